What follows belongs to an exercise in optimizing a design on an open flow for small area; a production flow would make more cautious choices.
RTL that was checked went through simulation tests only; none was proved equivalent to the original.
Order is by start time. A run may have started before the one above it ended, and the first run may already hold edits.
Some runs may be left out. An edit can pass the tests and still lose a function that they never use.
No functional check of the RTL was part of runs 13, 14, 18 and 21.
In runs 22 to 28 the design's own scripts or RTL, not TritonCTS, make the clock network.
No driver is modelled on the clock port, so clock power and skew are understated where the tree is cut down; a real chip needs a root buffer or a tree.
No activity file was given, so power comes from the tool's default toggle rates.

[design.v]
module interFrameSpace (samplePoint, rst, canRX, frameReady, endOverload, isOverload, isStart);
	input wire samplePoint, rst, canRX, frameReady, endOverload;
	output wire isOverload, isStart;
	parameter bit1_intermission = 0, bit2_intermission = 1, bit3_intermission = 2, bus_idle = 3;
	reg [2:0]state;
	reg isOverload0, isStart0;
	reg endError;
	assign isOverload = isOverload0;
	assign isStart = isStart0;
	always @ (posedge samplePoint) begin
		if (rst) begin
			state <= bus_idle;
			isOverload0 <= 0;
			isStart0 <= 0;
			endError <= 0;
		end else begin
		if (frameReady == 0)begin
			state <= bit1_intermission;
			isOverload0 <= 0;
			isStart0 <= 0;
			if (endOverload)
				endError <= 1;
		end
		if (isOverload) begin
			isOverload0 <= 0;
		end
		if (frameReady == 1 && endOverload == 1) begin
			if (canRX == 1) begin
				state <= bit2_intermission;
				isOverload0 <= 0;
				isStart0 <= 0;
			end else begin
				state <= bit1_intermission;
				isOverload0 <= 1;
				isStart0 <= 0;
			end
		end
		if ((frameReady == 1 && endOverload == 0) || endError == 1) begin
			case (state)
				bit1_intermission:
					if (canRX == 1) begin
						state <= bit2_intermission;
						isOverload0 <= 0;
						isStart0 <= 0;
					end else begin
						state <= bit1_intermission;
						isOverload0 <= 1;
						isStart0 <= 0;
						endError <= 0;
					end
				bit2_intermission:
					if (canRX == 1) begin
						state <= bit3_intermission;
						isOverload0 <= 0;
						isStart0 <= 0;
					end else begin
						state <= bit1_intermission;
						isOverload0 <= 1;
						isStart0 <= 0;
						endError <= 0;
					end
				bit3_intermission:
					if (canRX == 1) begin
						state <= bus_idle;
						isOverload0 <= 0;
						isStart0 <= 0;
					end else begin
						state <= bit1_intermission;
						isOverload0 <= 0;
						isStart0 <= 1;
						endError <= 0;
					end
				bus_idle:
					if (canRX == 1) begin
						state <= bus_idle;
						isOverload0 <= 0;
						isStart0 <= 0;
					end else begin
						state <= bit1_intermission;
						isOverload0 <= 0;
						isStart0 <= 1;
						endError <= 0;
					end
			endcase
		end
		end
	end
endmodule
module overload (samplePoint, rst, canRX, isOverload, isError, endOverload);
	input wire samplePoint, rst, canRX, isOverload, isError;
	output wire endOverload;
	parameter overload_flag = 0, overload_superposition = 1, overload_delimiter = 2;
	reg [1:0]state;
	reg [4:0]count;
	reg endOverload0;
	reg alredyOverError;
	assign endOverload = endOverload0;
	always @ (posedge samplePoint) begin
		if (rst) begin
			state <= overload_flag;
			count <= 0;
			endOverload0 <= 0;
			alredyOverError <= 0;
		end else begin
		if (endOverload0) begin
			endOverload0 <= 0;
		end
		if (isOverload == 1 || isError == 1 || alredyOverError == 1) begin
			case (state)
				overload_flag:  
					if (isOverload == 1 || alredyOverError == 1) begin
						if (canRX == 0) begin 
							if (count == 4) begin
								state <= overload_superposition;
								count <= count + 1;
							end else begin
								alredyOverError <= 1;
								count <= count + 1;
							end
						end else if (canRX == 1) begin
							alredyOverError <= 1;
							count <= 0;
							state <= overload_flag;
						end
					end else if (isError == 1 || alredyOverError == 1) begin
						if (canRX == 0) begin 
							if (count == 5) begin
								state <= overload_superposition;
								count <= count + 1;
							end else begin
								alredyOverError <= 1;
								count <= count + 1;
							end
						end else if (canRX == 1) begin
							alredyOverError <= 1;
							count <= 0;
							state <= overload_flag;
						end
					end
				overload_superposition:
					if (canRX == 0) begin 
						if (count < 11) begin
							count <= count + 1;
						end else begin
							count <= 0;
							state <= overload_flag;
						end
					end else if (canRX == 1) begin
						state <= overload_delimiter;
						count <= 1;
					end
				overload_delimiter:
					if (canRX == 1) begin 
						if (count < 7) begin
							count <= count + 1;
						end else begin
							endOverload0 <= 1;
							alredyOverError <= 0;
							state <= overload_flag;
							count <= 0;
						end
					end else if (canRX == 0) begin
						if (count == 7) begin 
							state <= overload_flag;
							count <= 1;
						end else begin
							count <= 0;
							state <= overload_flag;
						end
					end
			endcase
		end
		end
	end
endmodule
module framecontroller
(
	input	sp, rst, CAN_RX, reset, isStuff, errorFlag,
	output reg BS_onoff,
	output reg [1:0]CRCtype,
	output reg BRS_Stop,
	output reg invalidBit,
	output reg  CRCcalc_on,
	output reg  CRCtime, 
	output reg ackValue,
	output reg  RTR_SRR,
	output reg  IDE,
	output reg 	EDL,
	output reg  BRS,
	output reg RTR_r1,
	output reg frameReady
);
	parameter arbID_st = 0, RTR_SRR_st = 1, IDE0_st = 2, IDE1_st = 3, r0_EDL_st = 4;
	parameter extID_st = 5, extRTR_st = 6, r1_EDL_st = 7, r0_FD_st = 8, BRS_st = 9;
	parameter ESI_st = 10, DLC_st = 11, data_st = 12, crc15_st = 13, crc17_st = 14;
	parameter crc21_st = 15, crcDel_st = 16, ack_st = 17, ackDel_st = 18, eof_st = 19;
	parameter ready_st = 20, error_st = 21;
	reg		[4:0]state;
	reg		[9:0]cont;
	reg		[6:0]dlc;
	reg		FD;
	reg		bitlido;
	reg		frameReady_v;
	always @ (posedge sp) begin
		if (rst) begin
			state <= ready_st;
			cont = 0;
			dlc = 0;
			FD = 0;
			BS_onoff = 0;
			CRCtype = 0;
			CRCtime = 0;
			CRCcalc_on = 0;
			BRS_Stop = 0;
			invalidBit = 0;
			ackValue = 0;
			RTR_SRR = 0;
			IDE = 0;
			EDL = 0;
			BRS = 0;
			RTR_r1 = 0;
			frameReady_v = 1;
		end
		else
		if (reset) begin
			state <= arbID_st;
			cont = 1;
			dlc = 0;
			FD = 0;
			BS_onoff = 0;
			CRCtype = 0;
			CRCtime = 0;
			CRCcalc_on = 0;
			BRS_Stop = 0;
			invalidBit = 0;
			ackValue = 0;
			RTR_SRR = 0;
			IDE = 0;
			EDL = 0;
			BRS = 0;
			RTR_r1 = 0;
			frameReady_v = 0;
			BS_onoff = 1;
			CRCcalc_on = 1;
			if(errorFlag)
			begin
				state <= error_st;
			end
		end
		else
		if (~isStuff) begin
			case (state)
				arbID_st:  
					begin
						if(cont < 10)
						begin
							cont = cont +1;
						end
						else
						begin
							state <= RTR_SRR_st;
						end
					end
				RTR_SRR_st:  
					begin
						RTR_SRR = CAN_RX;
						if (CAN_RX)
						begin
							state <= IDE1_st;
						end
						else
						begin
							state <= IDE0_st;
						end
					end
				IDE0_st:
					begin
					IDE = CAN_RX;
					if(~CAN_RX)
						begin
							state <= r0_EDL_st;
						end
					else
						begin
							state <= error_st;
						end
					end
				IDE1_st:
					begin
					IDE = CAN_RX;
					if (CAN_RX)
						begin
							cont = 0;
							state <= extID_st;
						end
						else
						begin
							state <= r0_EDL_st;
						end
					end
				extID_st:
					if (cont < 17)
					begin
						cont = cont + 1;
					end
					else
					begin
						state <= extRTR_st;
					end
				extRTR_st:
					begin
						RTR_r1 = CAN_RX;
						state <= r1_EDL_st;
					end
				r1_EDL_st:
					begin
						EDL = CAN_RX;
						if (CAN_RX)
						begin
							state <= r0_FD_st;
						end
						else
						begin
							state <= r0_EDL_st;
						end
					end
				r0_EDL_st:
					begin
						EDL = CAN_RX;
						if (CAN_RX)
						begin
							state <= r0_FD_st;
						end
						else
						begin
							cont = 0;
							state <= DLC_st;
						end
					end
				r0_FD_st:
					if(~CAN_RX)
					begin
						FD = 1;
						state <= BRS_st;
					end
					else
					begin
						state <= error_st;
					end
				BRS_st:
					begin
						BRS = CAN_RX;
						BRS_Stop = CAN_RX;
						state <= ESI_st;
					end
				ESI_st:
					begin
						cont = 0;
						state <= DLC_st;
					end
				DLC_st: 
					begin
						dlc = dlc << 1;
						dlc = dlc + CAN_RX;
						cont = cont + 1;
						bitlido = CAN_RX;
						if (cont == 4  && dlc != 0) 
						begin
							cont = 0;
							if(dlc > 8 && FD == 0)
							begin
								dlc = 8;
							end
							else if(dlc > 8)
							begin
								case(dlc)
									9:
										dlc = 12;
									10:
										dlc = 16;
									11:
										dlc = 20;
									12:
										dlc = 24;
									13:
										dlc = 32;
									14:
										dlc = 48;
									15:
										dlc = 64;
								endcase
							end
							state <= data_st;
						end
						else if(cont == 4 && dlc == 0)
						begin
							cont =0;
							if(FD == 0)
							begin
								state <= crc15_st;
							end
							else if(dlc <= 16)
							begin
								state <= crc17_st;
							end
							else
							begin
								state <= crc21_st;
							end
						end
					end
				data_st:
					begin
						if(FD)
							begin
								BRS_Stop = 1;
							end
						cont = cont + 1;
						if (cont==8*dlc)  
						begin
							if(FD == 0)
							begin
								cont = 0;
								state <= crc15_st;
							end
							else if(dlc <= 16)
							begin
								cont = 0;
								state <= crc17_st;
							end
							else
							begin
								cont = 0;
								state <= crc21_st;
							end
						end
					end
				crc15_st:
					begin
						CRCcalc_on =0;
						CRCtime = 1;
						CRCtype = 1;
						cont = cont +1;
						if (cont==15)
						begin
							state <= crcDel_st;
						end
					end
				crc17_st:
					begin
						CRCcalc_on =0;
						CRCtime = 1;
						CRCtype = 2;
						cont = cont +1;
						if (cont==17)
						begin
							state <= crcDel_st;
						end
					end
				crc21_st:
					begin
						CRCcalc_on =0;
						CRCtime = 1;
						CRCtype = 3;
						cont = cont +1;
						if (cont==21)
						begin
							state <= crcDel_st;
						end
					end
				crcDel_st:
					begin
						CRCtime = 0;
						CRCtype = 0;
						BS_onoff = 0;
						BRS_Stop = 0;
						if(CAN_RX)
						begin
							state <= ack_st;
						end
						else
						begin
							state <= error_st;
						end
					end
				ack_st:
					state <= ackDel_st;
				ackDel_st:
					if(CAN_RX)
					begin
						cont = 0;
						state <= eof_st;
					end
					else
					begin
						state <= error_st;
					end
				eof_st:
					begin
						cont = cont +1;
						if(cont==7)
						begin
							frameReady_v = 1;
							state <= ready_st;
						end
					end
				ready_st:
					begin
						frameReady_v = 1;
						state <= ready_st;
					end
				error_st:
					begin
						cont = 0;
						dlc = 0;
						FD = 0;
					end
			endcase
		end
		frameReady <= frameReady_v;
	end
endmodule
module DatavsRemote(
RTR_SRR,
IDE,
RTR_r1,
isRemote
);
	input RTR_SRR, IDE, RTR_r1;
	output isRemote;
	assign isRemote = RTR_SRR & (IDE ~^ RTR_r1);
endmodule
module frameSize
(
	input	sp, rst, isStuff, reset,
	output reg [9:0] size
);
	always @ (posedge sp) begin
		if (rst)
			begin
				size <= 10'b0;
			end
		else if (reset)
			begin
				size <= 10'b1;
			end
		else if (~isStuff)
			begin
				size <= size + 1;
			end
	end
endmodule
module frameStorage
(
	input	sp, rst, CAN_RX, isStuff, reset,
	output reg [150:0] frame
);
	always @ (posedge sp) begin
		if (rst)
			begin
				frame = 0;
			end
		else if (reset)
			begin
				frame = 0;
				frame = frame << 1;
				frame = frame + CAN_RX;
			end
		else if (~isStuff)
			begin
				frame = frame << 1;
				frame = frame + CAN_RX;
			end
	end
endmodule
module frameMakerTop (samplePoint, reset, canRX, isError, isStuff, endOverload, BS_onoff, CRCtype, BRS_Stop, invalidBit, CRCcalc_on, CRCtime, ackValue, IDE, EDL, BRS, isRemote, size, frame, frameReady, isStart);
	input wire samplePoint, reset, canRX, isError, isStuff;
	output wire endOverload, BS_onoff, BRS_Stop, invalidBit, CRCcalc_on, CRCtime, ackValue, IDE, EDL, BRS, isRemote, frameReady, isStart;
	output wire [1:0] CRCtype;
	output wire [9:0] size;
	output wire [150:0] frame;
	wire isOverloadFromInterframe, RTR_SRR, RTR_r1;
	interFrameSpace ifs (samplePoint, reset, canRX, frameReady, endOverload, isOverloadFromInterframe, isStart);
	overload ov (samplePoint, reset, canRX, isOverloadFromInterframe, isError, endOverload);
	framecontroller fc (samplePoint, reset, canRX, isStart, isStuff, isError, BS_onoff, CRCtype, BRS_Stop, invalidBit, CRCcalc_on, CRCtime, ackValue, RTR_SRR, IDE, EDL, BRS, RTR_r1, frameReady);
	DatavsRemote dr (RTR_SRR, IDE, RTR_r1, isRemote);
	frameSize fsz (samplePoint, reset, isStuff, isStart, size);
	frameStorage fst (samplePoint, reset, canRX, isStuff, isStart, frame);
endmodule
[run.sh]
#!/bin/bash
# synth_recipe.tcl (not shown) runs the flow's synth.tcl, then flattens the netlist and writes it again
# the make line also repeats each setting of config.mk as NAME=value (left out here)
make -C /OpenROAD-flow-scripts/flow DESIGN_CONFIG=/design/flow/config.mk WORK_HOME=/design/flow/orfs CLKGATE_MAP_FILE= SYNTH_SCRIPT=/design/flow/synth_recipe.tcl finish
[config.mk]
export PLATFORM = sky130hd
export DESIGN_NAME = frameMakerTop
export DESIGN_NICKNAME = frameMakerTop
export VERILOG_FILES = /design/flow/design.v
export SDC_FILE = /design/flow/constraint.sdc
export NUM_CORES = 4
export LEC_CHECK = 0
export ABC_AREA = 1
export CAP_MARGIN = 20
export CORE_MARGIN = 2
export CORE_UTILIZATION = 40
export SLEW_MARGIN = 20
[constraint.sdc]
create_clock -name core_clock -period 5.0 [get_ports {samplePoint}]
set_input_delay 1.0000 -clock core_clock [delete_from_list [all_inputs] [get_ports {samplePoint}]]
set_output_delay 1.0000 -clock core_clock [all_outputs]
set_load 0.01 [all_outputs]
==> results of run 1 <==
[power breakdown]
part / leakage, nW / internal, mW / total (mW) / switching (mW)
Sequential: 1.70 / 1.76 / 1.89 / 0.128
Clock: 0.381 / 1.00 / 1.72 / 0.720
Combinational: 2.20 / 0.371 / 1.14 / 0.767
Total: 4.28 / 3.13 / 4.75 / 1.61
[registers in the layout, summed over array words and instances, names as in the netlist, 2 cells and up]
signal      cells
fst.frame     151
fc.cont        10
fsz.size       10
fc.dlc          7
fc.state        5
ov.count        5
ifs.state       3
fc.CRCtype      2
ov.state        2
[layout make-up]
cell class	count	area [sq um]	share of cell area [%]
multi-input combinational	975	4522	37.40
sequential	211	4224	34.94
timing repair buffer	187	1859	15.38
clock buffer	34	678.2	5.610
tap	313	391.6	3.239
inverter	83	316.6	2.619
clock inverter	9	97.59	0.8073
[path summary, 6_finish.rpt]
| kind | endpoint | slack (ns) | startpoint |
|---|---|---|---|
| worst max-delay path | fc.cont[2] | 2.20 | canRX |
| worst min-delay path | ov.alredyOverError | 0.46 | ov.alredyOverError |
| worst max register to register | fc.state[0] | 2.59 | fc.cont[1] |
| worst min register to register | ov.alredyOverError | 0.46 | ov.alredyOverError |
[worst reg2reg max path: cells and delay by family, from the launching register on]
family                     cells  cell delay, ns
AOI/OAI and AO/OA              1            0.15
adders and majority gates      1            0.27
DFF                            1            0.46
and+or+nand+nor               14            1.42
[metal layers]
metal	up-vias	global-route usage, %	wire [microns]
met5	-	0	0
met4	0	4.937	521
met3	41	6.896	2245
met2	224	33.31	11850
met1	4125	27.49	11620
li1	4628	-	-
[cell usage in the layout (no fill, tap or decap), types with 3 or more instances in the layout]
cell / count
a211oi_1: 3
nand3_1: 60
a21oi_1: 212
nand2_2: 8
nand2_1: 458
nor2_2: 9
ha_1: 12
nand4_1: 14
nor3_1: 12
nor2_4: 8
buf_4: 9
clkbuf_16: 24
nand3_2: 5
o21ai_0: 44
clkdlybuf4s50_1: 177
dfxtp_1: 211
o21ai_1: 5
o211ai_1: 4
clkinv_2: 6
clkbuf_1: 6
clkbuf_8: 4
inv_2: 8
inv_1: 71
nor2_1: 92
[logic make-up after synthesis]
family                     count (synthesis)  synth area share (%)
other                                      1               0.04016
DFF                                      211                 45.24
and+or+nand+nor                          677                 30.70
buffers and inverters                    152                 6.405
AOI/OAI and AO/OA                        284                 16.01
adders and majority gates                 12                 1.608
==> flow_summary.toml, run 1 <==
[clock_tree]
postCtsResizedCells = 0
clock-sinks = 211
cts-buffers-inserted = 24
postCtsHoldBufs = 0
clock-root-buffer = "clkbuf_16"
cts_post_setup_buffers_inserted = 0
worst_setup_hold_path_clk_slew_ns = 0.06
cts_tree = "built"
cts-root-to-sink-buffers = 3
htree_num_levels = 1
clock_latency_ns = 0.53

[yosys]
synth.avg_cell_area_sq_um = 6.984
synth.lib_cells_used.distinct = 45
synth_most_common_cell = "nand2_1"
synth-main-ff-cell = "dfxtp_1"
synth_sequential_area_ratio_pct = 45.24
synth.area.top_cells = "dfxtp_1 (45%), nand2_1 (18%), a21oi_1 (11%)"
synth_common_cells = "nand2_1 (458), a21oi_1 (212), dfxtp_1 (211)"
synth_top_cell_by_area = "dfxtp_1"
ys_seq_elements = 211
postSynth.asyncResetShare_pct = 0
synthDominantCellAreaShare_pct = 45.24
synth_edf_count = 0
netlist_instances = 1337
synth.cell_area_sq_mm = 0.009338
ys.warnings.count = 5

[grt]
vias_in_the_first_global_route = 8286
pin_count_of_the_biggest_net_entering_global_routing = 104
grt_first_pass_wirelength_microns = 42550
antenna_found_initial = 0
gr_usage_total_pct = 20.93
global_route.overflow_total = 0

[floorplan]
std_cell_rows = 55
top_level_ports = 181
start_util_pct = 40.99
die-width_microns = 156.8
die_y_microns = 156.8
core_sq_mm = 0.02278
floorplan.die_area_sq_mm = 0.02458

[min_path]
min_path_cells = 2
hold_path_class = "flip-flop to flip-flop"

[routing]
drt-initial-drc-count = 609
detail_route.drc_violations = 0
antenna_violating_nets_post_route = 0
vias = 9018
via_per_inst = 4.977
wl_per_cell_microns = 14.48
detail_route.first_pass.iterations = 5
wirelength_microns = 26230

[timing]
clock_skew_ns = 0.01112
rsz0062_at_grt = "no"
fin_worst_hold_slack_ns = 0.4599
timing.setup.tns_ns = 0
post-route-min-period_ns = 2.798
timing_hold_violations_final = 0
max_slew.worst_pin.slew_ns = 1.060
final.period_utilization_pct = 55.96
postLayoutSetupSlackWorst_ns = 2.202
slew_violations = 0
setup_viol_count_final = 0
achievable-frequency_mhz = 357.4
timing.max_slew.rel_slack_pct = 29.35

[worst_setup_path]
worst-endpoint-required_ns = 5.48
critPathTopFamily = "buffers and inverters"
critical_path_max_stage_delay_ns = 0.57
path_depth = 12
timing.critical_path.buf_inv = 5
cp_cell_sequence = "clkdlybuf4s50_1 > buf_4 > clkinv_1 > buf_4 > o21ai_0 > a21oi_1 > o211ai_1 > nor2_2 > nand3_1 > o21ai_1 > nand2_1 > inv_1"
critPathSlowestCell = "nor2_2"
worst_r2r_path_depth = 16
timing.critical_path.from_type = "input pin"
timing.setup.critical_path_class = "input pin to flip-flop"
cp_common_cell = "buf_4"
cp-end-kind = "flip-flop"
critical_path_arrival_ns = 3.27
path_max_fanout = 20

[power_and_ir_drop]
fin_total_pwr_mw = 4.749
power-per-cell-area_mw_per_mm2 = 392.9
leakage_power_figure_nw = 4.285
irDropWorstVdd_mv = 0.2569

[placed_design]
globalplace.congestion = 0.9565
post-place-cells = 1769
io_buffer_count = 178
detailedPlace.worstSlack_ns = 1.734
place_hpwl_microns = 17720
post_dp_cell_area_sq_mm = 0.01131

[run_status]
run_status = "finished clean"

[cells_and_area]
instances_no_fill = 1812
numnets_final = 1499
finish.instance_area_sq_mm = 0.01209
fillers = 2256
layout-drive-gt1-share_pct = 6.604
finish.utilization_pct = 53.07
antenna_cells_inserted = 0
synthToLayoutAreaGrowth_pct = 29.47

[flow_run]
maxCapViolations = 0
==> run 2, diff against run 1 <==
==> design.v (replaced) <==
module interFrameSpace (samplePoint, rst, canRX, frameReady, endOverload, isOverload, isStart);
	input wire samplePoint, rst, canRX, frameReady, endOverload;
	output wire isOverload, isStart;
	parameter bit1_intermission = 0, bit2_intermission = 1, bit3_intermission = 2, bus_idle = 3;
	reg [1:0]state;
	reg isOverload0, isStart0;
	reg endError;
	assign isOverload = isOverload0;
	assign isStart = isStart0;
	always @ (posedge samplePoint) begin
		if (rst) begin
			state <= bus_idle;
			isOverload0 <= 0;
			isStart0 <= 0;
			endError <= 0;
		end else begin
		if (frameReady == 0)begin
			state <= bit1_intermission;
			isOverload0 <= 0;
			isStart0 <= 0;
			if (endOverload)
				endError <= 1;
		end
		if (isOverload) begin
			isOverload0 <= 0;
		end
		if (frameReady == 1 && endOverload == 1) begin
			if (canRX == 1) begin
				state <= bit2_intermission;
				isOverload0 <= 0;
				isStart0 <= 0;
			end else begin
				state <= bit1_intermission;
				isOverload0 <= 1;
				isStart0 <= 0;
			end
		end
		if ((frameReady == 1 && endOverload == 0) || endError == 1) begin
			case (state)
				bit1_intermission:
					if (canRX == 1) begin
						state <= bit2_intermission;
						isOverload0 <= 0;
						isStart0 <= 0;
					end else begin
						state <= bit1_intermission;
						isOverload0 <= 1;
						isStart0 <= 0;
						endError <= 0;
					end
				bit2_intermission:
					if (canRX == 1) begin
						state <= bit3_intermission;
						isOverload0 <= 0;
						isStart0 <= 0;
					end else begin
						state <= bit1_intermission;
						isOverload0 <= 1;
						isStart0 <= 0;
						endError <= 0;
					end
				bit3_intermission:
					if (canRX == 1) begin
						state <= bus_idle;
						isOverload0 <= 0;
						isStart0 <= 0;
					end else begin
						state <= bit1_intermission;
						isOverload0 <= 0;
						isStart0 <= 1;
						endError <= 0;
					end
				bus_idle:
					if (canRX == 1) begin
						state <= bus_idle;
						isOverload0 <= 0;
						isStart0 <= 0;
					end else begin
						state <= bit1_intermission;
						isOverload0 <= 0;
						isStart0 <= 1;
						endError <= 0;
					end
			endcase
		end
		end
	end
endmodule
module overload (samplePoint, rst, canRX, isOverload, isError, endOverload);
	input wire samplePoint, rst, canRX, isOverload, isError;
	output reg endOverload;
	reg [3:0] count;
	reg del;
	reg alredyOverError;
	wire active = isOverload | isError | alredyOverError;
	wire flag = ~count[3] & ~(count[2] & (count[1] | count[0]));
	wire c7 = count[2] & count[1] & count[0];
	wire c11 = count[3] & count[1] & count[0];
	always @ (posedge samplePoint) begin
		if (rst) begin
			count <= 4'd0;
			del <= 1'b0;
			endOverload <= 1'b0;
			alredyOverError <= 1'b0;
		end else begin
			endOverload <= 1'b0;
			if (active) begin
				alredyOverError <= 1'b1;
				if (!del) begin
					if (!canRX)
						count <= (!flag && c11) ? 4'd0 : count + 4'd1;
					else if (flag)
						count <= 4'd0;
					else begin
						del <= 1'b1;
						count <= 4'd1;
					end
				end else begin
					if (canRX) begin
						if (c7) begin
							endOverload <= 1'b1;
							alredyOverError <= 1'b0;
							del <= 1'b0;
							count <= 4'd0;
						end else
							count <= count + 4'd1;
					end else begin
						del <= 1'b0;
						count <= {3'b000, c7};
					end
				end
			end
		end
	end
endmodule
module framecontroller
(
	input	sp, rst, CAN_RX, reset, isStuff, errorFlag,
	output reg BS_onoff,
	output reg [1:0] CRCtype,
	output reg BRS_Stop,
	output wire invalidBit,
	output reg CRCcalc_on,
	output wire CRCtime,
	output wire ackValue,
	output reg RTR_SRR,
	output reg IDE,
	output reg EDL,
	output reg BRS,
	output reg RTR_r1,
	output reg frameReady
);
	localparam [3:0] ARB = 4'd0, RTR = 4'd1, IDEs = 4'd2, EXT = 4'd3,
	                 EXTRTR = 4'd4, R1EDL = 4'd5, R0EDL = 4'd6, R0FD = 4'd7,
	                 BRSs = 4'd8, ESI = 4'd9, DLC = 4'd10, DATA = 4'd11,
	                 CRC = 4'd12, TAIL = 4'd13, ERR = 4'd14;
	reg [3:0] state;
	reg [8:0] cnt;
	reg big;    
	assign invalidBit = 1'b0;
	assign ackValue = 1'b0;
	assign CRCtime = |CRCtype;
	wire zero = (cnt == 9'd0);
	wire [3:0] dlc = {cnt[2:0], CAN_RX};
	reg [5:0] nbm1;
	always @* begin
		if (!EDL || !dlc[3])
			nbm1 = dlc[3] ? 6'd7 : {3'b000, dlc[2:0] - 3'd1};
		else case (dlc[2:0])
			3'd0: nbm1 = 6'd7;
			3'd1: nbm1 = 6'd11;
			3'd2: nbm1 = 6'd15;
			3'd3: nbm1 = 6'd19;
			3'd4: nbm1 = 6'd23;
			3'd5: nbm1 = 6'd31;
			3'd6: nbm1 = 6'd47;
			default: nbm1 = 6'd63;
		endcase
	end
	always @ (posedge sp) begin
		if (rst) begin
			state <= ERR;
			frameReady <= 1'b1;
			BS_onoff <= 1'b0;
			CRCtype <= 2'd0;
			CRCcalc_on <= 1'b0;
			BRS_Stop <= 1'b0;
			RTR_SRR <= 1'b0;
			IDE <= 1'b0;
			EDL <= 1'b0;
			BRS <= 1'b0;
			RTR_r1 <= 1'b0;
		end else if (reset) begin
			state <= errorFlag ? ERR : ARB;
			cnt <= 9'd9;
			frameReady <= 1'b0;
			BS_onoff <= 1'b1;
			CRCtype <= 2'd0;
			CRCcalc_on <= 1'b1;
			BRS_Stop <= 1'b0;
			RTR_SRR <= 1'b0;
			IDE <= 1'b0;
			EDL <= 1'b0;
			BRS <= 1'b0;
			RTR_r1 <= 1'b0;
		end else if (!isStuff) begin
			case (state)
				ARB: begin
					cnt <= cnt - 9'd1;
					if (zero) state <= RTR;
				end
				RTR: begin
					RTR_SRR <= CAN_RX;
					state <= IDEs;
				end
				IDEs: begin
					IDE <= CAN_RX;
					cnt <= 9'd17;
					if (!CAN_RX) state <= R0EDL;
					else if (RTR_SRR) state <= EXT;
					else state <= ERR;
				end
				EXT: begin
					cnt <= cnt - 9'd1;
					if (zero) state <= EXTRTR;
				end
				EXTRTR: begin
					RTR_r1 <= CAN_RX;
					state <= R1EDL;
				end
				R1EDL, R0EDL: begin
					EDL <= CAN_RX;
					cnt <= 9'd1;
					if (CAN_RX) state <= R0FD;
					else if (state == R1EDL) state <= R0EDL;
					else state <= DLC;
				end
				R0FD: state <= CAN_RX ? ERR : BRSs;
				BRSs: begin
					BRS <= CAN_RX;
					BRS_Stop <= CAN_RX;
					state <= ESI;
				end
				ESI: state <= DLC;
				DLC: begin
					if (!cnt[3]) begin
						cnt <= {cnt[7:0], CAN_RX};
					end else if (dlc != 4'd0) begin
						cnt <= {nbm1, 3'b111};
						big <= EDL & dlc[3] & (dlc[2] | (dlc[1] & dlc[0]));
						state <= DATA;
					end else begin
						cnt <= EDL ? 9'd16 : 9'd14;
						state <= CRC;
					end
				end
				DATA: begin
					if (EDL) BRS_Stop <= 1'b1;
					cnt <= cnt - 9'd1;
					if (zero) begin
						cnt <= !EDL ? 9'd14 : big ? 9'd20 : 9'd16;
						state <= CRC;
					end
				end
				CRC: begin
					CRCcalc_on <= 1'b0;
					if (CRCtype == 2'd0)
						CRCtype <= {cnt[4], ~cnt[4] | cnt[2]};
					cnt <= cnt - 9'd1;
					if (zero) begin
						cnt <= 9'd9;
						state <= TAIL;
					end
				end
				TAIL: begin
					CRCtype <= 2'd0;
					BS_onoff <= 1'b0;
					BRS_Stop <= 1'b0;
					cnt <= cnt - 9'd1;
					if (!CAN_RX && ((cnt[3] && cnt[0]) || (cnt[2] && cnt[1] && cnt[0])))
						state <= ERR;
					else if (zero) begin
						frameReady <= 1'b1;
						state <= ERR;
					end
				end
				default: ;
			endcase
		end
	end
endmodule
module DatavsRemote(
RTR_SRR,
IDE,
RTR_r1,
isRemote
);
	input RTR_SRR, IDE, RTR_r1;
	output isRemote;
	assign isRemote = RTR_SRR & (IDE ~^ RTR_r1);
endmodule
module frameSize
(
	input	sp, rst, isStuff, reset,
	output reg [9:0] size
);
	always @ (posedge sp) begin
		if (rst)
			begin
				size <= 10'b0;
			end
		else if (reset)
			begin
				size <= 10'b1;
			end
		else if (~isStuff)
			begin
				size <= size + 1;
			end
	end
endmodule
module frameStorage
(
	input	sp, rst, CAN_RX, isStuff, reset,
	output reg [150:0] frame
);
	wire clr = rst | reset;
	wire hold = isStuff & ~clr;
	wire shift = ~isStuff & ~clr;
	always @ (posedge sp) begin
		frame[150:1] <= ({150{hold}} & frame[150:1]) | ({150{shift}} & frame[149:0]);
		frame[0] <= ~rst & ((isStuff & ~reset) ? frame[0] : CAN_RX);
	end
endmodule
module frameMakerTop (samplePoint, reset, canRX, isError, isStuff, endOverload, BS_onoff, CRCtype, BRS_Stop, invalidBit, CRCcalc_on, CRCtime, ackValue, IDE, EDL, BRS, isRemote, size, frame, frameReady, isStart);
	input wire samplePoint, reset, canRX, isError, isStuff;
	output wire endOverload, BS_onoff, BRS_Stop, invalidBit, CRCcalc_on, CRCtime, ackValue, IDE, EDL, BRS, isRemote, frameReady, isStart;
	output wire [1:0] CRCtype;
	output wire [9:0] size;
	output wire [150:0] frame;
	wire isOverloadFromInterframe, RTR_SRR, RTR_r1;
	interFrameSpace ifs (samplePoint, reset, canRX, frameReady, endOverload, isOverloadFromInterframe, isStart);
	overload ov (samplePoint, reset, canRX, isOverloadFromInterframe, isError, endOverload);
	framecontroller fc (samplePoint, reset, canRX, isStart, isStuff, isError, BS_onoff, CRCtype, BRS_Stop, invalidBit, CRCcalc_on, CRCtime, ackValue, RTR_SRR, IDE, EDL, BRS, RTR_r1, frameReady);
	DatavsRemote dr (RTR_SRR, IDE, RTR_r1, isRemote);
	frameSize fsz (samplePoint, reset, isStuff, isStart, size);
	frameStorage fst (samplePoint, reset, canRX, isStuff, isStart, frame);
endmodule
==> run 2 against run 1 <==
  * Fmax shrank 7.7%
  * Count of clock-buffer cells in the layout shrank 17
  * Sequential cell count shrank 13
  * Clock power shrank 23%
  * Clock skew is essentially flat
  * Global-route usage shrank 2.4 points
  * Worst setup slack lost 0.23 ns
  * Area after synthesis shrank 18%
  * Worst hold slack gained 0.0065 ns
  * Largest cell class is now flip-flops and latches
  * Largest power group unchanged
  * Highest routed layer unchanged
==> flow_summary.toml, run 2 <==
[timing]
final.period_utilization_pct = 60.61
max_slew.worst_pin.slew_ns = 1.020
timing.max_slew.rel_slack_pct = 31.69
timing_hold_violations_final = 0
post-route-min-period_ns = 3.031
rsz0062_at_grt = "no"
achievable-frequency_mhz = 330.0
timing.setup.tns_ns = 0
slew_violations = 0
clock_skew_ns = 0.01137
setup_viol_count_final = 0

[cells_and_area]
antenna_cells_inserted = 0
most-common-layout-cells = "inv_1 (201), dfxtp_1 (188), clkdlybuf4s50_1 (178)"
finish.utilization_pct = 54.49
instances_no_fill = 1330
numnets_final = 1100
synthToLayoutAreaGrowth_pct = 32.85
fillers = 1802
layout-drive-gt1-share_pct = 6.478
largest_reg_flops = 151
layout.cells.most_common = "inv_1"
finish.instance_area_sq_mm = 0.01023

[clock_tree]
clock_latency_ns = 0.42
cts-buffers-inserted = 17
clock-root-buffer = "clkbuf_16"
clock-sinks = 198
cts_post_setup_buffers_inserted = 0
cts_tree = "built"
cts-root-to-sink-buffers = 2
postCtsResizedCells = 0
htree_num_levels = 4
postCtsHoldBufs = 0
worst_setup_hold_path_clk_slew_ns = 0.07

[worst_setup_path]
ff2ff_setup_slack_ns = 2.61
cp-end-kind = "flip-flop"
worst_r2r_endpoint = "fc.cnt[5]"
critical_path.reg2reg.startpoint = "fc.state[1]"
timing.critical_path.from_type = "input pin"
worst_r2r_path_depth = 8
path_max_fanout = 15
timing.setup.critical_path_class = "input pin to flip-flop"
worst-endpoint-required_ns = 5.04
critical_path_arrival_ns = 3.07

[floorplan]
std_cell_rows = 50
floorplan.die_area_sq_mm = 0.02037
die-width_microns = 142.7
top_level_ports = 181
start_util_pct = 41.02
core_sq_mm = 0.01877
die_y_microns = 142.7

[min_path]
hold_path_class = "flip-flop to flip-flop"
hold-path-endpoint = "ifs.isStart0"
min_path_cells = 2
hold_start = "ifs.state[1]"

[placed_design]
globalplace.congestion = 0.9074
post_dp_cell_area_sq_mm = 0.009666
io_buffer_count = 178
post-place-cells = 1299
place_hpwl_microns = 13620

[routing]
vias = 6607
antenna_violating_nets_post_route = 0
wl_per_cell_microns = 14.51
via_per_inst = 4.968
drt-initial-drc-count = 299
detail_route.first_pass.iterations = 7
wirelength_microns = 19290
detail_route.drc_violations = 0

[yosys]
synth-main-ff-cell = "dfxtp_1"
synth_most_common_cell = "inv_1"
synth.cell_area_sq_mm = 0.007699
postSynth.asyncResetShare_pct = 0
synth_edf_count = 10
synth_common_cells = "inv_1 (201), dfxtp_1 (188), o22ai_1 (151)"
synth_top_cell_by_area = "dfxtp_1"
ys_seq_elements = 198
synth.area.top_cells = "dfxtp_1 (49%), o22ai_1 (12%), inv_1 (9.8%)"
synthDominantCellAreaShare_pct = 48.89
synth.lib_cells_used.distinct = 38
synth_sequential_area_ratio_pct = 52.79
synth.avg_cell_area_sq_um = 8.350
ys.warnings.count = 5
netlist_instances = 922

[grt]
gr_usage_total_pct = 18.56
grt_first_pass_wirelength_microns = 30300
pin_count_of_the_biggest_net_entering_global_routing = 76
global_route.overflow_total = 0
antenna_found_initial = 0
vias_in_the_first_global_route = 6025

[flow_run]
maxCapViolations = 0

[power_and_ir_drop]
leakage_power_figure_nw = 3.618
p_int_mw = 2.494
irDropWorstVdd_mv = 0.2374
p_comb_share_pct = 13.9
power.share.sequential_pct = 48.3
power_frac_clock_pct = 37.9
net_sw_power_uw = 999.5
power-per-cell-area_mw_per_mm2 = 341.6
sw_frac_of_total_pct = 28.61

[run_status]
run_status = "finished clean"
## run 2: cell count changes in the layout (fill, tap and decap cells not counted), sizes merged, moves of 17 or more
cell,previous run,this run
clkbuf,34,17
o22ai,2,151
o21ai,49,30
dfxtp,211,188
nor2,109,61
nand3,67,35
a21oi,213,41
nand2,468,92
inv,81,217
## run 2: kinds of logic (layout without fill, tap and decap cells)
| group | after synthesis | after routing | share of synthesized area [%] |
|---|---|---|---|
| buffers and inverters | 255 | 428 | 13.02 |
| AOI/OAI and AO/OA | 245 | 245 | 19.11 |
| and+or+nand+nor | 207 | 207 | 12.68 |
| DFF | 198 | 198 | 52.79 |
| adders and majority gates | 11 | 11 | 1.788 |
| xor gates and xnor gates | 5 | 5 | 0.5688 |
| other | 1 | 2 | 0.04871 |
## run 2: stage by stage
stage               setup WS [ns]  power [mW]  hold WS [ns]
floorplan                   2.463       2.084        0.4322
global placement            1.572       2.204        0.4491
detailed placement          1.532       2.203        0.4467
CTS                         1.962       3.533        0.4630
global route                1.853       3.666        0.4906
finish                      1.969       3.494        0.4664
## run 2: how the worst max path moves through the flow
| stage | start | end | slack (ns) | depth (start not counted) |
|---|---|---|---|---|
| after global routing | isStuff | fc.cnt[1] | 1.85 | 4 |
| after global placement | isStuff | fc.cnt[2] | 1.57 | 4 |
| final | isStuff | fc.cnt[5] | 1.97 | 4 |
| after floorplan | canRX | fc.cnt[2] | 2.46 | 13 |
| after CTS | isStuff | fc.cnt[5] | 1.96 | 4 |
| after detailed placement | isStuff | fc.cnt[4] | 1.53 | 4 |
## run 2: layout make-up
cell class / instances / area [sq um] / share of cell area, %
Tap cell: 234 / 292.8 / 2.863
Clock inverter: 14 / 136.4 / 1.333
Sequential cell: 198 / 4064 / 39.74
Clock buffer: 17 / 425.4 / 4.160
Multi-Input combinational cell: 470 / 2651 / 25.92
Inverter: 212 / 798.3 / 7.805
Timing Repair Buffer: 185 / 1859 / 18.18
## run 2: layer usage
metal  track usage [%]  wire (microns)  share of wire [%]  vias to the layer above
li1                  -               -                  -                     3386
met1             24.58            9235                 48                     3030
met2             29.58            8547                 44                      176
met3             6.103            1342                7.0                       15
met4             4.117             166               0.86                        0
met5                 0               0                  0                        -
## run 2: power groups by stage
stage / registers (mW) / clock network [mW] / logic (mW)
after floorplan: 1.71 / 0 / 0.376
after global routing: 1.69 / 1.43 / 0.541
final: 1.69 / 1.32 / 0.484
after CTS: 1.69 / 1.36 / 0.483
after global placement: 1.72 / 0 / 0.481
after detailed placement: 1.72 / 0 / 0.481
## run 2: critical path, stage by stage
cell             delay [ns]
clkdlybuf4s50_1        0.68
inv_2                  0.39
o21ai_0                0.18
a31oi_1                0.80
==> run 3, diff against run 2 <==
==> flow/run.sh (new file) <==
#!/bin/bash
# Standard ORFS flow with smaller port buffers and a lighter clock tree.
set -uo pipefail
export BUFFER_PORTS_ARGS="-buffer_cell sky130_fd_sc_hd__buf_1"
export CTS_ARGS="-sink_clustering_enable -repair_clock_nets -dont_use_dummy_load -buf_list sky130_fd_sc_hd__clkbuf_8 -root_buf sky130_fd_sc_hd__clkbuf_8 -sink_clustering_size 24 -sink_clustering_max_diameter 60"
bash standard.sh > standard.log 2>&1
==> standard.sh (new file) <==
#!/bin/bash
# synth_recipe.tcl (not shown) runs the flow's synth.tcl, then flattens the netlist and writes it again
# the make line also repeats each setting of config.mk as NAME=value (left out here)
make -C /OpenROAD-flow-scripts/flow DESIGN_CONFIG=/design/flow/config.mk WORK_HOME=/design/flow/orfs CLKGATE_MAP_FILE= SYNTH_SCRIPT=/design/flow/synth_recipe.tcl "${@:-finish}"
--- a/config.mk
+++ b/config.mk
@@ -10,3 +10,3 @@
 export CORE_MARGIN = 2
-export CORE_UTILIZATION = 40
+export CORE_UTILIZATION = 60
 export SLEW_MARGIN = 20
removed: run.sh
==> run 3 against run 2 <==
  * Via count decreased by 0.54%
  * Count of clock-buffer cells in the layout is the same
  * Critical path depth up 5
  * Global-route usage increased by 5.7 points
  * Highest routed layer unchanged
  * Die area is 32% lower
  * Utilization rose by 15 points
  * Power decreased by 17%
  * Fmax is 14% higher
  * Sequential power is essentially flat
==> flow_summary.toml, run 3 <==
[routing]
via_per_inst = 5.244
drt-initial-drc-count = 493
wirelength_microns = 17090
antenna_violating_nets_post_route = 0
wl_per_cell_microns = 13.64
vias = 6571
detail_route.drc_violations = 0
detail_route.first_pass.iterations = 5

[placed_design]
globalplace.congestion = 0.9719
io_buffer_count = 178
post_dp_cell_area_sq_mm = 0.008442
place_hpwl_microns = 12210
detailedPlace.worstSlack_ns = 1.936

[timing]
post-route-min-period_ns = 2.648
max_slew.worst_pin.slew_ns = 1.012
timing.max_slew.rel_slack_pct = 32.21
slew_violations = 0
clock_skew_ns = 0.02729
timing.setup.tns_ns = 0
final.period_utilization_pct = 52.96
postLayoutSetupSlackWorst_ns = 2.352
setup_viol_count_final = 0
fin_worst_hold_slack_ns = 0.4634
achievable-frequency_mhz = 377.7
timing_hold_violations_final = 0
rsz0062_at_grt = "no"

[cells_and_area]
fillers = 1095
finish.instance_area_sq_mm = 0.008676
most-common-layout-cells = "inv_1 (201), dfxtp_1 (188), buf_1 (178)"
antenna_cells_inserted = 0
largest_reg_flops = 151
numnets_final = 1099
layout-drive-gt1-share_pct = 5.180
layout.cells.most_common = "inv_1"
synthToLayoutAreaGrowth_pct = 12.69

[worst_setup_path]
cp_cell_sequence = "buf_1 > clkinv_1 > ha_1 > nand2_1 > nand3_1 > o211ai_1 > nand2_1 > nor2_1 > a21oi_1"
critical_path_arrival_ns = 2.80
cp_common_cell = "nand2_1"
path_max_fanout = 13
cp-end-kind = "flip-flop"
timing.setup.critical_path_class = "input pin to flip-flop"
critPathTopFamily = "buffers and inverters"
worst-endpoint-required_ns = 5.15
timing.critical_path.from_type = "input pin"
critPathSlowestCell = "buf_1"
critical_path_max_stage_delay_ns = 0.49
timing.critical_path.buf_inv = 2

[grt]
grt_first_pass_wirelength_microns = 26590
pin_count_of_the_biggest_net_entering_global_routing = 93
vias_in_the_first_global_route = 5637
antenna_found_initial = 0
global_route.overflow_total = 0
gr_usage_total_pct = 24.29

[clock_tree]
worst_setup_hold_path_clk_slew_ns = 0.08
cts-buffers-inserted = 17
clock_latency_ns = 0.45
postCtsHoldBufs = 0
clock-sinks = 198
postCtsResizedCells = 0
htree_num_levels = 4
cts_tree = "built"
cts_post_setup_buffers_inserted = 0
clock-root-buffer = "clkbuf_8"
cts-root-to-sink-buffers = 2

[floorplan]
start_util_pct = 61.25
die-width_microns = 117.3
top_level_ports = 181
std_cell_rows = 41
core_sq_mm = 0.01257
die_y_microns = 117.3
floorplan.die_area_sq_mm = 0.01375

[yosys]
synth_most_common_cell = "inv_1"
ys_seq_elements = 198
synth.lib_cells_used.distinct = 38
synth-main-ff-cell = "dfxtp_1"
ys.warnings.count = 5
synth.area.top_cells = "dfxtp_1 (49%), o22ai_1 (12%), inv_1 (9.8%)"
synth.avg_cell_area_sq_um = 8.350
synthDominantCellAreaShare_pct = 48.89
netlist_instances = 922
synth_edf_count = 10
synth_sequential_area_ratio_pct = 52.79
synth.cell_area_sq_mm = 0.007699
postSynth.asyncResetShare_pct = 0
synth_common_cells = "inv_1 (201), dfxtp_1 (188), o22ai_1 (151)"
synth_top_cell_by_area = "dfxtp_1"

[power_and_ir_drop]
power-per-cell-area_mw_per_mm2 = 335.7
p_int_mw = 2.081
p_comb_share_pct = 16.0
irDropWorstVdd_mv = 0.1857
power_frac_clock_pct = 26.0
leakage_power_figure_nw = 3.060
sw_frac_of_total_pct = 28.54
fin_total_pwr_mw = 2.913
net_sw_power_uw = 831.2
power.share.sequential_pct = 58.0

[min_path]
hold_path_class = "flip-flop to flip-flop"

[flow_run]
maxCapViolations = 0

[run_status]
run_status = "finished clean"
run 3: changes by cell type in the layout (fill, tap and decap cells not counted), moves of 2 or more:
cell             delta
inv_6               -5
buf_12              -2
clkbuf_8           +17
clkinv_2            -2
inv_8               -2
clkbuf_16          -17
clkdlybuf4s50_1   -178
buf_1             +178
clkinvlp_4          -4
run 3: cells by family after synthesis:
group / count (synthesis) / share of synthesized area, %
AO/OA/AOI/OAI: 245 / 19.11
XOR/XNOR: 5 / 0.5688
adder cells (fa/ha/maj): 11 / 1.788
buffers and inverters: 255 / 13.02
flip-flops: 198 / 52.79
other: 1 / 0.04871
AND/OR/NAND/NOR: 207 / 12.68
run 3: area by class of cell:
cell class | count | area (sq um) | share of cell area, %
Sequential cell | 198 | 4064 | 46.84
Timing Repair Buffer | 184 | 713.2 | 8.220
Inverter | 212 | 798.3 | 9.201
Tap cell | 172 | 215.2 | 2.481
Clock buffer | 17 | 234.0 | 2.697
Multi-Input combinational cell | 470 | 2651 | 30.56
run 3: final timing paths:
path	from	endpoint	slack, ns	cells past startpoint
worst min register to register	ifs.state[1]	ifs.isStart0	0.46	2
worst min-delay path	ifs.state[1]	ifs.isStart0	0.46	2
worst max-delay path	canRX	fc.cnt[4]	2.35	9
worst max register to register	ifs.isStart0	fst.frame[59]	2.56	5
run 3: power groups by stage:
stage | Clock [mW] | Combinational [mW] | Sequential [mW]
3_3_place_gp | 0 | 0.460 | 1.72
3_5_place_dp | 0 | 0.458 | 1.72
4_1_cts | 0.777 | 0.460 | 1.69
6_report | 0.758 | 0.466 | 1.69
5_1_grt | 0.833 | 0.527 | 1.69
2_1_floorplan | 0 | 0.376 | 1.71
run 3: tightest hold or removal path: cells and delay by family (launching register included):
family / cells / cell delay, ns
DFF: 1 / 0.33
and+or+nand+nor: 2 / 0.10
run 3: per-layer routing:
layer	track usage, %	part of all wire, %	vias to the layer above
met4	8.392	1.8	0
li1	-	-	3351
met5	0	0	-
met1	33.67	47	2958
met3	5.664	7.5	27
met2	37.47	43	235
run 3: per-stage QoR:
| stage | instances | util (%) |
|---|---|---|
| 6_report | 1253 | 69.03 |
| 5_1_grt | 1253 | 69.03 |
| 4_1_cts | 1253 | 69.03 |
| 3_5_place_dp | 1236 | 67.17 |
| 3_3_place_gp | 1236 | 67.17 |
| 2_1_floorplan | 923 | - |
==> run 4, diff against run 3 <==
==> flow/run.sh (replaced) <==
#!/bin/bash
# Layout flow: the standard ORFS flow (standard.sh) with three changes:
#  - synthesis maps the logic with an area-oriented ABC script (flow/area.abc);
#    the rest of the synthesis script, and so every register, is unchanged
#  - ports are buffered with sky130_fd_sc_hd__buf_1
#  - the clock tree uses small clock buffers and no dummy loads
# Each tool's output goes to the ORFS logs under orfs/logs and to standard.log.
set -uo pipefail
W=$PWD
F=$W/flow
sed 's#^source \$::env(SCRIPTS_DIR)/synth_preamble.tcl$#&\nset abc_args [lreplace $abc_args 1 1 '"$F"'/area.abc]#' \
  "$FLOW_HOME/scripts/synth.tcl" > "$W/my_synth.tcl"
grep -q "area.abc" "$W/my_synth.tcl" || { echo "synth.tcl patch failed"; exit 1; }
sed 's#source \$::env(SCRIPTS_DIR)/synth.tcl#source '"$W"'/my_synth.tcl#' synth_recipe.tcl > "$W/my_synth_recipe.tcl"
grep -q "my_synth.tcl" "$W/my_synth_recipe.tcl" || { echo "synth_recipe.tcl patch failed"; exit 1; }
sed 's#SYNTH_SCRIPT=[^ ]*#SYNTH_SCRIPT='"$W"'/my_synth_recipe.tcl#' standard.sh > "$W/my_standard.sh"
grep -q "my_synth_recipe.tcl" "$W/my_standard.sh" || { echo "standard.sh patch failed"; exit 1; }
export BUFFER_PORTS_ARGS="-buffer_cell sky130_fd_sc_hd__buf_1"
export CTS_ARGS="-sink_clustering_enable -repair_clock_nets -dont_use_dummy_load -buf_list sky130_fd_sc_hd__clkbuf_8 -root_buf sky130_fd_sc_hd__clkbuf_8 -sink_clustering_size 30 -sink_clustering_max_diameter 120"
bash "$W/my_standard.sh" > "$W/standard.log" 2>&1
==> flow/area.abc (new file) <==
strash
&get -n
&dch
&nf -R 1000
&put
topo
stime -c
==> run 4 against run 3 <==
  * Sequential power up 2%
  * Via count down 11%
  * Final area fell by 5.7%
  * Critical path type is now flip-flop to flip-flop
  * Largest cell class unchanged
==> flow_summary.toml, run 4 <==
[grt]
vias_in_the_first_global_route = 5301
global_route.overflow_total = 0
pin_count_of_the_biggest_net_entering_global_routing = 128
grt_first_pass_wirelength_microns = 26210
gr_usage_total_pct = 25.32
antenna_found_initial = 0

[cells_and_area]
antenna_cells_inserted = 0
register_area_sq_mm = 0.004064
synthToLayoutAreaGrowth_pct = 16.47
finish.instance_area_sq_mm = 0.008183
most-common-layout-cells = "dfxtp_1 (188), buf_1 (178), a22o_1 (151)"
fillers = 897
area_of_combinational_cells_with_multiple_inputs_sq_mm = 0.002913
largest_reg_flops = 151
numnets_final = 859
layout-drive-gt1-share_pct = 3.210
layout.cells.most_common = "dfxtp_1"

[timing]
post-route-min-period_ns = 3.288
timing.setup.tns_ns = 0
timing.max_slew.rel_slack_pct = 36.49
slew_violations = 0
setup_viol_count_final = 0
max_slew.worst_pin.slew_ns = 0.9454
rsz0062_at_grt = "no"
achievable-frequency_mhz = 304.1
clock_skew_ns = 0.02514
final.period_utilization_pct = 65.76
timing_hold_violations_final = 0

[yosys]
synth_edf_count = 10
netlist_instances = 639
ys_seq_elements = 198
ys.warnings.count = 5
synth-main-ff-cell = "dfxtp_1"
synth.avg_cell_area_sq_um = 10.99
synth.lib_cells_used.distinct = 44
synth.cell_area_sq_mm = 0.007025
synth.area.top_cells = "dfxtp_1 (54%), a22o_1 (19%), edfxtp_1 (4.3%)"
synthDominantCellAreaShare_pct = 53.57
synth_top_cell_by_area = "dfxtp_1"
synth_common_cells = "dfxtp_1 (188), a22o_1 (151), nor2_1 (51)"
synth_sequential_area_ratio_pct = 57.85
synth_most_common_cell = "dfxtp_1"
postSynth.asyncResetShare_pct = 0

[clock_tree]
postCtsResizedCells = 0
clock-sinks = 198
cts_tree = "built"
postCtsHoldBufs = 0
cts-buffers-inserted = 17
clock-root-buffer = "clkbuf_8"
cts-root-to-sink-buffers = 2
cts_post_setup_buffers_inserted = 0
worst_setup_hold_path_clk_slew_ns = 0.08
clock_latency_ns = 0.44
htree_num_levels = 4

[routing]
detail_route.first_pass.iterations = 5
antenna_violating_nets_post_route = 0
detail_route.drc_violations = 0
wirelength_microns = 16020
via_per_inst = 5.967
drt-initial-drc-count = 481
wl_per_cell_microns = 16.28
vias = 5872

[run_status]
run_status = "finished clean"

[worst_setup_path]
worst-endpoint-required_ns = 5.31
timing.setup.critical_path_class = "flip-flop to flip-flop"
cp_common_cell = "nor2_1"
critical_path_arrival_ns = 3.60
cp_cell_sequence = "clkinv_1 > ha_1 > nand2_1 > nor3_1 > or3b_1 > nor2_1 > a31oi_1 > nor4_1 > nor2_1 > a21oi_1 > o21ai_0"
critical_path_max_stage_delay_ns = 0.53
critPathSlowestCell = "edfxtp_1"
cp-end-kind = "flip-flop"
timing.critical_path.from_type = "flip-flop"
path_max_fanout = 8

[floorplan]
floorplan.die_area_sq_mm = 0.01259
core_sq_mm = 0.01142
die-width_microns = 112.2
start_util_pct = 61.53
std_cell_rows = 39
die_y_microns = 112.2
top_level_ports = 181

[power_and_ir_drop]
irDropWorstVdd_mv = 0.3192
leakage_power_figure_nw = 3.043
power-per-cell-area_mw_per_mm2 = 359.8

[min_path]
hold_path_class = "flip-flop to flip-flop"

[flow_run]
maxCapViolations = 0

[placed_design]
post_dp_cell_area_sq_mm = 0.007949
place_hpwl_microns = 11000
io_buffer_count = 178
globalplace.congestion = 0.9149
[run 4: cell types whose count changed in the layout (fill, tap and decap cells not counted), moves of 7 or more]
cell | previous run | this run
nor2b_1 | 0 | 7
a22o_1 | 0 | 151
o22ai_1 | 151 | 2
nand2_1 | 83 | 26
clkinv_1 | 2 | 14
o21ai_0 | 30 | 15
inv_1 | 201 | 0
and3_1 | 0 | 11
inv_2 | 8 | 0
nor3_1 | 10 | 20
nand3_1 | 33 | 13
[run 4: kinds of logic after synthesis]
logic type,count (synthesis),share of synthesized area [%]
compound gates,250,27.39
xor+xnor,9,1.122
fa+ha+maj,11,1.959
buf+inv,16,0.9616
flops,198,57.85
mux,3,0.4274
other cells,1,0.05338
simple gates,151,10.24
[run 4: report_power, final]
| group | switching [mW] | internal, mW | leakage [nW] |
|---|---|---|---|
| registers | 0.0771 | 1.65 | 1.61 |
| clock network | 0.450 | 0.302 | 0.122 |
| logic | 0.300 | 0.166 | 1.31 |
| total | 0.827 | 2.12 | 3.04 |
[run 4: layout make-up]
cell class,instances,share of cell area (%)
clock buffers,17,2.859
inverters,14,0.6422
multi-input cells,426,35.60
flip-flops and latches,198,49.66
well taps,143,2.187
repair buffers,186,9.052
[run 4: path summary, 6_finish.rpt]
| path | cells past startpoint | slack (ns) | endpoint | startpoint |
|---|---|---|---|---|
| max | 11 | 1.71 | fc.state[3] | fc.cnt[0] |
| min | 1 | 0.46 | fsz.size[9] | fsz.size[9] |
| max reg2reg | 11 | 1.71 | fc.state[3] | fc.cnt[0] |
| min reg2reg | 1 | 0.46 | fsz.size[9] | fsz.size[9] |
[run 4: stage by stage]
stage	utilization (%)	setup WS [ns]	std cells	total power, mW	hold slack, ns
floorplan	-	0.1314	640	2.082	0.4667
global placement	69.61	1.644	967	2.211	0.4321
detailed placement	69.61	1.648	967	2.217	0.4571
CTS	71.66	1.764	984	2.954	0.4626
global route	71.66	1.359	984	3.084	0.4924
finish	71.66	1.712	984	2.944	0.4622
[run 4: metal layers]
metal | vias to the layer above | part of all wire, % | track usage [%]
met2 | 192 | 46 | 39.68
li1 | 2864 | - | -
met5 | - | 0 | 0
met3 | 18 | 5.8 | 6.479
met1 | 2798 | 46 | 34.52
met4 | 0 | 1.4 | 8.618
[run 4: worst max-delay path, delay by kind of cell, from the launching register on]
kind | cells | cell delay (ns)
adders and majority gates | 1 | 0.21
buffers and inverters | 1 | 0.17
and+or+nand+nor | 6 | 1.92
DFF | 1 | 0.53
AOI/OAI and AO/OA | 3 | 0.36
==> run 5, diff against run 4 <==
--- a/flow/run.sh
+++ b/flow/run.sh
@@ -18,3 +18,3 @@
 export BUFFER_PORTS_ARGS="-buffer_cell sky130_fd_sc_hd__buf_1"
-export CTS_ARGS="-sink_clustering_enable -repair_clock_nets -dont_use_dummy_load -buf_list sky130_fd_sc_hd__clkbuf_8 -root_buf sky130_fd_sc_hd__clkbuf_8 -sink_clustering_size 30 -sink_clustering_max_diameter 120"
+export CTS_ARGS="-sink_clustering_enable -repair_clock_nets -dont_use_dummy_load -buf_list sky130_fd_sc_hd__clkbuf_8 -root_buf sky130_fd_sc_hd__clkbuf_8 -sink_clustering_size 24 -sink_clustering_max_diameter 60"
 bash "$W/my_standard.sh" > "$W/standard.log" 2>&1
==> run 5 against run 4 <==
  * Still clean
  * Fmax unchanged
  * Sequential cell count stayed put
  * Worst hold slack unchanged
  * Worst setup slack is the same
  * Die area stayed put
  * Critical path depth unchanged
  * Register-to-register slack about the same
  * Power unchanged
  * Final area is the same
  * Count of clock-buffer cells in the layout is the same
  * Via count unchanged
  * Largest cell class unchanged
  * Highest routed layer unchanged
==> flow_summary.toml, run 5 <==
[cells_and_area]
fillers = 897
numnets_final = 859
synthToLayoutAreaGrowth_pct = 16.47
antenna_cells_inserted = 0
largest_reg_flops = 151
layout.cells.most_common = "dfxtp_1"
finish.utilization_pct = 71.66
most-common-layout-cells = "dfxtp_1 (188), buf_1 (178), a22o_1 (151)"
layout-drive-gt1-share_pct = 3.210

[timing]
post-route-min-period_ns = 3.288
achievable-frequency_mhz = 304.1
final.period_utilization_pct = 65.76
timing.max_slew.rel_slack_pct = 36.49
postLayoutSetupSlackWorst_ns = 1.712
timing.setup.tns_ns = 0
max_slew.worst_pin.slew_ns = 0.9454
slew_violations = 0
timing_hold_violations_final = 0
setup_viol_count_final = 0
fin_worst_hold_slack_ns = 0.4622
clock_skew_ns = 0.02514
rsz0062_at_grt = "no"

[floorplan]
start_util_pct = 61.53
top_level_ports = 181
core_sq_mm = 0.01142
die-width_microns = 112.2
die_y_microns = 112.2
std_cell_rows = 39
floorplan.die_area_sq_mm = 0.01259

[placed_design]
globalplace.congestion = 0.9149
place_hpwl_microns = 11000
io_buffer_count = 178
detailedPlace.worstSlack_ns = 1.648

[min_path]
hold_path_class = "flip-flop to flip-flop"

[yosys]
synth.cell_area_sq_mm = 0.007025
synth.lib_cells_used.distinct = 44
ys.warnings.count = 5
synth.area.top_cells = "dfxtp_1 (54%), a22o_1 (19%), edfxtp_1 (4.3%)"
synth.avg_cell_area_sq_um = 10.99
synth_common_cells = "dfxtp_1 (188), a22o_1 (151), nor2_1 (51)"
ys_seq_elements = 198
synth_top_cell_by_area = "dfxtp_1"
synth_sequential_area_ratio_pct = 57.85
postSynth.asyncResetShare_pct = 0
netlist_instances = 639
synthDominantCellAreaShare_pct = 53.57
synth_most_common_cell = "dfxtp_1"
synth_edf_count = 10
synth-main-ff-cell = "dfxtp_1"

[routing]
vias = 5872
detail_route.drc_violations = 0
via_per_inst = 5.967
wirelength_microns = 16020
wl_per_cell_microns = 16.28
detail_route.first_pass.iterations = 5
drt-initial-drc-count = 481
antenna_violating_nets_post_route = 0

[worst_setup_path]
cp_common_cell = "nor2_1"
critPathSlowestCell = "edfxtp_1"
path_max_fanout = 8
timing.critical_path.from_type = "flip-flop"
cp_cell_sequence = "clkinv_1 > ha_1 > nand2_1 > nor3_1 > or3b_1 > nor2_1 > a31oi_1 > nor4_1 > nor2_1 > a21oi_1 > o21ai_0"
cp-end-kind = "flip-flop"
critical_path_max_stage_delay_ns = 0.53
worst-endpoint-required_ns = 5.31
timing.setup.critical_path_class = "flip-flop to flip-flop"
critical_path_arrival_ns = 3.60

[flow_run]
maxCapViolations = 0

[power_and_ir_drop]
irDropWorstVdd_mv = 0.3192
power-per-cell-area_mw_per_mm2 = 359.8
leakage_power_figure_nw = 3.043
fin_total_pwr_mw = 2.944

[clock_tree]
cts_tree = "built"
clock-sinks = 198
worst_setup_hold_path_clk_slew_ns = 0.08
postCtsHoldBufs = 0
clock_latency_ns = 0.44
postCtsResizedCells = 0
cts-root-to-sink-buffers = 2
htree_num_levels = 4
cts_post_setup_buffers_inserted = 0
clock-root-buffer = "clkbuf_8"
cts-buffers-inserted = 17

[grt]
grt_first_pass_wirelength_microns = 26210
met2_usage_pct = 39.68
global_route.overflow_total = 0
gr-max-usage-layer = "met2"
globalRouteMet1Util_pct = 34.52
pin_count_of_the_biggest_net_entering_global_routing = 128
antenna_found_initial = 0
vias_in_the_first_global_route = 5301
gr_usage_total_pct = 25.32
globalRouteMet3Util_pct = 6.479

[run_status]
run_status = "finished clean"
-- run 5: cell counts after synthesis --
Identical to the previous run, type by type.
-- run 5: path summary, 6_finish.rpt --
path | cells past startpoint | slack, ns | from | end
max | 11 | 1.71 | fc.cnt[0] | fc.state[3]
min | 1 | 0.46 | fsz.size[9] | fsz.size[9]
max reg2reg | 11 | 1.71 | fc.cnt[0] | fc.state[3]
min reg2reg | 1 | 0.46 | fsz.size[9] | fsz.size[9]
-- run 5: power breakdown --
part	total, mW	switching (mW)	internal, mW
Sequential	1.73	0.0771	1.65
Combinational	0.465	0.300	0.166
Clock	0.752	0.450	0.302
Total	2.94	0.827	2.12
-- run 5: area by class of cell --
type | count | area [sq um] | area share (%)
clock buffers | 17 | 234.0 | 2.859
multi-input cells | 426 | 2913 | 35.60
repair buffers | 186 | 740.7 | 9.052
flip-flops and latches | 198 | 4064 | 49.66
well taps | 143 | 178.9 | 2.187
inverters | 14 | 52.55 | 0.6422
-- run 5: worst max-delay path: cells and delay by family (launching register included) --
family	cells	cell delay, ns
buffers and inverters	1	0.17
flip-flops	1	0.53
adder cells (fa/ha/maj)	1	0.21
AND/OR/NAND/NOR	6	1.92
AO/OA/AOI/OAI	3	0.36
-- run 5: cells by family (layout without fill, tap and decap cells) --
group / after synthesis / after routing / synth area share [%]
DFF: 198 / 198 / 57.85
and+or+nand+nor: 151 / 151 / 10.24
buffers and inverters: 16 / 217 / 0.9616
xor gates and xnor gates: 9 / 9 / 1.122
adders and majority gates: 11 / 11 / 1.959
AOI/OAI and AO/OA: 250 / 250 / 27.39
muxes: 3 / 3 / 0.4274
other: 1 / 2 / 0.05338
-- run 5: per-stage QoR --
| stage | instance area [sq um] | instances |
|---|---|---|
| CTS | 8183 | 984 |
| finish | 8183 | 984 |
| global route | 8183 | 984 |
| detailed placement | 7949 | 967 |
| global placement | 7949 | 967 |
| floorplan | 7034 | 640 |
-- run 5: metal layers --
metal / wire [microns] / part of all wire, % / vias to the layer above
met5: 0 / 0 / -
met4: 225 / 1.4 / 0
met3: 937 / 5.8 / 18
met2: 7448 / 46 / 192
met1: 7408 / 46 / 2798
li1: - / - / 2864
==> run 6, diff against run 5 <==
--- a/design.v
+++ b/design.v
@@ -138,2 +138,3 @@
 	input	sp, rst, CAN_RX, reset, isStuff, errorFlag,
+	input	[4:0] size,
 	output reg BS_onoff,
@@ -194,3 +195,2 @@
 			state <= errorFlag ? ERR : ARB;
-			cnt <= 9'd9;
 			frameReady <= 1'b0;
@@ -207,6 +207,3 @@
 			case (state)
-				ARB: begin
-					cnt <= cnt - 9'd1;
-					if (zero) state <= RTR;
-				end
+				ARB: if (size[3] && size[1]) state <= RTR;    
 				RTR: begin
@@ -217,3 +214,2 @@
 					IDE <= CAN_RX;
-					cnt <= 9'd17;
 					if (!CAN_RX) state <= R0EDL;
@@ -222,6 +218,3 @@
 				end
-				EXT: begin
-					cnt <= cnt - 9'd1;
-					if (zero) state <= EXTRTR;
-				end
+				EXT: if (&size[4:1]) state <= EXTRTR;    
 				EXTRTR: begin
@@ -343,3 +336,3 @@
 	overload ov (samplePoint, reset, canRX, isOverloadFromInterframe, isError, endOverload);
-	framecontroller fc (samplePoint, reset, canRX, isStart, isStuff, isError, BS_onoff, CRCtype, BRS_Stop, invalidBit, CRCcalc_on, CRCtime, ackValue, RTR_SRR, IDE, EDL, BRS, RTR_r1, frameReady);
+	framecontroller fc (samplePoint, reset, canRX, isStart, isStuff, isError, size[4:0], BS_onoff, CRCtype, BRS_Stop, invalidBit, CRCcalc_on, CRCtime, ackValue, RTR_SRR, IDE, EDL, BRS, RTR_r1, frameReady);
 	DatavsRemote dr (RTR_SRR, IDE, RTR_r1, isRemote);
==> run 6 against run 5 <==
  * First-iteration DRC count rose by 23%
  * Largest cell class unchanged
  * Via count is 1.2% higher
  * Final cell count shrank 0.81%
==> flow_summary.toml, run 6 <==
[min_path]
hold_start = "fsz.size[9]"
min_path_cells = 1
hold_path_class = "flip-flop to flip-flop"
hold-path-endpoint = "fsz.size[9]"

[routing]
vias = 5945
wl_per_cell_microns = 16.68
wirelength_microns = 16280
drt-initial-drc-count = 594
detail_route.drc_violations = 0
antenna_violating_nets_post_route = 0
via_per_inst = 6.091
detail_route.first_pass.iterations = 6

[cells_and_area]
layout-drive-gt1-share_pct = 3.001
antenna_cells_inserted = 0
synthToLayoutAreaGrowth_pct = 16.50
largest_reg_flops = 151
layout.cells.most_common = "dfxtp_1"
fillers = 904
finish.instance_area_sq_mm = 0.008155
finish.utilization_pct = 71.42
most-common-layout-cells = "dfxtp_1 (188), buf_1 (178), a22o_1 (151)"
instances_no_fill = 976
numnets_final = 850

[timing]
timing.setup.tns_ns = 0
fin_worst_hold_slack_ns = 0.4590
clock_skew_ns = 0.02353
post-route-min-period_ns = 3.176
rsz0062_at_grt = "no"
max_slew.worst_pin.slew_ns = 0.9544
timing.max_slew.rel_slack_pct = 36.37
achievable-frequency_mhz = 314.9
final.period_utilization_pct = 63.52
setup_viol_count_final = 0
postLayoutSetupSlackWorst_ns = 1.824
timing_hold_violations_final = 0
slew_violations = 0

[run_status]
run_status = "finished clean"

[grt]
vias_in_the_first_global_route = 5172
gr-max-usage-layer = "met2"
global_route.overflow_total = 0
globalRouteMet3Util_pct = 5.886
pin_count_of_the_biggest_net_entering_global_routing = 124
antenna_found_initial = 0
grt_first_pass_wirelength_microns = 25760
met2_usage_pct = 40.20
gr_usage_total_pct = 25.13
globalRouteMet1Util_pct = 33.82

[floorplan]
std_cell_rows = 39
core_sq_mm = 0.01142
floorplan.die_area_sq_mm = 0.01255
start_util_pct = 61.31
die-width_microns = 112.0
die_y_microns = 112.0
top_level_ports = 181

[worst_setup_path]
worst-endpoint-required_ns = 5.18
path_max_fanout = 21
critical_path_arrival_ns = 3.36
timing.setup.critical_path_class = "input pin to flip-flop"
ff2ff_setup_slack_ns = 1.99
timing.critical_path.from_type = "input pin"
cp-end-kind = "flip-flop"
worst_r2r_endpoint = "fc.state[2]"
worst_r2r_path_depth = 12
critical_path.reg2reg.startpoint = "fc.cnt[0]"

[placed_design]
place_hpwl_microns = 11150
post-place-cells = 959
globalplace.congestion = 0.8746
detailedPlace.worstSlack_ns = 1.423
io_buffer_count = 178
post_dp_cell_area_sq_mm = 0.007921

[clock_tree]
cts-buffers-inserted = 17
clock-root-buffer = "clkbuf_8"
worst_setup_hold_path_clk_slew_ns = 0.07
clock-sinks = 198
postCtsResizedCells = 0
clock_latency_ns = 0.44
cts-root-to-sink-buffers = 2
cts_tree = "built"
cts_post_setup_buffers_inserted = 0
htree_num_levels = 4
postCtsHoldBufs = 0

[yosys]
compound_cell_area_share_of_the_yosys_netlist_pct = 28.44
synth_sequential_area_ratio_pct = 58.05
synth.lib_cells_used.distinct = 46
synth_common_cells = "dfxtp_1 (188), a22o_1 (151), nor2_1 (39)"
netlist_instances = 633
synth_edf_count = 10
synth_top_cell_by_area = "dfxtp_1"
postSynth.asyncResetShare_pct = 0
ys.warnings.count = 5
synth_adder_area_share_pct = 1.787
synth.area.top_cells = "dfxtp_1 (54%), a22o_1 (19%), edfxtp_1 (4.3%)"
synth-simple-area-share_pct = 9.437
synth-main-ff-cell = "dfxtp_1"
muxShareOfSynthArea_pct = 0.1430
ys_seq_elements = 198
main_combinational_cell_family_by_area_after_synthesis = "compound AO/OA/AOI/OAI gates"
synth_most_common_cell = "dfxtp_1"
synth_xor_xnor_area_share_pct = 1.126
synthDominantCellAreaShare_pct = 53.76
synth.cell_area_sq_mm = 0.007000
synth.avg_cell_area_sq_um = 11.06

[power_and_ir_drop]
irDropWorstVdd_mv = 0.2689
net_sw_power_uw = 779.6
p_int_mw = 2.080
power-per-cell-area_mw_per_mm2 = 350.7
sw_frac_of_total_pct = 27.26
power.share.sequential_pct = 59.8
power_frac_clock_pct = 26.3
leakage_power_figure_nw = 3.013
fin_total_pwr_mw = 2.860
p_comb_share_pct = 14.0

[flow_run]
maxCapViolations = 0
[run 6: cell count changes after synthesis, sizes merged, moves of 3 or more]
cell,before,now
o31ai,4,1
o21ai,15,29
o211ai,5,2
a21oi,43,37
nand3,13,10
o21a,1,6
nand2b,5,2
a41oi,0,3
nor2,51,39
nand2,26,32
a211oi,3,7
a31oi,8,5
[run 6: worst max-delay path by stage]
stage	startpoint	to
final	canRX	fc.cnt[5]
after CTS	canRX	fc.cnt[5]
after detailed placement	canRX	fc.cnt[5]
after global placement	canRX	fc.state[2]
after floorplan	reset	fst.frame[100]
after global routing	canRX	fc.cnt[5]
[run 6: power by group through the flow]
| stage | clock [mW] | sequential (mW) | combinational, mW |
|---|---|---|---|
| after floorplan | 0 | 1.73 | 0.284 |
| after global placement | 0 | 1.74 | 0.378 |
| after detailed placement | 0 | 1.74 | 0.391 |
| after CTS | 0.771 | 1.71 | 0.393 |
| after global routing | 0.824 | 1.71 | 0.445 |
| final | 0.751 | 1.71 | 0.399 |
[run 6: kinds of logic after synthesis]
kind of cell,count (synthesis)
AOI/OAI and AO/OA,260
xor gates and xnor gates,9
adders and majority gates,10
buffers and inverters,16
DFF,198
muxes,1
other,1
and+or+nand+nor,138
[run 6: layout make-up]
class	count	area, sq um	share of cell area, %
sequential	198	4064	49.83
multi-input combinational	420	2888	35.41
timing repair buffer	184	738.2	9.052
clock buffer	17	234.0	2.869
tap	143	178.9	2.194
inverter	14	52.55	0.6444
[run 6: worst max-delay path, stage by stage]
cell and delay [ns]:
buf_1 0.69, clkinv_1 0.24, buf_4 0.26, ha_1 0.25, a2111oi_0 0.36, nand2_1 0.14, o21ai_0 0.10, nor3_1 0.08
a21oi_1 0.13, o21ai_0 0.10
[run 6: metal layers]
metal,part of all wire [%],vias up
met1,45,2834
met4,2.3,0
li1,-,2850
met5,0,-
met3,6.1,32
met2,47,229
==> run 7, diff against run 6 <==
==> flow/area.abc (replaced) <==
strash
&get -n
&deepsyn -T 60 -S 1
&dch
&nf -p -F 8 -A 4 -R 1000
&put
mfs3 -ae
topo
stime -c
==> run 7 against run 6 <==
  * Routed wire length fell by 4.3%
  * Die area fell by 2.6%
  * Worst setup slack got worse by 0.15 ns
  * Sequential share of layout area rose by 1.2 points
  * Critical path type is now flip-flop to flip-flop
  * Critical endpoint is now fc.cnt[4]
  * Highest routed layer unchanged
==> flow_summary.toml, run 7 <==
[run_status]
run_status = "finished clean"

[yosys]
synth_edf_count = 10
synth.cell_area_sq_mm = 0.006809
synth.lib_cells_used.distinct = 46
synth_common_cells = "dfxtp_1 (188), a22o_1 (153), nor2_1 (31)"
synth_sequential_area_ratio_pct = 59.68
postSynth.asyncResetShare_pct = 0
synth.avg_cell_area_sq_um = 11.52
synth_most_common_cell = "dfxtp_1"
netlist_instances = 591
ys.warnings.count = 5
synth.area.top_cells = "dfxtp_1 (55%), a22o_1 (20%), edfxtp_1 (4.4%)"
synth-main-ff-cell = "dfxtp_1"
ys_seq_elements = 198
synth_top_cell_by_area = "dfxtp_1"
synthDominantCellAreaShare_pct = 55.27

[cells_and_area]
finish.utilization_pct = 72.79
layout-drive-gt1-share_pct = 3.161
layout.cells.most_common = "dfxtp_1"
register_area_sq_mm = 0.004064
largest_reg_flops = 151
numnets_final = 808
antenna_cells_inserted = 0
synthToLayoutAreaGrowth_pct = 16.91
fillers = 852
most-common-layout-cells = "dfxtp_1 (188), buf_1 (178), a22o_1 (153)"
area_of_combinational_cells_with_multiple_inputs_sq_mm = 0.002700

[clock_tree]
postCtsResizedCells = 0
cts-root-to-sink-buffers = 2
cts-buffers-inserted = 17
worst_setup_hold_path_clk_slew_ns = 0.07
htree_num_levels = 4
cts_tree = "built"
postCtsHoldBufs = 0
clock-root-buffer = "clkbuf_8"
cts_post_setup_buffers_inserted = 0
clock-sinks = 198
clock_latency_ns = 0.45

[worst_setup_path]
path_max_fanout = 11
critical_path_max_stage_delay_ns = 0.64
ff2ff_setup_slack_ns = 1.67
critical_path.reg2reg.startpoint = "fc.cnt[0]"
critical_path_arrival_ns = 3.52
cp_common_cell = "nand2b_1"
timing.critical_path.from_type = "flip-flop"
worst_r2r_endpoint = "fc.cnt[4]"
timing.setup.critical_path_class = "flip-flop to flip-flop"
cp_cell_sequence = "clkinv_1 > ha_1 > nand2b_1 > or3_1 > nor4_1 > nand2b_1 > nor2_1 > nor3_1 > a21oi_1 > a22oi_1 > a21o_1"
cp-end-kind = "flip-flop"
critPathSlowestCell = "a21oi_1"
worst-endpoint-required_ns = 5.19
worst_r2r_path_depth = 11

[power_and_ir_drop]
fin_total_pwr_mw = 2.514
power-per-cell-area_mw_per_mm2 = 315.8
irDropWorstVdd_mv = 0.2629
leakage_power_figure_nw = 2.983

[timing]
slew_violations = 0
post-route-min-period_ns = 3.328
max_slew.worst_pin.slew_ns = 0.8771
final.period_utilization_pct = 66.56
setup_viol_count_final = 0
timing_hold_violations_final = 0
timing.setup.tns_ns = 0
fin_worst_hold_slack_ns = 0.4722
achievable-frequency_mhz = 300.5
clock_skew_ns = 0.02139
timing.max_slew.rel_slack_pct = 40.99
rsz0062_at_grt = "no"

[floorplan]
std_cell_rows = 38
floorplan.die_area_sq_mm = 0.01222
start_util_pct = 62.27
die-width_microns = 110.5
top_level_ports = 181
die_y_microns = 110.5
core_sq_mm = 0.01094

[grt]
gr_usage_total_pct = 25.49
grt_first_pass_wirelength_microns = 25660
global_route.overflow_total = 0
antenna_found_initial = 0
pin_count_of_the_biggest_net_entering_global_routing = 150
vias_in_the_first_global_route = 5037

[min_path]
hold_start = "ifs.state[1]"
hold-path-endpoint = "ifs.isStart0"
min_path_cells = 2
hold_path_class = "flip-flop to flip-flop"

[routing]
vias = 5665
detail_route.first_pass.iterations = 7
drt-initial-drc-count = 746
detail_route.drc_violations = 0
wirelength_microns = 15580
wl_per_cell_microns = 16.73
via_per_inst = 6.085
antenna_violating_nets_post_route = 0

[placed_design]
io_buffer_count = 178
place_hpwl_microns = 10700
globalplace.congestion = 0.9244

[flow_run]
maxCapViolations = 0
==> run 7: cell types whose count changed after synthesis, moves of 4 or more <==
cell	before	now
a211oi_1	7	3
nand2_1	32	24
o21ai_0	29	20
xor2_1	5	0
nand2b_1	2	8
a21oi_1	37	25
o21a_1	6	1
nor2_1	39	31
==> run 7: cells by family after synthesis <==
| group | synth area share [%] |
|---|---|
| buffers and inverters | 0.9371 |
| flip-flops | 59.68 |
| other | 0.05507 |
| adder cells (fa/ha/maj) | 1.838 |
| multiplexers | 0.1470 |
| AO/OA/AOI/OAI | 27.53 |
| XOR/XNOR | 0.7718 |
| AND/OR/NAND/NOR | 9.041 |
==> run 7: worst max-delay path: cells and delay by family, from the launching register on <==
family / cells / cell delay [ns]
AOI/OAI and AO/OA: 3 / 1.03
buffers and inverters: 1 / 0.16
and+or+nand+nor: 6 / 1.18
adders and majority gates: 1 / 0.18
DFF: 1 / 0.53
==> run 7: cell type report <==
class / count / share of cell area (%)
repair buffers: 184 / 9.274
inverters: 13 / 0.6130
flip-flops and latches: 198 / 51.05
clock buffers: 17 / 2.939
well taps: 140 / 2.201
multi-input cells: 379 / 33.92
==> run 7: through the flow <==
| stage | setup slack (ns) | std cells | instance area, sq um |
|---|---|---|---|
| floorplan | 0.7724 | 592 | 6828 |
| global placement | 1.867 | 914 | 7726 |
| detailed placement | 1.768 | 914 | 7726 |
| CTS | 1.738 | 931 | 7960 |
| global route | 1.290 | 931 | 7960 |
| finish | 1.672 | 931 | 7960 |
==> run 7: power breakdown <==
part / total (mW) / internal, mW / switching, mW
registers: 1.62 / 1.60 / 0.0197
clock network: 0.757 / 0.301 / 0.455
logic: 0.134 / 0.0391 / 0.0945
total: 2.51 / 1.94 / 0.570
==> run 7: routing by layer <==
layer	track usage, %	wire length, microns	up-vias	part of all wire (%)
met5	0	0	-	0
met4	10.92	387	0	2.5
met3	5.543	1048	33	6.7
met2	38.40	6913	279	44
met1	35.59	7231	2659	46
li1	-	-	2694	-
==> run 7: worst max-delay path by stage <==
stage	endpoint	slack, ns	start
3_5_place_dp	fc.cnt[4]	1.77	fc.cnt[0]
5_1_grt	fc.cnt[4]	1.29	fc.cnt[0]
4_1_cts	fc.cnt[4]	1.74	fc.cnt[0]
3_3_place_gp	fc.cnt[4]	1.87	fc.cnt[0]
6_report	fc.cnt[4]	1.67	fc.cnt[0]
2_1_floorplan	fc.CRCcalc_on	0.77	reset
==> run 8, diff against run 7 <==
--- a/design.v
+++ b/design.v
@@ -139,7 +139,7 @@
 	input	[4:0] size,
-	output reg BS_onoff,
-	output reg [1:0] CRCtype,
+	output wire BS_onoff,
+	output wire [1:0] CRCtype,
 	output reg BRS_Stop,
 	output wire invalidBit,
-	output reg CRCcalc_on,
+	output wire CRCcalc_on,
 	output wire CRCtime,
@@ -156,3 +156,3 @@
 	                 BRSs = 4'd8, ESI = 4'd9, DLC = 4'd10, DATA = 4'd11,
-	                 CRC = 4'd12, TAIL = 4'd13, ERR = 4'd14;
+	                 CRC = 4'd12, TAIL = 4'd13, ERR = 4'd14, ERR2 = 4'd15;
 	reg [3:0] state;
@@ -162,3 +162,8 @@
 	assign ackValue = 1'b0;
-	assign CRCtime = |CRCtype;
+	wire crcFirst = EDL ? (cnt[4] & ~cnt[3] & (cnt[2] == big) & ~cnt[1] & ~cnt[0])
+	                    : (~cnt[4] & cnt[3] & cnt[2] & cnt[1] & ~cnt[0]);
+	assign CRCtime = ((state == CRC) & ~crcFirst) | ((state == TAIL) & cnt[3] & cnt[0]);
+	assign CRCtype = {CRCtime & EDL, CRCtime & (~EDL | big)};
+	assign CRCcalc_on = ~CRCtime & (state != TAIL) & (state != ERR2);
+	assign BS_onoff = (state != ERR2) & ~((state == TAIL) & ~(cnt[3] & cnt[0]));
 	wire zero = (cnt == 9'd0);
@@ -182,7 +187,4 @@
 		if (rst) begin
-			state <= ERR;
+			state <= ERR2;
 			frameReady <= 1'b1;
-			BS_onoff <= 1'b0;
-			CRCtype <= 2'd0;
-			CRCcalc_on <= 1'b0;
 			BRS_Stop <= 1'b0;
@@ -196,5 +198,2 @@
 			frameReady <= 1'b0;
-			BS_onoff <= 1'b1;
-			CRCtype <= 2'd0;
-			CRCcalc_on <= 1'b1;
 			BRS_Stop <= 1'b0;
@@ -245,2 +244,3 @@
 					end else begin
+						big <= 1'b0;
 						cnt <= EDL ? 9'd16 : 9'd14;
@@ -258,6 +258,3 @@
 				CRC: begin
-					CRCcalc_on <= 1'b0;
-					if (CRCtype == 2'd0)
-						CRCtype <= {cnt[4], ~cnt[4] | cnt[2]};
-					cnt <= cnt - 9'd1;
+							cnt <= cnt - 9'd1;
 					if (zero) begin
@@ -268,11 +265,9 @@
 				TAIL: begin
-					CRCtype <= 2'd0;
-					BS_onoff <= 1'b0;
-					BRS_Stop <= 1'b0;
+							BRS_Stop <= 1'b0;
 					cnt <= cnt - 9'd1;
 					if (!CAN_RX && ((cnt[3] && cnt[0]) || (cnt[2] && cnt[1] && cnt[0])))
-						state <= ERR;
+						state <= ERR2;
 					else if (zero) begin
 						frameReady <= 1'b1;
-						state <= ERR;
+						state <= ERR2;
 					end
==> run 8 against run 7 <==
  * Still clean on timing, DRC and antenna
  * Worst hold slack got worse by 0.012 ns
  * Combinational power increased by 42%
  * Utilization decreased by 0.46 points
  * Routed wire length decreased by 4.4%
  * Final area decreased by 1.1%
  * Via count decreased by 3.2%
  * Final cell count decreased by 0.11%
  * Area after synthesis decreased by 1.1%
  * Critical path type is now flip-flop to output port
  * Highest routed layer unchanged
==> flow_summary.toml, run 8 <==
[yosys]
synthDominantCellAreaShare_pct = 54.72
ys.warnings.count = 5
synth.cell_area_sq_mm = 0.006731
ys_seq_elements = 194
synth-main-ff-cell = "dfxtp_1"
netlist_instances = 591
synth_common_cells = "dfxtp_1 (184), a22o_1 (153), nor2_1 (35)"
synth.lib_cells_used.distinct = 45
synth_top_cell_by_area = "dfxtp_1"
synth.avg_cell_area_sq_um = 11.39
synth.area.top_cells = "dfxtp_1 (55%), a22o_1 (20%), edfxtp_1 (4.5%)"
synth_edf_count = 10
synth_sequential_area_ratio_pct = 59.18
synth_most_common_cell = "dfxtp_1"
postSynth.asyncResetShare_pct = 0

[floorplan]
start_util_pct = 61.82
core_sq_mm = 0.01089
floorplan.die_area_sq_mm = 0.01208
top_level_ports = 181
std_cell_rows = 38
die_y_microns = 109.9
die-width_microns = 109.9

[grt]
pin_count_of_the_biggest_net_entering_global_routing = 152
grt_first_pass_wirelength_microns = 23020
globalRouteMet1Util_pct = 32.51
gr_usage_total_pct = 24.31
globalRouteMet3Util_pct = 5.809
gr-max-usage-layer = "met2"
vias_in_the_first_global_route = 4674
global_route.overflow_total = 0
antenna_found_initial = 0
met2_usage_pct = 38.17

[timing]
timing_hold_violations_final = 0
post-route-min-period_ns = 3.342
final.period_utilization_pct = 66.84
setup_viol_count_final = 0
max_slew.worst_pin.slew_ns = 0.8943
postLayoutSetupSlackWorst_ns = 1.658
timing.setup.tns_ns = 0
clock_skew_ns = 0.01825
rsz0062_at_grt = "no"
slew_violations = 0
timing.max_slew.rel_slack_pct = 39.83
achievable-frequency_mhz = 299.2

[clock_tree]
postCtsHoldBufs = 0
cts-root-to-sink-buffers = 2
htree_num_levels = 4
clock_latency_ns = 0.45
clock-sinks = 194
cts_post_setup_buffers_inserted = 0
worst_setup_hold_path_clk_slew_ns = 0.08
clock-root-buffer = "clkbuf_8"
cts_tree = "built"
cts-buffers-inserted = 17
postCtsResizedCells = 0

[placed_design]
io_buffer_count = 178
place_hpwl_microns = 10200
detailedPlace.worstSlack_ns = 1.362
post_dp_cell_area_sq_mm = 0.007641
post-place-cells = 913
globalplace.congestion = 0.8574

[worst_setup_path]
critical_path_arrival_ns = 2.34
worst-endpoint-required_ns = 4.00
cp-end-kind = "output port"
critical_path_max_stage_delay_ns = 0.57
path_max_fanout = 12
critical_path.reg2reg.startpoint = "fc.cnt[0]"
cp_cell_sequence = "nor2_1 > o21ai_0 > a21o_1 > a2111oi_0 > nor3_1 > and3_1 > buf_1"
critPathSlowestCell = "edfxtp_1"
timing.setup.critical_path_class = "flip-flop to output port"
setup.worst_path.start = "fc.cnt[3]"
timing.critical_path.from_type = "flip-flop"

[cells_and_area]
most-common-layout-cells = "dfxtp_1 (184), buf_1 (178), a22o_1 (153)"
layout.cells.most_common = "dfxtp_1"
instances_no_fill = 930
largest_reg_flops = 151
synthToLayoutAreaGrowth_pct = 16.99
numnets_final = 807
finish.instance_area_sq_mm = 0.007875
antenna_cells_inserted = 0
layout-drive-gt1-share_pct = 3.038
fillers = 853

[routing]
wl_per_cell_microns = 16.02
detail_route.first_pass.iterations = 5
drt-initial-drc-count = 467
detail_route.drc_violations = 0
via_per_inst = 5.894
antenna_violating_nets_post_route = 0
wirelength_microns = 14900
vias = 5481

[power_and_ir_drop]
fin_total_pwr_mw = 2.544
irDropWorstVdd_mv = 0.2199
power-per-cell-area_mw_per_mm2 = 323.0
leakage_power_figure_nw = 2.897

[flow_run]
maxCapViolations = 0

[min_path]
hold_path_class = "flip-flop to flip-flop"
hold_start = "ifs.state[0]"

[run_status]
run_status = "finished clean"
-- run 8: changes by cell type in the layout (fill, tap and decap cells not counted), sizes merged, moves of 3 or more --
cell	delta
xnor2	+3
clkinv	+4
nand2	+3
o21a	+4
dfxtp	-4
nand3b	-3
and3	-4
o21ai	-3
o21bai	-3
nand2b	-6
nor2	+4
o22ai	+3
nor2b	+4
-- run 8: worst paths after layout --
path	cells after the start	slack, ns	end
worst max-delay path	7	1.66	CRCtype[1]
worst min-delay path	1	0.46	ifs.state[0]
worst max register to register	12	1.91	fc.state[2]
worst min register to register	1	0.46	ifs.state[0]
-- run 8: final cells by class --
| cell class | instances | area, sq um | share of cell area [%] |
|---|---|---|---|
| clock buffers | 17 | 234.0 | 2.971 |
| multi-input cells | 379 | 2688 | 34.13 |
| flip-flops and latches | 194 | 3984 | 50.59 |
| repair buffers | 183 | 730.7 | 9.279 |
| well taps | 140 | 175.2 | 2.224 |
| inverters | 17 | 63.81 | 0.8103 |
-- run 8: critical path: cells and delay by family, from the launching register on --
kind / cells / cell delay (ns)
AO/OA/AOI/OAI: 3 / 0.69
buffers and inverters: 1 / 0.12
flip-flops: 1 / 0.57
AND/OR/NAND/NOR: 3 / 0.51
-- run 8: cell families after synthesis --
logic type,Yosys count,synth area share (%)
AO/OA/AOI/OAI,237,27.94
flip-flops,194,59.18
AND/OR/NAND/NOR,121,8.625
buffers and inverters,19,1.171
adder cells (fa/ha/maj),10,1.859
XOR/XNOR,9,1.171
other,1,0.05571
-- run 8: routing by layer --
layer,routed length (microns),up-vias
li1,-,2683
met1,6662,2597
met2,6944,180
met3,1029,21
met4,261,0
met5,0,-
-- run 8: power breakdown --
part           switching, mW  total, mW  internal [mW]
Sequential            0.0300       1.61           1.58
Combinational          0.131      0.190         0.0591
Clock                  0.445      0.746          0.301
-- run 8: through the flow --
stage	utilization (%)	hold slack, ns
2_1_floorplan	-	0.4161
5_1_grt	72.33	0.4995
3_5_place_dp	70.18	0.4474
3_3_place_gp	70.18	0.4291
6_report	72.33	0.4605
4_1_cts	72.33	0.4608
==> run 9, diff against run 8 <==
--- a/config.mk
+++ b/config.mk
@@ -8,5 +8,5 @@
 export ABC_AREA = 1
-export CAP_MARGIN = 20
+export CAP_MARGIN = 0
 export CORE_MARGIN = 2
 export CORE_UTILIZATION = 60
-export SLEW_MARGIN = 20
+export SLEW_MARGIN = 0
==> run 9 against run 8 <==
  * Still clean on timing, DRC and antenna
  * Count of clock-buffer cells in the layout stayed put
  * Via count is the same
  * Critical path depth unchanged
  * Final area did not move
  * Fmax unchanged
  * Utilization is the same
  * Final cell count did not move
  * First-iteration DRC count unchanged
  * Global-route usage is the same
  * Worst setup slack stayed put
  * Largest cell class unchanged
  * Largest power group unchanged
==> flow_summary.toml, run 9 <==
[yosys]
ys.warnings.count = 5
synth_most_common_cell = "dfxtp_1"
postSynth.asyncResetShare_pct = 0
synth.lib_cells_used.distinct = 45
synth_top_cell_by_area = "dfxtp_1"
synth.cell_area_sq_mm = 0.006731
synthDominantCellAreaShare_pct = 54.72
synth-main-ff-cell = "dfxtp_1"
compound_cell_area_share_of_the_yosys_netlist_pct = 27.94
synth-simple-area-share_pct = 8.625
synth_common_cells = "dfxtp_1 (184), a22o_1 (153), nor2_1 (35)"
synth_edf_count = 10
synth_sequential_area_ratio_pct = 59.18
muxShareOfSynthArea_pct = 0
synth_xor_xnor_area_share_pct = 1.171
ys_seq_elements = 194
synth.area.top_cells = "dfxtp_1 (55%), a22o_1 (20%), edfxtp_1 (4.5%)"
synth_adder_area_share_pct = 1.859
netlist_instances = 591
synth.avg_cell_area_sq_um = 11.39
main_combinational_cell_family_by_area_after_synthesis = "compound AO/OA/AOI/OAI gates"

[clock_tree]
clock-root-buffer = "clkbuf_8"
clock_latency_ns = 0.45
worst_setup_hold_path_clk_slew_ns = 0.08
cts-root-to-sink-buffers = 2
clock-sinks = 194
cts_post_setup_buffers_inserted = 0
cts-buffers-inserted = 17
postCtsResizedCells = 0
htree_num_levels = 4
postCtsHoldBufs = 0
cts_tree = "built"

[floorplan]
std_cell_rows = 38
floorplan.die_area_sq_mm = 0.01208
start_util_pct = 61.82
die_y_microns = 109.9
die-width_microns = 109.9
core_sq_mm = 0.01089
top_level_ports = 181

[grt]
gr_usage_total_pct = 24.31
pin_count_of_the_biggest_net_entering_global_routing = 152
grt_first_pass_wirelength_microns = 23020
antenna_found_initial = 0
vias_in_the_first_global_route = 4674
global_route.overflow_total = 0

[worst_setup_path]
critPathTopFamily = "compound AO/OA/AOI/OAI gates"
critPathSlowestCell = "edfxtp_1"
critical_path_arrival_ns = 2.34
path_max_fanout = 12
critical_path_max_stage_delay_ns = 0.57
timing.setup.critical_path_class = "flip-flop to output port"
cp-end-kind = "output port"
worst-endpoint-required_ns = 4.00
timing.critical_path.buf_inv = 1
critical_path.reg2reg.startpoint = "fc.cnt[0]"
cp_cell_sequence = "nor2_1 > o21ai_0 > a21o_1 > a2111oi_0 > nor3_1 > and3_1 > buf_1"
timing.critical_path.from_type = "flip-flop"
setup.worst_path.start = "fc.cnt[3]"

[routing]
drt-initial-drc-count = 467
detail_route.first_pass.iterations = 5
vias = 5481
detail_route.drc_violations = 0
via_per_inst = 5.894
wl_per_cell_microns = 16.02
antenna_violating_nets_post_route = 0
wirelength_microns = 14900

[timing]
max_slew.worst_pin.slew_ns = 0.8943
clock_skew_ns = 0.01825
rsz0062_at_grt = "no"
timing.max_slew.rel_slack_pct = 39.83
final.period_utilization_pct = 66.84
post-route-min-period_ns = 3.342
timing_hold_violations_final = 0
timing.setup.tns_ns = 0
setup_viol_count_final = 0
achievable-frequency_mhz = 299.2
slew_violations = 0

[cells_and_area]
numnets_final = 807
fillers = 853
largest_reg_flops = 151
register_area_sq_mm = 0.003984
synthToLayoutAreaGrowth_pct = 16.99
antenna_cells_inserted = 0
layout.cells.most_common = "dfxtp_1"
most-common-layout-cells = "dfxtp_1 (184), buf_1 (178), a22o_1 (153)"
area_of_combinational_cells_with_multiple_inputs_sq_mm = 0.002688
layout-drive-gt1-share_pct = 3.038
instances_no_fill = 930

[placed_design]
io_buffer_count = 178
place_hpwl_microns = 10200
globalplace.congestion = 0.8574
post-place-cells = 913

[min_path]
hold_path_class = "flip-flop to flip-flop"
hold_start = "ifs.state[0]"

[run_status]
run_status = "finished clean"

[power_and_ir_drop]
leakage_power_figure_nw = 2.897
irDropWorstVdd_mv = 0.2199
power-per-cell-area_mw_per_mm2 = 323.0

[flow_run]
maxCapViolations = 0
run 9: cell counts after synthesis:
Identical to the previous run, type by type.
run 9: routing by layer:
layer | GRT usage [%] | up-vias | routed length [microns]
met5 | 0 | - | 0
met4 | 9.313 | 0 | 261
met3 | 5.809 | 21 | 1029
met2 | 38.17 | 180 | 6944
met1 | 32.51 | 2597 | 6662
li1 | - | 2683 | -
run 9: kinds of logic (layout without fill, tap and decap cells):
group / after synthesis / count (layout)
xor gates and xnor gates: 9 / 9
DFF: 194 / 194
other: 1 / 2
buffers and inverters: 19 / 217
AOI/OAI and AO/OA: 237 / 237
adders and majority gates: 10 / 10
and+or+nand+nor: 121 / 121
run 9: power breakdown:
group | internal [mW] | leakage [nW] | switching [mW]
combinational | 0.0591 | 1.20 | 0.131
sequential | 1.58 | 1.58 | 0.0300
clock | 0.301 | 0.122 | 0.445
run 9: worst paths after layout:
kind                                endpoint  slack (ns)  depth (start not counted)
worst min register to register  ifs.state[0]        0.46                          1
worst max register to register   fc.state[2]        1.91                         12
worst min-delay path            ifs.state[0]        0.46                          1
worst max-delay path              CRCtype[1]        1.66                          7
run 9: layout make-up:
class,count,share of cell area (%)
sequential,194,50.59
multi-input combinational,379,34.13
timing repair buffer,183,9.279
clock buffer,17,2.971
tap,140,2.224
inverter,17,0.8103
run 9: through the flow:
step | setup slack, ns | utilization (%) | cell area (sq um) | hold slack (ns) | total power [mW]
final | 1.658 | 72.33 | 7875 | 0.4605 | 2.544
after CTS | 1.654 | 72.33 | 7875 | 0.4608 | 2.556
after floorplan | 0.3348 | - | 6750 | 0.4161 | 1.768
after global placement | 1.492 | 70.18 | 7641 | 0.4291 | 1.827
after global routing | 1.417 | 72.33 | 7875 | 0.4995 | 2.642
after detailed placement | 1.362 | 70.18 | 7641 | 0.4474 | 1.831
run 9: worst reg2reg max path: stages, from the launching register on:
cell and delay [ns]:
edfxtp_1 0.55, clkinv_1 0.18, ha_1 0.20, nand2_1 0.09, nor4_1 0.40, nand2b_1 0.12, or3_1 0.47, nand2_1 0.19
o21a_1 0.23, o2111a_1 0.22, nand2_1 0.09, o21ai_0 0.17, a21oi_1 0.08
==> run 10, diff against run 9 <==
--- a/config.mk
+++ b/config.mk
@@ -8,5 +8,5 @@
 export ABC_AREA = 1
-export CAP_MARGIN = 0
+export CAP_MARGIN = 20
 export CORE_MARGIN = 2
-export CORE_UTILIZATION = 60
-export SLEW_MARGIN = 0
+export CORE_UTILIZATION = 70
+export SLEW_MARGIN = 20
==> run 10 against run 9 <==
  * Non-clock buffer count is 1 higher
  * Critical path depth stayed put
  * Final area fell by 0.40%
  * Combinational power about the same
  * Fmax fell by 0.47%
  * Sequential share of layout area up 0.20 points
  * Utilization increased by 12 points
  * Area after synthesis stayed put
  * Largest power group unchanged
==> flow_summary.toml, run 10 <==
[run_status]
run_status = "finished clean"

[clock_tree]
cts_post_setup_buffers_inserted = 0
worst_setup_hold_path_clk_slew_ns = 0.08
htree_num_levels = 4
postCtsResizedCells = 0
clock-sinks = 194
cts-root-to-sink-buffers = 2
clock-root-buffer = "clkbuf_8"
cts-buffers-inserted = 17
cts_tree = "built"
postCtsHoldBufs = 0
clock_latency_ns = 0.46

[power_and_ir_drop]
fin_total_pwr_mw = 2.539
irDropWorstVdd_mv = 0.2477
leakage_power_figure_nw = 2.896
power-per-cell-area_mw_per_mm2 = 323.7

[routing]
detail_route.first_pass.iterations = 5
wl_per_cell_microns = 17.38
vias = 5590
wirelength_microns = 15990
detail_route.drc_violations = 0
antenna_violating_nets_post_route = 0
via_per_inst = 6.076
drt-initial-drc-count = 267

[worst_setup_path]
path_max_fanout = 12
cp_cell_sequence = "nor2_1 > o21ai_0 > a21o_1 > a2111oi_0 > nor3_1 > and3_1 > buf_1"
critPathSlowestCell = "edfxtp_1"
timing.critical_path.from_type = "flip-flop"
timing.setup.critical_path_class = "flip-flop to output port"
worst-endpoint-required_ns = 4.00
critical_path_max_stage_delay_ns = 0.57
timing.critical_path.buf_inv = 1
critical_path_arrival_ns = 2.36
ff2ff_setup_slack_ns = 1.87
critPathTopFamily = "compound AO/OA/AOI/OAI gates"
cp-end-kind = "output port"

[timing]
clock_skew_ns = 0.02746
postLayoutSetupSlackWorst_ns = 1.642
post-route-min-period_ns = 3.358
max_slew.worst_pin.slew_ns = 0.9500
achievable-frequency_mhz = 297.8
fin_worst_hold_slack_ns = 0.4564
timing.setup.tns_ns = 0
timing.max_slew.rel_slack_pct = 36.66
timing_hold_violations_final = 0
slew_violations = 0
setup_viol_count_final = 0
final.period_utilization_pct = 67.16
rsz0062_at_grt = "no"

[yosys]
ys_seq_elements = 194
synth.area.top_cells = "dfxtp_1 (55%), a22o_1 (20%), edfxtp_1 (4.5%)"
synth-main-ff-cell = "dfxtp_1"
synthDominantCellAreaShare_pct = 54.72
synth_most_common_cell = "dfxtp_1"
postSynth.asyncResetShare_pct = 0
synth_sequential_area_ratio_pct = 59.18
ys.warnings.count = 5
synth_edf_count = 10
synth_top_cell_by_area = "dfxtp_1"
synth.lib_cells_used.distinct = 45
synth_common_cells = "dfxtp_1 (184), a22o_1 (153), nor2_1 (35)"
synth.avg_cell_area_sq_um = 11.39
synth.cell_area_sq_mm = 0.006731
netlist_instances = 591

[placed_design]
detailedPlace.worstSlack_ns = 1.369
globalplace.congestion = 0.9121
place_hpwl_microns = 11000
io_buffer_count = 178

[cells_and_area]
most-common-layout-cells = "dfxtp_1 (184), buf_1 (178), a22o_1 (153)"
layout-drive-gt1-share_pct = 3.161
largest_reg_flops = 151
layout.cells.most_common = "dfxtp_1"
antenna_cells_inserted = 0
finish.utilization_pct = 84.49
numnets_final = 808
synthToLayoutAreaGrowth_pct = 16.52

[floorplan]
die_y_microns = 102.1
start_util_pct = 72.51
top_level_ports = 181
floorplan.die_area_sq_mm = 0.01042
std_cell_rows = 35
die-width_microns = 102.1
core_sq_mm = 0.009284

[min_path]
hold_path_class = "flip-flop to flip-flop"

[grt]
gr_usage_total_pct = 30.88
vias_in_the_first_global_route = 5004
grt_first_pass_wirelength_microns = 25270
global_route.overflow_total = 0
antenna_found_initial = 0
pin_count_of_the_biggest_net_entering_global_routing = 100

[flow_run]
maxCapViolations = 0
## run 10: cell types whose count changed in the layout (fill, tap and decap cells not counted), sizes merged
cell  previous run  this run
buf            183       184
## run 10: final cells by class
cell class                      count  area, sq um
Tap cell                          129        161.4
Sequential cell                   194         3984
Multi-Input combinational cell    379         2688
Fill cell                         552         1440
Clock buffer                       17        234.0
Timing Repair Buffer              184        713.2
Inverter                           17        63.81
## run 10: worst paths after layout
kind / endpoint / cells past startpoint / from
min: ifs.state[0] / 1 / ifs.state[0]
max: CRCtype[1] / 7 / fc.cnt[3]
max reg2reg: fc.state[2] / 12 / fc.cnt[0]
min reg2reg: ifs.state[0] / 1 / ifs.state[0]
## run 10: layer usage
metal  up-vias  global-route usage, %  wire length [microns]
li1       2680                      -                      -
met1      2670                  40.24                   6657
met2       217                  49.54                   7836
met3        23                  9.302                   1240
met4         0                  10.36                    257
met5         -                      0                      0
## run 10: through the flow
stage | cell area (sq um) | cells
detailed placement | 7610 | 903
global route | 7844 | 920
CTS | 7844 | 920
finish | 7844 | 920
floorplan | 6750 | 592
global placement | 7610 | 903
## run 10: cell families after synthesis
kind of cell    after synthesis  share of synthesized area [%]
fa+ha+maj                    10                          1.859
flops                       194                          59.18
buf+inv                      19                          1.171
compound gates              237                          27.94
xor+xnor                      9                          1.171
simple gates                121                          8.625
other cells                   1                        0.05571
## run 10: where the power goes
part / internal, mW / leakage [nW] / switching (mW) / total, mW
clock: 0.301 / 0.122 / 0.441 / 0.742
sequential: 1.58 / 1.58 / 0.0307 / 1.61
combinational: 0.0572 / 1.20 / 0.132 / 0.189
total: 1.94 / 2.90 / 0.603 / 2.54
==> run 11, diff against run 10 <==
--- a/design.v
+++ b/design.v
@@ -146,3 +146,3 @@
 	output wire ackValue,
-	output reg RTR_SRR,
+	output reg isRemote,
 	output reg IDE,
@@ -150,4 +150,3 @@
 	output reg BRS,
-	output reg RTR_r1,
-	output reg frameReady
+	output wire frameReady
 );
@@ -164,2 +163,3 @@
 	                    : (~cnt[4] & cnt[3] & cnt[2] & cnt[1] & ~cnt[0]);
+	assign frameReady = (state == ERR2) & cnt[8];
 	assign CRCtime = ((state == CRC) & ~crcFirst) | ((state == TAIL) & cnt[3] & cnt[0]);
@@ -188,5 +188,5 @@
 			state <= ERR2;
-			frameReady <= 1'b1;
+			cnt[8] <= 1'b1;
 			BRS_Stop <= 1'b0;
-			RTR_SRR <= 1'b0;
+			isRemote <= 1'b0;
 			IDE <= 1'b0;
@@ -194,8 +194,6 @@
 			BRS <= 1'b0;
-			RTR_r1 <= 1'b0;
 		end else if (reset) begin
 			state <= errorFlag ? ERR : ARB;
-			frameReady <= 1'b0;
 			BRS_Stop <= 1'b0;
-			RTR_SRR <= 1'b0;
+			isRemote <= 1'b0;
 			IDE <= 1'b0;
@@ -203,3 +201,2 @@
 			BRS <= 1'b0;
-			RTR_r1 <= 1'b0;
 		end else if (!isStuff) begin
@@ -208,3 +205,3 @@
 				RTR: begin
-					RTR_SRR <= CAN_RX;
+					isRemote <= CAN_RX;
 					state <= IDEs;
@@ -213,4 +210,5 @@
 					IDE <= CAN_RX;
+					isRemote <= isRemote & ~CAN_RX;
 					if (!CAN_RX) state <= R0EDL;
-					else if (RTR_SRR) state <= EXT;
+					else if (isRemote) state <= EXT;
 					else state <= ERR;
@@ -219,3 +217,3 @@
 				EXTRTR: begin
-					RTR_r1 <= CAN_RX;
+					isRemote <= CAN_RX;
 					state <= R1EDL;
@@ -269,6 +267,4 @@
 						state <= ERR2;
-					else if (zero) begin
-						frameReady <= 1'b1;
-						state <= ERR2;
-					end
+					else if (zero)
+						state <= ERR2;    
 				end
@@ -328,7 +324,6 @@
 	output wire [150:0] frame;
-	wire isOverloadFromInterframe, RTR_SRR, RTR_r1;
+	wire isOverloadFromInterframe;
 	interFrameSpace ifs (samplePoint, reset, canRX, frameReady, endOverload, isOverloadFromInterframe, isStart);
 	overload ov (samplePoint, reset, canRX, isOverloadFromInterframe, isError, endOverload);
-	framecontroller fc (samplePoint, reset, canRX, isStart, isStuff, isError, size[4:0], BS_onoff, CRCtype, BRS_Stop, invalidBit, CRCcalc_on, CRCtime, ackValue, RTR_SRR, IDE, EDL, BRS, RTR_r1, frameReady);
-	DatavsRemote dr (RTR_SRR, IDE, RTR_r1, isRemote);
+	framecontroller fc (samplePoint, reset, canRX, isStart, isStuff, isError, size[4:0], BS_onoff, CRCtype, BRS_Stop, invalidBit, CRCcalc_on, CRCtime, ackValue, isRemote, IDE, EDL, BRS, frameReady);
 	frameSize fsz (samplePoint, reset, isStuff, isStart, size);
==> run 11 against run 10 <==
  * Synthesized cell count shrank 0.85%
  * Sequential cell count shrank 2
  * First-iteration DRC count rose by 33%
  * Clock power down 0.5%
  * Sequential share of layout area decreased by 0.34 points
  * Via count up 2.0%
  * Utilization fell by 0.10 points
  * Power rose by 12%
  * Critical path type is now flip-flop to flip-flop
==> flow_summary.toml, run 11 <==
[power_and_ir_drop]
p_comb_share_pct = 15.2
sw_frac_of_total_pct = 28.60
leakage_power_figure_nw = 2.901
power.share.sequential_pct = 58.8
power-per-cell-area_mw_per_mm2 = 363.4
net_sw_power_uw = 810.4
power_frac_clock_pct = 26.1
irDropWorstVdd_mv = 0.2125
p_int_mw = 2.024

[cells_and_area]
area_of_combinational_cells_with_multiple_inputs_sq_mm = 0.002675
layout.cells.most_common = "dfxtp_1"
finish.instance_area_sq_mm = 0.007797
fillers = 545
most-common-layout-cells = "dfxtp_1 (183), buf_1 (178), a22o_1 (155)"
instances_no_fill = 916
layout-drive-gt1-share_pct = 3.431
register_area_sq_mm = 0.003934
finish.utilization_pct = 84.39
synthToLayoutAreaGrowth_pct = 17.23
numnets_final = 804
largest_reg_flops = 151
antenna_cells_inserted = 0

[clock_tree]
clock_latency_ns = 0.45
htree_num_levels = 4
cts-root-to-sink-buffers = 2
cts-buffers-inserted = 17
cts_tree = "built"
clock-sinks = 192
worst_setup_hold_path_clk_slew_ns = 0.07
clock-root-buffer = "clkbuf_8"
cts_post_setup_buffers_inserted = 0
postCtsResizedCells = 0
postCtsHoldBufs = 0

[timing]
post-route-min-period_ns = 3.503
timing_hold_violations_final = 0
rsz0062_at_grt = "no"
slew_violations = 0
clock_skew_ns = 0.04245
setup_viol_count_final = 0
achievable-frequency_mhz = 285.4
timing.setup.tns_ns = 0
final.period_utilization_pct = 70.07
timing.max_slew.rel_slack_pct = 33.00
max_slew.worst_pin.slew_ns = 0.9944

[routing]
wl_per_cell_microns = 17.32
drt-initial-drc-count = 354
detail_route.drc_violations = 0
detail_route.first_pass.iterations = 5
wirelength_microns = 15860
vias = 5701
via_per_inst = 6.224
antenna_violating_nets_post_route = 0

[floorplan]
std_cell_rows = 35
top_level_ports = 181
die_y_microns = 101.5
die-width_microns = 101.5
floorplan.die_area_sq_mm = 0.01030
core_sq_mm = 0.009240
start_util_pct = 71.98

[yosys]
synth.lib_cells_used.distinct = 43
synth.area.top_cells = "dfxtp_1 (55%), a22o_1 (20%), edfxtp_1 (4.1%)"
synth_sequential_area_ratio_pct = 59.14
synth_most_common_cell = "dfxtp_1"
synth_top_cell_by_area = "dfxtp_1"
ys.warnings.count = 5
synth_common_cells = "dfxtp_1 (183), a22o_1 (155), nor2_1 (29)"
synth.cell_area_sq_mm = 0.006651
postSynth.asyncResetShare_pct = 0
netlist_instances = 586
synthDominantCellAreaShare_pct = 55.08
ys_seq_elements = 192
synth-main-ff-cell = "dfxtp_1"
synth.avg_cell_area_sq_um = 11.35
synth_edf_count = 9

[worst_setup_path]
path_max_fanout = 9
worst-endpoint-required_ns = 5.29
ff2ff_setup_slack_ns = 1.50
cp-end-kind = "flip-flop"
critPathTopFamily = "simple AND/OR/NAND/NOR gates"
timing.critical_path.from_type = "flip-flop"
timing.critical_path.buf_inv = 1
critPathSlowestCell = "edfxtp_1"
cp_cell_sequence = "clkinv_1 > ha_1 > nand2_1 > nor3_1 > nand2b_1 > or3_1 > nand3_1 > o21ai_0 > o311a_1 > nor3_1 > nand3_1 > a211oi_1 > nor2_1"
critical_path_max_stage_delay_ns = 0.54
critical_path_arrival_ns = 3.79
timing.setup.critical_path_class = "flip-flop to flip-flop"

[grt]
globalRouteMet3Util_pct = 7.384
gr-max-usage-layer = "met2"
vias_in_the_first_global_route = 5014
globalRouteMet1Util_pct = 39.67
grt_first_pass_wirelength_microns = 24860
antenna_found_initial = 0
pin_count_of_the_biggest_net_entering_global_routing = 96
met2_usage_pct = 49.01
global_route.overflow_total = 0
gr_usage_total_pct = 30.31

[placed_design]
post_dp_cell_area_sq_mm = 0.007536
io_buffer_count = 178
globalplace.congestion = 0.9056
place_hpwl_microns = 10730
post-place-cells = 898

[min_path]
hold_path_class = "flip-flop to flip-flop"

[flow_run]
maxCapViolations = 0

[run_status]
run_status = "finished clean"
-- run 11: cell count changes in the layout (fill, tap and decap cells not counted), sizes merged, moves of 5 or more --
cell	previous run	this run
nor2	35	29
nand4	1	6
nand2b	2	7
nor2b	10	1
nand3	8	13
o21ai	17	22
-- run 11: power groups by stage --
stage	clock network [mW]	logic (mW)	registers [mW]
5_1_grt	0.813	0.478	1.67
3_5_place_dp	0	0.414	1.70
6_report	0.738	0.430	1.67
4_1_cts	0.743	0.418	1.66
2_1_floorplan	0	0.297	1.68
3_3_place_gp	0	0.400	1.69
-- run 11: routing by layer --
metal	vias up	share of wire (%)
li1	2687	-
met1	2705	42
met2	274	48
met4	0	2.2
met3	35	7.5
met5	-	0
-- run 11: cells by family after synthesis --
| family | share of synthesized area, % |
|---|---|
| xor+xnor | 1.053 |
| flops | 59.14 |
| other cells | 0.05638 |
| simple gates | 9.406 |
| buf+inv | 1.016 |
| fa+ha+maj | 1.881 |
| mux | 0.1505 |
| compound gates | 27.30 |
-- run 11: final cells by class --
type / instances / share of cell area (%)
Timing Repair Buffer: 185 / 9.499
Multi-Input combinational cell: 379 / 34.31
Sequential cell: 192 / 50.45
Inverter: 14 / 0.6739
Clock buffer: 17 / 3.001
Tap cell: 129 / 2.070
-- run 11: worst paths after layout --
| path | from | end | cells after the start |
|---|---|---|---|
| worst max-delay path | fc.cnt[0] | fc.state[2] | 13 |
| worst max register to register | fc.cnt[0] | fc.state[2] | 13 |
| worst min-delay path | fc.BRS | fc.BRS | 2 |
| worst min register to register | fc.BRS | fc.BRS | 2 |
-- run 11: worst min-delay path: cells and delay by family (launching register included) --
| kind | cells | cell delay (ns) |
|---|---|---|
| AO/OA/AOI/OAI | 1 | 0.05 |
| buffers and inverters | 1 | 0.04 |
| flip-flops | 1 | 0.31 |
-- run 11: metrics by stage --
stage / setup slack [ns] / power, mW / hold WS (ns)
final: 1.497 / 2.834 / 0.4516
after global routing: 1.190 / 2.962 / 0.4693
after CTS: 1.560 / 2.824 / 0.4516
after detailed placement: 1.206 / 2.112 / 0.4403
after global placement: 1.347 / 2.094 / 0.4320
after floorplan: 0.01336 / 1.977 / 0.4161
==> run 12, diff against run 11 <==
--- a/design.v
+++ b/design.v
@@ -163,8 +163,10 @@
 	                    : (~cnt[4] & cnt[3] & cnt[2] & cnt[1] & ~cnt[0]);
-	assign frameReady = (state == ERR2) & cnt[8];
-	assign CRCtime = ((state == CRC) & ~crcFirst) | ((state == TAIL) & cnt[3] & cnt[0]);
+	wire tailFirst = cnt[3] & cnt[2] & cnt[1] & cnt[0];    
+	assign frameReady = (state == ERR2) & cnt[0];
+	assign CRCtime = ((state == CRC) & ~crcFirst) | ((state == TAIL) & tailFirst);
 	assign CRCtype = {CRCtime & EDL, CRCtime & (~EDL | big)};
 	assign CRCcalc_on = ~CRCtime & (state != TAIL) & (state != ERR2);
-	assign BS_onoff = (state != ERR2) & ~((state == TAIL) & ~(cnt[3] & cnt[0]));
+	assign BS_onoff = (state != ERR2) & ~((state == TAIL) & ~tailFirst);
 	wire zero = (cnt == 9'd0);
+	wire [8:0] crcLoad = !EDL ? 9'd14 : big ? 9'd20 : 9'd16;
 	wire [3:0] dlc = {cnt[2:0], CAN_RX};
@@ -188,3 +190,3 @@
 			state <= ERR2;
-			cnt[8] <= 1'b1;
+			cnt[0] <= 1'b1;
 			BRS_Stop <= 1'b0;
@@ -196,2 +198,3 @@
 			state <= errorFlag ? ERR : ARB;
+			big <= 1'b0;
 			BRS_Stop <= 1'b0;
@@ -242,4 +245,3 @@
 					end else begin
-						big <= 1'b0;
-						cnt <= EDL ? 9'd16 : 9'd14;
+						cnt <= crcLoad;
 						state <= CRC;
@@ -251,3 +253,3 @@
 					if (zero) begin
-						cnt <= !EDL ? 9'd14 : big ? 9'd20 : 9'd16;
+						cnt <= crcLoad;
 						state <= CRC;
@@ -256,15 +258,12 @@
 				CRC: begin
-							cnt <= cnt - 9'd1;
-					if (zero) begin
-						cnt <= 9'd9;
-						state <= TAIL;
-					end
+					cnt <= cnt - 9'd1;
+					if (zero) state <= TAIL;    
 				end
 				TAIL: begin
-							BRS_Stop <= 1'b0;
+					BRS_Stop <= 1'b0;
 					cnt <= cnt - 9'd1;
-					if (!CAN_RX && ((cnt[3] && cnt[0]) || (cnt[2] && cnt[1] && cnt[0])))
+					if (!CAN_RX && cnt[3] && cnt[2] && cnt[0])    
+						state <= ERR2;
+					else if (!cnt[3] && !cnt[0])                 
 						state <= ERR2;
-					else if (zero)
-						state <= ERR2;    
 				end
==> run 12 against run 11 <==
  * Sequential power fell by 5%
  * Final area decreased by 0.91%
  * Sequential cell count did not move
  * Final cell count shrank 2.6%
  * Still clean
==> flow_summary.toml, run 12 <==
[run_status]
run_status = "finished clean"

[worst_setup_path]
worst_r2r_path_depth = 12
critical_path_max_stage_delay_ns = 0.53
critical_path.reg2reg.startpoint = "fc.cnt[1]"
critical_path.endpoint = "fc.state[0]"
worst_r2r_endpoint = "fc.state[0]"
cp_common_cell = "or3_1"
ff2ff_setup_slack_ns = 1.47
critPathSlowestCell = "edfxtp_1"
path_max_fanout = 9
timing.critical_path.from_type = "flip-flop"
cp-end-kind = "flip-flop"
setup.worst_path.start = "fc.cnt[1]"
critical_path_arrival_ns = 3.86
cp_cell_sequence = "clkinv_1 > ha_1 > nand2_1 > or3_1 > nor4_1 > nand2b_1 > a21oi_1 > o21ai_0 > or3_1 > a311oi_1 > o2111ai_1 > a21o_1"
worst-endpoint-required_ns = 5.33
critPathTopFamily = "simple AND/OR/NAND/NOR gates"
timing.setup.critical_path_class = "flip-flop to flip-flop"
timing.critical_path.buf_inv = 1
path_depth = 12

[cells_and_area]
layout.cells.most_common = "dfxtp_1"
largest_reg_flops = 151
antenna_cells_inserted = 0
finish.utilization_pct = 84.01
layout-drive-gt1-share_pct = 3.329
fillers = 554
synthToLayoutAreaGrowth_pct = 16.53
instances_no_fill = 892
most-common-layout-cells = "dfxtp_1 (183), buf_1 (178), a22o_1 (152)"
numnets_final = 798

[routing]
antenna_violating_nets_post_route = 0
via_per_inst = 6.404
met2_length_microns = 8530
detail_route.first_pass.iterations = 5
vias = 5712
met3_routed_length_microns = 1169
drt-initial-drc-count = 403
wirelength_microns = 16990
detail_route.drc_violations = 0
top_layer = "met4"
m1WireLength_microns = 6913
wl_per_cell_microns = 19.04

[clock_tree]
cts_post_setup_buffers_inserted = 0
htree_num_levels = 4
worst_setup_hold_path_clk_slew_ns = 0.07
clock-root-buffer = "clkbuf_8"
postCtsResizedCells = 0
postCtsHoldBufs = 0
cts-root-to-sink-buffers = 2
clock_latency_ns = 0.46
cts_tree = "built"
cts-buffers-inserted = 17
clock-sinks = 192

[yosys]
synth_common_cells = "dfxtp_1 (183), a22o_1 (152), nor2_1 (31)"
netlist_instances = 581
synth_edf_count = 9
synth_top_cell_by_area = "dfxtp_1"
synth_most_common_cell = "dfxtp_1"
synth.avg_cell_area_sq_um = 11.41
synth.area.top_cells = "dfxtp_1 (55%), a22o_1 (20%), edfxtp_1 (4.1%)"
synth_sequential_area_ratio_pct = 59.33
synth.lib_cells_used.distinct = 46
ys_seq_elements = 192
postSynth.asyncResetShare_pct = 0
synth.cell_area_sq_mm = 0.006630
ys.warnings.count = 5
synth-main-ff-cell = "dfxtp_1"
synthDominantCellAreaShare_pct = 55.26

[flow_run]
maxCapViolations = 0

[min_path]
hold_path_class = "flip-flop to flip-flop"

[floorplan]
floorplan.die_area_sq_mm = 0.01027
die-width_microns = 101.3
top_level_ports = 181
core_sq_mm = 0.009196
die_y_microns = 101.3
start_util_pct = 72.10
std_cell_rows = 35

[placed_design]
place_hpwl_microns = 11510
post-place-cells = 875
globalplace.congestion = 0.9065
detailedPlace.worstSlack_ns = 1.528
io_buffer_count = 178

[grt]
global_route.overflow_total = 0
antenna_found_initial = 0
pin_count_of_the_biggest_net_entering_global_routing = 79
gr_usage_total_pct = 32.69
grt_first_pass_wirelength_microns = 26320
vias_in_the_first_global_route = 5117

[timing]
timing.setup.tns_ns = 0
rsz0062_at_grt = "no"
clock_skew_ns = 0.03224
achievable-frequency_mhz = 283.5
timing.max_slew.rel_slack_pct = 41.05
max_slew.worst_pin.slew_ns = 0.8843
post-route-min-period_ns = 3.528
timing_hold_violations_final = 0
slew_violations = 0
final.period_utilization_pct = 70.55
postLayoutSetupSlackWorst_ns = 1.472
setup_viol_count_final = 0

[power_and_ir_drop]
power-per-cell-area_mw_per_mm2 = 326.1
irDropWorstVdd_mv = 0.2331
leakage_power_figure_nw = 2.896
[run 12: changes by cell type in the layout (fill, tap and decap cells not counted), sizes merged, moves of 3 or more]
cell	delta
nand3	-6
nand4	-5
o22ai	+4
or3	+4
a211o	+3
a22o	-3
a31oi	-3
o31ai	+3
[run 12: how the worst min path moves through the flow]
stage | start | to | cells past startpoint
final | fsz.size[9] | fsz.size[9] | 1
after global routing | fsz.size[9] | fsz.size[9] | 1
after CTS | fsz.size[9] | fsz.size[9] | 1
after detailed placement | fsz.size[9] | fsz.size[9] | 1
after global placement | fsz.size[9] | fsz.size[9] | 1
after floorplan | ifs.state[0] | ifs.state[0] | 1
[run 12: cells by family after synthesis]
group           synth area share [%]
buf+inv                        1.076
xor+xnor                      0.9247
simple gates                   8.303
mux                           0.4718
fa+ha+maj                      1.887
compound gates                 27.95
flops                          59.33
other cells                  0.05656
[run 12: report_power, final]
part / total (mW) / switching, mW / internal (mW) / leakage (nW)
Clock: 0.751 / 0.450 / 0.301 / 0.122
Sequential: 1.59 / 0.0291 / 1.56 / 1.56
Combinational: 0.181 / 0.132 / 0.0494 / 1.21
Total: 2.52 / 0.611 / 1.91 / 2.90
[run 12: layout make-up]
class                      count  area [sq um]  area share, %
clock buffer                  17         234.0          3.028
inverter                      15         56.30         0.7287
multi-input combinational    373          2650          34.30
sequential                   192          3934          50.91
tap                          111         138.9          1.798
timing repair buffer         184         713.2          9.231
[run 12: through the flow]
step	cell area, sq um	hold slack [ns]	total power [mW]
global route	7726	0.4756	2.604
floorplan	6644	0.4246	1.736
detailed placement	7492	0.4394	1.799
finish	7726	0.4479	2.520
global placement	7486	0.4360	1.789
CTS	7726	0.4510	2.520
[run 12: worst reg2reg max path, cell delays in order (launching register included)]
cell	delay, ns
edfxtp_1	0.53
clkinv_1	0.13
ha_1	0.21
nand2_1	0.08
or3_1	0.36
nor4_1	0.38
nand2b_1	0.19
a21oi_1	0.17
o21ai_0	0.11
or3_1	0.47
a311oi_1	0.42
o2111ai_1	0.19
a21o_1	0.19
[run 12: layer usage]
layer | up-vias | global-route usage (%)
met5 | - | 0
met4 | 0 | 12.37
met3 | 31 | 7.246
met2 | 254 | 55.53
met1 | 2771 | 40.93
li1 | 2656 | -
==> run 13, diff against run 12 <==
--- a/design.v
+++ b/design.v
@@ -90,3 +90,3 @@
 	input wire samplePoint, rst, canRX, isOverload, isError;
-	output reg endOverload;
+	output wire endOverload;
 	reg [3:0] count;
@@ -98,2 +98,4 @@
 	wire c11 = count[3] & count[1] & count[0];
+	wire ended = del & (count == 4'd0);
+	assign endOverload = ended;
 	always @ (posedge samplePoint) begin
@@ -102,33 +104,29 @@
 			del <= 1'b0;
-			endOverload <= 1'b0;
 			alredyOverError <= 1'b0;
-		end else begin
-			endOverload <= 1'b0;
-			if (active) begin
-				alredyOverError <= 1'b1;
-				if (!del) begin
-					if (!canRX)
-						count <= (!flag && c11) ? 4'd0 : count + 4'd1;
-					else if (flag)
+		end else if (active) begin
+			alredyOverError <= 1'b1;
+			if (!del || ended) begin
+				del <= 1'b0;
+				if (!canRX)
+					count <= (!flag && c11) ? 4'd0 : count + 4'd1;
+				else if (flag)
+					count <= 4'd0;
+				else begin
+					del <= 1'b1;
+					count <= 4'd1;
+				end
+			end else begin
+				if (canRX) begin
+					if (c7) begin
+						alredyOverError <= 1'b0;
 						count <= 4'd0;
-					else begin
-						del <= 1'b1;
-						count <= 4'd1;
-					end
+					end else
+						count <= count + 4'd1;
 				end else begin
-					if (canRX) begin
-						if (c7) begin
-							endOverload <= 1'b1;
-							alredyOverError <= 1'b0;
-							del <= 1'b0;
-							count <= 4'd0;
-						end else
-							count <= count + 4'd1;
-					end else begin
-						del <= 1'b0;
-						count <= {3'b000, c7};
-					end
+					del <= 1'b0;
+					count <= {3'b000, c7};
 				end
 			end
-		end
+		end else if (ended)
+			del <= 1'b0;
 	end
==> run 13 against run 12 <==
  * Worst setup slack worse by 0.61 ns
  * Worst hold slack better by 0.030 ns
  * Sequential power is essentially flat
  * Critical path type unchanged
  * Critical endpoint is now fc.state[2]
  * Largest cell class unchanged
==> flow_summary.toml, run 13 <==
[run_status]
run_status = "finished clean"

[clock_tree]
htree_num_levels = 4
postCtsResizedCells = 0
clock_latency_ns = 0.46
clock-root-buffer = "clkbuf_8"
postCtsHoldBufs = 0
clock-sinks = 191
worst_setup_hold_path_clk_slew_ns = 0.09
cts-root-to-sink-buffers = 2
cts_post_setup_buffers_inserted = 0
cts-buffers-inserted = 17
cts_tree = "built"

[yosys]
ys.warnings.count = 5
synth.area.top_cells = "dfxtp_1 (55%), a22o_1 (20%), edfxtp_1 (4.1%)"
synth_top_cell_by_area = "dfxtp_1"
synth_edf_count = 9
synth_common_cells = "dfxtp_1 (182), a22o_1 (154), nor2_1 (38)"
netlist_instances = 588
synth.avg_cell_area_sq_um = 11.29
synth.cell_area_sq_mm = 0.006639
ys_seq_elements = 191
synth_most_common_cell = "dfxtp_1"
synth.lib_cells_used.distinct = 45
postSynth.asyncResetShare_pct = 0
synth_sequential_area_ratio_pct = 58.95
synth-main-ff-cell = "dfxtp_1"
synthDominantCellAreaShare_pct = 54.88

[timing]
fin_worst_hold_slack_ns = 0.4779
post-route-min-period_ns = 4.140
timing_hold_violations_final = 0
max_slew.worst_pin.slew_ns = 0.9367
rsz0062_at_grt = "no"
clock_skew_ns = 0.04269
postLayoutSetupSlackWorst_ns = 0.8603
timing.max_slew.rel_slack_pct = 37.07
setup_viol_count_final = 0
timing.setup.tns_ns = 0
slew_violations = 0
achievable-frequency_mhz = 241.6
final.period_utilization_pct = 82.79

[worst_setup_path]
cp-end-kind = "flip-flop"
path_max_fanout = 12
timing.setup.critical_path_class = "flip-flop to flip-flop"
timing.critical_path.from_type = "flip-flop"
ff2ff_setup_slack_ns = 0.86
critical_path_arrival_ns = 4.50
worst-endpoint-required_ns = 5.36

[floorplan]
die_y_microns = 101.4
floorplan.die_area_sq_mm = 0.01028
core_sq_mm = 0.009240
start_util_pct = 71.85
die-width_microns = 101.4
std_cell_rows = 35
top_level_ports = 181

[placed_design]
place_hpwl_microns = 11350
detailedPlace.worstSlack_ns = 0.9919
io_buffer_count = 178
post-place-cells = 898
globalplace.congestion = 0.8763
post_dp_cell_area_sq_mm = 0.007515

[cells_and_area]
finish.instance_area_sq_mm = 0.007776
register_area_sq_mm = 0.003914
most-common-layout-cells = "dfxtp_1 (182), buf_1 (178), a22o_1 (154)"
largest_reg_flops = 151
fillers = 514
layout.cells.most_common = "dfxtp_1"
instances_no_fill = 916
numnets_final = 804
antenna_cells_inserted = 0
synthToLayoutAreaGrowth_pct = 17.13
layout-drive-gt1-share_pct = 3.050
area_of_combinational_cells_with_multiple_inputs_sq_mm = 0.002673

[routing]
drt-initial-drc-count = 386
vias = 5809
antenna_violating_nets_post_route = 0
detail_route.first_pass.iterations = 5
detail_route.drc_violations = 0
wirelength_microns = 16810
via_per_inst = 6.342
wl_per_cell_microns = 18.35

[power_and_ir_drop]
sw_frac_of_total_pct = 23.78
p_int_mw = 1.896
power.share.sequential_pct = 63.1
net_sw_power_uw = 591.6
p_comb_share_pct = 6.8
power-per-cell-area_mw_per_mm2 = 319.9
irDropWorstVdd_mv = 0.1951
power_frac_clock_pct = 30.1
leakage_power_figure_nw = 2.923

[grt]
pin_count_of_the_biggest_net_entering_global_routing = 143
antenna_found_initial = 0
vias_in_the_first_global_route = 5217
grt_first_pass_wirelength_microns = 25810
global_route.overflow_total = 0
gr_usage_total_pct = 31.49

[flow_run]
maxCapViolations = 0

[min_path]
hold_path_class = "flip-flop to flip-flop"
==> run 13: worst max-delay path, cell delays in order, from the launching register on <==
cell	delay, ns
edfxtp_1	0.59
clkinv_1	0.12
ha_1	0.21
nand2_1	0.08
or3_1	0.34
or3_1	0.37
or3_1	0.38
and2_0	0.19
or3_1	0.42
a221oi_1	0.42
a21oi_1	0.13
nor2_1	0.20
nand2_1	0.11
nor3_1	0.22
a21oi_1	0.08
a31oi_1	0.18
==> run 13: path summary, 6_finish.rpt <==
check | startpoint | end | cells past startpoint
min | ifs.state[0] | ifs.state[0] | 1
min reg2reg | ifs.state[0] | ifs.state[0] | 1
max reg2reg | fc.cnt[1] | fc.state[2] | 15
max | fc.cnt[1] | fc.state[2] | 15
==> run 13: power groups by stage <==
stage	logic [mW]	registers (mW)	clock network (mW)
2_1_floorplan	0.110	1.60	0
3_3_place_gp	0.153	1.60	0
3_5_place_dp	0.160	1.60	0
4_1_cts	0.161	1.57	0.751
5_1_grt	0.185	1.57	0.815
6_report	0.168	1.57	0.749
==> run 13: cell type report <==
cell class              count  share of cell area [%]
repair buffers            183                   9.493
inverters                  15                  0.7241
multi-input cells         381                   34.37
well taps                 129                   2.076
flip-flops and latches    191                   50.33
clock buffers              17                   3.009
==> run 13: per-stage QoR <==
step | power [mW] | utilization, %
after floorplan | 1.709 | -
after global placement | 1.756 | 81.33
after detailed placement | 1.765 | 81.33
after CTS | 2.481 | 83.86
after global routing | 2.572 | 84.16
final | 2.487 | 84.16
==> run 13: routing by layer <==
layer,GRT usage (%),vias to the layer above,routed length (microns)
li1,-,2679,-
met1,42.16,2806,7004
met2,49.97,294,8241
met3,7.729,30,1259
met4,11.64,0,306
met5,0,-,0
==> run 13: cell families after synthesis <==
family	synth area share, %
xor gates and xnor gates	0.7916
AOI/OAI and AO/OA	28.35
other	0.05649
buffers and inverters	1.074
muxes	0.1508
and+or+nand+nor	8.745
adders and majority gates	1.885
DFF	58.95
==> run 14, diff against run 13 <==
--- a/design.v
+++ b/design.v
@@ -90,3 +90,3 @@
 	input wire samplePoint, rst, canRX, isOverload, isError;
-	output wire endOverload;
+	output reg endOverload;
 	reg [3:0] count;
@@ -98,4 +98,2 @@
 	wire c11 = count[3] & count[1] & count[0];
-	wire ended = del & (count == 4'd0);
-	assign endOverload = ended;
 	always @ (posedge samplePoint) begin
@@ -104,29 +102,33 @@
 			del <= 1'b0;
+			endOverload <= 1'b0;
 			alredyOverError <= 1'b0;
-		end else if (active) begin
-			alredyOverError <= 1'b1;
-			if (!del || ended) begin
-				del <= 1'b0;
-				if (!canRX)
-					count <= (!flag && c11) ? 4'd0 : count + 4'd1;
-				else if (flag)
-					count <= 4'd0;
-				else begin
-					del <= 1'b1;
-					count <= 4'd1;
-				end
-			end else begin
-				if (canRX) begin
-					if (c7) begin
-						alredyOverError <= 1'b0;
+		end else begin
+			endOverload <= 1'b0;
+			if (active) begin
+				alredyOverError <= 1'b1;
+				if (!del) begin
+					if (!canRX)
+						count <= (!flag && c11) ? 4'd0 : count + 4'd1;
+					else if (flag)
 						count <= 4'd0;
-					end else
-						count <= count + 4'd1;
+					else begin
+						del <= 1'b1;
+						count <= 4'd1;
+					end
 				end else begin
-					del <= 1'b0;
-					count <= {3'b000, c7};
+					if (canRX) begin
+						if (c7) begin
+							endOverload <= 1'b1;
+							alredyOverError <= 1'b0;
+							del <= 1'b0;
+							count <= 4'd0;
+						end else
+							count <= count + 4'd1;
+					end else begin
+						del <= 1'b0;
+						count <= {3'b000, c7};
+					end
 				end
 			end
-		end else if (ended)
-			del <= 1'b0;
+		end
 	end
@@ -152,3 +154,3 @@
 	                 EXTRTR = 4'd4, R1EDL = 4'd5, R0EDL = 4'd6, R0FD = 4'd7,
-	                 BRSs = 4'd8, ESI = 4'd9, DLC = 4'd10, DATA = 4'd11,
+	                 BRSs = 4'd8, CRC0 = 4'd9, DLC = 4'd10, DATA = 4'd11,
 	                 CRC = 4'd12, TAIL = 4'd13, ERR = 4'd14, ERR2 = 4'd15;
@@ -159,7 +161,5 @@
 	assign ackValue = 1'b0;
-	wire crcFirst = EDL ? (cnt[4] & ~cnt[3] & (cnt[2] == big) & ~cnt[1] & ~cnt[0])
-	                    : (~cnt[4] & cnt[3] & cnt[2] & cnt[1] & ~cnt[0]);
 	wire tailFirst = cnt[3] & cnt[2] & cnt[1] & cnt[0];    
 	assign frameReady = (state == ERR2) & cnt[0];
-	assign CRCtime = ((state == CRC) & ~crcFirst) | ((state == TAIL) & tailFirst);
+	assign CRCtime = (state == CRC) | ((state == TAIL) & tailFirst);
 	assign CRCtype = {CRCtime & EDL, CRCtime & (~EDL | big)};
@@ -223,3 +223,3 @@
 					EDL <= CAN_RX;
-					cnt <= 9'd1;
+					cnt <= {8'd0, ~CAN_RX};    
 					if (CAN_RX) state <= R0FD;
@@ -230,7 +230,9 @@
 				BRSs: begin
-					BRS <= CAN_RX;
-					BRS_Stop <= CAN_RX;
-					state <= ESI;
+					if (!cnt[0]) begin
+						BRS <= CAN_RX;
+						BRS_Stop <= CAN_RX;
+						cnt[0] <= 1'b1;
+					end else
+						state <= DLC;
 				end
-				ESI: state <= DLC;
 				DLC: begin
@@ -244,3 +246,3 @@
 						cnt <= crcLoad;
-						state <= CRC;
+						state <= CRC0;
 					end
@@ -252,5 +254,9 @@
 						cnt <= crcLoad;
-						state <= CRC;
+						state <= CRC0;
 					end
 				end
+				CRC0: begin
+					cnt <= cnt - 9'd1;
+					state <= CRC;
+				end
 				CRC: begin
==> run 14 against run 13 <==
  * Largest cell class unchanged
  * Die area is 0.35% higher
  * Still clean
  * Utilization is 0.34 points higher
  * Final cell count is 0.11% lower
  * Clock power is 2% lower
  * Sequential cell count is 1 higher
  * First-iteration DRC count is 3.4% higher
  * Critical path type is now flip-flop to output port
  * Largest power group unchanged
  * Combinational power is 18% higher
  * Non-clock buffer count is 2 higher
==> flow_summary.toml, run 14 <==
[power_and_ir_drop]
net_sw_power_uw = 601.8
leakage_power_figure_nw = 2.925
p_comb_share_pct = 7.9
power.share.sequential_pct = 63.0
irDropWorstVdd_mv = 0.2087
sw_frac_of_total_pct = 23.89
p_int_mw = 1.918
power_frac_clock_pct = 29.1
power-per-cell-area_mw_per_mm2 = 322.7

[min_path]
min_path_cells = 1
hold-path-endpoint = "ifs.state[0]"
hold_start = "ifs.state[0]"
hold_path_class = "flip-flop to flip-flop"

[placed_design]
post_dp_cell_area_sq_mm = 0.007574
detailedPlace.worstSlack_ns = 1.698
globalplace.congestion = 1.045
io_buffer_count = 178
place_hpwl_microns = 10850

[yosys]
synth.area.top_cells = "dfxtp_1 (55%), a22o_1 (20%), edfxtp_1 (4.1%)"
netlist_instances = 585
synth.cell_area_sq_mm = 0.006663
main_combinational_cell_family_by_area_after_synthesis = "compound AO/OA/AOI/OAI gates"
synth_adder_area_share_pct = 2.254
synth_top_cell_by_area = "dfxtp_1"
synth.lib_cells_used.distinct = 46
muxShareOfSynthArea_pct = 0
synth_edf_count = 9
ys_seq_elements = 192
synth_most_common_cell = "dfxtp_1"
synth_sequential_area_ratio_pct = 59.04
compound_cell_area_share_of_the_yosys_netlist_pct = 27.38
synth-simple-area-share_pct = 8.732
synth.avg_cell_area_sq_um = 11.39
synthDominantCellAreaShare_pct = 54.99
synth_xor_xnor_area_share_pct = 1.183
postSynth.asyncResetShare_pct = 0
ys.warnings.count = 5
synth-main-ff-cell = "dfxtp_1"
synth_common_cells = "dfxtp_1 (183), a22o_1 (153), nand2_1 (30)"

[clock_tree]
postCtsResizedCells = 0
worst_setup_hold_path_clk_slew_ns = 0.06
cts_post_setup_buffers_inserted = 0
cts-root-to-sink-buffers = 2
cts-buffers-inserted = 17
clock-root-buffer = "clkbuf_8"
postCtsHoldBufs = 0
clock_latency_ns = 0.44
htree_num_levels = 4
clock-sinks = 192
cts_tree = "built"

[routing]
detail_route.drc_violations = 0
detail_route.first_pass.iterations = 7
wirelength_microns = 15790
via_per_inst = 6.227
antenna_violating_nets_post_route = 0
wl_per_cell_microns = 17.26
drt-initial-drc-count = 399
vias = 5698

[floorplan]
core_sq_mm = 0.009240
top_level_ports = 181
die_y_microns = 101.6
floorplan.die_area_sq_mm = 0.01031
start_util_pct = 72.11
std_cell_rows = 35
die-width_microns = 101.6

[worst_setup_path]
timing.critical_path.from_type = "flip-flop"
critPathSlowestCell = "o311ai_0"
critical_path.reg2reg.startpoint = "fc.state[2]"
worst_r2r_path_depth = 9
path_max_fanout = 10
ff2ff_setup_slack_ns = 2.19
cp_cell_sequence = "clkinv_1 > o311ai_0 > nand3_1 > nor2_1 > buf_1"
worst_r2r_endpoint = "fc.state[2]"
timing.setup.critical_path_class = "flip-flop to output port"
critical_path_arrival_ns = 2.40
worst-endpoint-required_ns = 4.00
cp-end-kind = "output port"
critical_path_max_stage_delay_ns = 0.62

[timing]
final.period_utilization_pct = 67.99
timing_hold_violations_final = 0
timing.max_slew.rel_slack_pct = 29.81
timing.setup.tns_ns = 0
max_slew.worst_pin.slew_ns = 1.050
clock_skew_ns = 0.03895
post-route-min-period_ns = 3.400
achievable-frequency_mhz = 294.2
postLayoutSetupSlackWorst_ns = 1.600
setup_viol_count_final = 0
slew_violations = 0
rsz0062_at_grt = "no"

[grt]
vias_in_the_first_global_route = 4937
antenna_found_initial = 0
global_route.overflow_total = 0
pin_count_of_the_biggest_net_entering_global_routing = 152
grt_first_pass_wirelength_microns = 24800
gr_usage_total_pct = 29.95

[cells_and_area]
synthToLayoutAreaGrowth_pct = 17.18
largest_reg_flops = 151
finish.instance_area_sq_mm = 0.007807
fillers = 556
most-common-layout-cells = "dfxtp_1 (183), buf_1 (178), a22o_1 (153)"
antenna_cells_inserted = 0
layout.cells.most_common = "dfxtp_1"
numnets_final = 805
layout-drive-gt1-share_pct = 3.308

[flow_run]
maxCapViolations = 0

[run_status]
run_status = "finished clean"
run 14: cell count changes after synthesis, sizes merged, moves of 3 or more:
cell    previous run  this run
nor2              38        29
a311oi             3         0
o32ai              0         4
clkinv            15        20
nand4              1         4
nand2             26        30
a31oi              6         3
a21oi             30        24
a311o              3         0
xor2               1         4
o21ai             19        14
nand3              6        11
run 14: worst max-delay path by stage:
stage	startpoint	endpoint	slack, ns	cells after the start
after global placement	reset	fst.frame[100]	1.77	6
after detailed placement	reset	fst.frame[109]	1.70	6
after global routing	fc.cnt[1]	CRCtype[0]	1.49	5
after CTS	fc.cnt[1]	CRCtype[0]	1.68	5
final	fc.cnt[1]	CRCtype[1]	1.60	5
after floorplan	reset	fst.frame[0]	-0.02	3
run 14: per-layer routing:
metal / GRT usage, % / routed length [microns] / share of wire, %
met5: 0 / 0 / 0
met4: 9.252 / 300 / 1.9
met3: 7.591 / 1191 / 7.5
met2: 46.66 / 7552 / 48
met1: 41.31 / 6747 / 43
run 14: cell type report:
cell class / instances / area (sq um) / share of cell area (%)
sequential: 192 / 3934 / 50.38
tap: 129 / 161.4 / 2.067
timing repair buffer: 185 / 745.7 / 9.551
multi-input combinational: 372 / 2658 / 34.04
inverter: 20 / 75.07 / 0.9615
clock buffer: 17 / 234.0 / 2.997
run 14: cell families after synthesis:
| group | Yosys count |
|---|---|
| AO/OA/AOI/OAI | 227 |
| flip-flops | 192 |
| AND/OR/NAND/NOR | 122 |
| buffers and inverters | 22 |
| adder cells (fa/ha/maj) | 12 |
| XOR/XNOR | 9 |
| other | 1 |
run 14: power by group through the flow:
| stage | Clock [mW] | Sequential [mW] | Combinational, mW |
|---|---|---|---|
| after floorplan | 0 | 1.62 | 0.128 |
| after global placement | 0 | 1.62 | 0.188 |
| after detailed placement | 0 | 1.62 | 0.195 |
| after CTS | 0.744 | 1.59 | 0.196 |
| after global routing | 0.804 | 1.59 | 0.220 |
| final | 0.734 | 1.59 | 0.199 |
run 14: worst max-delay path, delay by kind of cell, from the launching register on:
kind,cells,cell delay [ns]
buffers and inverters,2,0.41
DFF,1,0.55
and+or+nand+nor,2,0.41
AOI/OAI and AO/OA,1,0.62
run 14: stage by stage:
step / power (mW) / instances / utilization (%) / hold slack (ns)
global route: 2.614 / 915 / 84.50 / 0.4850
detailed placement: 1.816 / 898 / 81.96 / 0.4560
floorplan: 1.744 / 586 / - / 0.4161
finish: 2.519 / 915 / 84.50 / 0.4673
global placement: 1.808 / 898 / 81.96 / 0.4286
CTS: 2.526 / 915 / 84.50 / 0.4660
==> run 15, diff against run 14 <==
--- a/design.v
+++ b/design.v
@@ -154,3 +154,3 @@
 	                 EXTRTR = 4'd4, R1EDL = 4'd5, R0EDL = 4'd6, R0FD = 4'd7,
-	                 BRSs = 4'd8, CRC0 = 4'd9, DLC = 4'd10, DATA = 4'd11,
+	                 BRSs = 4'd8, ESI = 4'd9, DLC = 4'd10, DATA = 4'd11,
 	                 CRC = 4'd12, TAIL = 4'd13, ERR = 4'd14, ERR2 = 4'd15;
@@ -161,5 +161,7 @@
 	assign ackValue = 1'b0;
+	wire crcFirst = EDL ? (cnt[4] & ~cnt[3] & (cnt[2] == big) & ~cnt[1] & ~cnt[0])
+	                    : (~cnt[4] & cnt[3] & cnt[2] & cnt[1] & ~cnt[0]);
 	wire tailFirst = cnt[3] & cnt[2] & cnt[1] & cnt[0];    
 	assign frameReady = (state == ERR2) & cnt[0];
-	assign CRCtime = (state == CRC) | ((state == TAIL) & tailFirst);
+	assign CRCtime = ((state == CRC) & ~crcFirst) | ((state == TAIL) & tailFirst);
 	assign CRCtype = {CRCtime & EDL, CRCtime & (~EDL | big)};
@@ -223,3 +225,3 @@
 					EDL <= CAN_RX;
-					cnt <= {8'd0, ~CAN_RX};    
+					cnt <= 9'd1;
 					if (CAN_RX) state <= R0FD;
@@ -230,9 +232,7 @@
 				BRSs: begin
-					if (!cnt[0]) begin
-						BRS <= CAN_RX;
-						BRS_Stop <= CAN_RX;
-						cnt[0] <= 1'b1;
-					end else
-						state <= DLC;
+					BRS <= CAN_RX;
+					BRS_Stop <= CAN_RX;
+					state <= ESI;
 				end
+				ESI: state <= DLC;
 				DLC: begin
@@ -246,3 +246,3 @@
 						cnt <= crcLoad;
-						state <= CRC0;
+						state <= CRC;
 					end
@@ -254,9 +254,5 @@
 						cnt <= crcLoad;
-						state <= CRC0;
+						state <= CRC;
 					end
 				end
-				CRC0: begin
-					cnt <= cnt - 9'd1;
-					state <= CRC;
-				end
 				CRC: begin
--- a/config.mk
+++ b/config.mk
@@ -10,3 +10,3 @@
 export CORE_MARGIN = 2
-export CORE_UTILIZATION = 70
+export CORE_UTILIZATION = 76
 export SLEW_MARGIN = 20
==> run 15 against run 14 <==
  * Clock power grew 3.7%
  * Fmax shrank 2.0%
  * First-iteration DRC count grew 28%
  * Via count grew 3.7%
==> flow_summary.toml, run 15 <==
[grt]
globalRouteMet1Util_pct = 44.77
met2_usage_pct = 64.56
gr_usage_total_pct = 37.72
grt_first_pass_wirelength_microns = 28630
pin_count_of_the_biggest_net_entering_global_routing = 85
globalRouteMet3Util_pct = 9.784
vias_in_the_first_global_route = 5375
gr-max-usage-layer = "met2"
global_route.overflow_total = 0
antenna_found_initial = 0

[worst_setup_path]
path_depth = 12
timing.setup.critical_path_class = "flip-flop to flip-flop"
worst_r2r_path_depth = 12
worst-endpoint-required_ns = 5.33
worst_r2r_endpoint = "fc.state[0]"
critical_path_max_stage_delay_ns = 0.45
critical_path.reg2reg.startpoint = "fc.cnt[0]"
cp_common_cell = "or3_1"
timing.critical_path.buf_inv = 1
ff2ff_setup_slack_ns = 1.53
cp-end-kind = "flip-flop"
critPathSlowestCell = "or3_1"
critPathTopFamily = "simple AND/OR/NAND/NOR gates"
path_max_fanout = 8
critical_path_arrival_ns = 3.80
timing.critical_path.from_type = "flip-flop"
cp_cell_sequence = "clkinv_1 > ha_1 > nand2_1 > or3_1 > nor4_1 > nand2b_1 > a21oi_1 > o21ai_0 > or3_1 > a311oi_1 > o2111ai_1 > a21o_1"

[yosys]
synthDominantCellAreaShare_pct = 55.26
ys.warnings.count = 5
synth.cell_area_sq_mm = 0.006630
ys_seq_elements = 192
synth.avg_cell_area_sq_um = 11.41
synth_top_cell_by_area = "dfxtp_1"
postSynth.asyncResetShare_pct = 0
netlist_instances = 581
synth-main-ff-cell = "dfxtp_1"
synth_most_common_cell = "dfxtp_1"
synth_edf_count = 9
synth_common_cells = "dfxtp_1 (183), a22o_1 (152), nor2_1 (31)"
synth_sequential_area_ratio_pct = 59.33
synth.lib_cells_used.distinct = 46
synth.area.top_cells = "dfxtp_1 (55%), a22o_1 (20%), edfxtp_1 (4.1%)"

[floorplan]
die_y_microns = 97.40
std_cell_rows = 34
start_util_pct = 77.15
floorplan.die_area_sq_mm = 0.009487
top_level_ports = 181
die-width_microns = 97.40
core_sq_mm = 0.008593

[power_and_ir_drop]
power.share.sequential_pct = 62.8
p_comb_share_pct = 7.1
sw_frac_of_total_pct = 24.57
leakage_power_figure_nw = 2.886
irDropWorstVdd_mv = 0.2138
fin_total_pwr_mw = 2.529
power-per-cell-area_mw_per_mm2 = 328.1
power_frac_clock_pct = 30.1
p_int_mw = 1.908
net_sw_power_uw = 621.5

[timing]
achievable-frequency_mhz = 288.3
post-route-min-period_ns = 3.468
slew_violations = 0
rsz0062_at_grt = "no"
clock_skew_ns = 0.04314
timing_hold_violations_final = 0
final.period_utilization_pct = 69.37
setup_viol_count_final = 0
timing.setup.tns_ns = 0
max_slew.worst_pin.slew_ns = 0.9527
timing.max_slew.rel_slack_pct = 36.48
postLayoutSetupSlackWorst_ns = 1.532

[min_path]
hold_path_class = "flip-flop to flip-flop"
min_path_cells = 1
hold-path-endpoint = "ifs.state[0]"
hold_start = "ifs.state[0]"

[clock_tree]
postCtsResizedCells = 0
clock-root-buffer = "clkbuf_8"
cts-root-to-sink-buffers = 2
cts-buffers-inserted = 17
clock_latency_ns = 0.48
cts_tree = "built"
worst_setup_hold_path_clk_slew_ns = 0.07
postCtsHoldBufs = 0
cts_post_setup_buffers_inserted = 0
clock-sinks = 192
htree_num_levels = 4

[cells_and_area]
most-common-layout-cells = "dfxtp_1 (183), buf_1 (178), a22o_1 (152)"
synthToLayoutAreaGrowth_pct = 16.25
layout.cells.most_common = "dfxtp_1"
largest_reg_flops = 151
layout-drive-gt1-share_pct = 3.081
finish.instance_area_sq_mm = 0.007707
numnets_final = 796
fillers = 371
instances_no_fill = 887
antenna_cells_inserted = 0

[placed_design]
globalplace.congestion = 0.8844
post-place-cells = 870
io_buffer_count = 178
detailedPlace.worstSlack_ns = 1.405
post_dp_cell_area_sq_mm = 0.007467
place_hpwl_microns = 11650

[routing]
via_per_inst = 6.664
drt-initial-drc-count = 511
detail_route.drc_violations = 0
detail_route.first_pass.iterations = 5
vias = 5911
wl_per_cell_microns = 20.53
antenna_violating_nets_post_route = 0
wirelength_microns = 18210

[run_status]
run_status = "finished clean"

[flow_run]
maxCapViolations = 0
-- run 15: cell types whose count changed in the layout (fill, tap and decap cells not counted), moves of 3 or more --
cell,change
clkinv_1,-5
xor2_1,-3
o22ai_1,+3
nand2_1,-4
o21ai_0,+7
or3_1,+3
a21oi_1,+4
nand3_1,-4
nand4_1,-3
o32ai_1,-4
a311oi_1,+3
nor3_1,-4
-- run 15: per-layer routing --
metal	share of wire (%)	vias up
met5	0	-
met4	3.7	0
met3	8.6	73
met2	51	338
met1	37	2852
li1	-	2648
-- run 15: kinds of logic after synthesis --
family | count (synthesis) | synth area share, %
AOI/OAI and AO/OA | 236 | 27.95
adders and majority gates | 10 | 1.887
and+or+nand+nor | 115 | 8.303
muxes | 3 | 0.4718
xor gates and xnor gates | 7 | 0.9247
DFF | 192 | 59.33
other | 1 | 0.05656
buffers and inverters | 17 | 1.076
-- run 15: area by class of cell --
class | count | area, sq um | area share [%]
clock buffers | 17 | 234.0 | 3.036
inverters | 15 | 56.30 | 0.7305
multi-input cells | 373 | 2650 | 34.38
flip-flops and latches | 192 | 3934 | 51.04
well taps | 108 | 135.1 | 1.753
repair buffers | 182 | 698.2 | 9.058
-- run 15: worst reg2reg max path, stage by stage, from the launching register on --
cell and delay [ns]:
dfxtp_1 0.41, clkinv_1 0.21, ha_1 0.23, nand2_1 0.07, or3_1 0.36, nor4_1 0.35
nand2b_1 0.17, a21oi_1 0.17, o21ai_0 0.11, or3_1 0.45, a311oi_1 0.44, o2111ai_1 0.20
a21o_1 0.20
-- run 15: how the worst max path moves through the flow --
stage,startpoint,slack [ns],end
after detailed placement,canRX,1.41,fc.cnt[4]
after global routing,fc.cnt[1],1.19,fc.state[0]
after global placement,canRX,1.45,fc.cnt[4]
after CTS,fc.cnt[1],1.56,fc.state[0]
after floorplan,reset,0.03,fst.frame[0]
final,fc.cnt[0],1.53,fc.state[0]
-- run 15: per-stage QoR --
step                      utilization (%)  hold slack [ns]
after floorplan                         -           0.4246
after global placement              86.90           0.4380
after detailed placement            86.90           0.4516
after CTS                           89.62           0.4601
after global routing                89.69           0.4809
final                               89.69           0.4570
-- run 15: power by group through the flow --
stage / combinational (mW) / sequential (mW) / clock, mW
after floorplan: 0.121 / 1.61 / 0
after global placement: 0.166 / 1.62 / 0
after detailed placement: 0.174 / 1.62 / 0
after CTS: 0.176 / 1.58 / 0.759
after global routing: 0.199 / 1.59 / 0.811
final: 0.181 / 1.59 / 0.761
==> run 16, diff against run 15 <==
--- a/config.mk
+++ b/config.mk
@@ -10,3 +10,5 @@
 export CORE_MARGIN = 2
-export CORE_UTILIZATION = 76
+export CORE_UTILIZATION = 70
+export GPL_ROUTABILITY_DRIVEN = 0
+export GPL_TIMING_DRIVEN = 0
 export SLEW_MARGIN = 20
==> run 16 against run 15 <==
  * Area after synthesis unchanged
  * Clock power decreased by 3.4%
  * Critical endpoint unchanged
  * Critical path depth unchanged
  * Non-clock buffer count increased by 8
  * Die area increased by 8.2%
  * First-iteration DRC count decreased by 34%
  * Sequential share of layout area decreased by 1.6 points
  * Largest power group unchanged
  * Synthesized cell count unchanged
  * Global-route usage decreased by 6.8 points
  * Sequential cell count unchanged
==> flow_summary.toml, run 16 <==
[clock_tree]
postCtsResizedCells = 0
cts_post_setup_buffers_inserted = 0
postCtsHoldBufs = 0
cts-buffers-inserted = 17
cts_tree = "built"
worst_setup_hold_path_clk_slew_ns = 0.07
clock_latency_ns = 0.43
clock-root-buffer = "clkbuf_8"
cts-root-to-sink-buffers = 2
htree_num_levels = 4
clock-sinks = 192

[worst_setup_path]
critical_path_arrival_ns = 3.78
worst_r2r_endpoint = "fc.state[0]"
path_max_fanout = 9
critical_path.reg2reg.startpoint = "fc.cnt[1]"
ff2ff_setup_slack_ns = 1.50
setup.worst_path.start = "fc.cnt[1]"
timing.setup.critical_path_class = "flip-flop to flip-flop"
cp-end-kind = "flip-flop"
worst_r2r_path_depth = 12
worst-endpoint-required_ns = 5.29
timing.critical_path.from_type = "flip-flop"

[grt]
grt_first_pass_wirelength_microns = 25440
antenna_found_initial = 0
pin_count_of_the_biggest_net_entering_global_routing = 41
gr_usage_total_pct = 30.92
global_route.overflow_total = 0
vias_in_the_first_global_route = 5029

[routing]
via_per_inst = 6.392
drt-initial-drc-count = 338
wirelength_microns = 16240
vias = 5740
antenna_violating_nets_post_route = 0
wl_per_cell_microns = 18.08
detail_route.first_pass.iterations = 5
detail_route.drc_violations = 0

[yosys]
synth.avg_cell_area_sq_um = 11.41
ys_seq_elements = 192
synth.lib_cells_used.distinct = 46
netlist_instances = 581
synth_common_cells = "dfxtp_1 (183), a22o_1 (152), nor2_1 (31)"
synth_sequential_area_ratio_pct = 59.33
postSynth.asyncResetShare_pct = 0
synthDominantCellAreaShare_pct = 55.26
synth-main-ff-cell = "dfxtp_1"
synth_most_common_cell = "dfxtp_1"
ys.warnings.count = 5
synth.area.top_cells = "dfxtp_1 (55%), a22o_1 (20%), edfxtp_1 (4.1%)"
synth.cell_area_sq_mm = 0.006630
synth_top_cell_by_area = "dfxtp_1"
synth_edf_count = 9

[timing]
achievable-frequency_mhz = 286.1
clock_skew_ns = 0.03646
rsz0062_at_grt = "no"
max_slew.worst_pin.slew_ns = 0.9898
slew_violations = 0
timing.setup.tns_ns = 0
timing.max_slew.rel_slack_pct = 34.01
post-route-min-period_ns = 3.496
setup_viol_count_final = 0
postLayoutSetupSlackWorst_ns = 1.504
timing_hold_violations_final = 0
final.period_utilization_pct = 69.92

[cells_and_area]
layout-drive-gt1-share_pct = 4.066
finish.utilization_pct = 86.52
layout.cells.most_common = "dfxtp_1"
finish.instance_area_sq_mm = 0.007956
most-common-layout-cells = "dfxtp_1 (183), buf_1 (178), a22o_1 (152)"
antenna_cells_inserted = 0
synthToLayoutAreaGrowth_pct = 20.00
fillers = 504
largest_reg_flops = 151
numnets_final = 804

[floorplan]
die_y_microns = 101.3
floorplan.die_area_sq_mm = 0.01027
start_util_pct = 72.10
top_level_ports = 181
std_cell_rows = 35
die-width_microns = 101.3
core_sq_mm = 0.009196

[min_path]
hold-path-endpoint = "fsz.size[9]"
hold_path_class = "flip-flop to flip-flop"
hold_start = "fsz.size[9]"
min_path_cells = 1

[power_and_ir_drop]
power-per-cell-area_mw_per_mm2 = 318.4
fin_total_pwr_mw = 2.534
irDropWorstVdd_mv = 0.2001
leakage_power_figure_nw = 2.989

[run_status]
run_status = "finished clean"

[placed_design]
detailedPlace.worstSlack_ns = 1.270
io_buffer_count = 178
post_dp_cell_area_sq_mm = 0.007716
place_hpwl_microns = 11120

[flow_run]
maxCapViolations = 0
-- run 16: cell counts after synthesis --
No cell type changed its count.
-- run 16: per-layer routing --
metal	vias up	track usage, %	share of wire [%]
li1	2675	-	-
met1	2761	39.52	40
met2	267	51.76	49
met3	37	6.625	7.9
met4	0	11.75	2.4
met5	-	0	0
-- run 16: worst max path at each step --
stage / cells after the start / slack [ns] / end
after floorplan: 3 / 0.03 / fst.frame[0]
after global placement: 4 / -1.50 / fst.frame[0]
after detailed placement: 7 / 1.27 / fc.big
after CTS: 12 / 1.59 / fc.state[0]
after global routing: 12 / 1.29 / fc.state[0]
final: 12 / 1.50 / fc.state[0]
-- run 16: area by class of cell --
class                      count  area [sq um]  area share, %
tap                          111         138.9          1.746
multi-input combinational    373          2650          33.31
timing repair buffer         188         928.4          11.67
clock buffer                  17         234.0          2.941
sequential                   192          3934          49.44
inverter                      15         56.30         0.7077
buffer                         2         15.01         0.1887
-- run 16: through the flow --
step | instances | hold slack, ns
3_3_place_gp | 871 | 0.4371
5_1_grt | 898 | 0.5079
3_5_place_dp | 881 | 0.4438
6_report | 898 | 0.4689
4_1_cts | 898 | 0.4632
2_1_floorplan | 582 | 0.4246
-- run 16: power breakdown --
group	internal, mW	switching [mW]	total (mW)	leakage, nW
logic	0.0736	0.139	0.212	1.31
clock network	0.302	0.433	0.735	0.122
registers	1.56	0.0280	1.59	1.56
-- run 16: cells by family (layout without fill, tap and decap cells) --
group | count (synthesis) | count (layout) | share of synthesized area [%]
fa+ha+maj | 10 | 10 | 1.887
simple gates | 115 | 115 | 8.303
other cells | 1 | 2 | 0.05656
compound gates | 236 | 236 | 27.95
buf+inv | 17 | 222 | 1.076
mux | 3 | 3 | 0.4718
xor+xnor | 7 | 7 | 0.9247
flops | 192 | 192 | 59.33
-- run 16: worst max-delay path, stage by stage, from the launching register on --
cell       delay (ns)
edfxtp_1         0.52
clkinv_1         0.13
ha_1             0.20
nand2_1          0.07
or3_1            0.35
nor4_1           0.38
nand2b_1         0.19
a21oi_1          0.16
o21ai_0          0.11
or3_1            0.44
a311oi_1         0.46
o2111ai_1        0.18
a21o_1           0.19
==> run 17, diff against run 16 <==
--- a/design.v
+++ b/design.v
@@ -161,6 +161,6 @@
 	assign ackValue = 1'b0;
-	wire crcFirst = EDL ? (cnt[4] & ~cnt[3] & (cnt[2] == big) & ~cnt[1] & ~cnt[0])
-	                    : (~cnt[4] & cnt[3] & cnt[2] & cnt[1] & ~cnt[0]);
-	wire tailFirst = cnt[3] & cnt[2] & cnt[1] & cnt[0];    
-	assign frameReady = (state == ERR2) & cnt[0];
+	wire crcFirst = EDL ? (cnt[4] & ~cnt[3] & (cnt[2] == big) & ~cnt[1] & cnt[0])
+	                    : (~cnt[4] & cnt[3] & cnt[2] & cnt[1] & cnt[0]);
+	wire tailFirst = ~cnt[3] & ~cnt[2] & ~cnt[1] & ~cnt[0];    
+	assign frameReady = (state == ERR2) & ~cnt[0];
 	assign CRCtime = ((state == CRC) & ~crcFirst) | ((state == TAIL) & tailFirst);
@@ -169,18 +169,18 @@
 	assign BS_onoff = (state != ERR2) & ~((state == TAIL) & ~tailFirst);
-	wire zero = (cnt == 9'd0);
-	wire [8:0] crcLoad = !EDL ? 9'd14 : big ? 9'd20 : 9'd16;
+	wire one = (cnt == 9'd1);
+	wire [8:0] crcLoad = !EDL ? 9'd15 : big ? 9'd21 : 9'd17;
 	wire [3:0] dlc = {cnt[2:0], CAN_RX};
-	reg [5:0] nbm1;
+	reg [5:0] nb;
 	always @* begin
 		if (!EDL || !dlc[3])
-			nbm1 = dlc[3] ? 6'd7 : {3'b000, dlc[2:0] - 3'd1};
+			nb = dlc[3] ? 6'd8 : {3'b000, dlc[2:0]};
 		else case (dlc[2:0])
-			3'd0: nbm1 = 6'd7;
-			3'd1: nbm1 = 6'd11;
-			3'd2: nbm1 = 6'd15;
-			3'd3: nbm1 = 6'd19;
-			3'd4: nbm1 = 6'd23;
-			3'd5: nbm1 = 6'd31;
-			3'd6: nbm1 = 6'd47;
-			default: nbm1 = 6'd63;
+			3'd0: nb = 6'd8;
+			3'd1: nb = 6'd12;
+			3'd2: nb = 6'd16;
+			3'd3: nb = 6'd20;
+			3'd4: nb = 6'd24;
+			3'd5: nb = 6'd32;
+			3'd6: nb = 6'd48;
+			default: nb = 6'd0;    
 		endcase
@@ -190,3 +190,3 @@
 			state <= ERR2;
-			cnt[0] <= 1'b1;
+			cnt[0] <= 1'b0;
 			BRS_Stop <= 1'b0;
@@ -241,3 +241,3 @@
 					end else if (dlc != 4'd0) begin
-						cnt <= {nbm1, 3'b111};
+						cnt <= {nb, 3'b000};    
 						big <= EDL & dlc[3] & (dlc[2] | (dlc[1] & dlc[0]));
@@ -252,3 +252,3 @@
 					cnt <= cnt - 9'd1;
-					if (zero) begin
+					if (one) begin
 						cnt <= crcLoad;
@@ -259,3 +259,3 @@
 					cnt <= cnt - 9'd1;
-					if (zero) state <= TAIL;    
+					if (one) state <= TAIL;
 				end
@@ -264,5 +264,5 @@
 					cnt <= cnt - 9'd1;
-					if (!CAN_RX && cnt[3] && cnt[2] && cnt[0])    
+					if (!CAN_RX && !cnt[0] && (cnt[3:1] == 3'b000 || cnt[3:1] == 3'b111))    
 						state <= ERR2;
-					else if (!cnt[3] && !cnt[0])                 
+					else if (!cnt[3] && cnt[2] && cnt[1] && cnt[0])    
 						state <= ERR2;
--- a/config.mk
+++ b/config.mk
@@ -11,4 +11,2 @@
 export CORE_UTILIZATION = 70
-export GPL_ROUTABILITY_DRIVEN = 0
-export GPL_TIMING_DRIVEN = 0
 export SLEW_MARGIN = 20
==> run 17 against run 16 <==
  * Still clean on timing, DRC and antenna
  * Register-to-register slack improved by 0.45 ns
  * Final cell count decreased by 2.0%
  * Clock power increased by 3%
  * Fmax increased by 5.9%
  * Synthesized cell count decreased by 1.9%
  * First-iteration DRC count increased by 23%
  * Critical path depth decreased by 6
  * Clock skew increased by 0.0037 ns
  * Sequential power about the same
  * Critical path type is now flip-flop to output port
  * Critical endpoint is now CRCtype[1]
  * Largest power group unchanged
  * Highest routed layer unchanged
==> flow_summary.toml, run 17 <==
[yosys]
netlist_instances = 570
synth_most_common_cell = "dfxtp_1"
synth.avg_cell_area_sq_um = 11.53
postSynth.asyncResetShare_pct = 0
synth.area.top_cells = "dfxtp_1 (56%), a22o_1 (21%), edfxtp_1 (4.1%)"
ys.warnings.count = 5
synth_edf_count = 9
synth.lib_cells_used.distinct = 45
synthDominantCellAreaShare_pct = 55.74
synth-main-ff-cell = "dfxtp_1"
synth_common_cells = "dfxtp_1 (183), a22o_1 (155), nand2_1 (27)"
synth.cell_area_sq_mm = 0.006573
ys_seq_elements = 192
synth_top_cell_by_area = "dfxtp_1"
synth_sequential_area_ratio_pct = 59.85

[power_and_ir_drop]
p_int_mw = 1.906
power-per-cell-area_mw_per_mm2 = 326.8
p_comb_share_pct = 7.0
power_frac_clock_pct = 30.1
irDropWorstVdd_mv = 0.2073
sw_frac_of_total_pct = 24.05
leakage_power_figure_nw = 2.845
net_sw_power_uw = 603.7
power.share.sequential_pct = 62.9

[routing]
via_per_inst = 6.432
antenna_violating_nets_post_route = 0
wirelength_microns = 16280
detail_route.drc_violations = 0
drt-initial-drc-count = 415
vias = 5660
detail_route.first_pass.iterations = 8
wl_per_cell_microns = 18.50

[grt]
vias_in_the_first_global_route = 5003
antenna_found_initial = 0
global_route.overflow_total = 0
gr_usage_total_pct = 31.10
pin_count_of_the_biggest_net_entering_global_routing = 152
grt_first_pass_wirelength_microns = 25340

[clock_tree]
cts_post_setup_buffers_inserted = 0
postCtsResizedCells = 0
clock-sinks = 192
htree_num_levels = 4
clock-root-buffer = "clkbuf_8"
postCtsHoldBufs = 0
cts-root-to-sink-buffers = 2
worst_setup_hold_path_clk_slew_ns = 0.08
cts_tree = "built"
cts-buffers-inserted = 17
clock_latency_ns = 0.46

[floorplan]
die-width_microns = 100.9
top_level_ports = 181
die_y_microns = 100.9
floorplan.die_area_sq_mm = 0.01018
start_util_pct = 71.47
std_cell_rows = 35
core_sq_mm = 0.009196

[timing]
post-route-min-period_ns = 3.300
clock_skew_ns = 0.04018
slew_violations = 0
timing.max_slew.rel_slack_pct = 32.59
achievable-frequency_mhz = 303.0
timing_hold_violations_final = 0
setup_viol_count_final = 0
rsz0062_at_grt = "no"
final.period_utilization_pct = 66.00
max_slew.worst_pin.slew_ns = 1.011
timing.setup.tns_ns = 0

[cells_and_area]
largest_reg_flops = 151
layout.cells.most_common = "dfxtp_1"
instances_no_fill = 880
fillers = 535
antenna_cells_inserted = 0
layout-drive-gt1-share_pct = 3.121
finish.instance_area_sq_mm = 0.007680
numnets_final = 783
synthToLayoutAreaGrowth_pct = 16.85
most-common-layout-cells = "dfxtp_1 (183), buf_1 (178), a22o_1 (155)"

[placed_design]
io_buffer_count = 178
place_hpwl_microns = 10590
post_dp_cell_area_sq_mm = 0.007446
post-place-cells = 863
globalplace.congestion = 0.8888

[worst_setup_path]
worst-endpoint-required_ns = 4.00
cp-end-kind = "output port"
timing.setup.critical_path_class = "flip-flop to output port"
path_max_fanout = 13
timing.critical_path.from_type = "flip-flop"
critical_path_arrival_ns = 2.30

[min_path]
hold_path_class = "flip-flop to flip-flop"

[run_status]
run_status = "finished clean"

[flow_run]
maxCapViolations = 0
## run 17: cell types whose count changed in the layout (fill, tap and decap cells not counted), sizes merged, moves of 4 or more
cell | previous run | this run
a21oi | 28 | 23
buf | 190 | 183
nand3 | 7 | 12
nor2 | 31 | 26
nor2b | 3 | 7
nor3 | 17 | 13
o21ai | 21 | 14
or3 | 5 | 0
## run 17: stage by stage
stage	setup WS, ns	hold WS, ns	utilization [%]	power [mW]
after detailed placement	1.659	0.4373	80.97	1.786
after global placement	1.827	0.4312	80.97	1.778
final	1.700	0.4461	83.51	2.510
after floorplan	0.4872	0.4161	-	1.725
after CTS	1.737	0.4469	83.51	2.509
after global routing	1.539	0.4760	83.51	2.592
## run 17: kinds of logic after synthesis
logic type                 after synthesis  share of synthesized area [%]
muxes                                    2                         0.3046
buffers and inverters                   17                          1.085
DFF                                    192                          59.85
other                                    1                        0.05706
and+or+nand+nor                        115                          8.548
AOI/OAI and AO/OA                      226                          27.49
xor gates and xnor gates                10                          1.333
adders and majority gates                7                          1.333
## run 17: worst paths after layout
| check | slack, ns | startpoint | end | cells past startpoint |
|---|---|---|---|---|
| setup / recovery | 1.70 | fc.cnt[2] | CRCtype[1] | 6 |
| hold / removal | 0.45 | fc.BRS | fc.BRS | 2 |
| setup reg to reg | 1.95 | fc.state[1] | fc.cnt[1] | 8 |
| hold reg to reg | 0.45 | fc.BRS | fc.BRS | 2 |
## run 17: layout make-up
class | count | area (sq um) | area share, %
Multi-Input combinational cell | 362 | 2586 | 33.68
Timing Repair Buffer | 183 | 730.7 | 9.514
Clock buffer | 17 | 234.0 | 3.047
Inverter | 15 | 56.30 | 0.7331
Tap cell | 111 | 138.9 | 1.808
Sequential cell | 192 | 3934 | 51.22
## run 17: power by group through the flow
stage / Sequential [mW] / Combinational (mW) / Clock [mW]
after global placement: 1.61 / 0.165 / 0
after floorplan: 1.61 / 0.116 / 0
final: 1.58 / 0.176 / 0.754
after detailed placement: 1.61 / 0.173 / 0
after CTS: 1.58 / 0.173 / 0.758
after global routing: 1.58 / 0.195 / 0.815
## run 17: per-layer routing
layer	wire length (microns)	GRT usage, %	up-vias
met2	7851	50.31	314
met5	0	0	-
li1	-	-	2619
met3	1388	8.183	44
met1	6616	39.85	2683
met4	427	12.58	0
## run 17: critical path, cell delays in order (launching register included)
cell	delay (ns)
edfxtp_1	0.61
nor2_1	0.31
nand3_1	0.23
o21ai_0	0.29
nand2b_1	0.13
nor2_1	0.12
buf_1	0.17
==> run 18, diff against run 17 <==
--- a/design.v
+++ b/design.v
@@ -205,2 +205,3 @@
 		end else if (!isStuff) begin
+			if (state != ERR2) cnt <= cnt - 9'd1;
 			case (state)
@@ -236,3 +237,6 @@
 				end
-				ESI: state <= DLC;
+				ESI: begin
+					cnt <= 9'd1;
+					state <= DLC;
+				end
 				DLC: begin
@@ -251,3 +255,2 @@
 					if (EDL) BRS_Stop <= 1'b1;
-					cnt <= cnt - 9'd1;
 					if (one) begin
@@ -258,3 +261,2 @@
 				CRC: begin
-					cnt <= cnt - 9'd1;
 					if (one) state <= TAIL;
@@ -263,3 +265,2 @@
 					BRS_Stop <= 1'b0;
-					cnt <= cnt - 9'd1;
 					if (!CAN_RX && !cnt[0] && (cnt[3:1] == 3'b000 || cnt[3:1] == 3'b111))    
==> run 18 against run 17 <==
  * Fmax decreased by 4.5%
  * Via count is 1.9% lower
  * Synthesized cell count is 1.4% higher
  * Worst setup slack worse by 0.15 ns
  * Utilization is 0.24 points higher
  * Combinational power is 72% higher
  * Clock power down 2%
  * Global-route usage decreased by 1.6 points
  * Power rose by 6.2%
  * Routed wire length fell by 6.8%
  * Area after synthesis up 0.48%
  * Critical path depth up 2
  * Critical path type unchanged
==> flow_summary.toml, run 18 <==
[yosys]
synth_sequential_area_ratio_pct = 59.57
synth.lib_cells_used.distinct = 43
ys.warnings.count = 5
synth.avg_cell_area_sq_um = 11.43
synth_top_cell_by_area = "dfxtp_1"
synth_common_cells = "dfxtp_1 (183), a22o_1 (153), nand2_1 (34)"
synth_edf_count = 9
synth.area.top_cells = "dfxtp_1 (55%), a22o_1 (20%), edfxtp_1 (4.1%)"
ys_seq_elements = 192
netlist_instances = 578
synthDominantCellAreaShare_pct = 55.48
synth.cell_area_sq_mm = 0.006604
synth-main-ff-cell = "dfxtp_1"
synth_most_common_cell = "dfxtp_1"
postSynth.asyncResetShare_pct = 0

[timing]
postLayoutSetupSlackWorst_ns = 1.545
timing_hold_violations_final = 0
max_slew.worst_pin.slew_ns = 0.8236
final.period_utilization_pct = 69.09
achievable-frequency_mhz = 289.5
clock_skew_ns = 0.03124
timing.max_slew.rel_slack_pct = 45.09
setup_viol_count_final = 0
slew_violations = 0
timing.setup.tns_ns = 0
rsz0062_at_grt = "no"
post-route-min-period_ns = 3.455

[routing]
wirelength_microns = 15170
via_per_inst = 6.253
detail_route.first_pass.iterations = 5
vias = 5553
detail_route.drc_violations = 0
drt-initial-drc-count = 421
wl_per_cell_microns = 17.09
antenna_violating_nets_post_route = 0

[floorplan]
start_util_pct = 71.81
std_cell_rows = 35
top_level_ports = 181
core_sq_mm = 0.009196
die_y_microns = 101.1
die-width_microns = 101.1
floorplan.die_area_sq_mm = 0.01023

[power_and_ir_drop]
power-per-cell-area_mw_per_mm2 = 346.1
p_comb_share_pct = 11.4
irDropWorstVdd_mv = 0.2526
net_sw_power_uw = 694.5
leakage_power_figure_nw = 2.860
p_int_mw = 1.971
power_frac_clock_pct = 27.7
sw_frac_of_total_pct = 26.06
power.share.sequential_pct = 60.9

[clock_tree]
cts-root-to-sink-buffers = 2
clock_latency_ns = 0.44
cts-buffers-inserted = 17
postCtsResizedCells = 0
clock-sinks = 192
postCtsHoldBufs = 0
clock-root-buffer = "clkbuf_8"
cts_post_setup_buffers_inserted = 0
cts_tree = "built"
htree_num_levels = 4
worst_setup_hold_path_clk_slew_ns = 0.09

[cells_and_area]
fillers = 563
finish.utilization_pct = 83.76
finish.instance_area_sq_mm = 0.007702
antenna_cells_inserted = 0
layout.cells.most_common = "dfxtp_1"
most-common-layout-cells = "dfxtp_1 (183), buf_1 (178), a22o_1 (153)"
layout-drive-gt1-share_pct = 3.089
synthToLayoutAreaGrowth_pct = 16.64
largest_reg_flops = 151
numnets_final = 792

[grt]
gr-max-usage-layer = "met2"
global_route.overflow_total = 0
globalRouteMet1Util_pct = 39.89
vias_in_the_first_global_route = 4968
pin_count_of_the_biggest_net_entering_global_routing = 154
globalRouteMet3Util_pct = 9.593
met2_usage_pct = 45.08
antenna_found_initial = 0
grt_first_pass_wirelength_microns = 24230
gr_usage_total_pct = 29.52

[placed_design]
place_hpwl_microns = 9935
io_buffer_count = 178
detailedPlace.worstSlack_ns = 1.673
globalplace.congestion = 0.9144
post_dp_cell_area_sq_mm = 0.007465

[worst_setup_path]
timing.critical_path.from_type = "flip-flop"
cp-end-kind = "output port"
critical_path_arrival_ns = 2.45
worst-endpoint-required_ns = 4.00
timing.setup.critical_path_class = "flip-flop to output port"
path_max_fanout = 10

[run_status]
run_status = "finished clean"

[min_path]
hold_path_class = "flip-flop to flip-flop"

[flow_run]
maxCapViolations = 0
## run 18: logic make-up after synthesis
family	count (synthesis)	synth area share (%)
AOI/OAI and AO/OA	237	28.29
xor gates and xnor gates	7	0.9284
adders and majority gates	8	1.516
buffers and inverters	15	0.9663
DFF	192	59.57
other	1	0.05679
and+or+nand+nor	118	8.677
## run 18: worst max-delay path: stages, from the launching register on
cell and delay [ns]:
edfxtp_1 0.55, clkinv_1 0.31, o2111a_1 0.24, a32o_1 0.21, a21oi_1 0.14, o21bai_1 0.11, nor2b_1 0.19, and2_0 0.14
buf_1 0.15
## run 18: path summary, 6_finish.rpt
check	start	end	slack (ns)	depth (start not counted)
setup reg to reg	fc.state[2]	fc.state[2]	1.93	9
hold reg to reg	ifs.state[1]	ifs.isStart0	0.44	2
setup / recovery	fc.cnt[1]	CRCtype[1]	1.55	8
hold / removal	ifs.state[1]	ifs.isStart0	0.44	2
## run 18: cell type report
cell class | instances | area, sq um | area share [%]
Sequential cell | 192 | 3934 | 51.07
Multi-Input combinational cell | 372 | 2625 | 34.08
Timing Repair Buffer | 183 | 721.9 | 9.373
Clock buffer | 17 | 234.0 | 3.038
Tap cell | 111 | 138.9 | 1.803
Inverter | 13 | 48.80 | 0.6335
## run 18: power by group through the flow
stage	sequential, mW	combinational (mW)	clock (mW)
3_3_place_gp	1.65	0.279	0
3_5_place_dp	1.66	0.293	0
2_1_floorplan	1.65	0.210	0
6_report	1.62	0.303	0.738
5_1_grt	1.63	0.335	0.818
4_1_cts	1.62	0.296	0.745
## run 18: stage by stage
step	hold WS, ns	power (mW)	cells
detailed placement	0.4536	1.950	871
floorplan	0.4216	1.857	579
global route	0.4533	2.782	888
global placement	0.4369	1.933	871
CTS	0.4413	2.662	888
finish	0.4422	2.665	888
## run 18: metal layers
metal / part of all wire (%) / up-vias
met4: 2.5 / 0
met2: 46 / 266
met5: 0 / -
met1: 42 / 2604
met3: 9.1 / 40
li1: - / 2643
==> run 19, diff against run 18 <==
--- a/design.v
+++ b/design.v
@@ -90,3 +90,3 @@
 	input wire samplePoint, rst, canRX, isOverload, isError;
-	output reg endOverload;
+	output wire endOverload;
 	reg [3:0] count;
@@ -98,2 +98,4 @@
 	wire c11 = count[3] & count[1] & count[0];
+	wire ended = del & (count == 4'd0);
+	assign endOverload = ended;
 	always @ (posedge samplePoint) begin
@@ -102,33 +104,29 @@
 			del <= 1'b0;
-			endOverload <= 1'b0;
 			alredyOverError <= 1'b0;
-		end else begin
-			endOverload <= 1'b0;
-			if (active) begin
-				alredyOverError <= 1'b1;
-				if (!del) begin
-					if (!canRX)
-						count <= (!flag && c11) ? 4'd0 : count + 4'd1;
-					else if (flag)
+		end else if (active) begin
+			alredyOverError <= 1'b1;
+			if (!del || ended) begin
+				del <= 1'b0;
+				if (!canRX)
+					count <= (!flag && c11) ? 4'd0 : count + 4'd1;
+				else if (flag)
+					count <= 4'd0;
+				else begin
+					del <= 1'b1;
+					count <= 4'd1;
+				end
+			end else begin
+				if (canRX) begin
+					if (c7) begin
+						alredyOverError <= 1'b0;
 						count <= 4'd0;
-					else begin
-						del <= 1'b1;
-						count <= 4'd1;
-					end
+					end else
+						count <= count + 4'd1;
 				end else begin
-					if (canRX) begin
-						if (c7) begin
-							endOverload <= 1'b1;
-							alredyOverError <= 1'b0;
-							del <= 1'b0;
-							count <= 4'd0;
-						end else
-							count <= count + 4'd1;
-					end else begin
-						del <= 1'b0;
-						count <= {3'b000, c7};
-					end
+					del <= 1'b0;
+					count <= {3'b000, c7};
 				end
 			end
-		end
+		end else if (ended)
+			del <= 1'b0;
 	end
@@ -205,3 +203,2 @@
 		end else if (!isStuff) begin
-			if (state != ERR2) cnt <= cnt - 9'd1;
 			case (state)
@@ -237,6 +234,3 @@
 				end
-				ESI: begin
-					cnt <= 9'd1;
-					state <= DLC;
-				end
+				ESI: state <= DLC;
 				DLC: begin
@@ -255,2 +249,3 @@
 					if (EDL) BRS_Stop <= 1'b1;
+					cnt <= cnt - 9'd1;
 					if (one) begin
@@ -261,2 +256,3 @@
 				CRC: begin
+					cnt <= cnt - 9'd1;
 					if (one) state <= TAIL;
@@ -265,2 +261,3 @@
 					BRS_Stop <= 1'b0;
+					cnt <= cnt - 9'd1;
 					if (!CAN_RX && !cnt[0] && (cnt[3:1] == 3'b000 || cnt[3:1] == 3'b111))    
==> run 19 against run 18 <==
  * Worst setup slack better by 0.091 ns
  * Fmax is 2.7% higher
  * Utilization is 0.078 points lower
  * Routed wire length is 3.1% higher
  * Critical endpoint is now CRCtype[0]
  * Highest routed layer unchanged
==> flow_summary.toml, run 19 <==
[timing]
post-route-min-period_ns = 3.363
timing.setup.tns_ns = 0
clock_skew_ns = 0.03624
max_slew.worst_pin.slew_ns = 1.033
rsz0062_at_grt = "no"
final.period_utilization_pct = 67.27
achievable-frequency_mhz = 297.3
slew_violations = 0
timing.max_slew.rel_slack_pct = 31.17
timing_hold_violations_final = 0
setup_viol_count_final = 0

[routing]
vias = 5588
detail_route.first_pass.iterations = 5
detail_route.drc_violations = 0
drt-initial-drc-count = 377
antenna_violating_nets_post_route = 0
wirelength_microns = 15640
via_per_inst = 6.328
wl_per_cell_microns = 17.71

[power_and_ir_drop]
power.share.sequential_pct = 62.6
power-per-cell-area_mw_per_mm2 = 331.7
net_sw_power_uw = 626.1
leakage_power_figure_nw = 2.847
power_frac_clock_pct = 29.2
sw_frac_of_total_pct = 24.64
irDropWorstVdd_mv = 0.3606
p_int_mw = 1.914
p_comb_share_pct = 8.2

[cells_and_area]
finish.utilization_pct = 83.68
layout-drive-gt1-share_pct = 3.238
register_area_sq_mm = 0.003914
layout.cells.most_common = "dfxtp_1"
numnets_final = 785
area_of_combinational_cells_with_multiple_inputs_sq_mm = 0.002610
synthToLayoutAreaGrowth_pct = 16.59
most-common-layout-cells = "dfxtp_1 (182), buf_1 (178), a22o_1 (154)"
largest_reg_flops = 151
fillers = 557
antenna_cells_inserted = 0

[clock_tree]
htree_num_levels = 4
clock-root-buffer = "clkbuf_8"
worst_setup_hold_path_clk_slew_ns = 0.07
cts_tree = "built"
cts_post_setup_buffers_inserted = 0
postCtsResizedCells = 0
cts-root-to-sink-buffers = 2
cts-buffers-inserted = 17
clock-sinks = 191
clock_latency_ns = 0.44
postCtsHoldBufs = 0

[grt]
gr_usage_total_pct = 30.65
vias_in_the_first_global_route = 4981
global_route.overflow_total = 0
grt_first_pass_wirelength_microns = 24840
pin_count_of_the_biggest_net_entering_global_routing = 108
antenna_found_initial = 0

[yosys]
synthDominantCellAreaShare_pct = 55.47
synth_common_cells = "dfxtp_1 (182), a22o_1 (154), nand2_1 (29)"
synth_sequential_area_ratio_pct = 59.58
ys_seq_elements = 191
synth.cell_area_sq_mm = 0.006569
synth_most_common_cell = "dfxtp_1"
synth-main-ff-cell = "dfxtp_1"
synth.area.top_cells = "dfxtp_1 (55%), a22o_1 (21%), edfxtp_1 (4.1%)"
synth_edf_count = 9
postSynth.asyncResetShare_pct = 0
netlist_instances = 572
synth_top_cell_by_area = "dfxtp_1"
synth.lib_cells_used.distinct = 48
ys.warnings.count = 5
synth.avg_cell_area_sq_um = 11.48

[worst_setup_path]
timing.setup.critical_path_class = "flip-flop to output port"
worst_r2r_path_depth = 12
path_max_fanout = 12
cp-end-kind = "output port"
timing.critical_path.from_type = "flip-flop"
worst_r2r_endpoint = "fc.state[2]"
ff2ff_setup_slack_ns = 2.13
worst-endpoint-required_ns = 4.00
critical_path.reg2reg.startpoint = "fc.cnt[1]"
critical_path_arrival_ns = 2.36

[floorplan]
top_level_ports = 181
std_cell_rows = 35
floorplan.die_area_sq_mm = 0.01017
core_sq_mm = 0.009153
start_util_pct = 71.77
die_y_microns = 100.9
die-width_microns = 100.9

[placed_design]
globalplace.congestion = 0.8868
io_buffer_count = 178
place_hpwl_microns = 10460

[min_path]
hold-path-endpoint = "fc.IDE"
min_path_cells = 2
hold_start = "fc.IDE"
hold_path_class = "flip-flop to flip-flop"

[flow_run]
maxCapViolations = 0

[run_status]
run_status = "finished clean"
[run 19: layout make-up]
class / count / share of cell area, %
tap: 111 / 1.813
multi-input combinational: 367 / 34.08
timing repair buffer: 184 / 9.312
clock buffer: 17 / 3.055
inverter: 13 / 0.6372
sequential: 191 / 51.10
[run 19: power groups by stage]
stage               Clock, mW  Combinational, mW  Sequential (mW)
floorplan                   0              0.141             1.62
global placement            0              0.196             1.62
detailed placement          0              0.205             1.62
CTS                     0.748              0.206             1.59
global route            0.812              0.233             1.59
finish                  0.742              0.208             1.59
[run 19: critical path, stage by stage, from the launching register on]
cell and delay (ns):
dfxtp_1 0.59, clkinv_1 0.24, a2111oi_0 0.32, o21ai_0 0.15, a31oi_1 0.27, nor2b_1 0.10, and2_0 0.14, buf_1 0.13
[run 19: worst max path at each step]
stage	from	to	depth (start not counted)
floorplan	reset	fst.frame[0]	3
finish	fc.cnt[0]	CRCtype[0]	7
global placement	reset	fc.cnt[2]	7
CTS	fc.cnt[0]	CRCtype[0]	7
detailed placement	canRX	fc.state[2]	10
global route	fc.cnt[0]	CRCtype[0]	7
[run 19: metrics by stage]
step | hold slack, ns | area (sq um) | power, mW | worst slack, ns | std cells
2_1_floorplan | 0.4161 | 6583 | 1.756 | 0.04927 | 573
3_5_place_dp | 0.4496 | 7425 | 1.828 | 1.735 | 866
3_3_place_gp | 0.4292 | 7425 | 1.818 | 1.833 | 866
5_1_grt | 0.4924 | 7659 | 2.638 | 1.443 | 883
4_1_cts | 0.4577 | 7659 | 2.543 | 1.704 | 883
6_report | 0.4607 | 7659 | 2.540 | 1.637 | 883
[run 19: routing by layer]
metal	share of wire, %	track usage [%]	vias up
met4	2.0	9.589	0
li1	-	-	2620
met3	7.0	7.559	28
met1	42	40.95	2689
met5	0	0	-
met2	49	49.38	251
[run 19: cell families after synthesis]
| group | count (synthesis) | synth area share, % |
|---|---|---|
| mux | 3 | 0.4762 |
| flops | 191 | 59.58 |
| compound gates | 229 | 27.54 |
| fa+ha+maj | 6 | 1.143 |
| other cells | 1 | 0.05709 |
| simple gates | 117 | 8.895 |
| xor+xnor | 10 | 1.333 |
| buf+inv | 15 | 0.9714 |
==> run 20, diff against run 19 <==
--- a/design.v
+++ b/design.v
@@ -152,3 +152,3 @@
 	                 EXTRTR = 4'd4, R1EDL = 4'd5, R0EDL = 4'd6, R0FD = 4'd7,
-	                 BRSs = 4'd8, ESI = 4'd9, DLC = 4'd10, DATA = 4'd11,
+	                 BRSs = 4'd8, DLC = 4'd10, DATA = 4'd11,
 	                 CRC = 4'd12, TAIL = 4'd13, ERR = 4'd14, ERR2 = 4'd15;
@@ -223,3 +223,3 @@
 					EDL <= CAN_RX;
-					cnt <= 9'd1;
+					cnt <= {7'd0, ~CAN_RX, CAN_RX};    
 					if (CAN_RX) state <= R0FD;
@@ -232,7 +232,6 @@
 					BRS_Stop <= CAN_RX;
-					state <= ESI;
+					state <= DLC;
 				end
-				ESI: state <= DLC;
 				DLC: begin
-					if (!cnt[3]) begin
+					if (!cnt[4]) begin
 						cnt <= {cnt[7:0], CAN_RX};
==> run 20 against run 19 <==
  * Still clean
  * Sequential power about the same
  * Count of clock-buffer cells in the layout unchanged
  * Sequential share of layout area increased by 0.18 points
  * Area after synthesis shrank 0.19%
  * Clock power barely moved
  * Via count increased by 1.1%
  * Fmax decreased by 4.6%
  * Power fell by 0.85%
  * Combinational power shrank 6%
  * First-iteration DRC count shrank 8.2%
==> flow_summary.toml, run 20 <==
[yosys]
synth.area.top_cells = "dfxtp_1 (56%), a22o_1 (20%), edfxtp_1 (4.1%)"
postSynth.asyncResetShare_pct = 0
synth_common_cells = "dfxtp_1 (182), a22o_1 (153), nand2_1 (35)"
ys.warnings.count = 5
synth_sequential_area_ratio_pct = 59.69
synth_edf_count = 9
synth.cell_area_sq_mm = 0.006556
netlist_instances = 580
synth.avg_cell_area_sq_um = 11.30
ys_seq_elements = 191
synth_top_cell_by_area = "dfxtp_1"
synthDominantCellAreaShare_pct = 55.57
synth_most_common_cell = "dfxtp_1"
synth.lib_cells_used.distinct = 41
synth-main-ff-cell = "dfxtp_1"

[power_and_ir_drop]
leakage_power_figure_nw = 2.840
power-per-cell-area_mw_per_mm2 = 330.1
irDropWorstVdd_mv = 0.2049
fin_total_pwr_mw = 2.519

[timing]
clock_skew_ns = 0.04012
timing_hold_violations_final = 0
achievable-frequency_mhz = 283.5
post-route-min-period_ns = 3.527
rsz0062_at_grt = "no"
timing.max_slew.rel_slack_pct = 35.88
max_slew.worst_pin.slew_ns = 0.9544
slew_violations = 0
final.period_utilization_pct = 70.55
timing.setup.tns_ns = 0
setup_viol_count_final = 0

[cells_and_area]
instances_no_fill = 889
largest_reg_flops = 151
finish.utilization_pct = 83.38
most-common-layout-cells = "dfxtp_1 (182), buf_1 (178), a22o_1 (153)"
layout-drive-gt1-share_pct = 2.956
synthToLayoutAreaGrowth_pct = 16.39
antenna_cells_inserted = 0
fillers = 566
layout.cells.most_common = "dfxtp_1"
numnets_final = 791

[worst_setup_path]
critical_path_arrival_ns = 2.53
timing.setup.critical_path_class = "flip-flop to output port"
worst-endpoint-required_ns = 4.00
timing.critical_path.from_type = "flip-flop"
cp-end-kind = "output port"
path_max_fanout = 14

[floorplan]
std_cell_rows = 35
floorplan.die_area_sq_mm = 0.01016
core_sq_mm = 0.009153
start_util_pct = 71.63
die-width_microns = 100.8
die_y_microns = 100.8
top_level_ports = 181

[grt]
grt_first_pass_wirelength_microns = 25060
gr_usage_total_pct = 31.15
pin_count_of_the_biggest_net_entering_global_routing = 102
antenna_found_initial = 0
global_route.overflow_total = 0
vias_in_the_first_global_route = 5008

[clock_tree]
postCtsResizedCells = 0
postCtsHoldBufs = 0
cts_tree = "built"
cts_post_setup_buffers_inserted = 0
htree_num_levels = 4
cts-root-to-sink-buffers = 2
worst_setup_hold_path_clk_slew_ns = 0.08
clock-sinks = 191
clock_latency_ns = 0.45
cts-buffers-inserted = 17
clock-root-buffer = "clkbuf_8"

[routing]
via_per_inst = 6.355
antenna_violating_nets_post_route = 0
wl_per_cell_microns = 18.08
vias = 5650
detail_route.first_pass.iterations = 5
detail_route.drc_violations = 0
drt-initial-drc-count = 346
wirelength_microns = 16080

[placed_design]
io_buffer_count = 178
post-place-cells = 872
place_hpwl_microns = 10860
globalplace.congestion = 0.9351

[flow_run]
maxCapViolations = 0

[run_status]
run_status = "finished clean"

[min_path]
hold_path_class = "flip-flop to flip-flop"
[run 20: cell types whose count changed in the layout (fill, tap and decap cells not counted), sizes merged, moves of 3 or more]
cell | previous run | this run
xnor2 | 5 | 8
a21oi | 22 | 25
nor2b | 6 | 3
xor2 | 5 | 2
nand2b | 3 | 6
nor3 | 13 | 16
nor2 | 24 | 28
nand2 | 29 | 35
clkinv | 13 | 16
[run 20: area by class of cell]
class / count / area (sq um) / area share, %
Multi-Input combinational cell: 372 / 2586 / 33.89
Tap cell: 111 / 138.9 / 1.820
Timing Repair Buffer: 182 / 698.2 / 9.149
Inverter: 16 / 60.06 / 0.7870
Sequential cell: 191 / 3914 / 51.29
Clock buffer: 17 / 234.0 / 3.066
[run 20: cell families after synthesis]
group | Yosys count | synth area share [%]
flops | 191 | 59.69
compound gates | 232 | 27.86
simple gates | 122 | 8.760
xor+xnor | 10 | 1.336
other cells | 1 | 0.05720
fa+ha+maj | 6 | 1.145
buf+inv | 18 | 1.145
[run 20: worst paths after layout]
| check | from | to | slack [ns] | depth (start not counted) |
|---|---|---|---|---|
| min | fsz.size[9] | fsz.size[9] | 0.47 | 1 |
| max reg2reg | fc.state[3] | fc.cnt[4] | 1.94 | 8 |
| min reg2reg | fsz.size[9] | fsz.size[9] | 0.47 | 1 |
| max | fc.cnt[2] | CRCtype[0] | 1.47 | 6 |
[run 20: report_power, final]
group,internal [mW],switching [mW],total (mW)
Combinational,0.0504,0.144,0.195
Sequential,1.55,0.0275,1.58
Clock,0.302,0.444,0.745
[run 20: critical path, stage by stage (launching register included)]
cell and delay, ns:
edfxtp_1 0.60, nor3_1 0.41, nand2b_1 0.18, o2111ai_1 0.45
nand2_1 0.14, a21oi_1 0.13, buf_1 0.20
[run 20: per-stage QoR]
| step | hold WS, ns | cell area, sq um | setup slack [ns] |
|---|---|---|---|
| floorplan | 0.4317 | 6570 | 0.1236 |
| global placement | 0.4298 | 7397 | 1.546 |
| detailed placement | 0.4579 | 7397 | 1.468 |
| CTS | 0.4685 | 7631 | 1.525 |
| global route | 0.4852 | 7631 | 1.260 |
| finish | 0.4699 | 7631 | 1.473 |
[run 20: per-layer routing]
layer	track usage [%]	part of all wire, %
met5	0	0
met4	12.75	2.4
met3	6.727	6.7
met2	51.33	49
met1	39.95	42
==> run 21, diff against run 20 <==
--- a/design.v
+++ b/design.v
@@ -93,4 +93,6 @@
 	reg del;
-	reg alredyOverError;
-	wire active = isOverload | isError | alredyOverError;
+	wire idle = del & count[3];
+	wire ended = del & (count == 4'd0);
+	wire start = idle | ended;
+	wire active = isOverload | isError | ~start;
 	wire flag = ~count[3] & ~(count[2] & (count[1] | count[0]));
@@ -98,3 +100,2 @@
 	wire c11 = count[3] & count[1] & count[0];
-	wire ended = del & (count == 4'd0);
 	assign endOverload = ended;
@@ -102,12 +103,10 @@
 		if (rst) begin
-			count <= 4'd0;
-			del <= 1'b0;
-			alredyOverError <= 1'b0;
+			count <= 4'd8;
+			del <= 1'b1;
 		end else if (active) begin
-			alredyOverError <= 1'b1;
-			if (!del || ended) begin
+			if (!del || start) begin
 				del <= 1'b0;
 				if (!canRX)
-					count <= (!flag && c11) ? 4'd0 : count + 4'd1;
-				else if (flag)
+					count <= start ? 4'd1 : (!flag && c11) ? 4'd0 : count + 4'd1;
+				else if (flag || start)
 					count <= 4'd0;
@@ -118,9 +117,5 @@
 			end else begin
-				if (canRX) begin
-					if (c7) begin
-						alredyOverError <= 1'b0;
-						count <= 4'd0;
-					end else
-						count <= count + 4'd1;
-				end else begin
+				if (canRX)
+					count <= c7 ? 4'd0 : count + 4'd1;
+				else begin
 					del <= 1'b0;
@@ -130,3 +125,3 @@
 		end else if (ended)
-			del <= 1'b0;
+			count <= 4'd8;
 	end
==> run 21 against run 20 <==
  * Still clean
  * Routed wire length decreased by 2.5%
  * Combinational power grew 88%
  * Worst setup slack gained 0.052 ns
  * Utilization barely moved
  * Final cell count rose by 0.45%
  * Worst hold slack got worse by 0.0045 ns
  * Clock skew fell by 0.0034 ns
  * Final area rose by 0.44%
  * Clock power decreased by 0.7%
  * Synthesized cell count increased by 0.52%
  * Fmax grew 1.5%
  * Register-to-register slack improved by 0.49 ns
  * Highest routed layer unchanged
==> flow_summary.toml, run 21 <==
[routing]
antenna_violating_nets_post_route = 0
vias = 5685
detail_route.first_pass.iterations = 5
wirelength_microns = 15670
detail_route.drc_violations = 0
drt-initial-drc-count = 371
via_per_inst = 6.366
wl_per_cell_microns = 17.55

[timing]
rsz0062_at_grt = "no"
fin_worst_hold_slack_ns = 0.4654
timing.setup.tns_ns = 0
max_slew.worst_pin.slew_ns = 0.9699
post-route-min-period_ns = 3.476
final.period_utilization_pct = 69.51
setup_viol_count_final = 0
timing_hold_violations_final = 0
timing.max_slew.rel_slack_pct = 35.34
slew_violations = 0
achievable-frequency_mhz = 287.7
clock_skew_ns = 0.03670

[clock_tree]
clock_latency_ns = 0.45
htree_num_levels = 4
cts-buffers-inserted = 17
clock-sinks = 190
cts_tree = "built"
postCtsHoldBufs = 0
worst_setup_hold_path_clk_slew_ns = 0.06
cts-root-to-sink-buffers = 2
postCtsResizedCells = 0
cts_post_setup_buffers_inserted = 0
clock-root-buffer = "clkbuf_8"

[power_and_ir_drop]
leakage_power_figure_nw = 2.858
p_comb_share_pct = 13.4
power.share.sequential_pct = 59.4
power_frac_clock_pct = 27.2
irDropWorstVdd_mv = 0.2800
p_int_mw = 1.978
sw_frac_of_total_pct = 27.42
power-per-cell-area_mw_per_mm2 = 355.6
net_sw_power_uw = 747.4

[floorplan]
std_cell_rows = 35
top_level_ports = 181
start_util_pct = 71.54
core_sq_mm = 0.009196
die-width_microns = 100.9
die_y_microns = 100.9
floorplan.die_area_sq_mm = 0.01019

[worst_setup_path]
setup.worst_path.start = "fc.cnt[1]"
critPathTopFamily = "simple AND/OR/NAND/NOR gates"
timing.critical_path.from_type = "flip-flop"
critical_path_arrival_ns = 2.48
path_max_fanout = 9
cp-end-kind = "output port"
critPathSlowestCell = "edfxtp_1"
cp_cell_sequence = "clkinv_1 > nand2_1 > or4_1 > a31oi_1 > nor2b_1 > and2_0 > buf_1"
critical_path_max_stage_delay_ns = 0.54
critical_path.reg2reg.startpoint = "fc.cnt[1]"
timing.setup.critical_path_class = "flip-flop to output port"
worst-endpoint-required_ns = 4.00
timing.critical_path.buf_inv = 2

[yosys]
synth.avg_cell_area_sq_um = 11.28
synth_top_cell_by_area = "dfxtp_1"
postSynth.asyncResetShare_pct = 0
ys.warnings.count = 5
synth.area.top_cells = "dfxtp_1 (55%), a22o_1 (20%), edfxtp_1 (4.1%)"
netlist_instances = 583
synth-main-ff-cell = "dfxtp_1"
synth_edf_count = 9
ys_seq_elements = 190
synth_common_cells = "dfxtp_1 (181), a22o_1 (153), a21oi_1 (31), nand2_1 (31), nor2_1 (31)"
synth.lib_cells_used.distinct = 45
synthDominantCellAreaShare_pct = 55.08
synth.cell_area_sq_mm = 0.006579
synth_most_common_cell = "dfxtp_1"
synth_sequential_area_ratio_pct = 59.19

[cells_and_area]
most-common-layout-cells = "dfxtp_1 (181), buf_1 (178), a22o_1 (153)"
numnets_final = 796
layout.cells.most_common = "dfxtp_1"
largest_reg_flops = 151
layout-drive-gt1-share_pct = 3.069
antenna_cells_inserted = 0
finish.utilization_pct = 83.35
synthToLayoutAreaGrowth_pct = 16.51

[grt]
pin_count_of_the_biggest_net_entering_global_routing = 128
grt_first_pass_wirelength_microns = 24090
antenna_found_initial = 0
global_route.overflow_total = 0
vias_in_the_first_global_route = 4852
gr_usage_total_pct = 29.71

[min_path]
hold_start = "fc.IDE"
hold_path_class = "flip-flop to flip-flop"

[run_status]
run_status = "finished clean"

[flow_run]
maxCapViolations = 0

[placed_design]
io_buffer_count = 178
place_hpwl_microns = 10770
globalplace.congestion = 0.9575
-- run 21: changes by cell type in the layout (fill, tap and decap cells not counted), moves of 3 or more --
| cell | before | now |
|---|---|---|
| a21oi_1 | 25 | 31 |
| clkinv_1 | 16 | 11 |
| nand2_1 | 35 | 31 |
| nor3_1 | 16 | 20 |
| o21ai_0 | 21 | 17 |
| xnor2_1 | 8 | 4 |
| a31oi_1 | 6 | 3 |
| nand4_1 | 4 | 1 |
| nor2_1 | 26 | 29 |
| o211ai_1 | 0 | 3 |
| or4_1 | 0 | 3 |
-- run 21: layer usage --
metal / up-vias / wire length, microns / track usage [%]
met4: 0 / 311 / 11.02
met3: 29 / 1198 / 6.449
li1: 2662 / - / -
met1: 2708 / 6586 / 40.38
met5: - / 0 / 0
met2: 286 / 7575 / 46.97
-- run 21: worst reg2reg max path, delay by kind of cell, from the launching register on --
| kind | cells | cell delay (ns) |
|---|---|---|
| compound gates | 2 | 0.45 |
| fa+ha+maj | 1 | 0.27 |
| buf+inv | 1 | 0.32 |
| flops | 1 | 0.55 |
| simple gates | 5 | 0.70 |
-- run 21: kinds of logic after synthesis --
group / Yosys count / synth area share, %
mux: 1 / 0.1522
other cells: 1 / 0.05700
fa+ha+maj: 7 / 1.331
simple gates: 133 / 9.814
xor+xnor: 8 / 1.065
compound gates: 230 / 27.54
buf+inv: 13 / 0.8558
flops: 190 / 59.19
-- run 21: power by group through the flow --
stage	logic, mW	clock network, mW	registers [mW]
2_1_floorplan	0.256	0	1.64
3_3_place_gp	0.347	0	1.65
3_5_place_dp	0.358	0	1.65
4_1_cts	0.362	0.748	1.62
5_1_grt	0.404	0.813	1.62
6_report	0.367	0.740	1.62
-- run 21: final timing paths --
kind                            cells after the start  slack (ns)         end
worst max-delay path                                7        1.52  CRCtype[1]
worst min-delay path                                2        0.47      fc.IDE
worst max register to register                      9        2.43   fc.cnt[4]
worst min register to register                      2        0.47      fc.IDE
-- run 21: per-stage QoR --
step	total power [mW]	setup slack [ns]	cells	area [sq um]
global placement	1.996	1.528	876	7427
finish	2.726	1.524	893	7665
detailed placement	2.010	1.430	876	7427
CTS	2.727	1.553	893	7661
floorplan	1.896	0.1568	584	6593
global route	2.842	1.460	893	7665
-- run 21: cell type report --
type                            count  area (sq um)
Inverter                           11         41.29
Tap cell                          111         138.9
Clock buffer                       17         234.0
Sequential cell                   190          3894
Fill cell                         557          1531
Timing Repair Buffer              183         709.4
Multi-Input combinational cell    381          2648
==> run 22, diff against run 21 <==
--- a/design.v
+++ b/design.v
@@ -93,6 +93,4 @@
 	reg del;
-	wire idle = del & count[3];
-	wire ended = del & (count == 4'd0);
-	wire start = idle | ended;
-	wire active = isOverload | isError | ~start;
+	reg alredyOverError;
+	wire active = isOverload | isError | alredyOverError;
 	wire flag = ~count[3] & ~(count[2] & (count[1] | count[0]));
@@ -100,2 +98,3 @@
 	wire c11 = count[3] & count[1] & count[0];
+	wire ended = del & (count == 4'd0);
 	assign endOverload = ended;
@@ -103,10 +102,12 @@
 		if (rst) begin
-			count <= 4'd8;
-			del <= 1'b1;
+			count <= 4'd0;
+			del <= 1'b0;
+			alredyOverError <= 1'b0;
 		end else if (active) begin
-			if (!del || start) begin
+			alredyOverError <= 1'b1;
+			if (!del || ended) begin
 				del <= 1'b0;
 				if (!canRX)
-					count <= start ? 4'd1 : (!flag && c11) ? 4'd0 : count + 4'd1;
-				else if (flag || start)
+					count <= (!flag && c11) ? 4'd0 : count + 4'd1;
+				else if (flag)
 					count <= 4'd0;
@@ -117,5 +118,9 @@
 			end else begin
-				if (canRX)
-					count <= c7 ? 4'd0 : count + 4'd1;
-				else begin
+				if (canRX) begin
+					if (c7) begin
+						alredyOverError <= 1'b0;
+						count <= 4'd0;
+					end else
+						count <= count + 4'd1;
+				end else begin
 					del <= 1'b0;
@@ -125,3 +130,3 @@
 		end else if (ended)
-			count <= 4'd8;
+			del <= 1'b0;
 	end
--- a/flow/run.sh
+++ b/flow/run.sh
@@ -5,3 +5,5 @@
 #  - ports are buffered with sky130_fd_sc_hd__buf_1
-#  - the clock tree uses small clock buffers and no dummy loads
+#  - the clock tree is built by flow/manual_cts.tcl (run as ORFS's PRE_CTS_TCL
+#    hook, in place of clock_tree_synthesis): 12 balanced groups of clock
+#    sinks, each driven by a clkbuf_8 at its centre, fed by one clkbuf_8 root
 # Each tool's output goes to the ORFS logs under orfs/logs and to standard.log.
@@ -18,3 +20,9 @@
 export BUFFER_PORTS_ARGS="-buffer_cell sky130_fd_sc_hd__buf_1"
-export CTS_ARGS="-sink_clustering_enable -repair_clock_nets -dont_use_dummy_load -buf_list sky130_fd_sc_hd__clkbuf_8 -root_buf sky130_fd_sc_hd__clkbuf_8 -sink_clustering_size 24 -sink_clustering_max_diameter 60"
+cat > "$W/pre_cts.tcl" <<EOT
+source $F/manual_cts.tcl
+manual_cts 12 sky130_fd_sc_hd__clkbuf_8 sky130_fd_sc_hd__clkbuf_8
+set_propagated_clock [all_clocks]
+proc clock_tree_synthesis {args} { puts "clock tree already built by manual_cts" }
+EOT
+export PRE_CTS_TCL="$W/pre_cts.tcl"
 bash "$W/my_standard.sh" > "$W/standard.log" 2>&1
==> flow/manual_cts.tcl (new file) <==
# Manual clock tree (used by flow/run.sh): K leaf clock buffers, each driving
# a balanced, compact group of clock sinks, fed by one root buffer.
# clock sinks, fed by one root buffer at the centre of the leaves.
proc manual_cts {K leafm rootm} {
  set db [ord::get_db]
  set block [ord::get_db_block]
  set clknet [$block findNet samplePoint]
  set sinks {}
  foreach it [$clknet getITerms] {
    set inst [$it getInst]
    set b [$inst getBBox]
    lappend sinks [list $it [expr {([$b xMin]+[$b xMax])/2}] [expr {([$b yMin]+[$b yMax])/2}]]
  }
  set n [llength $sinks]
  # columns x rows grid of balanced groups
  set cols [expr {int(ceil(sqrt($K)))}]
  while {$K % $cols != 0} { incr cols -1 }
  set rows [expr {$K / $cols}]
  set byx [lsort -integer -index 1 $sinks]
  set percol [expr {double($n)/$cols}]
  set groups {}
  for {set c 0} {$c < $cols} {incr c} {
    set lo [expr {int(round($c*$percol))}]
    set hi [expr {int(round(($c+1)*$percol))-1}]
    set col [lsort -integer -index 2 [lrange $byx $lo $hi]]
    set m [llength $col]
    set perrow [expr {double($m)/$rows}]
    for {set r 0} {$r < $rows} {incr r} {
      set lo2 [expr {int(round($r*$perrow))}]
      set hi2 [expr {int(round(($r+1)*$perrow))-1}]
      lappend groups [lrange $col $lo2 $hi2]
    }
  }
  set lmaster [$db findMaster $leafm]
  set rmaster [$db findMaster $rootm]
  set rootnet [odb::dbNet_create $block clknet_root]
  $rootnet setSigType CLOCK
  set sx 0; set sy 0; set k 0
  foreach g $groups {
    set net [odb::dbNet_create $block clknet_leaf_$k]
    $net setSigType CLOCK
    set buf [odb::dbInst_create $block $lmaster clkbuf_leaf_$k]
    set cx 0; set cy 0
    foreach s $g {
      set it [lindex $s 0]
      $it disconnect
      $it connect $net
      set cx [expr {$cx + [lindex $s 1]}]; set cy [expr {$cy + [lindex $s 2]}]
    }
    set cx [expr {int($cx / [llength $g])}]; set cy [expr {int($cy / [llength $g])}]
    [$buf findITerm A] connect $rootnet
    [$buf findITerm X] connect $net
    $buf setLocation $cx $cy
    $buf setPlacementStatus PLACED
    set sx [expr {$sx + $cx}]; set sy [expr {$sy + $cy}]
    incr k
  }
  set root [odb::dbInst_create $block $rmaster clkbuf_root]
  [$root findITerm A] connect $clknet
  [$root findITerm X] connect $rootnet
  $root setLocation [expr {int($sx/$K)}] [expr {int($sy/$K)}]
  $root setPlacementStatus PLACED
  puts "manual_cts: $n sinks in $K groups of [llength [lindex $groups 0]]"
}
==> run 22 against run 21 <==
  * Sequential cell count rose by 1
  * Register-to-register slack got worse by 0.50 ns
  * Global-route usage fell by 0.32 points
  * Worst hold slack improved by 0.0071 ns
  * Synthesized cell count fell by 0.51%
  * Clock skew fell by 0.026 ns
  * Worst setup slack got worse by 0.11 ns
  * Routed wire length rose by 0.62%
  * Final cell count fell by 0.90%
  * Die area fell by 0.33%
  * First-iteration DRC count fell by 9.7%
  * Critical endpoint is now CRCtype[0]
  * Largest cell class unchanged
  * Largest power group unchanged
  * Highest routed layer unchanged
==> flow_summary.toml, run 22 <==
[run_status]
run_status = "finished clean"

[routing]
m1WireLength_microns = 6411
met3_routed_length_microns = 1043
drt-initial-drc-count = 335
detail_route.first_pass.iterations = 5
via_per_inst = 6.423
detail_route.drc_violations = 0
antenna_violating_nets_post_route = 0
vias = 5684
wirelength_microns = 15770
wl_per_cell_microns = 17.82
met2_length_microns = 7802
top_layer = "met4"

[timing]
clock_skew_ns = 0.01092
timing.setup.tns_ns = 0
setup_viol_count_final = 0
rsz0062_at_grt = "no"
timing_hold_violations_final = 0
postLayoutSetupSlackWorst_ns = 1.419
slew_violations = 0
max_slew.worst_pin.slew_ns = 0.9864
timing.max_slew.rel_slack_pct = 33.73
achievable-frequency_mhz = 279.2
final.period_utilization_pct = 71.63
post-route-min-period_ns = 3.581

[grt]
antenna_found_initial = 0
pin_count_of_the_biggest_net_entering_global_routing = 102
grt_first_pass_wirelength_microns = 24850
vias_in_the_first_global_route = 5062
gr_usage_total_pct = 29.39
global_route.overflow_total = 0

[clock_tree]
postCtsResizedCells = 0
postCtsHoldBufs = 0
clock_latency_ns = 0.43
cts_post_setup_buffers_inserted = 0
worst_setup_hold_path_clk_slew_ns = 0.10

[cells_and_area]
synthToLayoutAreaGrowth_pct = 15.55
numnets_final = 787
layout.cells.most_common = "dfxtp_1"
layout-drive-gt1-share_pct = 2.455
antenna_cells_inserted = 0
largest_reg_flops = 151
most-common-layout-cells = "dfxtp_1 (182), buf_1 (178), a22o_1 (153)"

[yosys]
synth.avg_cell_area_sq_um = 11.30
synth.lib_cells_used.distinct = 41
ys_seq_elements = 191
synth_sequential_area_ratio_pct = 59.69
synth_most_common_cell = "dfxtp_1"
synth.cell_area_sq_mm = 0.006556
synth_common_cells = "dfxtp_1 (182), a22o_1 (153), nand2_1 (35)"
synth_top_cell_by_area = "dfxtp_1"
postSynth.asyncResetShare_pct = 0
synth-main-ff-cell = "dfxtp_1"
synth.area.top_cells = "dfxtp_1 (56%), a22o_1 (20%), edfxtp_1 (4.1%)"
synthDominantCellAreaShare_pct = 55.57
netlist_instances = 580
ys.warnings.count = 5
synth_edf_count = 9

[worst_setup_path]
ff2ff_setup_slack_ns = 1.93
cp_cell_sequence = "nor3_1 > nand2b_1 > o2111ai_1 > nand2_1 > a21oi_1 > buf_1"
timing.setup.critical_path_class = "flip-flop to output port"
worst_r2r_path_depth = 8
critical_path.endpoint = "CRCtype[0]"
critical_path_max_stage_delay_ns = 0.61
worst_r2r_endpoint = "fc.cnt[4]"
cp-end-kind = "output port"
timing.critical_path.from_type = "flip-flop"
setup.worst_path.start = "fc.cnt[2]"
critPathSlowestCell = "edfxtp_1"
worst-endpoint-required_ns = 4.00
critical_path_arrival_ns = 2.58
critical_path.reg2reg.startpoint = "fc.state[3]"
path_max_fanout = 14

[power_and_ir_drop]
net_sw_power_uw = 588.6
p_comb_share_pct = 8.0
power.share.sequential_pct = 65.1
p_int_mw = 1.835
sw_frac_of_total_pct = 24.29
power_frac_clock_pct = 26.9
leakage_power_figure_nw = 2.811
power-per-cell-area_mw_per_mm2 = 319.8
irDropWorstVdd_mv = 0.2654

[flow_run]
maxCapViolations = 0

[placed_design]
detailedPlace.worstSlack_ns = 1.468
place_hpwl_microns = 10860
io_buffer_count = 178
globalplace.congestion = 0.9351

[floorplan]
top_level_ports = 181
die-width_microns = 100.8
start_util_pct = 71.63
die_y_microns = 100.8
core_sq_mm = 0.009153
std_cell_rows = 35
floorplan.die_area_sq_mm = 0.01016

[min_path]
hold_path_class = "flip-flop to flip-flop"
## run 22: cell count changes in the layout (fill, tap and decap cells not counted), moves of 4 or more
cell / change
clkinv_1: +5
nor3_1: -4
o21ai_0: +4
a21oi_1: -6
xnor2_1: +4
clkbuf_8: -4
nand2_1: +4
## run 22: critical path, delay by kind of cell, from the launching register on
kind            cells  cell delay (ns)
compound gates      2             0.60
simple gates        3             0.76
buf+inv             1             0.19
flops               1             0.61
## run 22: area by class of cell
type	count	area, sq um
plain buffers	13	178.9
repair buffers	182	698.2
well taps	111	138.9
flip-flops and latches	191	3914
fillers	565	1577
inverters	16	60.06
multi-input cells	372	2586
## run 22: kinds of logic after synthesis
family                   Yosys count  share of synthesized area, %
adder cells (fa/ha/maj)            6                         1.145
flip-flops                       191                         59.69
XOR/XNOR                          10                         1.336
buffers and inverters             18                         1.145
AND/OR/NAND/NOR                  122                         8.760
other                              1                       0.05720
AO/OA/AOI/OAI                    232                         27.86
## run 22: through the flow
step           power, mW  instance area [sq um]  hold WS, ns  util (%)  instances
2_1_floorplan      1.735                   6570       0.4317         -        581
3_3_place_gp       1.791                   7397       0.4298     80.82        872
3_5_place_dp       1.800                   7397       0.4579     80.82        872
4_1_cts            2.431                   7576       0.4708     82.78        885
5_1_grt            2.516                   7576       0.5085     82.78        885
6_report           2.423                   7576       0.4724     82.78        885
## run 22: how the worst min path moves through the flow
stage | start | endpoint | cells after the start
floorplan | ifs.state[1] | ifs.isOverload0 | 1
global placement | fsz.size[9] | fsz.size[9] | 1
detailed placement | fsz.size[9] | fsz.size[9] | 1
CTS | fsz.size[9] | fsz.size[9] | 1
global route | ifs.state[1] | ifs.isOverload0 | 1
finish | fsz.size[9] | fsz.size[9] | 1
## run 22: power groups by stage
| stage | Clock (mW) | Combinational [mW] | Sequential [mW] |
|---|---|---|---|
| 3_5_place_dp | 0 | 0.188 | 1.61 |
| 3_3_place_gp | 0 | 0.180 | 1.61 |
| 4_1_cts | 0.666 | 0.188 | 1.58 |
| 6_report | 0.653 | 0.193 | 1.58 |
| 2_1_floorplan | 0 | 0.128 | 1.61 |
| 5_1_grt | 0.723 | 0.212 | 1.58 |
## run 22: routing by layer
metal	vias up	track usage, %
met3	49	2.982
met1	2737	38.47
li1	2625	-
met5	-	0
met2	273	50.56
met4	0	10.96
==> run 23, diff against run 22 <==
--- a/flow/manual_cts.tcl
+++ b/flow/manual_cts.tcl
@@ -2,3 +2,2 @@
 # a balanced, compact group of clock sinks, fed by one root buffer.
-# clock sinks, fed by one root buffer at the centre of the leaves.
 proc manual_cts {K leafm rootm} {
==> run 23 against run 22 <==
  * Power decreased by 1.8%
  * Worst hold slack gained 0.011 ns
  * Final area is 0.25% higher
  * First-iteration DRC count grew 28%
  * Combinational power decreased by about 20%
  * Sequential cell count unchanged
  * Still clean
==> flow_summary.toml, run 23 <==
[run_status]
run_status = "finished clean"

[power_and_ir_drop]
leakage_power_figure_nw = 2.825
p_int_mw = 1.821
fin_total_pwr_mw = 2.380
p_comb_share_pct = 6.5
net_sw_power_uw = 559.4
power-per-cell-area_mw_per_mm2 = 313.4
power.share.sequential_pct = 65.9
irDropWorstVdd_mv = 0.2684
sw_frac_of_total_pct = 23.50
power_frac_clock_pct = 27.6

[timing]
timing.setup.tns_ns = 0
clock_skew_ns = 0.009454
final.period_utilization_pct = 65.37
achievable-frequency_mhz = 306.0
timing_hold_violations_final = 0
max_slew.worst_pin.slew_ns = 0.9608
timing.max_slew.rel_slack_pct = 35.95
slew_violations = 0
setup_viol_count_final = 0
rsz0062_at_grt = "no"
post-route-min-period_ns = 3.268

[worst_setup_path]
worst_r2r_endpoint = "fc.state[2]"
cp_common_cell = "nor2_1"
ff2ff_setup_slack_ns = 2.21
critical_path_arrival_ns = 2.27
critPathSlowestCell = "edfxtp_1"
critical_path_max_stage_delay_ns = 0.58
worst_r2r_path_depth = 11
timing.setup.critical_path_class = "flip-flop to output port"
critPathTopFamily = "simple AND/OR/NAND/NOR gates"
path_depth = 6
critical_path.reg2reg.startpoint = "fc.state[3]"
worst-endpoint-required_ns = 4.00
timing.critical_path.from_type = "flip-flop"
cp-end-kind = "output port"
path_max_fanout = 11
timing.critical_path.buf_inv = 1
cp_cell_sequence = "nor2_1 > nand2_1 > o2111ai_1 > nand3_1 > nor2_1 > buf_1"

[yosys]
synth.area.top_cells = "dfxtp_1 (56%), a22o_1 (20%), edfxtp_1 (4.1%)"
synth_top_cell_by_area = "dfxtp_1"
ys_seq_elements = 191
synth_most_common_cell = "dfxtp_1"
synth.cell_area_sq_mm = 0.006555
synthDominantCellAreaShare_pct = 55.58
ys.warnings.count = 5
postSynth.asyncResetShare_pct = 0
synth_edf_count = 9
synth.lib_cells_used.distinct = 46
synth.avg_cell_area_sq_um = 11.32
synth-main-ff-cell = "dfxtp_1"
netlist_instances = 579
synth_sequential_area_ratio_pct = 59.71
synth_common_cells = "dfxtp_1 (182), a22o_1 (152), nor2_1 (35)"

[placed_design]
io_buffer_count = 178
place_hpwl_microns = 10720
globalplace.congestion = 0.9771
post_dp_cell_area_sq_mm = 0.007416
post-place-cells = 872

[clock_tree]
postCtsHoldBufs = 0
clock_latency_ns = 0.44
cts_post_setup_buffers_inserted = 0
postCtsResizedCells = 0
worst_setup_hold_path_clk_slew_ns = 0.10

[min_path]
hold-path-endpoint = "fc.BRS"
min_path_cells = 2
hold_start = "fc.BRS"
hold_path_class = "flip-flop to flip-flop"

[cells_and_area]
largest_reg_flops = 151
antenna_cells_inserted = 0
finish.instance_area_sq_mm = 0.007595
finish.utilization_pct = 82.98
layout-drive-gt1-share_pct = 2.584
synthToLayoutAreaGrowth_pct = 15.86
numnets_final = 787
most-common-layout-cells = "dfxtp_1 (182), buf_1 (178), a22o_1 (152)"
layout.cells.most_common = "dfxtp_1"
instances_no_fill = 885

[routing]
wirelength_microns = 15390
detail_route.drc_violations = 0
vias = 5545
antenna_violating_nets_post_route = 0
via_per_inst = 6.266
detail_route.first_pass.iterations = 5
drt-initial-drc-count = 430
wl_per_cell_microns = 17.39

[grt]
antenna_found_initial = 0
met2_usage_pct = 49.23
grt_first_pass_wirelength_microns = 23810
gr-max-usage-layer = "met2"
pin_count_of_the_biggest_net_entering_global_routing = 121
global_route.overflow_total = 0
vias_in_the_first_global_route = 4861
globalRouteMet1Util_pct = 37.53
gr_usage_total_pct = 28.13
globalRouteMet3Util_pct = 3.953

[floorplan]
std_cell_rows = 35
die_y_microns = 100.8
start_util_pct = 71.62
floorplan.die_area_sq_mm = 0.01015
core_sq_mm = 0.009153
top_level_ports = 181
die-width_microns = 100.8

[flow_run]
maxCapViolations = 0
## run 23: cell types whose count changed after synthesis, moves of 2 or more
| cell | delta |
|---|---|
| nand4_1 | -3 |
| a21oi_1 | -7 |
| nand2b_1 | -5 |
| nand2_1 | -5 |
| nor2_1 | +7 |
| a21o_1 | +2 |
| o21ai_0 | +2 |
| a22oi_1 | +2 |
| nor2b_1 | +2 |
| clkinv_1 | +2 |
| o221ai_1 | -2 |
| and3_1 | -3 |
## run 23: layout make-up
type	count	area, sq um
multi-input cells	369	2577
inverters	18	67.56
flip-flops and latches	191	3914
plain buffers	13	178.9
fillers	554	1558
repair buffers	183	718.2
well taps	111	138.9
## run 23: kinds of logic after synthesis
group                    Yosys count  synth area share, %
AO/OA/AOI/OAI                    232                28.06
flip-flops                       191                59.71
AND/OR/NAND/NOR                  118                8.303
buffers and inverters             20                1.260
XOR/XNOR                          11                1.470
adder cells (fa/ha/maj)            6                1.145
other                              1              0.05721
## run 23: metal layers
layer	vias up	share of wire (%)
met2	233	50
met3	31	7.0
met4	0	1.9
met5	-	0
li1	2623	-
met1	2658	42
## run 23: power by group through the flow
stage	logic [mW]	registers (mW)	clock network, mW
2_1_floorplan	0.104	1.60	0
3_3_place_gp	0.147	1.60	0
3_5_place_dp	0.153	1.60	0
4_1_cts	0.153	1.57	0.671
5_1_grt	0.170	1.57	0.724
6_report	0.154	1.57	0.657
## run 23: per-stage QoR
| step | hold slack, ns | setup WS (ns) |
|---|---|---|
| after floorplan | 0.4388 | 0.01380 |
| after global placement | 0.4474 | 1.999 |
| after detailed placement | 0.4609 | 1.914 |
| after CTS | 0.4795 | 1.766 |
| after global routing | 0.4958 | 1.544 |
| final | 0.4836 | 1.732 |
## run 23: worst max-delay path by stage
stage               from           end  slack [ns]
2_1_floorplan      reset  fst.frame[0]        0.01
3_3_place_gp       reset     fc.cnt[6]        2.00
3_5_place_dp       reset     fc.cnt[7]        1.91
4_1_cts        fc.cnt[2]    CRCtype[0]        1.77
5_1_grt        fc.cnt[2]    CRCtype[1]        1.54
6_report       fc.cnt[2]    CRCtype[0]        1.73
## run 23: worst reg2reg max path: cells and delay by family, from the launching register on
family             cells  cell delay (ns)
and+or+nand+nor        7             1.54
DFF                    1             0.49
AOI/OAI and AO/OA      4             0.67
==> run 24, diff against run 23 <==
--- a/flow/run.sh
+++ b/flow/run.sh
@@ -6,3 +6,3 @@
 #  - the clock tree is built by flow/manual_cts.tcl (run as ORFS's PRE_CTS_TCL
-#    hook, in place of clock_tree_synthesis): 12 balanced groups of clock
+#    hook, in place of clock_tree_synthesis): 10 balanced groups of clock
 #    sinks, each driven by a clkbuf_8 at its centre, fed by one clkbuf_8 root
@@ -22,3 +22,3 @@
 source $F/manual_cts.tcl
-manual_cts 12 sky130_fd_sc_hd__clkbuf_8 sky130_fd_sc_hd__clkbuf_8
+manual_cts 10 sky130_fd_sc_hd__clkbuf_8 sky130_fd_sc_hd__clkbuf_8
 set_propagated_clock [all_clocks]
==> run 24 against run 23 <==
  * Sequential share of layout area is 0.19 points higher
  * Critical path type unchanged
  * Largest power group unchanged
  * Global-route usage fell by 0.36 points
  * Sequential cell count stayed put
  * Critical endpoint unchanged
  * Synthesized cell count is the same
==> flow_summary.toml, run 24 <==
[yosys]
synth-main-ff-cell = "dfxtp_1"
synth.area.top_cells = "dfxtp_1 (56%), a22o_1 (20%), edfxtp_1 (4.1%)"
synth.cell_area_sq_mm = 0.006555
synth_most_common_cell = "dfxtp_1"
ys_seq_elements = 191
synth_sequential_area_ratio_pct = 59.71
synth_top_cell_by_area = "dfxtp_1"
netlist_instances = 579
synth_common_cells = "dfxtp_1 (182), a22o_1 (152), nor2_1 (35)"
synthDominantCellAreaShare_pct = 55.58
synth_edf_count = 9
synth.avg_cell_area_sq_um = 11.32
postSynth.asyncResetShare_pct = 0
synth.lib_cells_used.distinct = 46
ys.warnings.count = 5

[power_and_ir_drop]
power-per-cell-area_mw_per_mm2 = 309.1
p_comb_share_pct = 6.6
p_int_mw = 1.789
sw_frac_of_total_pct = 23.52
irDropWorstVdd_mv = 0.1663
power_frac_clock_pct = 26.3
net_sw_power_uw = 550.2
leakage_power_figure_nw = 2.811
power.share.sequential_pct = 67.1

[timing]
post-route-min-period_ns = 3.213
final.period_utilization_pct = 64.26
rsz0062_at_grt = "no"
timing.setup.tns_ns = 0
postLayoutSetupSlackWorst_ns = 1.787
clock_skew_ns = 0.01676
setup_viol_count_final = 0
timing.max_slew.rel_slack_pct = 27.75
timing_hold_violations_final = 0
achievable-frequency_mhz = 311.2
slew_violations = 0
max_slew.worst_pin.slew_ns = 1.072
fin_worst_hold_slack_ns = 0.4876

[worst_setup_path]
path_max_fanout = 11
cp-end-kind = "output port"
timing.critical_path.from_type = "flip-flop"
critPathSlowestCell = "edfxtp_1"
cp_cell_sequence = "nor2_1 > nand2_1 > o2111ai_1 > nand3_1 > nor2_1 > buf_1"
worst-endpoint-required_ns = 4.00
worst_r2r_path_depth = 11
critical_path_max_stage_delay_ns = 0.58
ff2ff_setup_slack_ns = 2.23
critical_path.reg2reg.startpoint = "fc.state[3]"
critical_path_arrival_ns = 2.21
worst_r2r_endpoint = "fc.state[2]"
cp_common_cell = "nor2_1"
timing.setup.critical_path_class = "flip-flop to output port"

[grt]
global_route.overflow_total = 0
antenna_found_initial = 0
gr_usage_total_pct = 27.76
vias_in_the_first_global_route = 4787
pin_count_of_the_biggest_net_entering_global_routing = 121
grt_first_pass_wirelength_microns = 23530

[cells_and_area]
layout.cells.most_common = "dfxtp_1"
instances_no_fill = 883
area_of_combinational_cells_with_multiple_inputs_sq_mm = 0.002577
fillers = 567
synthToLayoutAreaGrowth_pct = 15.44
antenna_cells_inserted = 0
numnets_final = 785
register_area_sq_mm = 0.003914
layout-drive-gt1-share_pct = 2.332
most-common-layout-cells = "dfxtp_1 (182), buf_1 (178), a22o_1 (152)"
largest_reg_flops = 151

[run_status]
run_status = "finished clean"

[routing]
via_per_inst = 6.233
drt-initial-drc-count = 370
antenna_violating_nets_post_route = 0
detail_route.first_pass.iterations = 6
vias = 5504
wl_per_cell_microns = 17.26
detail_route.drc_violations = 0
wirelength_microns = 15240

[placed_design]
post-place-cells = 872
detailedPlace.worstSlack_ns = 1.914
io_buffer_count = 178
globalplace.congestion = 0.9771
place_hpwl_microns = 10720

[clock_tree]
postCtsResizedCells = 0
worst_setup_hold_path_clk_slew_ns = 0.12
clock_latency_ns = 0.42
postCtsHoldBufs = 0
cts_post_setup_buffers_inserted = 0

[floorplan]
top_level_ports = 181
std_cell_rows = 35
start_util_pct = 71.62
die-width_microns = 100.8
die_y_microns = 100.8
floorplan.die_area_sq_mm = 0.01015
core_sq_mm = 0.009153

[min_path]
hold-path-endpoint = "fc.BRS"
hold_start = "fc.BRS"
min_path_cells = 2
hold_path_class = "flip-flop to flip-flop"

[flow_run]
maxCapViolations = 0
[run 24: cell counts after synthesis]
Identical to the previous run, type by type.
[run 24: metrics by stage]
stage	utilization (%)	instance area [sq um]	total power [mW]
global route	82.68	7567	2.416
global placement	81.03	7416	1.751
CTS	82.68	7567	2.340
detailed placement	81.03	7416	1.756
finish	82.68	7567	2.339
floorplan	-	6569	1.703
[run 24: kinds of logic after synthesis]
| logic type | after synthesis | share of synthesized area (%) |
|---|---|---|
| adder cells (fa/ha/maj) | 6 | 1.145 |
| flip-flops | 191 | 59.71 |
| XOR/XNOR | 11 | 1.470 |
| buffers and inverters | 20 | 1.260 |
| AO/OA/AOI/OAI | 232 | 28.06 |
| other | 1 | 0.05721 |
| AND/OR/NAND/NOR | 118 | 8.303 |
[run 24: worst max path at each step]
stage / startpoint / endpoint / slack [ns] / depth (start not counted)
finish: fc.cnt[2] / CRCtype[0] / 1.79 / 6
CTS: fc.cnt[2] / CRCtype[1] / 1.81 / 6
global route: fc.cnt[2] / CRCtype[1] / 1.58 / 6
global placement: reset / fc.cnt[6] / 2.00 / 7
detailed placement: reset / fc.cnt[7] / 1.91 / 7
floorplan: reset / fst.frame[0] / 0.01 / 3
[run 24: worst max-delay path: cells and delay by family (launching register included)]
kind	cells	cell delay, ns
compound gates	1	0.31
buf+inv	1	0.15
flops	1	0.58
simple gates	4	0.76
[run 24: power groups by stage]
stage	Combinational (mW)	Clock [mW]	Sequential, mW
6_report	0.155	0.615	1.57
4_1_cts	0.153	0.619	1.57
3_3_place_gp	0.147	0	1.60
2_1_floorplan	0.104	0	1.60
3_5_place_dp	0.153	0	1.60
5_1_grt	0.171	0.673	1.57
[run 24: final cells by class]
cell class | instances | share of cell area (%)
inverter | 18 | 0.8929
sequential | 191 | 51.72
timing repair buffer | 183 | 9.491
tap | 111 | 1.835
multi-input combinational | 369 | 34.06
buffer | 11 | 2.001
[run 24: per-layer routing]
layer	track usage (%)	part of all wire, %	up-vias
li1	-	-	2617
met1	38.58	42	2615
met2	47.59	49	245
met3	2.566	6.8	27
met4	5.901	2.2	0
met5	0	0	-
==> run 25, diff against run 24 <==
--- a/flow/run.sh
+++ b/flow/run.sh
@@ -6,3 +6,3 @@
 #  - the clock tree is built by flow/manual_cts.tcl (run as ORFS's PRE_CTS_TCL
-#    hook, in place of clock_tree_synthesis): 10 balanced groups of clock
+#    hook, in place of clock_tree_synthesis): 11 balanced groups of clock
 #    sinks, each driven by a clkbuf_8 at its centre, fed by one clkbuf_8 root
@@ -22,3 +22,3 @@
 source $F/manual_cts.tcl
-manual_cts 10 sky130_fd_sc_hd__clkbuf_8 sky130_fd_sc_hd__clkbuf_8
+manual_cts 11 sky130_fd_sc_hd__clkbuf_8 sky130_fd_sc_hd__clkbuf_8
 set_propagated_clock [all_clocks]
==> flow/area.abc (replaced) <==
strash
&get -n
&deepsyn -I 1 -J 50
&dch
&nf -p -F 8 -A 4 -R 1000
&put
mfs3 -ae
topo
stime -c
==> run 25 against run 24 <==
  * Sequential power about the same
  * Largest power group unchanged
  * Highest routed layer unchanged
  * Largest cell class unchanged
  * Critical endpoint is now fst.frame[139]
  * Critical path type is now input pin to flip-flop
  * Clock power up 6.5%
  * Combinational power about the same
==> flow_summary.toml, run 25 <==
[floorplan]
die-width_microns = 100.8
top_level_ports = 181
die_y_microns = 100.8
std_cell_rows = 35
core_sq_mm = 0.009153
start_util_pct = 71.72
floorplan.die_area_sq_mm = 0.01017

[grt]
pin_count_of_the_biggest_net_entering_global_routing = 107
gr_usage_total_pct = 27.72
gr-max-usage-layer = "met2"
met2_usage_pct = 44.10
vias_in_the_first_global_route = 4788
globalRouteMet3Util_pct = 2.566
antenna_found_initial = 0
global_route.overflow_total = 0
globalRouteMet1Util_pct = 41.06
grt_first_pass_wirelength_microns = 23740

[timing]
postLayoutSetupSlackWorst_ns = 1.232
timing_hold_violations_final = 0
max_slew.worst_pin.slew_ns = 1.078
clock_skew_ns = 0.01153
timing.max_slew.rel_slack_pct = 27.98
final.period_utilization_pct = 75.36
post-route-min-period_ns = 3.768
timing.setup.tns_ns = 0
rsz0062_at_grt = "no"
slew_violations = 0
fin_worst_hold_slack_ns = 0.4747
achievable-frequency_mhz = 265.4
setup_viol_count_final = 0

[min_path]
hold_start = "ifs.state[1]"
hold-path-endpoint = "ifs.isStart0"
min_path_cells = 2
hold_path_class = "flip-flop to flip-flop"

[worst_setup_path]
cp-end-kind = "flip-flop"
path_max_fanout = 101
critical_path.reg2reg.startpoint = "ifs.isStart0"
worst_r2r_endpoint = "fst.frame[139]"
worst-endpoint-required_ns = 5.33
timing.critical_path.from_type = "input pin"
critical_path_arrival_ns = 4.09
timing.setup.critical_path_class = "input pin to flip-flop"
ff2ff_setup_slack_ns = 1.72
worst_r2r_path_depth = 4
setup.worst_path.start = "reset"

[power_and_ir_drop]
power.share.sequential_pct = 65.9
p_comb_share_pct = 6.5
sw_frac_of_total_pct = 24.09
fin_total_pwr_mw = 2.378
power_frac_clock_pct = 27.5
p_int_mw = 1.805
net_sw_power_uw = 573.0
leakage_power_figure_nw = 2.777
irDropWorstVdd_mv = 0.1795
power-per-cell-area_mw_per_mm2 = 313.6

[cells_and_area]
layout-drive-gt1-share_pct = 2.594
finish.instance_area_sq_mm = 0.007584
instances_no_fill = 882
numnets_final = 784
largest_reg_flops = 151
antenna_cells_inserted = 0
fillers = 572
synthToLayoutAreaGrowth_pct = 15.54
register_area_sq_mm = 0.003914
layout.cells.most_common = "dfxtp_1"
finish.utilization_pct = 82.86
most-common-layout-cells = "dfxtp_1 (182), buf_1 (178), a22o_1 (152)"
area_of_combinational_cells_with_multiple_inputs_sq_mm = 0.002604

[placed_design]
post-place-cells = 870
place_hpwl_microns = 10320
globalplace.congestion = 0.9394
detailedPlace.worstSlack_ns = 0.9266
io_buffer_count = 178
post_dp_cell_area_sq_mm = 0.007412

[clock_tree]
cts_post_setup_buffers_inserted = 0
postCtsHoldBufs = 0
worst_setup_hold_path_clk_slew_ns = 0.11
postCtsResizedCells = 0
clock_latency_ns = 0.39

[yosys]
compound_cell_area_share_of_the_yosys_netlist_pct = 27.60
synth_xor_xnor_area_share_pct = 1.201
synth_adder_area_share_pct = 1.144
ys.warnings.count = 5
synth.avg_cell_area_sq_um = 11.38
synthDominantCellAreaShare_pct = 55.51
synth.area.top_cells = "dfxtp_1 (56%), a22o_1 (20%), edfxtp_1 (4.1%)"
synth-simple-area-share_pct = 8.959
synth_common_cells = "dfxtp_1 (182), a22o_1 (152), nand2_1 (37)"
synth_edf_count = 9
synth_sequential_area_ratio_pct = 59.63
postSynth.asyncResetShare_pct = 0
synth_top_cell_by_area = "dfxtp_1"
netlist_instances = 577
synth-main-ff-cell = "dfxtp_1"
synth.lib_cells_used.distinct = 47
muxShareOfSynthArea_pct = 0.3241
synth_most_common_cell = "dfxtp_1"
main_combinational_cell_family_by_area_after_synthesis = "compound AO/OA/AOI/OAI gates"
synth.cell_area_sq_mm = 0.006564
ys_seq_elements = 191

[routing]
wirelength_microns = 15200
via_per_inst = 6.257
antenna_violating_nets_post_route = 0
detail_route.drc_violations = 0
vias = 5519
wl_per_cell_microns = 17.24
detail_route.first_pass.iterations = 5
drt-initial-drc-count = 364

[flow_run]
maxCapViolations = 0

[run_status]
run_status = "finished clean"
==> run 25: changes by cell type in the layout (fill, tap and decap cells not counted), moves of 4 or more <==
cell / change
and2_0: -4
o21ai_0: -6
and3_1: +4
nand2_1: +7
nand3_1: -6
a21oi_1: +6
nor2_1: -6
==> run 25: cells by family (layout without fill, tap and decap cells) <==
logic type,count (synthesis),count (layout)
fa+ha+maj,6,6
mux,2,2
buf+inv,17,210
flops,191,191
xor+xnor,9,9
compound gates,229,229
other cells,1,2
simple gates,122,122
==> run 25: worst max-delay path by stage <==
| stage | end | depth (start not counted) | slack, ns |
|---|---|---|---|
| 2_1_floorplan | fst.frame[0] | 3 | 0.09 |
| 3_3_place_gp | fst.frame[34] | 5 | 1.10 |
| 3_5_place_dp | fst.frame[139] | 5 | 0.93 |
| 4_1_cts | fst.frame[139] | 5 | 1.35 |
| 5_1_grt | fst.frame[139] | 5 | 1.03 |
| 6_report | fst.frame[139] | 5 | 1.23 |
==> run 25: cell type report <==
type                    instances  area share [%]
plain buffers                  12           2.178
inverters                      15          0.7425
multi-input cells             370           34.33
flip-flops and latches        191           51.61
well taps                     111           1.831
repair buffers                183           9.305
==> run 25: power groups by stage <==
stage	combinational [mW]	sequential, mW	clock, mW
6_report	0.155	1.57	0.655
5_1_grt	0.171	1.57	0.720
4_1_cts	0.152	1.57	0.661
3_5_place_dp	0.152	1.60	0
3_3_place_gp	0.146	1.60	0
2_1_floorplan	0.105	1.60	0
==> run 25: critical path: stages <==
cell	delay [ns]
buf_1	0.26
or2_0	0.62
nor2_4	0.96
buf_4	0.85
a22o_1	0.30
==> run 25: metal layers <==
metal	part of all wire, %	routed length, microns
met3	6.4	973
met1	46	6942
met2	46	7007
met5	0	0
met4	1.8	280
==> run 26, diff against run 25 <==
--- a/flow/run.sh
+++ b/flow/run.sh
@@ -6,3 +6,3 @@
 #  - the clock tree is built by flow/manual_cts.tcl (run as ORFS's PRE_CTS_TCL
-#    hook, in place of clock_tree_synthesis): 11 balanced groups of clock
+#    hook, in place of clock_tree_synthesis): 12 balanced groups of clock
 #    sinks, each driven by a clkbuf_8 at its centre, fed by one clkbuf_8 root
@@ -22,3 +22,3 @@
 source $F/manual_cts.tcl
-manual_cts 11 sky130_fd_sc_hd__clkbuf_8 sky130_fd_sc_hd__clkbuf_8
+manual_cts 12 sky130_fd_sc_hd__clkbuf_8 sky130_fd_sc_hd__clkbuf_8
 set_propagated_clock [all_clocks]
==> run 26 against run 25 <==
  * Power is 0.25% higher
  * Largest cell class unchanged
  * Worst setup slack better by 0.42 ns
  * Routed wire length is 0.40% higher
  * Sequential cell count stayed put
  * Via count is 0.29% higher
  * Final cell count is 0.23% higher
  * Largest power group unchanged
  * Still clean on timing, DRC and antenna
  * Combinational power hardly changed
  * First-iteration DRC count is 21% higher
  * Global-route usage is 0.57 points higher
==> flow_summary.toml, run 26 <==
[grt]
vias_in_the_first_global_route = 4838
global_route.overflow_total = 0
grt_first_pass_wirelength_microns = 24050
antenna_found_initial = 0
pin_count_of_the_biggest_net_entering_global_routing = 107
gr_usage_total_pct = 28.29

[yosys]
synth_sequential_area_ratio_pct = 59.63
synth.area.top_cells = "dfxtp_1 (56%), a22o_1 (20%), edfxtp_1 (4.1%)"
synth_most_common_cell = "dfxtp_1"
synth-main-ff-cell = "dfxtp_1"
ys_seq_elements = 191
synth.lib_cells_used.distinct = 47
postSynth.asyncResetShare_pct = 0
synth.avg_cell_area_sq_um = 11.38
synthDominantCellAreaShare_pct = 55.51
ys.warnings.count = 5
synth_edf_count = 9
synth_top_cell_by_area = "dfxtp_1"
synth_common_cells = "dfxtp_1 (182), a22o_1 (152), nand2_1 (37)"
synth.cell_area_sq_mm = 0.006564
netlist_instances = 577

[worst_setup_path]
critPathSlowestCell = "buf_4"
critical_path_max_stage_delay_ns = 0.74
timing.critical_path.from_type = "input pin"
worst_r2r_path_depth = 5
critical_path_arrival_ns = 3.72
cp-end-kind = "flip-flop"
cp_cell_sequence = "buf_1 > or2_0 > nor2_4 > buf_16 > buf_4 > a22o_1"
setup.worst_path.start = "reset"
ff2ff_setup_slack_ns = 2.11
worst_r2r_endpoint = "fst.frame[59]"
critical_path.reg2reg.startpoint = "ifs.isStart0"
worst-endpoint-required_ns = 5.37
path_max_fanout = 101
timing.setup.critical_path_class = "input pin to flip-flop"

[timing]
final.period_utilization_pct = 67.02
clock_skew_ns = 0.01230
slew_violations = 0
rsz0062_at_grt = "no"
post-route-min-period_ns = 3.351
timing.max_slew.rel_slack_pct = 33.25
setup_viol_count_final = 0
timing_hold_violations_final = 0
postLayoutSetupSlackWorst_ns = 1.649
fin_worst_hold_slack_ns = 0.4820
achievable-frequency_mhz = 298.4
timing.setup.tns_ns = 0
max_slew.worst_pin.slew_ns = 1.001

[power_and_ir_drop]
irDropWorstVdd_mv = 0.2306
fin_total_pwr_mw = 2.384
power-per-cell-area_mw_per_mm2 = 312.7
leakage_power_figure_nw = 2.796

[routing]
vias = 5535
wirelength_microns = 15260
detail_route.first_pass.iterations = 5
detail_route.drc_violations = 0
antenna_violating_nets_post_route = 0
drt-initial-drc-count = 441
via_per_inst = 6.261
wl_per_cell_microns = 17.27

[cells_and_area]
instances_no_fill = 884
largest_reg_flops = 151
most-common-layout-cells = "dfxtp_1 (182), buf_1 (178), a22o_1 (152)"
layout.cells.most_common = "dfxtp_1"
synthToLayoutAreaGrowth_pct = 16.16
numnets_final = 786
antenna_cells_inserted = 0
layout-drive-gt1-share_pct = 2.846
fillers = 565

[clock_tree]
cts_post_setup_buffers_inserted = 0
clock_latency_ns = 0.44
worst_setup_hold_path_clk_slew_ns = 0.10
postCtsHoldBufs = 0
postCtsResizedCells = 0

[placed_design]
place_hpwl_microns = 10320
globalplace.congestion = 0.9394
post-place-cells = 870
detailedPlace.worstSlack_ns = 0.9266
io_buffer_count = 178

[run_status]
run_status = "finished clean"

[min_path]
hold_path_class = "flip-flop to flip-flop"
hold_start = "ifs.state[1]"
min_path_cells = 2
hold-path-endpoint = "ifs.isStart0"

[floorplan]
floorplan.die_area_sq_mm = 0.01017
core_sq_mm = 0.009153
die_y_microns = 100.8
start_util_pct = 71.72
die-width_microns = 100.8
std_cell_rows = 35
top_level_ports = 181

[flow_run]
maxCapViolations = 0
## run 26: cell count changes in the layout (fill, tap and decap cells not counted), sizes merged
cell    delta
buf        +1
clkbuf     +1
## run 26: worst max-delay path: cells and delay by family
family / cells / cell delay, ns
and+or+nand+nor: 2 / 1.13
buffers and inverters: 3 / 1.25
AOI/OAI and AO/OA: 1 / 0.27
## run 26: cell families after synthesis
group,synth area share [%]
AOI/OAI and AO/OA,27.60
DFF,59.63
and+or+nand+nor,8.959
buffers and inverters,1.086
xor gates and xnor gates,1.201
adders and majority gates,1.144
muxes,0.3241
other,0.05713
## run 26: layout make-up
type,instances,area [sq um],area share [%]
buffer,13,178.9,2.347
sequential,191,3914,51.33
tap,111,138.9,1.821
timing repair buffer,184,733.2,9.616
multi-input combinational,370,2604,34.15
inverter,15,56.30,0.7384
## run 26: stage by stage
| stage | area [sq um] | utilization [%] |
|---|---|---|
| after floorplan | 6578 | - |
| after global placement | 7412 | 80.98 |
| after detailed placement | 7412 | 80.98 |
| after CTS | 7591 | 82.94 |
| after global routing | 7625 | 83.31 |
| final | 7625 | 83.31 |
## run 26: power by group
group | total (mW) | switching [mW] | internal, mW
clock | 0.659 | 0.425 | 0.233
sequential | 1.57 | 0.0210 | 1.55
combinational | 0.158 | 0.116 | 0.0426
## run 26: worst max path at each step
stage	endpoint	slack [ns]	cells after the start
final	fst.frame[59]	1.65	6
after global routing	CRCtype[0]	1.42	7
after CTS	fst.frame[139]	1.41	5
after detailed placement	fst.frame[139]	0.93	5
after global placement	fst.frame[34]	1.10	5
after floorplan	fst.frame[0]	0.09	3
## run 26: layer usage
layer	vias up	GRT usage, %	part of all wire, %
met1	2613	39.63	43
met2	252	46.15	48
met4	0	7.692	2.1
li1	2639	-	-
met3	31	4.161	7.0
met5	-	0	0
==> run 27, diff against run 26 <==
--- a/flow/run.sh
+++ b/flow/run.sh
@@ -6,3 +6,3 @@
 #  - the clock tree is built by flow/manual_cts.tcl (run as ORFS's PRE_CTS_TCL
-#    hook, in place of clock_tree_synthesis): 12 balanced groups of clock
+#    hook, in place of clock_tree_synthesis): 11 compact groups of clock
 #    sinks, each driven by a clkbuf_8 at its centre, fed by one clkbuf_8 root
@@ -22,3 +22,3 @@
 source $F/manual_cts.tcl
-manual_cts 12 sky130_fd_sc_hd__clkbuf_8 sky130_fd_sc_hd__clkbuf_8
+manual_cts 11 sky130_fd_sc_hd__clkbuf_8 sky130_fd_sc_hd__clkbuf_8
 set_propagated_clock [all_clocks]
==> flow/manual_cts.tcl (replaced) <==
# Manual clock tree (used by flow/run.sh): K leaf clock buffers, each driving
# a compact group of clock sinks, fed by one root buffer. The groups come from
# recursive bisection of the sink locations along the wider side, with sizes
# in proportion to the number of leaves on each side.
proc mcts_split {sinks K} {
  if {$K <= 1} { return [list $sinks] }
  set xs [lmap s $sinks {lindex $s 1}]
  set ys [lmap s $sinks {lindex $s 2}]
  set w [expr {[tcl::mathfunc::max {*}$xs] - [tcl::mathfunc::min {*}$xs]}]
  set h [expr {[tcl::mathfunc::max {*}$ys] - [tcl::mathfunc::min {*}$ys]}]
  set idx [expr {$w >= $h ? 1 : 2}]
  set sorted [lsort -integer -index $idx $sinks]
  set K1 [expr {$K / 2}]
  set n1 [expr {int(round(double([llength $sinks]) * $K1 / $K))}]
  return [concat [mcts_split [lrange $sorted 0 [expr {$n1 - 1}]] $K1] \
                 [mcts_split [lrange $sorted $n1 end] [expr {$K - $K1}]]]
}

proc manual_cts {K leafm rootm} {
  set db [ord::get_db]
  set block [ord::get_db_block]
  set clknet [$block findNet samplePoint]
  set sinks {}
  foreach it [$clknet getITerms] {
    set b [[$it getInst] getBBox]
    lappend sinks [list $it [expr {([$b xMin] + [$b xMax]) / 2}] [expr {([$b yMin] + [$b yMax]) / 2}]]
  }
  set groups [mcts_split $sinks $K]
  set lmaster [$db findMaster $leafm]
  set rmaster [$db findMaster $rootm]
  set rootnet [odb::dbNet_create $block clknet_root]
  $rootnet setSigType CLOCK
  set sx 0; set sy 0; set k 0
  foreach g $groups {
    set net [odb::dbNet_create $block clknet_leaf_$k]
    $net setSigType CLOCK
    set buf [odb::dbInst_create $block $lmaster clkbuf_leaf_$k]
    set cx 0; set cy 0
    foreach s $g {
      set it [lindex $s 0]
      $it disconnect
      $it connect $net
      set cx [expr {$cx + [lindex $s 1]}]
      set cy [expr {$cy + [lindex $s 2]}]
    }
    set cx [expr {int($cx / [llength $g])}]
    set cy [expr {int($cy / [llength $g])}]
    [$buf findITerm A] connect $rootnet
    [$buf findITerm X] connect $net
    $buf setLocation $cx $cy
    $buf setPlacementStatus PLACED
    set sx [expr {$sx + $cx}]
    set sy [expr {$sy + $cy}]
    incr k
  }
  set root [odb::dbInst_create $block $rmaster clkbuf_root]
  [$root findITerm A] connect $clknet
  [$root findITerm X] connect $rootnet
  $root setLocation [expr {int($sx / $K)}] [expr {int($sy / $K)}]
  $root setPlacementStatus PLACED
  puts "manual_cts: [llength $sinks] sinks in $K groups of [lmap g $groups {llength $g}]"
}
==> run 27 against run 26 <==
  * Clock power decreased by 3.8%
  * Area after synthesis did not move
  * Synthesized cell count unchanged
  * Worst hold slack better by 0.0043 ns
  * Routed wire length shrank 1.0%
  * Combinational power is essentially flat
  * Die area unchanged
  * Global-route usage is 0.59 points lower
  * Sequential power is essentially flat
  * Critical endpoint is now fst.frame[139]
  * Highest routed layer unchanged
==> flow_summary.toml, run 27 <==
[yosys]
compound_cell_area_share_of_the_yosys_netlist_pct = 27.60
netlist_instances = 577
synth.avg_cell_area_sq_um = 11.38
synth_xor_xnor_area_share_pct = 1.201
synthDominantCellAreaShare_pct = 55.51
synth_most_common_cell = "dfxtp_1"
synth.area.top_cells = "dfxtp_1 (56%), a22o_1 (20%), edfxtp_1 (4.1%)"
ys_seq_elements = 191
synth-simple-area-share_pct = 8.959
main_combinational_cell_family_by_area_after_synthesis = "compound AO/OA/AOI/OAI gates"
synth.lib_cells_used.distinct = 47
synth_adder_area_share_pct = 1.144
synth_sequential_area_ratio_pct = 59.63
synth.cell_area_sq_mm = 0.006564
synth-main-ff-cell = "dfxtp_1"
ys.warnings.count = 5
muxShareOfSynthArea_pct = 0.3241
postSynth.asyncResetShare_pct = 0
synth_top_cell_by_area = "dfxtp_1"
synth_common_cells = "dfxtp_1 (182), a22o_1 (152), nand2_1 (37)"
synth_edf_count = 9

[routing]
via_per_inst = 6.212
drt-initial-drc-count = 483
detail_route.drc_violations = 0
wirelength_microns = 15100
vias = 5485
wl_per_cell_microns = 17.11
antenna_violating_nets_post_route = 0
detail_route.first_pass.iterations = 6

[placed_design]
place_hpwl_microns = 10320
globalplace.congestion = 0.9394
detailedPlace.worstSlack_ns = 0.9266
io_buffer_count = 178

[floorplan]
std_cell_rows = 35
start_util_pct = 71.72
core_sq_mm = 0.009153
die_y_microns = 100.8
top_level_ports = 181
floorplan.die_area_sq_mm = 0.01017
die-width_microns = 100.8

[timing]
rsz0062_at_grt = "no"
timing.max_slew.rel_slack_pct = 33.56
timing.setup.tns_ns = 0
post-route-min-period_ns = 3.381
timing_hold_violations_final = 0
setup_viol_count_final = 0
achievable-frequency_mhz = 295.8
postLayoutSetupSlackWorst_ns = 1.619
clock_skew_ns = 0.01070
final.period_utilization_pct = 67.61
max_slew.worst_pin.slew_ns = 0.9966
slew_violations = 0

[worst_setup_path]
path_max_fanout = 101
cp-end-kind = "flip-flop"
worst-endpoint-required_ns = 5.36
timing.critical_path.from_type = "input pin"
timing.setup.critical_path_class = "input pin to flip-flop"
critical_path_arrival_ns = 3.74

[cells_and_area]
numnets_final = 785
layout-drive-gt1-share_pct = 2.720
synthToLayoutAreaGrowth_pct = 15.96
fillers = 563
area_of_combinational_cells_with_multiple_inputs_sq_mm = 0.002604
register_area_sq_mm = 0.003914
layout.cells.most_common = "dfxtp_1"
antenna_cells_inserted = 0
most-common-layout-cells = "dfxtp_1 (182), buf_1 (178), a22o_1 (152)"
largest_reg_flops = 151

[clock_tree]
clock_latency_ns = 0.42
postCtsHoldBufs = 0
cts_post_setup_buffers_inserted = 0
worst_setup_hold_path_clk_slew_ns = 0.10
postCtsResizedCells = 0

[grt]
gr-max-usage-layer = "met2"
globalRouteMet1Util_pct = 39.51
vias_in_the_first_global_route = 4744
globalRouteMet3Util_pct = 3.051
global_route.overflow_total = 0
gr_usage_total_pct = 27.70
pin_count_of_the_biggest_net_entering_global_routing = 107
grt_first_pass_wirelength_microns = 23650
antenna_found_initial = 0
met2_usage_pct = 46.00

[power_and_ir_drop]
fin_total_pwr_mw = 2.360
irDropWorstVdd_mv = 0.2770
power-per-cell-area_mw_per_mm2 = 310.0
leakage_power_figure_nw = 2.789

[run_status]
run_status = "finished clean"

[flow_run]
maxCapViolations = 0

[min_path]
hold_path_class = "flip-flop to flip-flop"
[run 27: critical path, cell delays in order]
cell and delay (ns):
buf_1 0.27, or2_0 0.63, nor2_4 0.51, buf_16 0.24, buf_4 0.74, a22o_1 0.28
[run 27: power breakdown]
group	internal [mW]	switching, mW
sequential	1.55	0.0211
combinational	0.0426	0.115
clock	0.217	0.417
[run 27: worst paths after layout]
check | start | end | slack, ns | cells past startpoint
worst max-delay path | reset | fst.frame[139] | 1.62 | 6
worst min-delay path | fc.isRemote | fc.isRemote | 0.49 | 2
worst max register to register | ifs.isStart0 | fst.frame[139] | 2.10 | 5
worst min register to register | fc.isRemote | fc.isRemote | 0.49 | 2
[run 27: layout make-up]
cell class / count / area share, %
tap: 111 / 1.825
inverter: 15 / 0.7398
multi-input combinational: 370 / 34.21
buffer: 12 / 2.170
timing repair buffer: 184 / 9.633
sequential: 191 / 51.42
[run 27: metrics by stage]
step / area (sq um) / hold slack (ns) / util [%] / std cells
2_1_floorplan: 6578 / 0.4388 / - / 578
3_3_place_gp: 7412 / 0.4521 / 80.98 / 870
3_5_place_dp: 7412 / 0.4612 / 80.98 / 870
4_1_cts: 7577 / 0.4767 / 82.79 / 882
5_1_grt: 7611 / 0.5049 / 83.16 / 883
6_report: 7611 / 0.4863 / 83.16 / 883
[run 27: logic make-up after synthesis]
family / count (synthesis)
xor+xnor: 9
buf+inv: 17
other cells: 1
mux: 2
flops: 191
compound gates: 229
fa+ha+maj: 6
simple gates: 122
[run 27: routing by layer]
| layer | part of all wire (%) | up-vias |
|---|---|---|
| li1 | - | 2635 |
| met1 | 42 | 2565 |
| met2 | 49 | 261 |
| met3 | 7.2 | 24 |
| met4 | 1.6 | 0 |
| met5 | 0 | - |
==> run 28, diff against run 27 <==
--- a/flow/run.sh
+++ b/flow/run.sh
@@ -7,3 +7,3 @@
 #    hook, in place of clock_tree_synthesis): 11 compact groups of clock
-#    sinks, each driven by a clkbuf_8 at its centre, fed by one clkbuf_8 root
+#    sinks, each driven by a clkbuf_8 at its centre, fed by one clkbuf_4 root
 # Each tool's output goes to the ORFS logs under orfs/logs and to standard.log.
@@ -22,3 +22,3 @@
 source $F/manual_cts.tcl
-manual_cts 11 sky130_fd_sc_hd__clkbuf_8 sky130_fd_sc_hd__clkbuf_8
+manual_cts 11 sky130_fd_sc_hd__clkbuf_8 sky130_fd_sc_hd__clkbuf_4
 set_propagated_clock [all_clocks]
==> flow/area.abc (replaced) <==
strash
&get -n
&deepsyn -T 60 -S 1
&dch
&nf -p -F 8 -A 4 -R 1000
&put
mfs3 -ae
topo
stime -c
==> run 28 against run 27 <==
  * Sequential power barely moved
  * Worst setup slack got worse by 0.016 ns
  * Clock power fell by 2%
  * Routed wire length rose by 2.3%
  * Global-route usage rose by 0.34 points
  * Critical path depth did not move
  * Clock skew fell by 0.0012 ns
  * Area after synthesis fell by 0.13%
  * Register-to-register slack improved by 0.12 ns
  * Power fell by 0.46%
==> flow_summary.toml, run 28 <==
[timing]
clock_skew_ns = 0.009454
rsz0062_at_grt = "no"
achievable-frequency_mhz = 294.4
postLayoutSetupSlackWorst_ns = 1.603
timing.max_slew.rel_slack_pct = 33.66
max_slew.worst_pin.slew_ns = 0.9951
timing.setup.tns_ns = 0
setup_viol_count_final = 0
slew_violations = 0
timing_hold_violations_final = 0
final.period_utilization_pct = 67.94
post-route-min-period_ns = 3.397

[yosys]
synth.cell_area_sq_mm = 0.006555
synth_most_common_cell = "dfxtp_1"
synthDominantCellAreaShare_pct = 55.58
synth.area.top_cells = "dfxtp_1 (56%), a22o_1 (20%), edfxtp_1 (4.1%)"
synth-main-ff-cell = "dfxtp_1"
synth.lib_cells_used.distinct = 46
synth_top_cell_by_area = "dfxtp_1"
netlist_instances = 579
postSynth.asyncResetShare_pct = 0
synth_common_cells = "dfxtp_1 (182), a22o_1 (152), nor2_1 (35)"
synth_sequential_area_ratio_pct = 59.71
ys_seq_elements = 191
synth.avg_cell_area_sq_um = 11.32
synth_edf_count = 9
ys.warnings.count = 5

[worst_setup_path]
timing.setup.critical_path_class = "flip-flop to output port"
cp-end-kind = "output port"
timing.critical_path.from_type = "flip-flop"
critical_path_arrival_ns = 2.40
cp_common_cell = "nor2_1"
critPathSlowestCell = "edfxtp_1"
path_max_fanout = 11
worst-endpoint-required_ns = 4.00
cp_cell_sequence = "nor2_1 > nand2_1 > o2111ai_1 > nand3_1 > nor2_1 > buf_1"
critical_path_max_stage_delay_ns = 0.59

[cells_and_area]
layout.cells.most_common = "dfxtp_1"
fillers = 563
register_area_sq_mm = 0.003914
numnets_final = 786
finish.utilization_pct = 82.79
area_of_combinational_cells_with_multiple_inputs_sq_mm = 0.002577
finish.instance_area_sq_mm = 0.007577
instances_no_fill = 885
most-common-layout-cells = "dfxtp_1 (182), buf_1 (178), a22o_1 (152)"
largest_reg_flops = 151
synthToLayoutAreaGrowth_pct = 15.59
layout-drive-gt1-share_pct = 2.458

[routing]
drt-initial-drc-count = 376
detail_route.first_pass.iterations = 5
wirelength_microns = 15450
vias = 5533
via_per_inst = 6.252
wl_per_cell_microns = 17.46
antenna_violating_nets_post_route = 0
detail_route.drc_violations = 0

[floorplan]
std_cell_rows = 35
floorplan.die_area_sq_mm = 0.01015
die_y_microns = 100.8
start_util_pct = 71.62
core_sq_mm = 0.009153
die-width_microns = 100.8
top_level_ports = 181

[grt]
pin_count_of_the_biggest_net_entering_global_routing = 121
global_route.overflow_total = 0
vias_in_the_first_global_route = 4823
grt_first_pass_wirelength_microns = 23760
gr_usage_total_pct = 28.04
antenna_found_initial = 1

[clock_tree]
postCtsHoldBufs = 0
worst_setup_hold_path_clk_slew_ns = 0.11
cts_post_setup_buffers_inserted = 0
postCtsResizedCells = 0
clock_latency_ns = 0.55

[placed_design]
post_dp_cell_area_sq_mm = 0.007416
io_buffer_count = 178
globalplace.congestion = 0.9771
place_hpwl_microns = 10720
post-place-cells = 872
detailedPlace.worstSlack_ns = 1.914

[min_path]
hold_path_class = "flip-flop to flip-flop"

[power_and_ir_drop]
irDropWorstVdd_mv = 0.2808
sw_frac_of_total_pct = 23.68
power-per-cell-area_mw_per_mm2 = 310.0
p_int_mw = 1.793
net_sw_power_uw = 556.2
p_comb_share_pct = 6.6
leakage_power_figure_nw = 2.815
power_frac_clock_pct = 26.6
power.share.sequential_pct = 66.8

[flow_run]
maxCapViolations = 0

[run_status]
run_status = "finished clean"
[run 28: cell count changes after synthesis, moves of 4 or more]
cell,previous run,this run
nand2_1,37,30
nor2_1,29,35
a21oi_1,24,18
and2_0,0,4
nand3_1,7,13
o21ai_0,18,24
and3_1,9,5
[run 28: logic make-up after synthesis]
family,synth area share [%]
buffers and inverters,1.260
AO/OA/AOI/OAI,28.06
adder cells (fa/ha/maj),1.145
XOR/XNOR,1.470
other,0.05721
AND/OR/NAND/NOR,8.303
flip-flops,59.71
[run 28: worst paths after layout]
kind / from / to / slack (ns) / cells after the start
setup / recovery: fc.cnt[2] / CRCtype[0] / 1.60 / 6
hold / removal: fst.frame[150] / fst.frame[150] / 0.48 / 1
setup reg to reg: fc.state[3] / fc.state[2] / 2.22 / 11
hold reg to reg: fst.frame[150] / fst.frame[150] / 0.48 / 1
[run 28: layer usage]
layer / vias to the layer above / share of wire (%) / track usage [%]
met4: 0 / 2.0 / 5.585
met5: - / 0 / 0
met1: 2659 / 42 / 37.66
met2: 218 / 49 / 49.03
li1: 2621 / - / -
met3: 35 / 7.3 / 3.537
[run 28: power by group through the flow]
stage                     Clock, mW  Sequential (mW)  Combinational, mW
after floorplan                   0             1.60              0.104
after global placement            0             1.60              0.147
after detailed placement          0             1.60              0.153
after CTS                     0.636             1.57              0.153
after global routing          0.690             1.57              0.171
final                         0.624             1.57              0.155
[run 28: through the flow]
| step | hold slack [ns] | power, mW |
|---|---|---|
| 3_5_place_dp | 0.4609 | 1.756 |
| 2_1_floorplan | 0.4388 | 1.703 |
| 4_1_cts | 0.4813 | 2.357 |
| 6_report | 0.4812 | 2.349 |
| 3_3_place_gp | 0.4474 | 1.751 |
| 5_1_grt | 0.4975 | 2.433 |
[run 28: area by class of cell]
| class | instances | share of cell area [%] |
|---|---|---|
| sequential | 191 | 51.65 |
| multi-input combinational | 369 | 34.02 |
| timing repair buffer | 183 | 9.478 |
| buffer | 12 | 2.097 |
| tap | 111 | 1.833 |
| inverter | 18 | 0.8917 |
| antenna | 1 | 0.03303 |
[run 28: critical path: cells and delay by family (launching register included)]
kind / cells / cell delay, ns
AOI/OAI and AO/OA: 1 / 0.33
buffers and inverters: 1 / 0.15
and+or+nand+nor: 4 / 0.77
DFF: 1 / 0.59

[static timing again, ports no longer ideal]
The flow's constraints put no driver on any port. The routed layouts listed below were extracted and timed again, unchanged, in two steps.
Step 1 (the two cells are an assumption about what drives the block):
set clk [get_ports {samplePoint}]
set_driving_cell -lib_cell sky130_fd_sc_hd__clkbuf_16 $clk
set_driving_cell -lib_cell sky130_fd_sc_hd__buf_2 [delete_from_list [all_inputs] $clk]
Step 2 also shifts input and output timing later by t, the mid clock arrival at the registers, as if the neighbouring blocks saw the same clock.
Slacks: ideal / step 1 / step 2; pairs: ideal / step 1.
run | t (ns) | slack for setup (ns) | hold WS [ns] | worst data-port slew with drivers (ns) | cell pins on the clock port's net
run 1 | 0.575 | 2.202 / 2.158 / 1.649 | 0.460 / 0.460 / 0.460 | 0.03 | 1
run 2 | 0.461 | 1.969 / 1.986 / 1.525 | 0.466 / 0.466 / 0.466 | 0.03 | 1
run 3 | 0.473 | 2.352 / 2.363 / 1.890 | 0.463 / 0.463 / 0.463 | 0.05 | 1
run 4 | 0.471 | 1.712 / 1.712 / 1.570 | 0.462 / 0.462 / 0.462 | 0.03 | 1
run 5 | 0.471 | 1.712 / 1.712 / 1.570 | 0.462 / 0.462 / 0.462 | 0.03 | 1
run 6 | 0.468 | 1.824 / 1.834 / 1.366 | 0.459 / 0.459 / 0.459 | 0.03 | 1
run 7 | 0.479 | 1.672 / 1.672 / 1.672 | 0.472 / 0.472 / 0.472 | 0.03 | 1
run 8 | 0.478 | 1.658 / 1.623 / 1.349 | 0.461 / 0.461 / 0.461 | 0.03 | 1
run 9 | 0.478 | 1.658 / 1.623 / 1.349 | 0.461 / 0.461 / 0.461 | 0.03 | 1
run 10 | 0.471 | 1.642 / 1.606 / 1.326 | 0.456 / 0.456 / 0.456 | 0.03 | 1
run 11 | 0.468 | 1.497 / 1.497 / 1.465 | 0.452 / 0.452 / 0.452 | 0.04 | 1
run 12 | 0.477 | 1.472 / 1.472 / 1.441 | 0.448 / 0.448 / 0.448 | 0.03 | 1
run 13 | 0.472 | 0.860 / 0.860 / 0.860 | 0.478 / 0.478 / 0.478 | 0.03 | 1
run 14 | 0.456 | 1.600 / 1.566 / 1.645 | 0.467 / 0.467 / 0.467 | 0.03 | 1
run 15 | 0.488 | 1.532 / 1.532 / 1.226 | 0.457 / 0.457 / 0.457 | 0.06 | 1
run 16 | 0.449 | 1.504 / 1.504 / 1.177 | 0.469 / 0.469 / 0.469 | 0.03 | 1
run 17 | 0.474 | 1.700 / 1.665 / 1.522 | 0.446 / 0.446 / 0.446 | 0.05 | 1
run 18 | 0.461 | 1.545 / 1.510 / 1.856 | 0.442 / 0.442 / 0.442 | 0.03 | 1
run 19 | 0.461 | 1.637 / 1.599 / 1.604 | 0.461 / 0.461 / 0.461 | 0.03 | 1
run 20 | 0.467 | 1.473 / 1.438 / 1.374 | 0.470 / 0.470 / 0.470 | 0.04 | 1
run 21 | 0.460 | 1.524 / 1.489 / 1.338 | 0.465 / 0.465 / 0.465 | 0.03 | 1
run 22 | 0.457 | 1.419 / 1.383 / 1.360 | 0.472 / 0.472 / 0.472 | 0.04 | 1
run 23 | 0.473 | 1.732 / 1.698 / 1.840 | 0.484 / 0.484 / 0.484 | 0.03 | 1
run 24 | 0.443 | 1.787 / 1.752 / 1.872 | 0.488 / 0.488 / 0.488 | 0.03 | 1
run 25 | 0.424 | 1.232 / 1.247 / 0.823 | 0.475 / 0.475 / 0.475 | 0.03 | 1
run 26 | 0.466 | 1.649 / 1.639 / 1.199 | 0.482 / 0.482 / 0.482 | 0.03 | 1
run 27 | 0.454 | 1.619 / 1.636 / 1.182 | 0.486 / 0.486 / 0.486 | 0.03 | 1
run 28 | 0.577 | 1.603 / 1.568 / 1.822 | 0.481 / 0.481 / 0.481 | 0.03 | 1
After both steps setup and hold are still met in every run listed. The setup slack of run 1, which loses most, moves by -0.044 ns with the drivers and by -0.553 ns with both steps.
